This is an optimization exercise on Yosys and OpenROAD, whose aim is a short achievable clock period, not a production implementation. Where RTL was checked, it was by simulation tests only, not by an equivalence proof against the original. The runs stand in the order in which they began. Some may have run side by side, so a run need not build on the results above it, and the first need not be the original design. The series may have gaps, and a smaller design here may also do less where the tests do not look. The RTL of run 2 was laid out without a check of its function. Power figures rest on the tool's default switching activity, not on a simulated workload.

==> design.v <==
module qcv_alu (
    input  wire [3:0]  operator_i,     
    input  wire [31:0] operand_a_i,    
    input  wire [31:0] operand_b_i,    
    output wire [31:0] adder_result_o,       
    output wire [31:0] result_o,             
    output wire        comparison_result_o,  
    output wire        is_equal_result_o     
);
    localparam ALU_ADD  = 4'b0000;  
    localparam ALU_SUB  = 4'b1000;  
    localparam ALU_SLL  = 4'b0001;  
    localparam ALU_SLT  = 4'b0010;  
    localparam ALU_SLTU = 4'b0011;  
    localparam ALU_XOR  = 4'b0100;  
    localparam ALU_SRL  = 4'b0101;  
    localparam ALU_SRA  = 4'b1101;  
    localparam ALU_OR   = 4'b0110;  
    localparam ALU_AND  = 4'b0111;  
    localparam ALU_LUI  = 4'b1111;  
    wire [31:0] operand_b_neg;     
    wire [32:0] adder_result_ext;  
    wire [31:0] shift_result;      
    wire [31:0] logic_result;      
    wire        op_a_lt_op_b_signed;  
    wire        op_a_lt_op_b_unsigned;  
    assign operand_b_neg = ~operand_b_i;
    assign adder_result_ext = (operator_i == ALU_SUB || operator_i == ALU_SLT || operator_i == ALU_SLTU) ?
                              ({1'b0, operand_a_i} + {1'b0, operand_b_neg} + 33'd1) :  
                              ({1'b0, operand_a_i} + {1'b0, operand_b_i} + 33'd0);    
    assign adder_result_o = adder_result_ext[31:0];
    wire [4:0] shamt = operand_b_i[4:0];
    wire [31:0] sll_result = operand_a_i << shamt;
    wire [31:0] srl_result = operand_a_i >> shamt;
    wire [31:0] sra_result = $signed(operand_a_i) >>> shamt;  
    assign shift_result = (operator_i == ALU_SLL) ? sll_result :
                          (operator_i == ALU_SRL) ? srl_result :
                          (operator_i == ALU_SRA) ? sra_result :
                          32'b0;  
    assign logic_result = (operator_i == ALU_AND) ? (operand_a_i & operand_b_i) :
                          (operator_i == ALU_OR)  ? (operand_a_i | operand_b_i) :
                          (operator_i == ALU_XOR) ? (operand_a_i ^ operand_b_i) :
                          32'b0;  
    assign op_a_lt_op_b_signed = $signed(operand_a_i) < $signed(operand_b_i);
    assign op_a_lt_op_b_unsigned = operand_a_i < operand_b_i;
    assign is_equal_result_o = (adder_result_o == 32'b0) & (operator_i == ALU_SUB);
    assign comparison_result_o = (operator_i == ALU_SLT)  ? op_a_lt_op_b_signed :
                                 (operator_i == ALU_SLTU) ? op_a_lt_op_b_unsigned :
                                 1'b0;  
    assign result_o = (operator_i == ALU_ADD || operator_i == ALU_SUB) ? adder_result_o :  
                      (operator_i == ALU_SLL || operator_i == ALU_SRL || operator_i == ALU_SRA) ? shift_result :  
                      (operator_i == ALU_AND || operator_i == ALU_OR || operator_i == ALU_XOR) ? logic_result :  
                      (operator_i == ALU_SLT || operator_i == ALU_SLTU) ? {31'b0, comparison_result_o} :  
                      (operator_i == ALU_LUI) ? operand_b_i :  
                      32'b0;
endmodule
module qcv_controller (
    input  wire        clk_i,
    input  wire        rst_ni,
    input  wire        illegal_insn_i,
    input  wire        ecall_insn_i,          
    input  wire        mret_insn_i,           
    input  wire        dret_insn_i,           
    input  wire        wfi_insn_i,            
    input  wire        ebrk_insn_i,           
    input  wire        csr_pipe_flush_i,      
    input  wire [1:0]  priv_mode_i,           
    input  wire        instr_valid_i,
    input  wire        instr_fetch_err_i,
    input  wire [31:0] pc_id_i,
    input  wire        load_err_i,
    input  wire        store_err_i,
    input  wire        branch_set_i,          
    input  wire        jump_set_i,            
    input  wire        stall_id_i,            
    output wire        instr_valid_clear_o,   
    output wire        id_in_ready_o,         
    output wire        instr_req_o,           
    output wire        pc_set_o,              
    output wire [1:0]  pc_mux_o,              
    output wire        exc_pc_mux_o,          
    output wire        controller_run_o,      
    output wire        flush_id_o,            
    output wire [6:0]  exc_cause_o,           
    output wire        csr_save_if_o,         
    output wire        csr_save_id_o,         
    output wire        csr_restore_mret_id_o, 
    output wire        csr_restore_dret_id_o, 
    output wire        csr_save_cause_o,      
    output wire [31:0] csr_mtval_o            
);
    localparam EXC_CAUSE_ILLEGAL_INSTRUCTION = 7'd2;
    localparam EXC_CAUSE_LOAD_ACCESS_FAULT   = 7'd5;  
    localparam EXC_CAUSE_STORE_ACCESS_FAULT  = 7'd7;  
    localparam EXC_CAUSE_INSTRUCTION_ACCESS_FAULT = 7'd1;  
    localparam PC_JUMP  = 2'b01;
    localparam PC_EXC   = 2'b10;
    localparam EXC_PC_EXC = 1'b0;
    wire exception_detected;  
    wire exception_in_id;     
    wire exception_in_lsu;    
    wire exception_in_if;     
    wire take_branch;         
    wire take_jump;           
    wire do_flush;            
    wire do_stall;            
    wire [6:0]  exc_cause_comb;
    wire [31:0] csr_mtval_comb;
    assign exception_in_id  = illegal_insn_i;  
    assign exception_in_lsu = load_err_i | store_err_i;  
    assign exception_in_if  = instr_fetch_err_i;  
    assign exception_detected = instr_valid_i & (exception_in_if | exception_in_id | exception_in_lsu);
    assign take_branch = branch_set_i;
    assign take_jump   = jump_set_i;
    assign do_stall = stall_id_i | exception_detected;
    assign do_flush = (take_branch | take_jump | exception_detected) & instr_valid_i;
    assign id_in_ready_o = ~do_stall;
    assign controller_run_o = ~do_stall;
    assign instr_valid_clear_o = do_flush;
    assign flush_id_o = do_flush;
    assign pc_set_o = do_flush;  
    assign pc_mux_o = exception_detected ? PC_EXC : PC_JUMP;  
    assign exc_pc_mux_o = EXC_PC_EXC;  
    assign exc_cause_comb = exception_in_if  ? EXC_CAUSE_INSTRUCTION_ACCESS_FAULT :
                            exception_in_id  ? EXC_CAUSE_ILLEGAL_INSTRUCTION :
                            load_err_i       ? EXC_CAUSE_LOAD_ACCESS_FAULT :
                            store_err_i      ? EXC_CAUSE_STORE_ACCESS_FAULT :
                            7'b0;  
    assign csr_mtval_comb = (exception_in_if | exception_in_id | exception_in_lsu) ? pc_id_i : 32'b0;
    assign exc_cause_o = exception_detected ? exc_cause_comb : 7'b0;
    assign csr_mtval_o = exception_detected ? csr_mtval_comb : 32'b0;
    assign csr_save_cause_o = exception_detected;
    assign csr_save_id_o = exception_detected;
    assign csr_save_if_o = 1'b0;  
    assign instr_req_o = 1'b1;
    assign csr_restore_mret_id_o = 1'b0;
    assign csr_restore_dret_id_o = 1'b0;
endmodule
module qcv_cs_registers (
    input  wire        clk_i,
    input  wire        rst_ni,
    input  wire [31:0] hart_id_i,           
    input  wire        csr_mtvec_init_i,    
    input  wire [31:0] boot_addr_i,         
    input  wire        csr_access_i,        
    input  wire [11:0] csr_addr_i,          
    input  wire [31:0] csr_wdata_i,         
    input  wire [1:0]  csr_op_i,            
    input  wire        csr_op_en_i,         
    input  wire [31:0] pc_if_i,             
    input  wire [31:0] pc_id_i,             
    input  wire        csr_save_if_i,       
    input  wire        csr_save_id_i,       
    input  wire        csr_save_cause_i,    
    input  wire [6:0]  csr_mcause_i,        
    input  wire [31:0] csr_mtval_i,         
    output wire [1:0]  priv_mode_id_o,      
    output wire [1:0]  priv_mode_lsu_o,     
    output wire [31:0] csr_mtvec_o,         
    output wire [31:0] csr_rdata_o,         
    output wire [31:0] csr_mepc_o,          
    output wire        illegal_csr_insn_o   
);
    localparam CSR_MSTATUS  = 12'h300;
    localparam CSR_MISA     = 12'h301;
    localparam CSR_MIE      = 12'h304;  
    localparam CSR_MTVEC    = 12'h305;
    localparam CSR_MSCRATCH = 12'h340;
    localparam CSR_MEPC     = 12'h341;
    localparam CSR_MCAUSE   = 12'h342;
    localparam CSR_MTVAL    = 12'h343;
    localparam CSR_MIP      = 12'h344;  
    localparam CSR_MHARTID  = 12'hF14;  
    localparam CSR_OP_READ  = 2'b00;  
    localparam CSR_OP_WRITE = 2'b01;
    localparam CSR_OP_SET   = 2'b10;
    localparam CSR_OP_CLEAR = 2'b11;
    localparam PRIV_LVL_M = 2'b11;
    localparam MISA_VALUE = 32'h40000100;  
    reg [31:0] mstatus_q;
    reg [31:0] mie_q;      
    reg [31:0] mip_q;      
    reg [31:0] mtvec_q;
    reg [31:0] mscratch_q;
    reg [31:0] mepc_q;
    reg [31:0] mcause_q;
    reg [31:0] mtval_q;
    reg [1:0]  priv_lvl_q;  
    wire [31:0] csr_read_data;     
    wire [31:0] csr_write_data;    
    wire        csr_write_enable;  
    wire        illegal_csr_addr;  
    wire        illegal_csr_write; 
    wire        illegal_csr_priv;  
    assign csr_read_data =
        (csr_addr_i == CSR_MSTATUS)  ? mstatus_q  :
        (csr_addr_i == CSR_MISA)     ? MISA_VALUE :
        (csr_addr_i == CSR_MIE)      ? mie_q      :  
        (csr_addr_i == CSR_MTVEC)    ? mtvec_q    :
        (csr_addr_i == CSR_MSCRATCH) ? mscratch_q :
        (csr_addr_i == CSR_MEPC)     ? mepc_q     :
        (csr_addr_i == CSR_MCAUSE)   ? mcause_q   :
        (csr_addr_i == CSR_MTVAL)    ? mtval_q    :
        (csr_addr_i == CSR_MIP)      ? mip_q      :  
        (csr_addr_i == CSR_MHARTID)  ? hart_id_i  :
        32'b0;  
    assign csr_write_data =
        (csr_op_i == CSR_OP_WRITE) ? csr_wdata_i :
        (csr_op_i == CSR_OP_SET)   ? (csr_read_data | csr_wdata_i) :
        (csr_op_i == CSR_OP_CLEAR) ? (csr_read_data & ~csr_wdata_i) :
        csr_read_data;  
    assign illegal_csr_addr = ~((csr_addr_i == CSR_MSTATUS)  ||
                                (csr_addr_i == CSR_MISA)     ||  
                                (csr_addr_i == CSR_MIE)      ||  
                                (csr_addr_i == CSR_MTVEC)    ||
                                (csr_addr_i == CSR_MSCRATCH) ||
                                (csr_addr_i == CSR_MEPC)     ||
                                (csr_addr_i == CSR_MCAUSE)   ||
                                (csr_addr_i == CSR_MTVAL)    ||
                                (csr_addr_i == CSR_MIP)      ||  
                                (csr_addr_i == CSR_MHARTID));     
    assign illegal_csr_write = (csr_op_i != CSR_OP_READ) &
                               ((csr_addr_i == CSR_MISA) || (csr_addr_i == CSR_MHARTID));
    assign illegal_csr_priv = 1'b0;  
    assign illegal_csr_insn_o = csr_access_i & (illegal_csr_addr | illegal_csr_write | illegal_csr_priv);
    assign csr_write_enable = csr_access_i & csr_op_en_i & (csr_op_i != CSR_OP_READ) & ~illegal_csr_insn_o;
    wire mstatus_en = csr_write_enable & (csr_addr_i == CSR_MSTATUS);
    wire mie_en     = csr_write_enable & (csr_addr_i == CSR_MIE);
    wire mip_en     = csr_write_enable & (csr_addr_i == CSR_MIP);
    wire mtvec_en   = csr_write_enable & (csr_addr_i == CSR_MTVEC);
    wire mscratch_en= csr_write_enable & (csr_addr_i == CSR_MSCRATCH);
    wire mepc_en    = csr_write_enable & (csr_addr_i == CSR_MEPC);
    wire mcause_en  = csr_write_enable & (csr_addr_i == CSR_MCAUSE);
    wire mtval_en   = csr_write_enable & (csr_addr_i == CSR_MTVAL);
    wire save_on_exception = csr_save_cause_i;  
    wire [31:0] pc_to_save = csr_save_id_i ? pc_id_i : pc_if_i;  
    localparam MSTATUS_MIE_BIT = 3;
    localparam MSTATUS_MPIE_BIT = 7;
    localparam MSTATUS_MPP_BIT_HI = 12;
    localparam MSTATUS_MPP_BIT_LO = 11;
    wire mstatus_mie = mstatus_q[MSTATUS_MIE_BIT];
    wire [1:0] mstatus_mpp = mstatus_q[MSTATUS_MPP_BIT_HI:MSTATUS_MPP_BIT_LO];
    wire [31:0] mstatus_next_write = csr_write_data;  
    wire [31:0] mstatus_next_exception;
    assign mstatus_next_exception = {mstatus_q[31:MSTATUS_MPP_BIT_HI+1],
                                     priv_lvl_q,  
                                     mstatus_q[MSTATUS_MPP_BIT_LO-1:MSTATUS_MPIE_BIT+1],
                                     mstatus_mie,  
                                     mstatus_q[MSTATUS_MPIE_BIT-1:MSTATUS_MIE_BIT+1],
                                     1'b0,  
                                     mstatus_q[MSTATUS_MIE_BIT-1:0]};
    always @(posedge clk_i or negedge rst_ni) begin
        if (!rst_ni) begin
            mstatus_q <= 32'b0;  
            priv_lvl_q <= PRIV_LVL_M;  
        end else begin
            if (save_on_exception) begin
                mstatus_q <= mstatus_next_exception;
                priv_lvl_q <= PRIV_LVL_M;  
            end else if (mstatus_en) begin
                mstatus_q <= mstatus_next_write;
            end
        end
    end
    always @(posedge clk_i or negedge rst_ni) begin
        if (!rst_ni) begin
            mie_q <= 32'b0;
        end else if (mie_en) begin
            mie_q <= csr_write_data;  
        end
    end
    always @(posedge clk_i or negedge rst_ni) begin
        if (!rst_ni) begin
            mip_q <= 32'b0;
        end else if (mip_en) begin
            mip_q <= csr_write_data;
        end
    end
    always @(posedge clk_i or negedge rst_ni) begin
        if (!rst_ni) begin
            mtvec_q <= 32'b0;  
        end else if (csr_mtvec_init_i) begin
             mtvec_q <= {boot_addr_i[31:2], 2'b00};  
        end else if (mtvec_en) begin
            mtvec_q <= {csr_write_data[31:2], csr_write_data[1:0] & 2'b01};
        end
    end
    always @(posedge clk_i or negedge rst_ni) begin
        if (!rst_ni) begin
            mscratch_q <= 32'b0;
        end else if (mscratch_en) begin
            mscratch_q <= csr_write_data;
        end
    end
    always @(posedge clk_i or negedge rst_ni) begin
        if (!rst_ni) begin
            mepc_q <= 32'b0;
        end else if (save_on_exception) begin
            mepc_q <= {pc_to_save[31:1], 1'b0};  
        end else if (mepc_en) begin
            mepc_q <= {csr_write_data[31:1], 1'b0};  
        end
    end
    always @(posedge clk_i or negedge rst_ni) begin
        if (!rst_ni) begin
            mcause_q <= 32'b0;
        end else if (save_on_exception) begin
            mcause_q <= {1'b0, 24'b0, csr_mcause_i};
        end else if (mcause_en) begin
            mcause_q <= csr_write_data;
        end
    end
    always @(posedge clk_i or negedge rst_ni) begin
        if (!rst_ni) begin
            mtval_q <= 32'b0;
        end else if (save_on_exception) begin
            mtval_q <= csr_mtval_i;  
        end else if (mtval_en) begin
            mtval_q <= csr_write_data;
        end
    end
    assign priv_mode_id_o  = priv_lvl_q;
    assign priv_mode_lsu_o = priv_lvl_q;
    assign csr_mtvec_o     = mtvec_q;
    assign csr_mepc_o      = mepc_q;
    assign csr_rdata_o     = csr_read_data;
endmodule
module qcv_decoder (
    input  wire [31:0] instr_rdata_i,
    output wire        illegal_insn_o,
    output wire        ebrk_insn_o,           
    output wire        mret_insn_o,           
    output wire        dret_insn_o,           
    output wire        ecall_insn_o,          
    output wire        wfi_insn_o,            
    output wire        jump_set_o,            
    output wire        imm_a_mux_sel_o,       
    output wire [2:0]  imm_b_mux_sel_o,       
    output wire [31:0] imm_i_type_o,
    output wire [31:0] imm_s_type_o,
    output wire [31:0] imm_b_type_o,
    output wire [31:0] imm_u_type_o,
    output wire [31:0] imm_j_type_o,
    output wire [31:0] zimm_rs1_type_o,       
    output wire        rf_wdata_sel_o,        
    output wire        rf_we_o,               
    output wire [4:0]  rf_raddr_a_o,          
    output wire [4:0]  rf_raddr_b_o,          
    output wire [4:0]  rf_waddr_o,            
    output wire        rf_ren_a_o,            
    output wire        rf_ren_b_o,            
    output wire [3:0]  alu_operator_o,        
    output wire [1:0]  alu_op_a_mux_sel_o,    
    output wire        alu_op_b_mux_sel_o,    
    output wire        csr_access_o,          
    output wire [1:0]  csr_op_o,              
    output wire        data_req_o,            
    output wire        data_we_o,             
    output wire [1:0]  data_type_o,           
    output wire        data_sign_extension_o, 
    output wire        jump_in_dec_o,         
    output wire        branch_in_dec_o        
);
    wire [6:0] opcode = instr_rdata_i[6:0];
    wire [4:0] rd     = instr_rdata_i[11:7];
    wire [2:0] funct3 = instr_rdata_i[14:12];
    wire [4:0] rs1    = instr_rdata_i[19:15];
    wire [4:0] rs2    = instr_rdata_i[24:20];
    wire [6:0] funct7 = instr_rdata_i[31:25];
    wire [11:0] imm_i_raw = instr_rdata_i[31:20];
    wire [11:0] imm_s_raw = {instr_rdata_i[31:25], instr_rdata_i[11:7]};
    wire [12:0] imm_b_raw = {instr_rdata_i[31], instr_rdata_i[7], instr_rdata_i[30:25], instr_rdata_i[11:8], 1'b0};
    wire [31:12] imm_u_raw = instr_rdata_i[31:12];
    wire [20:0] imm_j_raw = {instr_rdata_i[31], instr_rdata_i[19:12], instr_rdata_i[20], instr_rdata_i[30:21], 1'b0};
    assign imm_i_type_o = {{20{imm_i_raw[11]}}, imm_i_raw};
    assign imm_s_type_o = {{20{imm_s_raw[11]}}, imm_s_raw};
    assign imm_b_type_o = {{19{imm_b_raw[12]}}, imm_b_raw};
    assign imm_u_type_o = {imm_u_raw, 12'b0};
    assign imm_j_type_o = {{11{imm_j_raw[20]}}, imm_j_raw};
    assign zimm_rs1_type_o = {27'b0, rs1};
    localparam ALU_ADD  = 4'b0000;
    localparam ALU_SUB  = 4'b1000;
    localparam ALU_SLL  = 4'b0001;
    localparam ALU_SLT  = 4'b0010;
    localparam ALU_SLTU = 4'b0011;
    localparam ALU_XOR  = 4'b0100;
    localparam ALU_SRL  = 4'b0101;
    localparam ALU_SRA  = 4'b1101;
    localparam ALU_OR   = 4'b0110;
    localparam ALU_AND  = 4'b0111;
    localparam ALU_LUI  = 4'b1111;  
    localparam CSR_OP_READ  = 2'b00;  
    localparam CSR_OP_WRITE = 2'b01;
    localparam CSR_OP_SET   = 2'b10;
    localparam CSR_OP_CLEAR = 2'b11;
    reg        illegal_insn_int;
    reg        ebrk_insn_int;
    reg        mret_insn_int;
    reg        dret_insn_int;
    reg        ecall_insn_int;
    reg        wfi_insn_int;
    reg        jump_set_int;
    reg        imm_a_mux_sel_int;
    reg [2:0]  imm_b_mux_sel_int;
    reg        rf_wdata_sel_int;
    reg        rf_we_int;
    reg [4:0]  rf_raddr_a_int;
    reg [4:0]  rf_raddr_b_int;
    reg [4:0]  rf_waddr_int;
    reg        rf_ren_a_int;
    reg        rf_ren_b_int;
    reg [3:0]  alu_operator_int;
    reg [1:0]  alu_op_a_mux_sel_int;
    reg        alu_op_b_mux_sel_int;
    reg        csr_access_int;
    reg [1:0]  csr_op_int;
    reg        data_req_int;
    reg        data_we_int;
    reg [1:0]  data_type_int;
    reg        data_sign_extension_int;
    reg        jump_in_dec_int;
    reg        branch_in_dec_int;
    always @(*) begin
        illegal_insn_int        = 1'b0;
        ebrk_insn_int           = 1'b0;
        mret_insn_int           = 1'b0;
        dret_insn_int           = 1'b0;
        ecall_insn_int          = 1'b0;
        wfi_insn_int            = 1'b0;
        jump_set_int            = 1'b0;
        imm_a_mux_sel_int       = 1'b0;  
        imm_b_mux_sel_int       = 3'b000;  
        rf_wdata_sel_int        = 1'b0;  
        rf_we_int               = 1'b0;
        rf_raddr_a_int          = 5'b0;
        rf_raddr_b_int          = 5'b0;
        rf_waddr_int            = 5'b0;
        rf_ren_a_int            = 1'b0;
        rf_ren_b_int            = 1'b0;
        alu_operator_int        = ALU_ADD;  
        alu_op_a_mux_sel_int    = 2'b00;  
        alu_op_b_mux_sel_int    = 1'b0;  
        csr_access_int          = 1'b0;
        csr_op_int              = CSR_OP_READ;  
        data_req_int            = 1'b0;
        data_we_int             = 1'b0;
        data_type_int           = 2'b00;  
        data_sign_extension_int = 1'b0;
        jump_in_dec_int         = 1'b0;
        branch_in_dec_int       = 1'b0;
        case (opcode)
            7'b0110111: begin  
                rf_we_int            = 1'b1;
                rf_waddr_int         = rd;
                alu_operator_int     = ALU_LUI;  
                alu_op_b_mux_sel_int = 1'b1;  
                imm_b_mux_sel_int    = 3'b011;  
            end
            7'b0010111: begin  
                rf_we_int            = 1'b1;
                rf_waddr_int         = rd;
                alu_operator_int     = ALU_ADD;
                alu_op_a_mux_sel_int = 2'b01;  
                alu_op_b_mux_sel_int = 1'b1;  
                imm_b_mux_sel_int    = 3'b011;  
            end
            7'b1101111: begin  
                rf_we_int            = 1'b1;
                rf_waddr_int         = rd;
                alu_operator_int     = ALU_ADD;  
                alu_op_a_mux_sel_int = 2'b01;  
                alu_op_b_mux_sel_int = 1'b1;  
                imm_b_mux_sel_int    = 3'b100;  
                jump_in_dec_int      = 1'b1;
                jump_set_int         = 1'b1;  
            end
            7'b1100111: begin  
                rf_we_int            = 1'b1;
                rf_waddr_int         = rd;
                rf_ren_a_int         = 1'b1;  
                rf_raddr_a_int       = rs1;
                alu_operator_int     = ALU_ADD;  
                alu_op_a_mux_sel_int = 2'b01;  
                alu_op_b_mux_sel_int = 1'b1;  
                imm_b_mux_sel_int    = 3'b000;  
                jump_in_dec_int      = 1'b1;
                jump_set_int         = 1'b1;  
            end
            7'b1100011: begin  
                rf_ren_a_int         = 1'b1;  
                rf_raddr_a_int       = rs1;
                rf_ren_b_int         = 1'b1;  
                rf_raddr_b_int       = rs2;
                alu_operator_int     = ALU_SUB;  
                alu_op_a_mux_sel_int = 2'b00;  
                alu_op_b_mux_sel_int = 1'b0;  
                imm_b_mux_sel_int    = 3'b010;  
                branch_in_dec_int    = 1'b1;
            end
            7'b0000011: begin  
                rf_we_int            = 1'b1;
                rf_waddr_int         = rd;
                rf_ren_a_int         = 1'b1;  
                rf_raddr_a_int       = rs1;
                alu_operator_int     = ALU_ADD;  
                alu_op_a_mux_sel_int = 2'b00;  
                alu_op_b_mux_sel_int = 1'b1;  
                imm_b_mux_sel_int    = 3'b000;  
                data_req_int         = 1'b1;
                data_we_int          = 1'b0;  
                rf_wdata_sel_int     = 1'b1;  
                case (funct3)
                    3'b000: begin  
                        data_type_int           = 2'b01;  
                        data_sign_extension_int = 1'b1;
                    end
                    3'b001: begin  
                        data_type_int           = 2'b10;  
                        data_sign_extension_int = 1'b1;
                    end
                    3'b010: begin  
                        data_type_int           = 2'b11;  
                        data_sign_extension_int = 1'b0;  
                    end
                    3'b100: begin  
                        data_type_int           = 2'b01;  
                        data_sign_extension_int = 1'b0;
                    end
                    3'b101: begin  
                        data_type_int           = 2'b10;  
                        data_sign_extension_int = 1'b0;
                    end
                    default: illegal_insn_int = 1'b1;
                endcase
            end
            7'b0100011: begin  
                rf_ren_a_int         = 1'b1;  
                rf_raddr_a_int       = rs1;
                rf_ren_b_int         = 1'b1;  
                rf_raddr_b_int       = rs2;
                alu_operator_int     = ALU_ADD;  
                alu_op_a_mux_sel_int = 2'b00;  
                alu_op_b_mux_sel_int = 1'b1;  
                imm_b_mux_sel_int    = 3'b001;  
                data_req_int         = 1'b1;
                data_we_int          = 1'b1;  
                case (funct3)
                    3'b000: data_type_int = 2'b01;  
                    3'b001: data_type_int = 2'b10;  
                    3'b010: data_type_int = 2'b11;  
                    default: illegal_insn_int = 1'b1;
                endcase
            end
            7'b0010011: begin  
                rf_we_int            = 1'b1;
                rf_waddr_int         = rd;
                rf_ren_a_int         = 1'b1;  
                rf_raddr_a_int       = rs1;
                alu_op_a_mux_sel_int = 2'b00;  
                alu_op_b_mux_sel_int = 1'b1;  
                imm_b_mux_sel_int    = 3'b000;  
                case (funct3)
                    3'b000: alu_operator_int = ALU_ADD;   
                    3'b010: alu_operator_int = ALU_SLT;   
                    3'b011: alu_operator_int = ALU_SLTU;  
                    3'b100: alu_operator_int = ALU_XOR;   
                    3'b110: alu_operator_int = ALU_OR;    
                    3'b111: alu_operator_int = ALU_AND;   
                    3'b001: begin  
                        alu_operator_int = ALU_SLL;
                        if (funct7 != 7'b0000000) illegal_insn_int = 1'b1;
                    end
                    3'b101: begin  
                        if (funct7 == 7'b0000000) alu_operator_int = ALU_SRL;  
                        else if (funct7 == 7'b0100000) alu_operator_int = ALU_SRA;  
                        else illegal_insn_int = 1'b1;
                    end
                    default: illegal_insn_int = 1'b1;
                endcase
            end
            7'b0110011: begin  
                rf_we_int            = 1'b1;
                rf_waddr_int         = rd;
                rf_ren_a_int         = 1'b1;  
                rf_raddr_a_int       = rs1;
                rf_ren_b_int         = 1'b1;  
                rf_raddr_b_int       = rs2;
                alu_op_a_mux_sel_int = 2'b00;  
                alu_op_b_mux_sel_int = 1'b0;  
                case (funct3)
                    3'b000: begin  
                        if (funct7 == 7'b0000000) alu_operator_int = ALU_ADD;  
                        else if (funct7 == 7'b0100000) alu_operator_int = ALU_SUB;  
                        else illegal_insn_int = 1'b1;
                    end
                    3'b001: begin  
                        alu_operator_int = ALU_SLL;
                        if (funct7 != 7'b0000000) illegal_insn_int = 1'b1;
                    end
                    3'b010: begin  
                        alu_operator_int = ALU_SLT;
                        if (funct7 != 7'b0000000) illegal_insn_int = 1'b1;
                    end
                    3'b011: begin  
                        alu_operator_int = ALU_SLTU;
                        if (funct7 != 7'b0000000) illegal_insn_int = 1'b1;
                    end
                    3'b100: begin  
                        alu_operator_int = ALU_XOR;
                        if (funct7 != 7'b0000000) illegal_insn_int = 1'b1;
                    end
                    3'b101: begin  
                        if (funct7 == 7'b0000000) alu_operator_int = ALU_SRL;  
                        else if (funct7 == 7'b0100000) alu_operator_int = ALU_SRA;  
                        else illegal_insn_int = 1'b1;
                    end
                    3'b110: begin  
                        alu_operator_int = ALU_OR;
                        if (funct7 != 7'b0000000) illegal_insn_int = 1'b1;
                    end
                    3'b111: begin  
                        alu_operator_int = ALU_AND;
                        if (funct7 != 7'b0000000) illegal_insn_int = 1'b1;
                    end
                    default: illegal_insn_int = 1'b1;
                endcase
            end
            7'b0001111: begin  
                jump_in_dec_int = (funct3 == 3'b001);  
                jump_set_int    = (funct3 == 3'b001);  
            end
            7'b1110011: begin  
                csr_access_int = 1'b1;
                case (funct3)
                    3'b000: begin  
                        casex (instr_rdata_i[31:20])
                            12'b000000000000: ecall_insn_int = 1'b1;  
                            12'b000000000001: ebrk_insn_int  = 1'b1;  
                            12'b001100000010: mret_insn_int  = 1'b1;  
                            12'b011110110010: dret_insn_int  = 1'b1;  
                            12'b000100000101: wfi_insn_int   = 1'b1;  
                            default: illegal_insn_int = 1'b1;
                        endcase
                    end
                    3'b001: begin  
                        rf_we_int            = (rd != 5'b0);  
                        rf_waddr_int         = rd;
                        rf_ren_a_int         = 1'b1;  
                        rf_raddr_a_int       = rs1;
                        alu_op_a_mux_sel_int = 2'b00;  
                        csr_op_int           = CSR_OP_WRITE;
                        rf_wdata_sel_int     = 1'b1;  
                    end
                    3'b010: begin  
                        rf_we_int            = (rd != 5'b0);
                        rf_waddr_int         = rd;
                        rf_ren_a_int         = (rs1 != 5'b0);  
                        rf_raddr_a_int       = rs1;
                        alu_op_a_mux_sel_int = 2'b00;  
                        csr_op_int           = (rs1 == 5'b0) ? CSR_OP_READ : CSR_OP_SET;  
                        rf_wdata_sel_int     = 1'b1;  
                    end
                    3'b011: begin  
                        rf_we_int            = (rd != 5'b0);
                        rf_waddr_int         = rd;
                        rf_ren_a_int         = (rs1 != 5'b0);  
                        rf_raddr_a_int       = rs1;
                        alu_op_a_mux_sel_int = 2'b00;  
                        csr_op_int           = (rs1 == 5'b0) ? CSR_OP_READ : CSR_OP_CLEAR;  
                        rf_wdata_sel_int     = 1'b1;  
                    end
                    3'b101: begin  
                        rf_we_int            = (rd != 5'b0);
                        rf_waddr_int         = rd;
                        alu_op_a_mux_sel_int = 2'b10;  
                        imm_a_mux_sel_int    = 1'b1;  
                        csr_op_int           = CSR_OP_WRITE;
                        rf_wdata_sel_int     = 1'b1;  
                    end
                    3'b110: begin  
                        rf_we_int            = (rd != 5'b0);
                        rf_waddr_int         = rd;
                        alu_op_a_mux_sel_int = 2'b10;  
                        imm_a_mux_sel_int    = 1'b1;  
                        csr_op_int           = (rs1 == 5'b0) ? CSR_OP_READ : CSR_OP_SET;  
                        rf_wdata_sel_int     = 1'b1;  
                    end
                    3'b111: begin  
                        rf_we_int            = (rd != 5'b0);
                        rf_waddr_int         = rd;
                        alu_op_a_mux_sel_int = 2'b10;  
                        imm_a_mux_sel_int    = 1'b1;  
                        csr_op_int           = (rs1 == 5'b0) ? CSR_OP_READ : CSR_OP_CLEAR;  
                        rf_wdata_sel_int     = 1'b1;  
                    end
                    default: illegal_insn_int = 1'b1;
                endcase
            end
            default: illegal_insn_int = 1'b1;  
        endcase
        if (rf_waddr_int == 5'b0) begin
            rf_we_int = 1'b0;
        end
    end  
    assign illegal_insn_o        = illegal_insn_int;
    assign ebrk_insn_o           = ebrk_insn_int;
    assign mret_insn_o           = mret_insn_int;
    assign dret_insn_o           = dret_insn_int;
    assign ecall_insn_o          = ecall_insn_int;
    assign wfi_insn_o            = wfi_insn_int;
    assign jump_set_o            = jump_set_int;
    assign imm_a_mux_sel_o       = imm_a_mux_sel_int;
    assign imm_b_mux_sel_o       = imm_b_mux_sel_int;
    assign rf_wdata_sel_o        = rf_wdata_sel_int;
    assign rf_we_o               = rf_we_int;
    assign rf_raddr_a_o          = rf_raddr_a_int;
    assign rf_raddr_b_o          = rf_raddr_b_int;
    assign rf_waddr_o            = rf_waddr_int;
    assign rf_ren_a_o            = rf_ren_a_int;
    assign rf_ren_b_o            = rf_ren_b_int;
    assign alu_operator_o        = alu_operator_int;
    assign alu_op_a_mux_sel_o    = alu_op_a_mux_sel_int;
    assign alu_op_b_mux_sel_o    = alu_op_b_mux_sel_int;
    assign csr_access_o          = csr_access_int;
    assign csr_op_o              = csr_op_int;
    assign data_req_o            = data_req_int;
    assign data_we_o             = data_we_int;
    assign data_type_o           = data_type_int;
    assign data_sign_extension_o = data_sign_extension_int;
    assign jump_in_dec_o         = jump_in_dec_int;
    assign branch_in_dec_o       = branch_in_dec_int;
endmodule
module qcv_ex_block (
    input  wire        clk_i,
    input  wire        rst_ni,
    input  wire [3:0]  alu_operator_i,
    input  wire [31:0] alu_operand_a_i,
    input  wire [31:0] alu_operand_b_i,
    input  wire        alu_instr_first_cycle_i,  
    output wire [31:0] result_ex_o,            
    output wire [31:0] branch_target_o,        
    output wire        branch_decision_o,      
    output wire        ex_valid_o,             
    output wire [31:0] alu_adder_result_ex_o   
);
    wire [31:0] alu_result;
    wire [31:0] alu_adder_result;
    wire        alu_comparison_result;
    wire        alu_is_equal_result;  
    qcv_alu u_alu (
        .operator_i   (alu_operator_i),
        .operand_a_i  (alu_operand_a_i),
        .operand_b_i  (alu_operand_b_i),
        .adder_result_o      (alu_adder_result),
        .result_o            (alu_result),
        .comparison_result_o (alu_comparison_result),
        .is_equal_result_o   (alu_is_equal_result)
    );
    assign result_ex_o = alu_result;
    assign alu_adder_result_ex_o = alu_adder_result;
    assign branch_target_o = alu_adder_result;
    assign branch_decision_o = alu_comparison_result;
    assign ex_valid_o = 1'b1;
endmodule
module qcv_id_stage (
    input  wire        clk_i,
    input  wire        rst_ni,
    input  wire        instr_valid_i,
    input  wire [31:0] instr_rdata_i,
    input  wire        instr_fetch_err_i,
    input  wire [31:0] pc_id_i,
    output wire        instr_req_o,           
    output wire        instr_valid_clear_o,   
    output wire        id_in_ready_o,         
    output wire        pc_set_o,              
    output wire [1:0]  pc_mux_o,              
    output wire        exc_pc_mux_o,          
    input  wire        branch_decision_i,
    input  wire        ex_valid_i,
    input  wire [31:0] result_ex_i,
    output wire [3:0]  alu_operator_ex_o,
    output wire [31:0] alu_operand_a_ex_o,
    output wire [31:0] alu_operand_b_ex_o,
    output wire        instr_first_cycle_id_o,  
    input  wire        lsu_resp_valid_i,
    input  wire        lsu_load_err_i,
    input  wire        lsu_store_err_i,
    output wire        lsu_req_o,
    output wire        lsu_we_o,
    output wire [1:0]  lsu_type_o,
    output wire        lsu_sign_ext_o,
    output wire [31:0] lsu_wdata_o,
    input  wire [31:0] rf_rdata_a_i,
    input  wire [31:0] rf_rdata_b_i,
    output wire [4:0]  rf_raddr_a_o,
    output wire [4:0]  rf_raddr_b_o,
    output wire        rf_ren_a_o,
    output wire        rf_ren_b_o,
    input  wire [1:0]  priv_mode_i,
    input  wire        illegal_csr_insn_i,
    input  wire [31:0] csr_rdata_i,
    output wire        csr_access_o,
    output wire [1:0]  csr_op_o,
    output wire        csr_op_en_o,           
    output wire        csr_save_if_o,         
    output wire        csr_save_id_o,         
    output wire        csr_save_cause_o,      
    output wire [31:0] csr_mtval_o,           
    output wire [6:0]  exc_cause_o,           
    output wire [4:0]  rf_waddr_id_o,
    output wire [31:0] rf_wdata_id_o,
    output wire        rf_we_id_o,
    output wire        en_wb_o,               
    output wire        instr_id_done_o        
);
    wire        illegal_insn_dec;
    wire        ebrk_insn_dec;
    wire        mret_insn_dec;
    wire        dret_insn_dec;
    wire        ecall_insn_dec;
    wire        wfi_insn_dec;
    wire        jump_set_dec;
    wire        imm_a_mux_sel_dec;
    wire [2:0]  imm_b_mux_sel_dec;
    wire [31:0] imm_i_type_dec;
    wire [31:0] imm_s_type_dec;
    wire [31:0] imm_b_type_dec;
    wire [31:0] imm_u_type_dec;
    wire [31:0] imm_j_type_dec;
    wire [31:0] zimm_rs1_type_dec;
    wire        rf_wdata_sel_dec;
    wire        rf_we_dec;
    wire [4:0]  rf_raddr_a_dec;
    wire [4:0]  rf_raddr_b_dec;
    wire [4:0]  rf_waddr_dec;
    wire        rf_ren_a_dec;
    wire        rf_ren_b_dec;
    wire [3:0]  alu_operator_dec;
    wire [1:0]  alu_op_a_mux_sel_dec;
    wire        alu_op_b_mux_sel_dec;
    wire        csr_access_dec;
    wire [1:0]  csr_op_dec;
    wire        data_req_dec;
    wire        data_we_dec;
    wire [1:0]  data_type_dec;
    wire        data_sign_extension_dec;
    wire        jump_in_dec;
    wire        branch_in_dec;
    wire        controller_run;
    wire        flush_id;
    wire [31:0] alu_operand_a;
    wire [31:0] alu_operand_b;
    wire [31:0] immediate;  
    reg         id_fsm_q;  
    wire        id_fsm_next;
    wire        stall_id;  
    wire        branch_set;  
    wire        jump_set;    
    wire        instr_executing;  
    wire        instr_done;       
    wire [31:0] wb_rf_wdata;
    wire        wb_rf_we;
    qcv_decoder u_decoder (
        .instr_rdata_i          (instr_rdata_i),
        .illegal_insn_o         (illegal_insn_dec),
        .ebrk_insn_o            (ebrk_insn_dec),
        .mret_insn_o            (mret_insn_dec),
        .dret_insn_o            (dret_insn_dec),
        .ecall_insn_o           (ecall_insn_dec),
        .wfi_insn_o             (wfi_insn_dec),
        .jump_set_o             (jump_set_dec),
        .imm_a_mux_sel_o        (imm_a_mux_sel_dec),  
        .imm_b_mux_sel_o        (imm_b_mux_sel_dec),
        .imm_i_type_o           (imm_i_type_dec),
        .imm_s_type_o           (imm_s_type_dec),
        .imm_b_type_o           (imm_b_type_dec),
        .imm_u_type_o           (imm_u_type_dec),
        .imm_j_type_o           (imm_j_type_dec),
        .zimm_rs1_type_o        (zimm_rs1_type_dec),
        .rf_wdata_sel_o         (rf_wdata_sel_dec),
        .rf_we_o                (rf_we_dec),
        .rf_raddr_a_o           (rf_raddr_a_dec),
        .rf_raddr_b_o           (rf_raddr_b_dec),
        .rf_waddr_o             (rf_waddr_dec),
        .rf_ren_a_o             (rf_ren_a_dec),
        .rf_ren_b_o             (rf_ren_b_dec),
        .alu_operator_o         (alu_operator_dec),
        .alu_op_a_mux_sel_o     (alu_op_a_mux_sel_dec),
        .alu_op_b_mux_sel_o     (alu_op_b_mux_sel_dec),
        .csr_access_o           (csr_access_dec),
        .csr_op_o               (csr_op_dec),
        .data_req_o             (data_req_dec),
        .data_we_o              (data_we_dec),
        .data_type_o            (data_type_dec),
        .data_sign_extension_o  (data_sign_extension_dec),
        .jump_in_dec_o          (jump_in_dec),
        .branch_in_dec_o        (branch_in_dec)
    );
    qcv_controller u_controller (
        .clk_i                  (clk_i),
        .rst_ni                 (rst_ni),
        .illegal_insn_i         (illegal_insn_dec),
        .ecall_insn_i           (ecall_insn_dec),
        .mret_insn_i            (mret_insn_dec),
        .dret_insn_i            (dret_insn_dec),
        .wfi_insn_i             (wfi_insn_dec),
        .ebrk_insn_i            (ebrk_insn_dec),
        .csr_pipe_flush_i       (1'b0),  
        .priv_mode_i            (priv_mode_i),
        .instr_valid_i          (instr_valid_i),
        .instr_fetch_err_i      (instr_fetch_err_i),
        .pc_id_i                (pc_id_i),
        .load_err_i             (lsu_load_err_i),
        .store_err_i            (lsu_store_err_i),
        .branch_set_i           (branch_set),
        .jump_set_i             (jump_set),
        .stall_id_i             (stall_id),
        .instr_valid_clear_o    (instr_valid_clear_o),
        .id_in_ready_o          (id_in_ready_o),
        .controller_run_o       (controller_run),
        .instr_req_o            (instr_req_o),
        .pc_set_o               (pc_set_o),
        .pc_mux_o               (pc_mux_o),
        .exc_pc_mux_o           (exc_pc_mux_o),
        .exc_cause_o            (exc_cause_o),
        .csr_save_if_o          (csr_save_if_o),
        .csr_save_id_o          (csr_save_id_o),
        .csr_restore_mret_id_o  (),  
        .csr_restore_dret_id_o  (),  
        .csr_save_cause_o       (csr_save_cause_o),
        .csr_mtval_o            (csr_mtval_o),
        .flush_id_o             (flush_id)
    );
    assign immediate = (imm_b_mux_sel_dec == 3'b000) ? imm_i_type_dec :
                       (imm_b_mux_sel_dec == 3'b001) ? imm_s_type_dec :
                       (imm_b_mux_sel_dec == 3'b010) ? imm_b_type_dec :
                       (imm_b_mux_sel_dec == 3'b011) ? imm_u_type_dec :
                       (imm_b_mux_sel_dec == 3'b100) ? imm_j_type_dec :
                       32'b0;  
    assign alu_operand_a = (alu_op_a_mux_sel_dec == 2'b00) ? rf_rdata_a_i :
                           (alu_op_a_mux_sel_dec == 2'b01) ? pc_id_i :
                           (alu_op_a_mux_sel_dec == 2'b10) ? zimm_rs1_type_dec :
                           32'b0;  
    assign alu_operand_b = alu_op_b_mux_sel_dec ? immediate : rf_rdata_b_i;
    assign stall_id = id_fsm_q & ~lsu_resp_valid_i;
    assign id_fsm_next = ~id_fsm_q ? (instr_valid_i & controller_run & data_req_dec) :  
                         id_fsm_q  ? (lsu_resp_valid_i | flush_id) :  
                         1'b0;  
    always @(posedge clk_i or negedge rst_ni) begin
        if (!rst_ni) begin
            id_fsm_q <= 1'b0;
        end else begin
            if (flush_id) begin  
                id_fsm_q <= 1'b0;
            end else begin
                id_fsm_q <= id_fsm_next;
            end
        end
    end
    assign instr_executing = instr_valid_i & controller_run;
    assign instr_done = instr_executing & (~data_req_dec | lsu_resp_valid_i);
    wire [2:0] funct3 = instr_rdata_i[14:12];
    wire branch_cond_met;
    assign branch_cond_met = (branch_in_dec &
                             ((funct3 == 3'b000 & (result_ex_i == 32'b0)) |  
                              (funct3 == 3'b001 & (result_ex_i != 32'b0)) |  
                              (funct3 == 3'b100 & branch_decision_i) |  
                              (funct3 == 3'b101 & ~branch_decision_i)|  
                              (funct3 == 3'b110 & branch_decision_i) |  
                              (funct3 == 3'b111 & ~branch_decision_i)   
                             ));
    assign branch_set = instr_executing & branch_cond_met;
    assign jump_set   = instr_executing & jump_in_dec;  
    assign alu_operator_ex_o    = alu_operator_dec;
    assign alu_operand_a_ex_o   = alu_operand_a;
    assign alu_operand_b_ex_o   = alu_operand_b;
    assign instr_first_cycle_id_o = ~id_fsm_q;  
    assign lsu_req_o      = instr_executing & data_req_dec & ~id_fsm_q;  
    assign lsu_we_o       = data_we_dec;
    assign lsu_type_o     = data_type_dec;
    assign lsu_sign_ext_o = data_sign_extension_dec;
    assign lsu_wdata_o    = rf_rdata_b_i;  
    assign rf_raddr_a_o = rf_raddr_a_dec;
    assign rf_raddr_b_o = rf_raddr_b_dec;
    assign rf_ren_a_o   = instr_valid_i & controller_run & rf_ren_a_dec;  
    assign rf_ren_b_o   = instr_valid_i & controller_run & rf_ren_b_dec;
    assign csr_access_o = instr_executing & csr_access_dec;
    assign csr_op_o     = csr_op_dec;
    assign csr_op_en_o  = instr_executing;  
    assign wb_rf_wdata = rf_wdata_sel_dec ? csr_rdata_i : result_ex_i;
    assign rf_wdata_id_o = wb_rf_wdata;  
    assign rf_waddr_id_o = rf_waddr_dec;
    assign rf_we_id_o    = instr_done & rf_we_dec & ~data_req_dec;
    assign en_wb_o       = instr_done;  
    assign instr_id_done_o = instr_done;
endmodule
module qcv_if_stage (
    input  wire        clk_i,
    input  wire        rst_ni,
    input  wire [31:0] boot_addr_i,
    input  wire        req_i,            
    output wire        instr_req_o,
    output wire [31:0] instr_addr_o,
    input  wire        instr_gnt_i,
    input  wire        instr_rvalid_i,
    input  wire [31:0] instr_rdata_i,
    input  wire        instr_err_i,
    output wire        instr_valid_id_o,
    output wire        instr_new_id_o,      
    output wire [31:0] instr_rdata_id_o,
    output wire        instr_fetch_err_o,
    output wire [31:0] pc_id_o,
    input  wire        instr_valid_clear_i,  
    input  wire        pc_set_i,             
    input  wire [1:0]  pc_mux_i,             
    input  wire [0:0]  exc_pc_mux_i,         
    input  wire [6:0]  exc_cause,            
    input  wire [31:0] branch_target_ex_i,   
    input  wire        id_in_ready_i,        
    input  wire [31:0] csr_mepc_i,           
    input  wire [31:0] csr_depc_i,           
    input  wire [31:0] csr_mtvec_i,          
    output wire        csr_mtvec_init_o,     
    output wire        if_busy_o             
);
    localparam PC_BOOT  = 2'b00;  
    localparam PC_JUMP  = 2'b01;  
    localparam PC_EXC   = 2'b10;  
    localparam EXC_PC_EXC = 1'b0;  
    reg  [31:0] pc_q;              
    wire [31:0] pc_next;           
    wire [31:0] pc_plus4;          
    wire [31:0] exc_pc;            
    wire        pc_set;            
    wire        fetch_valid;
    wire [31:0] fetch_rdata;
    wire [31:0] fetch_addr;
    wire        fetch_err;
    wire        prefetch_busy;
    wire [31:0] fetch_addr_n;      
    reg         instr_valid_id_q;
    reg  [31:0] pc_id_q;
    reg  [31:0] instr_rdata_id_q;
    reg         instr_fetch_err_q;
    wire        if_id_pipe_valid;  
    wire        if_id_pipe_ready;  
    wire        if_id_pipe_flush;  
    assign pc_plus4 = pc_q + 32'd4;
    assign exc_pc = csr_mtvec_i;  
    assign pc_next = pc_set_i ?
                     (pc_mux_i == PC_JUMP ? branch_target_ex_i :
                      pc_mux_i == PC_EXC  ? exc_pc :
                      pc_plus4  
                     ) :
                     pc_plus4;  
    always @(posedge clk_i or negedge rst_ni) begin
        if (!rst_ni) begin
            pc_q <= 32'b0;
        end else begin
             pc_q <= pc_next;
        end
    end
    assign fetch_addr_n = pc_next;  
    qcv_prefetch_buffer u_prefetch_buffer (
        .clk_i            (clk_i),
        .rst_ni           (rst_ni),
        .req_i            (req_i),           
        .branch_i         (pc_set_i),        
        .addr_i           (pc_next),         
        .ready_i          (if_id_pipe_ready), 
        .valid_o          (fetch_valid),
        .rdata_o          (fetch_rdata),
        .addr_o           (fetch_addr),
        .err_o            (fetch_err),
        .instr_req_o      (instr_req_o),
        .instr_gnt_i      (instr_gnt_i),
        .instr_addr_o     (instr_addr_o),
        .instr_rdata_i    (instr_rdata_i),
        .instr_err_i      (instr_err_i),
        .instr_rvalid_i   (instr_rvalid_i),
        .busy_o           (prefetch_busy)
    );
    assign if_busy_o = prefetch_busy;
    assign if_id_pipe_ready = id_in_ready_i;  
    assign if_id_pipe_flush = instr_valid_clear_i | pc_set_i;  
    always @(posedge clk_i or negedge rst_ni) begin
        if (!rst_ni) begin
            instr_valid_id_q  <= 1'b0;
            pc_id_q           <= 32'b0;
            instr_rdata_id_q  <= 32'b0;
            instr_fetch_err_q <= 1'b0;
        end else begin
            if (if_id_pipe_flush) begin  
                instr_valid_id_q <= 1'b0;
                pc_id_q           <= 32'b0;
                instr_rdata_id_q  <= 32'b0;
                instr_fetch_err_q <= 1'b0;
            end else if (if_id_pipe_ready) begin  
                instr_valid_id_q  <= fetch_valid;
                if (fetch_valid) begin
                    pc_id_q           <= fetch_addr;
                    instr_rdata_id_q  <= fetch_rdata;
                    instr_fetch_err_q <= fetch_err;
                end else begin
                    instr_valid_id_q <= 1'b0;
                end
            end
        end
    end
    assign instr_valid_id_o  = instr_valid_id_q;
    assign pc_id_o           = pc_id_q;
    assign instr_rdata_id_o  = instr_rdata_id_q;
    assign instr_fetch_err_o = instr_fetch_err_q;
    assign instr_new_id_o    = instr_valid_id_q;  
    reg rst_req_q;
    always @(posedge clk_i or negedge rst_ni) begin
        if (!rst_ni) begin
            rst_req_q <= 1'b1;
        end else begin
            rst_req_q <= 1'b0;
        end
    end
    assign csr_mtvec_init_o = rst_req_q;
endmodule
module qcv_load_store_unit (
    input  wire        clk_i,
    input  wire        rst_ni,
    output wire        data_req_o,
    input  wire        data_gnt_i,
    input  wire        data_rvalid_i,
    input  wire        data_err_i,
    output wire [31:0] data_addr_o,
    output wire        data_we_o,
    output wire [3:0]  data_be_o,
    output wire [31:0] data_wdata_o,
    input  wire [31:0] data_rdata_i,
    input  wire        lsu_we_i,              
    input  wire [1:0]  lsu_type_i,            
    input  wire [31:0] lsu_wdata_i,           
    input  wire        lsu_sign_ext_i,        
    input  wire        lsu_req_i,             
    input  wire [31:0] adder_result_ex_i,     
    output wire [31:0] lsu_rdata_o,           
    output wire        lsu_rdata_valid_o,     
    output wire        addr_incr_req_o,       
    output wire [31:0] addr_last_o,           
    output wire        lsu_resp_valid_o,      
    output wire        load_err_o,            
    output wire        store_err_o,           
    output wire        busy_o                 
);
    localparam [1:0] FSM_IDLE      = 2'b00;
    localparam [1:0] FSM_WAIT_GNT  = 2'b01;
    localparam [1:0] FSM_WAIT_RVALID = 2'b10;
    reg [1:0]  ls_fsm_cs;  
    reg [1:0]  ls_fsm_ns;  
    reg [31:0] data_addr_q;       
    reg [3:0]  data_be_q;         
    reg [31:0] data_wdata_q;      
    reg        data_we_q;         
    reg        data_req_q;        
    reg [1:0]  data_type_q;       
    reg        data_sign_ext_q;   
    reg [1:0]  rdata_offset_q;    
    reg [31:0] lsu_rdata_q;       
    reg        lsu_rdata_valid_int;  
    reg        lsu_err_q;         
    reg [31:0] addr_last_q;       
    wire [1:0] addr_offset;       
    wire [31:0] data_addr_w_aligned;  
    wire [3:0]  data_be_calc;      
    wire [31:0] data_wdata_aligned;  
    wire        is_load;
    wire        is_store;
    wire        req_valid_and_ready;  
    assign addr_offset = adder_result_ex_i[1:0];
    assign data_addr_w_aligned = {adder_result_ex_i[31:2], 2'b00};
    assign data_be_calc = (lsu_type_i == 2'b01) ? (4'b1 << addr_offset) :  
                          (lsu_type_i == 2'b10) ? (4'b11 << addr_offset) :  
                          (lsu_type_i == 2'b11) ? 4'b1111 :  
                          4'b0000;  
    assign data_wdata_aligned = lsu_wdata_i << (addr_offset * 8);
    assign req_valid_and_ready = lsu_req_i & (ls_fsm_cs == FSM_IDLE);
    assign is_load = req_valid_and_ready & ~lsu_we_i;
    assign is_store = req_valid_and_ready & lsu_we_i;
    always @(*) begin
        ls_fsm_ns = ls_fsm_cs;  
        lsu_rdata_valid_int = 1'b0;  
        lsu_err_q = 1'b0;          
        case (ls_fsm_cs)
            FSM_IDLE: begin
                if (lsu_req_i) begin
                    ls_fsm_ns = FSM_WAIT_GNT;
                end
            end
            FSM_WAIT_GNT: begin
                if (data_gnt_i) begin
                    if (data_we_q) begin  
                        ls_fsm_ns = FSM_IDLE;  
                        lsu_err_q = data_err_i;  
                    end else begin  
                        ls_fsm_ns = FSM_WAIT_RVALID;
                    end
                end
            end
            FSM_WAIT_RVALID: begin  
                if (data_rvalid_i) begin
                    ls_fsm_ns = FSM_IDLE;
                    lsu_rdata_valid_int = 1'b1;  
                    lsu_err_q = data_err_i;    
                end
            end
            default: ls_fsm_ns = FSM_IDLE;
        endcase
    end
    always @(posedge clk_i or negedge rst_ni) begin
        if (!rst_ni) begin
            ls_fsm_cs <= FSM_IDLE;
        end else begin
            ls_fsm_cs <= ls_fsm_ns;
        end
    end
    always @(posedge clk_i or negedge rst_ni) begin
        if (!rst_ni) begin
            data_req_q <= 1'b0;
            data_addr_q <= 32'b0;
            data_be_q <= 4'b0;
            data_wdata_q <= 32'b0;
            data_we_q <= 1'b0;
            addr_last_q <= 32'b0;
        end else begin
            if (req_valid_and_ready) begin
                data_req_q <= 1'b1;  
                data_addr_q <= data_addr_w_aligned;
                data_be_q <= data_be_calc;
                data_wdata_q <= data_wdata_aligned;
                data_we_q <= lsu_we_i;
                addr_last_q <= adder_result_ex_i;  
            end else if (ls_fsm_cs == FSM_WAIT_GNT && data_gnt_i) begin
                data_req_q <= 1'b0;
            end else if (ls_fsm_cs == FSM_IDLE) begin
                 data_req_q <= 1'b0;  
            end
        end
    end
    assign data_req_o   = data_req_q;
    assign data_addr_o  = data_addr_q;
    assign data_be_o    = data_be_q;
    assign data_wdata_o = data_wdata_q;
    assign data_we_o    = data_we_q;
    always @(posedge clk_i or negedge rst_ni) begin
        if (!rst_ni) begin
            data_type_q <= 2'b0;
            data_sign_ext_q <= 1'b0;
            rdata_offset_q <= 2'b0;
        end else begin
            if (req_valid_and_ready) begin
                data_type_q <= lsu_type_i;
                data_sign_ext_q <= lsu_sign_ext_i;
                rdata_offset_q <= addr_offset;
            end
        end
    end
    wire [31:0] rdata_shifted = data_rdata_i >> (rdata_offset_q * 8);
    wire [15:0] rdata_half = rdata_shifted[15:0];
    wire [7:0]  rdata_byte = rdata_shifted[7:0];
    reg [31:0]  lsu_rdata_comb;  
    always @(*) begin
        case (data_type_q)
            2'b01: begin  
                lsu_rdata_comb = data_sign_ext_q ? {{24{rdata_byte[7]}}, rdata_byte} : {24'b0, rdata_byte};
            end
            2'b10: begin  
                lsu_rdata_comb = data_sign_ext_q ? {{16{rdata_half[15]}}, rdata_half} : {16'b0, rdata_half};
            end
            2'b11: begin  
                lsu_rdata_comb = data_rdata_i;
            end
            default: lsu_rdata_comb = 32'b0;  
        endcase
    end
    always @(posedge clk_i or negedge rst_ni) begin
        if (!rst_ni) begin
            lsu_rdata_q <= 32'b0;
        end else begin
            if (lsu_rdata_valid_int) begin
                lsu_rdata_q <= lsu_rdata_comb;
            end
        end
    end
    assign lsu_rdata_o = lsu_rdata_q;
    assign lsu_rdata_valid_o = lsu_rdata_valid_int;  
    assign lsu_resp_valid_o = lsu_rdata_valid_int | (ls_fsm_cs == FSM_WAIT_GNT && data_gnt_i && data_we_q);
    assign load_err_o  = lsu_err_q & lsu_rdata_valid_int;  
    assign store_err_o = lsu_err_q & (ls_fsm_cs == FSM_WAIT_GNT && data_gnt_i && data_we_q);   
    assign busy_o = (ls_fsm_cs != FSM_IDLE);
    assign addr_last_o = addr_last_q;
    assign addr_incr_req_o = 1'b0;  
endmodule
module qcv_prefetch_buffer (
    input  wire        clk_i,
    input  wire        rst_ni,
    input  wire        req_i,        
    input  wire        branch_i,     
    input  wire [31:0] addr_i,       
    input  wire        ready_i,      
    output wire        valid_o,      
    output wire [31:0] rdata_o,      
    output wire [31:0] addr_o,       
    output wire        err_o,        
    output wire        instr_req_o,    
    input  wire        instr_gnt_i,    
    output wire [31:0] instr_addr_o,   
    input  wire [31:0] instr_rdata_i,  
    input  wire        instr_err_i,    
    input  wire        instr_rvalid_i, 
    output wire        busy_o        
);
    localparam NUM_REQS = 2;  
    reg [31:0] fifo_rdata_q [NUM_REQS-1:0];
    reg [31:0] fifo_addr_q  [NUM_REQS-1:0];
    reg [NUM_REQS-1:0]       fifo_err_q   ;
    reg [NUM_REQS-1:0]       fifo_valid_q ;
    reg [0:0] fifo_wptr_q;  
    reg [0:0] fifo_rptr_q;  
    reg [1:0]  fifo_cnt_q;  
    reg [31:0] fetch_addr_q;         
    reg [31:0] stored_addr_q [NUM_REQS-1:0];  
    reg [NUM_REQS-1:0]       rdata_outstanding_q;  
    reg [NUM_REQS-1:0]       branch_discard_q;     
    wire fifo_full;
    wire fifo_empty;
    wire fifo_push;
    wire fifo_pop;
    wire [0:0] fifo_wptr_next;  
    wire [0:0] fifo_rptr_next;  
    reg  [1:0] fifo_cnt_next;
    wire [31:0] fetch_addr_next;
    wire        do_fetch;
    wire        mem_req_ok;
    wire        accept_branch;
    wire        clear_outstanding;
    wire [31:0] fifo_rdata_out;
    wire [31:0] fifo_addr_out;
    wire        fifo_err_out;
    assign fifo_empty = (fifo_cnt_q == 2'b00);
    assign fifo_full  = (fifo_cnt_q == NUM_REQS);  
    assign fifo_pop = ~fifo_empty & ready_i;
    assign fifo_push = instr_rvalid_i & ~branch_discard_q[0];  
    assign fifo_wptr_next = fifo_push ? ~fifo_wptr_q : fifo_wptr_q;
    assign fifo_rptr_next = fifo_pop  ? ~fifo_rptr_q : fifo_rptr_q;
    always @(*) begin
        case ({fifo_push, fifo_pop})
            2'b00: fifo_cnt_next = fifo_cnt_q;
            2'b01: fifo_cnt_next = fifo_cnt_q - 1;  
            2'b10: fifo_cnt_next = fifo_cnt_q + 1;  
            2'b11: fifo_cnt_next = fifo_cnt_q;      
            default: fifo_cnt_next = fifo_cnt_q;
        endcase
    end
    always @(posedge clk_i or negedge rst_ni) begin
        if (!rst_ni) begin
            fifo_valid_q[0] <= 1'b0;
            fifo_valid_q[1] <= 1'b0;
            fifo_wptr_q <= 1'b0;
            fifo_rptr_q <= 1'b0;
            fifo_cnt_q  <= 2'b00;
        end else begin
            fifo_wptr_q <= fifo_wptr_next;
            fifo_rptr_q <= fifo_rptr_next;
            fifo_cnt_q  <= fifo_cnt_next;
            if (fifo_push) begin
                fifo_rdata_q[fifo_wptr_q] <= instr_rdata_i;
                fifo_addr_q[fifo_wptr_q]  <= stored_addr_q[0];  
                fifo_err_q[fifo_wptr_q]   <= instr_err_i;
                fifo_valid_q[fifo_wptr_q] <= 1'b1;
            end
            if (fifo_pop) begin
                fifo_valid_q[fifo_rptr_q] <= 1'b0;
            end
            if (branch_i) begin
                fifo_valid_q[0] <= 1'b0;
                fifo_valid_q[1] <= 1'b0;
                fifo_wptr_q <= 1'b0;
                fifo_rptr_q <= 1'b0;
                fifo_cnt_q  <= 2'b00;
            end
        end
    end
    assign fifo_rdata_out = fifo_rdata_q[fifo_rptr_q];
    assign fifo_addr_out  = fifo_addr_q[fifo_rptr_q];
    assign fifo_err_out   = fifo_err_q[fifo_rptr_q];
    assign valid_o        = fifo_valid_q[fifo_rptr_q] & ~fifo_empty;  
    assign rdata_o        = fifo_rdata_out;
    assign addr_o         = fifo_addr_out;
    assign err_o          = fifo_err_out;
    assign fetch_addr_next = branch_i ? addr_i : fetch_addr_q + 32'd4;
    always @(posedge clk_i or negedge rst_ni) begin
        if (!rst_ni) begin
            fetch_addr_q <= 32'b0;  
        end else begin
            if (do_fetch || branch_i) begin
                 fetch_addr_q <= fetch_addr_next;
            end
        end
    end
    assign mem_req_ok = req_i & ~fifo_full & (rdata_outstanding_q[NUM_REQS-1] == 1'b0);  
    assign do_fetch = mem_req_ok & instr_gnt_i;  
    assign instr_req_o = mem_req_ok;
    assign instr_addr_o = fetch_addr_q;  
    assign accept_branch = branch_i;
    assign clear_outstanding = ~rst_ni | accept_branch;
    always @(posedge clk_i or negedge rst_ni) begin
        if (!rst_ni) begin
            rdata_outstanding_q[0] <= 1'b0;
            rdata_outstanding_q[1] <= 1'b0;
            branch_discard_q[0]    <= 1'b0;
            branch_discard_q[1]    <= 1'b0;
            stored_addr_q[0]       <= 32'b0;
            stored_addr_q[1]       <= 32'b0;
        end else begin
            if (instr_rvalid_i) begin  
                rdata_outstanding_q[0] <= rdata_outstanding_q[1];
                branch_discard_q[0]    <= branch_discard_q[1];
                stored_addr_q[0]       <= stored_addr_q[1];
            end else begin  
                if (do_fetch) begin  
                     rdata_outstanding_q[0] <= rdata_outstanding_q[1];
                     branch_discard_q[0]    <= branch_discard_q[1];
                     stored_addr_q[0]       <= stored_addr_q[1];
                end
            end
            if (do_fetch) begin
                rdata_outstanding_q[1] <= 1'b1;  
                branch_discard_q[1]    <= accept_branch;  
                stored_addr_q[1]       <= fetch_addr_q;  
            end else begin
                 if (~instr_rvalid_i) begin  
                     rdata_outstanding_q[1] <= rdata_outstanding_q[0] ? rdata_outstanding_q[1] : 1'b0;  
                 end else begin  
                     rdata_outstanding_q[1] <= 1'b0;
                 end
            end
            if (accept_branch) begin
                rdata_outstanding_q[0] <= 1'b0;  
                rdata_outstanding_q[1] <= 1'b0;
                branch_discard_q[0]    <= 1'b1;  
                branch_discard_q[1]    <= 1'b1;
            end
        end
    end
    assign busy_o = |rdata_outstanding_q | instr_req_o;  
endmodule
module qcv_register_file_ff (
    input  wire        clk_i,
    input  wire        rst_ni,
    input  wire [4:0]  raddr_a_i,
    output wire [31:0] rdata_a_o,
    input  wire [4:0]  raddr_b_i,
    output wire [31:0] rdata_b_o,
    input  wire [4:0]  waddr_a_i,
    input  wire [31:0] wdata_a_i,
    input  wire        we_a_i
);
    reg [31:0] rf_reg_q [31:1];
    integer i;
    always @(posedge clk_i or negedge rst_ni) begin
        if (!rst_ni) begin
            for (i = 1; i <= 31; i = i + 1) begin
                rf_reg_q[i] <= 32'b0;
            end
        end else begin
            if (we_a_i && (waddr_a_i != 5'b0)) begin
                rf_reg_q[waddr_a_i] <= wdata_a_i;
            end
        end
    end
    assign rdata_a_o = (raddr_a_i == 5'b0) ? 32'b0 : rf_reg_q[raddr_a_i];
    assign rdata_b_o = (raddr_b_i == 5'b0) ? 32'b0 : rf_reg_q[raddr_b_i];
endmodule
module qcv_wb (
    input  wire        clk_i,               
    input  wire        rst_ni,              
    input  wire        en_wb_i,             
    input  wire [4:0]  rf_waddr_id_i,       
    input  wire [31:0] rf_wdata_id_i,       
    input  wire        rf_we_id_i,          
    input  wire [31:0] rf_wdata_lsu_i,      
    input  wire        rf_we_lsu_i,         
    input  wire        lsu_resp_valid_i,    
    input  wire        lsu_resp_err_i,      
    output wire [4:0]  rf_waddr_wb_o,       
    output wire [31:0] rf_wdata_wb_o,       
    output wire        rf_we_wb_o           
);
    assign rf_waddr_wb_o = rf_waddr_id_i;
    assign rf_wdata_wb_o = rf_we_lsu_i ? rf_wdata_lsu_i : rf_wdata_id_i;
    assign rf_we_wb_o = rf_we_id_i | rf_we_lsu_i;
endmodule
module qcv_rv32i_core (
    input  wire        clk_i,
    input  wire        rst_ni,
    input  wire [31:0] hart_id_i,
    input  wire [31:0] boot_addr_i,
    output wire        instr_req_o,
    input  wire        instr_gnt_i,
    input  wire        instr_rvalid_i,
    output wire [31:0] instr_addr_o,
    input  wire [31:0] instr_rdata_i,
    input  wire        instr_err_i,
    output wire        data_req_o,
    input  wire        data_gnt_i,
    input  wire        data_rvalid_i,
    output wire        data_we_o,
    output wire [3:0]  data_be_o,
    output wire [31:0] data_addr_o,
    output wire [31:0] data_wdata_o,
    input  wire [31:0] data_rdata_i,
    input  wire        data_err_i,
    output wire        irq_pending_o,
    output wire        core_busy_o
);
    wire        if_instr_valid_id;
    wire        if_instr_new_id;
    wire [31:0] if_instr_rdata_id;
    wire        if_instr_fetch_err;
    wire [31:0] if_pc_id;
    wire        id_instr_req;           
    wire        id_instr_valid_clear;   
    wire        id_ready_if;            
    wire        id_pc_set;              
    wire [1:0]  id_pc_mux;              
    wire        id_exc_pc_mux;          
    wire [3:0]  id_alu_operator_ex;
    wire [31:0] id_alu_operand_a_ex;
    wire [31:0] id_alu_operand_b_ex;
    wire        id_instr_first_cycle;
    wire        ex_branch_decision;
    wire        ex_valid;
    wire [31:0] ex_result;
    wire [31:0] ex_branch_target;       
    wire        id_lsu_req;
    wire        id_lsu_we;
    wire [1:0]  id_lsu_type;
    wire        id_lsu_sign_ext;
    wire [31:0] id_lsu_wdata;
    wire        lsu_resp_valid;
    wire        lsu_load_err;
    wire        lsu_store_err;
    wire [31:0] lsu_rdata;              
    wire        lsu_rdata_valid;        
    wire        lsu_addr_incr_req;      
    wire [31:0] lsu_addr_last;          
    wire        lsu_busy;
    wire [31:0] ex_alu_adder_result;    
    wire [4:0]  id_rf_raddr_a;
    wire [4:0]  id_rf_raddr_b;
    wire        id_rf_ren_a;
    wire        id_rf_ren_b;
    wire [31:0] rf_rdata_a;
    wire [31:0] rf_rdata_b;
    wire [4:0]  id_rf_waddr;
    wire [31:0] id_rf_wdata;            
    wire        id_rf_we;               
    wire        id_en_wb;
    wire        id_instr_done;
    wire [4:0]  wb_rf_waddr;
    wire [31:0] wb_rf_wdata;
    wire        wb_rf_we;
    wire        id_csr_access;
    wire [1:0]  id_csr_op;
    wire        id_csr_op_en;
    wire        id_csr_save_if;
    wire        id_csr_save_id;
    wire        id_csr_save_cause;
    wire [31:0] id_csr_mtval;
    wire [6:0]  id_exc_cause;
    wire [1:0]  csr_priv_mode_id;
    wire        csr_illegal_insn;
    wire [31:0] csr_rdata;
    wire [31:0] csr_mepc;
    wire [31:0] csr_mtvec;
    wire        if_csr_mtvec_init;
    wire [1:0]  csr_priv_mode_lsu;  
    wire        if_busy;
    qcv_if_stage u_if_stage (
        .clk_i                (clk_i),
        .rst_ni               (rst_ni),
        .boot_addr_i          (boot_addr_i),
        .req_i                (1'b1),  
        .instr_req_o          (instr_req_o),
        .instr_addr_o         (instr_addr_o),
        .instr_gnt_i          (instr_gnt_i),
        .instr_rvalid_i       (instr_rvalid_i),
        .instr_rdata_i        (instr_rdata_i),
        .instr_err_i          (instr_err_i),
        .instr_valid_id_o     (if_instr_valid_id),
        .instr_new_id_o       (if_instr_new_id),  
        .instr_rdata_id_o     (if_instr_rdata_id),
        .instr_fetch_err_o    (if_instr_fetch_err),
        .pc_id_o              (if_pc_id),
        .instr_valid_clear_i  (id_instr_valid_clear),
        .pc_set_i             (id_pc_set),
        .pc_mux_i             (id_pc_mux),
        .exc_pc_mux_i         (id_exc_pc_mux),
        .exc_cause            (),  
        .branch_target_ex_i   (ex_branch_target),  
        .id_in_ready_i        (id_ready_if),
        .csr_mepc_i           (csr_mepc),
        .csr_depc_i           (32'b0),  
        .csr_mtvec_i          (csr_mtvec),
        .csr_mtvec_init_o     (if_csr_mtvec_init),
        .if_busy_o            (if_busy)
    );
    qcv_id_stage u_id_stage (
        .clk_i                (clk_i),
        .rst_ni               (rst_ni),
        .instr_valid_i        (if_instr_valid_id),
        .instr_rdata_i        (if_instr_rdata_id),
        .instr_fetch_err_i    (if_instr_fetch_err),
        .pc_id_i              (if_pc_id),
        .instr_req_o          (id_instr_req),
        .instr_valid_clear_o  (id_instr_valid_clear),
        .id_in_ready_o        (id_ready_if),
        .pc_set_o             (id_pc_set),
        .pc_mux_o             (id_pc_mux),
        .exc_pc_mux_o         (id_exc_pc_mux),
        .branch_decision_i    (ex_branch_decision),
        .ex_valid_i           (ex_valid),
        .result_ex_i          (ex_result),
        .alu_operator_ex_o    (id_alu_operator_ex),
        .alu_operand_a_ex_o   (id_alu_operand_a_ex),
        .alu_operand_b_ex_o   (id_alu_operand_b_ex),
        .instr_first_cycle_id_o(id_instr_first_cycle),
        .lsu_resp_valid_i     (lsu_resp_valid),
        .lsu_load_err_i       (lsu_load_err),
        .lsu_store_err_i      (lsu_store_err),
        .lsu_req_o            (id_lsu_req),
        .lsu_we_o             (id_lsu_we),
        .lsu_type_o           (id_lsu_type),
        .lsu_sign_ext_o       (id_lsu_sign_ext),
        .lsu_wdata_o          (id_lsu_wdata),
        .rf_rdata_a_i         (rf_rdata_a),
        .rf_rdata_b_i         (rf_rdata_b),
        .rf_raddr_a_o         (id_rf_raddr_a),
        .rf_raddr_b_o         (id_rf_raddr_b),
        .rf_ren_a_o           (id_rf_ren_a),
        .rf_ren_b_o           (id_rf_ren_b),
        .priv_mode_i          (csr_priv_mode_id),
        .illegal_csr_insn_i   (csr_illegal_insn),
        .csr_rdata_i          (csr_rdata),
        .csr_access_o         (id_csr_access),
        .csr_op_o             (id_csr_op),
        .csr_op_en_o          (id_csr_op_en),
        .csr_save_if_o        (id_csr_save_if),
        .csr_save_id_o        (id_csr_save_id),
        .csr_save_cause_o     (id_csr_save_cause),
        .csr_mtval_o          (id_csr_mtval),  
        .exc_cause_o          (id_exc_cause),  
        .rf_waddr_id_o        (id_rf_waddr),
        .rf_wdata_id_o        (id_rf_wdata),
        .rf_we_id_o           (id_rf_we),
        .en_wb_o              (id_en_wb),
        .instr_id_done_o      (id_instr_done)
    );
    qcv_ex_block u_ex_block (
        .clk_i                  (clk_i),
        .rst_ni                 (rst_ni),
        .alu_operator_i         (id_alu_operator_ex),
        .alu_operand_a_i        (id_alu_operand_a_ex),
        .alu_operand_b_i        (id_alu_operand_b_ex),
        .alu_instr_first_cycle_i(id_instr_first_cycle),
        .result_ex_o            (ex_result),
        .branch_target_o        (ex_branch_target),
        .branch_decision_o      (ex_branch_decision),
        .ex_valid_o             (ex_valid),
        .alu_adder_result_ex_o  (ex_alu_adder_result)
    );
    qcv_load_store_unit u_lsu (
        .clk_i                (clk_i),
        .rst_ni               (rst_ni),
        .data_req_o           (data_req_o),
        .data_gnt_i           (data_gnt_i),
        .data_rvalid_i        (data_rvalid_i),
        .data_err_i           (data_err_i),
        .data_addr_o          (data_addr_o),
        .data_we_o            (data_we_o),
        .data_be_o            (data_be_o),
        .data_wdata_o         (data_wdata_o),
        .data_rdata_i         (data_rdata_i),
        .lsu_we_i             (id_lsu_we),
        .lsu_type_i           (id_lsu_type),
        .lsu_wdata_i          (rf_rdata_b),  
        .lsu_sign_ext_i       (id_lsu_sign_ext),
        .lsu_req_i            (id_lsu_req),
        .adder_result_ex_i    (ex_alu_adder_result),  
        .lsu_rdata_o          (lsu_rdata),
        .lsu_rdata_valid_o    (lsu_rdata_valid),
        .addr_incr_req_o      (lsu_addr_incr_req),  
        .addr_last_o          (lsu_addr_last),      
        .lsu_resp_valid_o     (lsu_resp_valid),
        .load_err_o           (lsu_load_err),
        .store_err_o          (lsu_store_err),
        .busy_o               (lsu_busy)
    );
    qcv_wb u_wb_stage (
        .clk_i              (clk_i),  
        .rst_ni             (rst_ni),  
        .en_wb_i            (id_en_wb),
        .rf_waddr_id_i      (id_rf_waddr),
        .rf_wdata_id_i      (id_rf_wdata),  
        .rf_we_id_i         (id_rf_we),     
        .rf_wdata_lsu_i     (lsu_rdata),
        .rf_we_lsu_i        (lsu_rdata_valid & ~lsu_load_err),  
        .lsu_resp_valid_i   (lsu_resp_valid),  
        .lsu_resp_err_i     (lsu_load_err | lsu_store_err),  
        .rf_waddr_wb_o      (wb_rf_waddr),
        .rf_wdata_wb_o      (wb_rf_wdata),
        .rf_we_wb_o         (wb_rf_we)
    );
    qcv_register_file_ff u_register_file (
        .clk_i        (clk_i),
        .rst_ni       (rst_ni),
        .raddr_a_i    (id_rf_raddr_a),
        .rdata_a_o    (rf_rdata_a),
        .raddr_b_i    (id_rf_raddr_b),
        .rdata_b_o    (rf_rdata_b),
        .waddr_a_i    (wb_rf_waddr),
        .wdata_a_i    (wb_rf_wdata),
        .we_a_i       (wb_rf_we)
    );
    qcv_cs_registers u_cs_registers (
        .clk_i                (clk_i),
        .rst_ni               (rst_ni),
        .hart_id_i            (hart_id_i),
        .csr_mtvec_init_i     (if_csr_mtvec_init),
        .boot_addr_i          (boot_addr_i),
        .csr_access_i         (id_csr_access),
        .csr_addr_i           (if_instr_rdata_id[31:20]),  
        .csr_wdata_i          (id_alu_operand_a_ex),  
        .csr_op_i             (id_csr_op),
        .csr_op_en_i          (id_csr_op_en),
        .pc_if_i              (if_pc_id),  
        .pc_id_i              (if_pc_id),
        .csr_save_if_i        (id_csr_save_if),
        .csr_save_id_i        (id_csr_save_id),
        .csr_save_cause_i     (id_csr_save_cause),
        .csr_mcause_i         (id_exc_cause),  
        .csr_mtval_i          (id_csr_mtval),  
        .priv_mode_id_o       (csr_priv_mode_id),
        .priv_mode_lsu_o      (csr_priv_mode_lsu),  
        .csr_rdata_o          (csr_rdata),
        .illegal_csr_insn_o   (csr_illegal_insn),
        .csr_mtvec_o          (csr_mtvec),
        .csr_mepc_o           (csr_mepc)
    );
    assign core_busy_o = if_busy | lsu_busy;
    assign irq_pending_o = 1'b0;  
endmodule
==> run.sh <==
#!/bin/bash
# synth_recipe.tcl (not shown) runs the flow's synth.tcl, then flattens the netlist and writes it again
# the make line also repeats each setting of config.mk as NAME=value (left out here)
make -C /OpenROAD-flow-scripts/flow DESIGN_CONFIG=/design/flow/config.mk WORK_HOME=/design/flow/orfs CLKGATE_MAP_FILE= SYNTH_SCRIPT=/design/flow/synth_recipe.tcl finish
==> config.mk <==
export PLATFORM = sky130hd
export DESIGN_NAME = qcv_rv32i_core
export DESIGN_NICKNAME = qcv_rv32i_core
export VERILOG_FILES = /design/flow/design.v
export SDC_FILE = /design/flow/constraint.sdc
export NUM_CORES = 8
export LEC_CHECK = 0
export CAP_MARGIN = 20
export CORE_MARGIN = 2
export CORE_UTILIZATION = 40
export SLEW_MARGIN = 20
==> constraint.sdc <==
create_clock -name core_clock -period 13.0 [get_ports {clk_i}]
set_input_delay 2.6000 -clock core_clock [delete_from_list [all_inputs] [get_ports {clk_i}]]
set_output_delay 2.6000 -clock core_clock [all_outputs]
set_load 0.01 [all_outputs]
==> metrics.yaml, run 1 <==
status:
  status: "no timing/DRC/antenna violations"
timing:
  grt_setup_unrepaired: "no"
  slew_headroom_pct: 10.1
  maxSlewViolCount: 0
  max_freq_ghz: 0.0840
  setup-tns-final_ns: 0
  tightestPinTransition_ns: 1.35
  hold_viol: 0
  final.min_clock_period_ns: 11.91
  finalSetupViolCount: 0
  period_share_pct: 91.6
  final.setup.worst_slack_ns: 1.09
  fin_worst_skew_ns: 0.0954
critical_path:
  slowest_stage: "dfrtp_1"
  end_kind: "register"
  path_depth: 33
  critPathArrivalTime_ns: 12.61
  reg2regPathDepth: 33
  cp.required_ns: 13.71
  cpMostUsedCell: "buf_4"
  setup.worst_path.class: "reg -> reg"
  critPathBufInv: 6
  critical_path.max_stage_delay_ns: 0.79
  critical-path-top-delay-family: "simple AND/OR/NAND/NOR gates"
  crit_path_max_fanout: 24
  crit_path_start_kind: "register"
clock_tree:
  cts_setup_buffers: 0
  cts.sinks: 1657
  cts-buffers-inserted: 185
  h-tree-depth: 4
  cts_tree: "built"
  cts_root_buf: "clkbuf_16"
  cts_resized: 0
  clk_latency_ns: 0.92
  clk_pin_slew_ns: 0.06
  cts-hold-fix-buffers: 0
  cts_buffer_depth: 3
floorplanning:
  fp.dieH_um: 488
  fp-row-count: 177
  start_util_pct: 40.3
  core_um2: 233000
  die_x_um: 488
  floorplan.die_area_um2: 239000
  io_pins: 241
final_layout:
  area_delta_synth_final_pct: 16.3
  final.fill_count: 22869
  layout_common_cells: "1515 x dfrtp_1, 1454 x nand2_1, 1088 x o21ai_0"
  final_common_cell: "dfrtp_1"
  nets: 10991
  drive_gt1_share_pct: 12.5
power_and_ir_drop:
  powerDensity_nw_per_um2: 184
  ir_worst_vdd_v: 0.000171
  power_leakage_uw: 0.0446
grt:
  use_met1_pct: 63.0
  use_met2_pct: 66.0
  grt_pass1_vias: 93121
  busiest_layer: "met2"
  antenna_found_initial: 108
  grtUsageMet3_pct: 26.0
  grt_pass1_wl_um: 830000
  grt.total_usage_pct: 51.1
  grt_max_degree: 156
  grt_overflow: 0
detailed_routing:
  drtAntennaViolNets: 0
  vias_per_cell: 7.26
  totalWireLength_um: 627000
  wl_per_cell_um: 44.3
  dr.pass1.iters: 13
  drc: 0
  vias: 102667
  drt_iter0_markers: 19756
logic_synthesis:
  ys_types: 114
  synth-edff-count: 130
  avgSynthCellArea_um2: 8.74
  synth-seq-cells: 1657
  yosysSeqAreaShare_pct: 44.9
  syn_inst: 10732
  netlist_area_um2: 93800
  synth_top_flop_cell: "dfrtp_1"
  async_reset_ff_share_pct: 92.2
  ys_warn_count: 11
place:
  hpwl_um: 436000
  dp_slack_ns: 1.97
  portBuffers: 235
  gp_congestion: 1.12
flow_run:
  cap_viol_max_count: 0
hold_path:
  whs_path_depth: 0
  hp-class: "reg -> reg"
==> Yosys cell counts (78+ instances only) <==
| master | number | area [µm²] |
|---|---|---|
| a211oi_1 | 236 | 1770 |
| a221oi_1 | 189 | 1660 |
| nand4_1 | 96 | 601 |
| a31oi_1 | 78 | 488 |
| nand2_1 | 1477 | 5540 |
| o22ai_1 | 112 | 701 |
| clkbuf_1 | 773 | 2900 |
| mux2_2 | 146 | 1640 |
| a21oi_1 | 978 | 4890 |
| nor4_1 | 80 | 500 |
| buf_2 | 135 | 676 |
| o21ai_0 | 1103 | 5520 |
| edfxtp_1 | 130 | 3900 |
| dfrtp_1 | 1526 | 38200 |
| inv_1 | 133 | 499 |
| ha_1 | 106 | 1330 |
| a22oi_1 | 308 | 2310 |
| nor3_1 | 201 | 1010 |
| nor2_1 | 1006 | 3780 |
| mux2i_1 | 332 | 3320 |
| nand3_1 | 182 | 911 |
| a22o_1 | 186 | 1630 |
==> sequential cells by signal, summed over array words and instances (netlist names), 64 cells and up, named ones only <==
signal,flops
u_if_stage.u_prefetch_buffer.stored_addr_q,64
u_if_stage.u_prefetch_buffer.fifo_addr_q,64
u_if_stage.u_prefetch_buffer.fifo_rdata_q,64
u_register_file.rf_reg_q,992
==> per-layer routing <==
layer	vias up	wire, µm	part of all wire (%)
met5	-	1720	0.27
met3	2855	97300	16
met1	50391	230000	37
met2	9647	237000	38
li1	39686	-	-
met4	88	61300	9.8
==> cells by family after synthesis <==
group | share of synthesized area [%]
multiplexers | 5.82
AND/OR/NAND/NOR | 16.4
XOR/XNOR | 0.355
buffers and inverters | 4.85
flip-flops | 44.9
other | 0.00400
adder cells (fa/ha/maj) | 1.46
AO/OA/AOI/OAI | 26.2
==> cell type report <==
| class | count | area (µm²) | area share, % |
|---|---|---|---|
| diodes | 111 | 278 | 0.255 |
| repair buffers | 818 | 7290 | 6.68 |
| clock inverters | 91 | 1300 | 1.19 |
| multi-input cells | 7939 | 48400 | 44.3 |
| inverters | 146 | 549 | 0.503 |
| flip-flops and latches | 1657 | 42100 | 38.6 |
| well taps | 3132 | 3920 | 3.59 |
| clock buffers | 256 | 5280 | 4.84 |
==> report_power, final <==
group | internal [µW] | total [µW] | leakage [µW] | switching, µW
registers | 5690 | 6590 | 0.0220 | 898
logic | 1910 | 7760 | 0.0194 | 5850
clock network | 3270 | 5750 | 0.00320 | 2480
total | 10900 | 20100 | 0.0446 | 9230
==> final timing paths <==
path,startpoint,to,slack (ns)
worst max-delay path,u_if_stage.instr_rdata_id_q[3],u_if_stage.u_prefetch_buffer.fetch_addr_q[3],1.09
worst min-delay path,u_if_stage.u_prefetch_buffer.stored_addr_q[0][8],u_if_stage.u_prefetch_buffer.fifo_addr_q[0][8],0.46
worst max register to register,u_if_stage.instr_rdata_id_q[3],u_if_stage.u_prefetch_buffer.fetch_addr_q[3],1.09
worst min register to register,u_if_stage.u_prefetch_buffer.stored_addr_q[0][8],u_if_stage.u_prefetch_buffer.fifo_addr_q[0][8],0.46
max in group asynchronous,rst_ni,u_cs_registers.mtvec_q[26],8.47
min in group asynchronous,rst_ni,u_register_file.rf_reg_q[15][5],1.54
==> stage by stage <==
| stage | power, µW | cells | cell area [µm²] | utilization, % | hold WS, ns |
|---|---|---|---|---|---|
| after global routing | 20200 | 14052 | 109000 | 46.7 | 0.481 |
| after floorplan | 9620 | 10735 | 93900 | - | 0.437 |
| after CTS | 19400 | 14034 | 109000 | 46.7 | 0.466 |
| after detailed placement | 13800 | 13687 | 102000 | 43.8 | 0.452 |
| final | 20100 | 14150 | 109000 | 46.8 | 0.465 |
| after global placement | 13700 | 13677 | 102000 | 43.8 | 0.443 |
==> worst reg2reg max path, delay by kind of cell (launching register included) <==
family	cells	cell delay, ns
buf+inv	6	1.50
xor+xnor	1	0.29
fa+ha+maj	1	0.48
flops	1	0.79
simple gates	16	5.25
compound gates	9	3.41
==> run 2: changes to the inputs <==
==> design.v (replaced) <==
module qcv_alu (
    input  wire [10:0] op_i,         
    input  wire [31:0] a_i,
    input  wire [31:0] b_i,
    output wire [31:0] add_o,        
    output wire [31:0] res_o         
);
    wire op_add = op_i[0], op_sub = op_i[1], op_sll = op_i[2], op_srl = op_i[3];
    wire op_sra = op_i[4], op_and = op_i[5], op_or = op_i[6], op_xor = op_i[7];
    wire op_slt = op_i[8], op_sltu = op_i[9], op_lui = op_i[10];
    wire [31:0] bx  = b_i ^ {32{op_sub}};
    wire [31:0] add = a_i + bx + {31'b0, op_sub};
    wire [31:0] sll_r = a_i << b_i[4:0];
    wire [31:0] srl_r = a_i >> b_i[4:0];
    wire [31:0] sra_r = $signed(a_i) >>> b_i[4:0];
    wire        lt_s  = $signed(a_i) < $signed(b_i);
    wire        lt_u  = a_i < b_i;
    assign add_o = add;
    assign res_o = ({32{op_add}} & add) |
                   ({32{op_sll}} & sll_r) |
                   ({32{op_srl}} & srl_r) |
                   ({32{op_sra}} & sra_r) |
                   ({32{op_and}} & (a_i & b_i)) |
                   ({32{op_or}}  & (a_i | b_i)) |
                   ({32{op_xor}} & (a_i ^ b_i)) |
                   {31'b0, (op_slt & lt_s) | (op_sltu & lt_u)} |
                   ({32{op_lui}} & b_i);
endmodule
module qcv_eq (
    input  wire [31:0] a_i,
    input  wire [31:0] b_i,
    output wire        eq_o
);
    assign eq_o = (a_i == b_i);
endmodule
module qcv_lsel #(
    parameter W = 1
) (
    input  wire         ls_wr_i,       
    input  wire         ls_wgwe_i,     
    input  wire         data_gnt_i,
    input  wire         data_rvalid_i,
    input  wire         data_err_i,
    input  wire [W-1:0] x0_i,          
    input  wire [W-1:0] x10_i,         
    input  wire [W-1:0] x11_i,         
    output wire [W-1:0] y_o
);
    wire resp = ls_wr_i ? data_rvalid_i : (ls_wgwe_i & data_gnt_i);
    assign y_o = resp ? (data_err_i ? x11_i : x10_i) : x0_i;
endmodule
module qcv_ctl (
    input  wire       v_i,           
    input  wire       vexc0_i,       
    input  wire       idf_i,         
    input  wire       rfwe_i,        
    input  wire       dreq_i,        
    input  wire       dwe_dec_i,     
    input  wire       ls_wgwe_i,     
    input  wire       ls_wgld_i,     
    input  wire       ls_wr_i,       
    input  wire       ireq_i,        
    input  wire [1:0] cnt_i,
    input  wire       wp_i,
    input  wire       rp_i,
    input  wire       fva0_i,
    input  wire       fva1_i,
    input  wire       os0_i,
    input  wire       os1_i,
    input  wire       dis0_i,
    input  wire       dis1_i,
    input  wire       f_va_i,        
    input  wire       f_exc_i,       
    input  wire       taken_i,       
    input  wire       fa_i,          
    input  wire       fb_i,          
    input  wire       fr_i,          
    input  wire       data_gnt_i,
    input  wire       data_rvalid_i,
    input  wire       data_err_i,
    input  wire       instr_gnt_i,
    input  wire       instr_rvalid_i,
    output wire       run_o,         
    output wire       ex_o,          
    output wire       exc_o,         
    output wire       flush_o,       
    output wire       we_lsu_o,      
    output wire       cw_o,          
    output wire       fsa_o,         
    output wire       fsb_o,
    output wire       fsr_o,
    output wire       lrv_o,         
    output wire       push_o,
    output wire       dofetch_o,
    output wire       shift_o,
    output wire       v_n_o,
    output wire       vexc0_n_o,
    output wire       wa_clr_o,      
    output wire       wa_ld_o,       
    output wire       idf_n_o,
    output wire [1:0] cnt_n_o,
    output wire       wp_n_o,
    output wire       rp_n_o,
    output wire       fva0_n_o,
    output wire       fva1_n_o,
    output wire       os0_n_o,
    output wire       os1_n_o,
    output wire       dis0_n_o,
    output wire       dis1_n_o,
    output wire       ireq_n_o,
    output wire       busy_n_o,
    output wire       ls_wgwe_n_o,
    output wire       ls_wgld_n_o,
    output wire       ls_wr_n_o
);
    localparam N = 26;
    wire vok   = v_i & ~vexc0_i;
    wire empty = (cnt_i == 2'd0);
    wire push    = instr_rvalid_i & ~dis0_i;
    wire dofetch = ireq_i & instr_gnt_i;
    wire shift   = instr_rvalid_i | dofetch;
    wire ls_idle   = ~ls_wgwe_i & ~ls_wgld_i & ~ls_wr_i;
    wire lsu_req   = ls_idle & vok & ~idf_i & dreq_i;
    wire ls_wgwe_n = (lsu_req & dwe_dec_i)  | (ls_wgwe_i & ~data_gnt_i);
    wire ls_wgld_n = (lsu_req & ~dwe_dec_i) | (ls_wgld_i & ~data_gnt_i);
    wire ls_wr_n   = (ls_wgld_i & data_gnt_i) | (ls_wr_i & ~data_rvalid_i);
    wire ls_busy_n = ls_wgwe_n | ls_wgld_n | ls_wr_n;
    function [N-1:0] cof;
        input [1:0] c;
        reg run, ex, exc, flush, we_lsu, cw, pop, idf_n, v_n, vexc0_n, wa_clr, wa_ld;
        reg [1:0] cnt_n;
        reg os0_n, os1_n, ireq_n, busy_n, wp_n, rp_n, fva0_n, fva1_n, dis0_n, dis1_n;
        begin
            case (c)
                2'd0: begin
                    run    = ~vexc0_i & ~idf_i;
                    ex     = vok & ~idf_i;
                    exc    = vexc0_i;
                    flush  = vexc0_i | (vok & ~idf_i & taken_i);
                    we_lsu = 1'b0;
                    cw     = vok & ~idf_i & rfwe_i;
                    idf_n  = ~flush & ~idf_i & ex & dreq_i;
                end
                2'd1: begin
                    run    = ~vexc0_i;
                    ex     = vok;
                    exc    = vexc0_i;
                    flush  = vexc0_i | (v_i & taken_i);
                    we_lsu = ls_wr_i;
                    cw     = ls_wr_i | (vok & rfwe_i);
                    idf_n  = ~flush & (idf_i | (ex & dreq_i));
                end
                default: begin
                    run    = ~vexc0_i & ~v_i;
                    ex     = 1'b0;
                    exc    = vexc0_i | v_i;
                    flush  = vexc0_i | v_i;
                    we_lsu = 1'b0;
                    cw     = 1'b0;
                    idf_n  = ~flush & idf_i;
                end
            endcase
            pop = ~empty & run;
            v_n     = ~flush & (run ? f_va_i : v_i);
            vexc0_n = ~flush & (run ? f_exc_i : vexc0_i);
            wa_clr  = flush;
            wa_ld   = ~flush & run & f_va_i;
            case ({push, pop})
                2'b01:   cnt_n = cnt_i - 2'd1;
                2'b10:   cnt_n = cnt_i + 2'd1;
                default: cnt_n = cnt_i;
            endcase
            if (flush) cnt_n = 2'd0;
            wp_n   = ~flush & (wp_i ^ push);
            rp_n   = ~flush & (rp_i ^ pop);
            fva0_n = ~flush & ((pop & ~rp_i) ? 1'b0 : ((push & ~wp_i) ? 1'b1 : fva0_i));
            fva1_n = ~flush & ((pop &  rp_i) ? 1'b0 : ((push &  wp_i) ? 1'b1 : fva1_i));
            dis0_n = flush | (shift ? dis1_i : dis0_i);
            dis1_n = flush | (~dofetch & dis1_i);
            os1_n  = ~flush & (dofetch | (~instr_rvalid_i & os0_i & os1_i));
            os0_n  = ~flush & (shift ? os1_i : os0_i);
            ireq_n = ~(cnt_n == 2'd2) & ~os1_n;
            busy_n = os0_n | os1_n | ireq_n | ls_busy_n;
            cof = {run, ex, exc, flush, we_lsu, cw, cw & fa_i, cw & fb_i, cw & fr_i,
                   v_n, vexc0_n, wa_clr, wa_ld, idf_n, cnt_n, wp_n, rp_n, fva0_n, fva1_n,
                   os0_n, os1_n, dis0_n, dis1_n, ireq_n, busy_n};
        end
    endfunction
    wire [N-1:0] y;
    qcv_lsel #(.W(N)) u_lsel (
        .ls_wr_i(ls_wr_i), .ls_wgwe_i(ls_wgwe_i),
        .data_gnt_i(data_gnt_i), .data_rvalid_i(data_rvalid_i), .data_err_i(data_err_i),
        .x0_i(cof(2'd0)), .x10_i(cof(2'd1)), .x11_i(cof(2'd2)), .y_o(y));
    assign {run_o, ex_o, exc_o, flush_o, we_lsu_o, cw_o, fsa_o, fsb_o, fsr_o,
            v_n_o, vexc0_n_o, wa_clr_o, wa_ld_o, idf_n_o, cnt_n_o, wp_n_o, rp_n_o, fva0_n_o, fva1_n_o,
            os0_n_o, os1_n_o, dis0_n_o, dis1_n_o, ireq_n_o, busy_n_o} = y;
    assign lrv_o       = ls_wr_i & data_rvalid_i;
    assign push_o      = push;
    assign dofetch_o   = dofetch;
    assign shift_o     = shift;
    assign ls_wgwe_n_o = ls_wgwe_n;
    assign ls_wgld_n_o = ls_wgld_n;
    assign ls_wr_n_o   = ls_wr_n;
endmodule
module qcv_decoder (
    input  wire [31:0] instr_rdata_i,
    output wire        illegal_insn_o,
    output wire        ebrk_insn_o,           
    output wire        mret_insn_o,           
    output wire        dret_insn_o,           
    output wire        ecall_insn_o,          
    output wire        wfi_insn_o,            
    output wire        jump_set_o,            
    output wire        imm_a_mux_sel_o,       
    output wire [2:0]  imm_b_mux_sel_o,       
    output wire [31:0] imm_i_type_o,
    output wire [31:0] imm_s_type_o,
    output wire [31:0] imm_b_type_o,
    output wire [31:0] imm_u_type_o,
    output wire [31:0] imm_j_type_o,
    output wire [31:0] zimm_rs1_type_o,       
    output wire        rf_wdata_sel_o,        
    output wire        rf_we_o,               
    output wire [4:0]  rf_raddr_a_o,          
    output wire [4:0]  rf_raddr_b_o,          
    output wire [4:0]  rf_waddr_o,            
    output wire        rf_ren_a_o,            
    output wire        rf_ren_b_o,            
    output wire [3:0]  alu_operator_o,        
    output wire [1:0]  alu_op_a_mux_sel_o,    
    output wire        alu_op_b_mux_sel_o,    
    output wire        csr_access_o,          
    output wire [1:0]  csr_op_o,              
    output wire        data_req_o,            
    output wire        data_we_o,             
    output wire [1:0]  data_type_o,           
    output wire        data_sign_extension_o, 
    output wire        jump_in_dec_o,         
    output wire        branch_in_dec_o        
);
    wire [6:0] opcode = instr_rdata_i[6:0];
    wire [4:0] rd     = instr_rdata_i[11:7];
    wire [2:0] funct3 = instr_rdata_i[14:12];
    wire [4:0] rs1    = instr_rdata_i[19:15];
    wire [4:0] rs2    = instr_rdata_i[24:20];
    wire [6:0] funct7 = instr_rdata_i[31:25];
    wire [11:0] imm_i_raw = instr_rdata_i[31:20];
    wire [11:0] imm_s_raw = {instr_rdata_i[31:25], instr_rdata_i[11:7]};
    wire [12:0] imm_b_raw = {instr_rdata_i[31], instr_rdata_i[7], instr_rdata_i[30:25], instr_rdata_i[11:8], 1'b0};
    wire [31:12] imm_u_raw = instr_rdata_i[31:12];
    wire [20:0] imm_j_raw = {instr_rdata_i[31], instr_rdata_i[19:12], instr_rdata_i[20], instr_rdata_i[30:21], 1'b0};
    assign imm_i_type_o = {{20{imm_i_raw[11]}}, imm_i_raw};
    assign imm_s_type_o = {{20{imm_s_raw[11]}}, imm_s_raw};
    assign imm_b_type_o = {{19{imm_b_raw[12]}}, imm_b_raw};
    assign imm_u_type_o = {imm_u_raw, 12'b0};
    assign imm_j_type_o = {{11{imm_j_raw[20]}}, imm_j_raw};
    assign zimm_rs1_type_o = {27'b0, rs1};
    localparam ALU_ADD  = 4'b0000;
    localparam ALU_SUB  = 4'b1000;
    localparam ALU_SLL  = 4'b0001;
    localparam ALU_SLT  = 4'b0010;
    localparam ALU_SLTU = 4'b0011;
    localparam ALU_XOR  = 4'b0100;
    localparam ALU_SRL  = 4'b0101;
    localparam ALU_SRA  = 4'b1101;
    localparam ALU_OR   = 4'b0110;
    localparam ALU_AND  = 4'b0111;
    localparam ALU_LUI  = 4'b1111;  
    localparam CSR_OP_READ  = 2'b00;  
    localparam CSR_OP_WRITE = 2'b01;
    localparam CSR_OP_SET   = 2'b10;
    localparam CSR_OP_CLEAR = 2'b11;
    reg        illegal_insn_int;
    reg        ebrk_insn_int;
    reg        mret_insn_int;
    reg        dret_insn_int;
    reg        ecall_insn_int;
    reg        wfi_insn_int;
    reg        jump_set_int;
    reg        imm_a_mux_sel_int;
    reg [2:0]  imm_b_mux_sel_int;
    reg        rf_wdata_sel_int;
    reg        rf_we_int;
    reg [4:0]  rf_raddr_a_int;
    reg [4:0]  rf_raddr_b_int;
    reg [4:0]  rf_waddr_int;
    reg        rf_ren_a_int;
    reg        rf_ren_b_int;
    reg [3:0]  alu_operator_int;
    reg [1:0]  alu_op_a_mux_sel_int;
    reg        alu_op_b_mux_sel_int;
    reg        csr_access_int;
    reg [1:0]  csr_op_int;
    reg        data_req_int;
    reg        data_we_int;
    reg [1:0]  data_type_int;
    reg        data_sign_extension_int;
    reg        jump_in_dec_int;
    reg        branch_in_dec_int;
    always @(*) begin
        illegal_insn_int        = 1'b0;
        ebrk_insn_int           = 1'b0;
        mret_insn_int           = 1'b0;
        dret_insn_int           = 1'b0;
        ecall_insn_int          = 1'b0;
        wfi_insn_int            = 1'b0;
        jump_set_int            = 1'b0;
        imm_a_mux_sel_int       = 1'b0;  
        imm_b_mux_sel_int       = 3'b000;  
        rf_wdata_sel_int        = 1'b0;  
        rf_we_int               = 1'b0;
        rf_raddr_a_int          = 5'b0;
        rf_raddr_b_int          = 5'b0;
        rf_waddr_int            = 5'b0;
        rf_ren_a_int            = 1'b0;
        rf_ren_b_int            = 1'b0;
        alu_operator_int        = ALU_ADD;  
        alu_op_a_mux_sel_int    = 2'b00;  
        alu_op_b_mux_sel_int    = 1'b0;  
        csr_access_int          = 1'b0;
        csr_op_int              = CSR_OP_READ;  
        data_req_int            = 1'b0;
        data_we_int             = 1'b0;
        data_type_int           = 2'b00;  
        data_sign_extension_int = 1'b0;
        jump_in_dec_int         = 1'b0;
        branch_in_dec_int       = 1'b0;
        case (opcode)
            7'b0110111: begin  
                rf_we_int            = 1'b1;
                rf_waddr_int         = rd;
                alu_operator_int     = ALU_LUI;  
                alu_op_b_mux_sel_int = 1'b1;  
                imm_b_mux_sel_int    = 3'b011;  
            end
            7'b0010111: begin  
                rf_we_int            = 1'b1;
                rf_waddr_int         = rd;
                alu_operator_int     = ALU_ADD;
                alu_op_a_mux_sel_int = 2'b01;  
                alu_op_b_mux_sel_int = 1'b1;  
                imm_b_mux_sel_int    = 3'b011;  
            end
            7'b1101111: begin  
                rf_we_int            = 1'b1;
                rf_waddr_int         = rd;
                alu_operator_int     = ALU_ADD;  
                alu_op_a_mux_sel_int = 2'b01;  
                alu_op_b_mux_sel_int = 1'b1;  
                imm_b_mux_sel_int    = 3'b100;  
                jump_in_dec_int      = 1'b1;
                jump_set_int         = 1'b1;  
            end
            7'b1100111: begin  
                rf_we_int            = 1'b1;
                rf_waddr_int         = rd;
                rf_ren_a_int         = 1'b1;  
                rf_raddr_a_int       = rs1;
                alu_operator_int     = ALU_ADD;  
                alu_op_a_mux_sel_int = 2'b01;  
                alu_op_b_mux_sel_int = 1'b1;  
                imm_b_mux_sel_int    = 3'b000;  
                jump_in_dec_int      = 1'b1;
                jump_set_int         = 1'b1;  
            end
            7'b1100011: begin  
                rf_ren_a_int         = 1'b1;  
                rf_raddr_a_int       = rs1;
                rf_ren_b_int         = 1'b1;  
                rf_raddr_b_int       = rs2;
                alu_operator_int     = ALU_SUB;  
                alu_op_a_mux_sel_int = 2'b00;  
                alu_op_b_mux_sel_int = 1'b0;  
                imm_b_mux_sel_int    = 3'b010;  
                branch_in_dec_int    = 1'b1;
            end
            7'b0000011: begin  
                rf_we_int            = 1'b1;
                rf_waddr_int         = rd;
                rf_ren_a_int         = 1'b1;  
                rf_raddr_a_int       = rs1;
                alu_operator_int     = ALU_ADD;  
                alu_op_a_mux_sel_int = 2'b00;  
                alu_op_b_mux_sel_int = 1'b1;  
                imm_b_mux_sel_int    = 3'b000;  
                data_req_int         = 1'b1;
                data_we_int          = 1'b0;  
                rf_wdata_sel_int     = 1'b1;  
                case (funct3)
                    3'b000: begin  
                        data_type_int           = 2'b01;  
                        data_sign_extension_int = 1'b1;
                    end
                    3'b001: begin  
                        data_type_int           = 2'b10;  
                        data_sign_extension_int = 1'b1;
                    end
                    3'b010: begin  
                        data_type_int           = 2'b11;  
                        data_sign_extension_int = 1'b0;  
                    end
                    3'b100: begin  
                        data_type_int           = 2'b01;  
                        data_sign_extension_int = 1'b0;
                    end
                    3'b101: begin  
                        data_type_int           = 2'b10;  
                        data_sign_extension_int = 1'b0;
                    end
                    default: illegal_insn_int = 1'b1;
                endcase
            end
            7'b0100011: begin  
                rf_ren_a_int         = 1'b1;  
                rf_raddr_a_int       = rs1;
                rf_ren_b_int         = 1'b1;  
                rf_raddr_b_int       = rs2;
                alu_operator_int     = ALU_ADD;  
                alu_op_a_mux_sel_int = 2'b00;  
                alu_op_b_mux_sel_int = 1'b1;  
                imm_b_mux_sel_int    = 3'b001;  
                data_req_int         = 1'b1;
                data_we_int          = 1'b1;  
                case (funct3)
                    3'b000: data_type_int = 2'b01;  
                    3'b001: data_type_int = 2'b10;  
                    3'b010: data_type_int = 2'b11;  
                    default: illegal_insn_int = 1'b1;
                endcase
            end
            7'b0010011: begin  
                rf_we_int            = 1'b1;
                rf_waddr_int         = rd;
                rf_ren_a_int         = 1'b1;  
                rf_raddr_a_int       = rs1;
                alu_op_a_mux_sel_int = 2'b00;  
                alu_op_b_mux_sel_int = 1'b1;  
                imm_b_mux_sel_int    = 3'b000;  
                case (funct3)
                    3'b000: alu_operator_int = ALU_ADD;   
                    3'b010: alu_operator_int = ALU_SLT;   
                    3'b011: alu_operator_int = ALU_SLTU;  
                    3'b100: alu_operator_int = ALU_XOR;   
                    3'b110: alu_operator_int = ALU_OR;    
                    3'b111: alu_operator_int = ALU_AND;   
                    3'b001: begin  
                        alu_operator_int = ALU_SLL;
                        if (funct7 != 7'b0000000) illegal_insn_int = 1'b1;
                    end
                    3'b101: begin  
                        if (funct7 == 7'b0000000) alu_operator_int = ALU_SRL;  
                        else if (funct7 == 7'b0100000) alu_operator_int = ALU_SRA;  
                        else illegal_insn_int = 1'b1;
                    end
                    default: illegal_insn_int = 1'b1;
                endcase
            end
            7'b0110011: begin  
                rf_we_int            = 1'b1;
                rf_waddr_int         = rd;
                rf_ren_a_int         = 1'b1;  
                rf_raddr_a_int       = rs1;
                rf_ren_b_int         = 1'b1;  
                rf_raddr_b_int       = rs2;
                alu_op_a_mux_sel_int = 2'b00;  
                alu_op_b_mux_sel_int = 1'b0;  
                case (funct3)
                    3'b000: begin  
                        if (funct7 == 7'b0000000) alu_operator_int = ALU_ADD;  
                        else if (funct7 == 7'b0100000) alu_operator_int = ALU_SUB;  
                        else illegal_insn_int = 1'b1;
                    end
                    3'b001: begin  
                        alu_operator_int = ALU_SLL;
                        if (funct7 != 7'b0000000) illegal_insn_int = 1'b1;
                    end
                    3'b010: begin  
                        alu_operator_int = ALU_SLT;
                        if (funct7 != 7'b0000000) illegal_insn_int = 1'b1;
                    end
                    3'b011: begin  
                        alu_operator_int = ALU_SLTU;
                        if (funct7 != 7'b0000000) illegal_insn_int = 1'b1;
                    end
                    3'b100: begin  
                        alu_operator_int = ALU_XOR;
                        if (funct7 != 7'b0000000) illegal_insn_int = 1'b1;
                    end
                    3'b101: begin  
                        if (funct7 == 7'b0000000) alu_operator_int = ALU_SRL;  
                        else if (funct7 == 7'b0100000) alu_operator_int = ALU_SRA;  
                        else illegal_insn_int = 1'b1;
                    end
                    3'b110: begin  
                        alu_operator_int = ALU_OR;
                        if (funct7 != 7'b0000000) illegal_insn_int = 1'b1;
                    end
                    3'b111: begin  
                        alu_operator_int = ALU_AND;
                        if (funct7 != 7'b0000000) illegal_insn_int = 1'b1;
                    end
                    default: illegal_insn_int = 1'b1;
                endcase
            end
            7'b0001111: begin  
                jump_in_dec_int = (funct3 == 3'b001);  
                jump_set_int    = (funct3 == 3'b001);  
            end
            7'b1110011: begin  
                csr_access_int = 1'b1;
                case (funct3)
                    3'b000: begin  
                        casex (instr_rdata_i[31:20])
                            12'b000000000000: ecall_insn_int = 1'b1;  
                            12'b000000000001: ebrk_insn_int  = 1'b1;  
                            12'b001100000010: mret_insn_int  = 1'b1;  
                            12'b011110110010: dret_insn_int  = 1'b1;  
                            12'b000100000101: wfi_insn_int   = 1'b1;  
                            default: illegal_insn_int = 1'b1;
                        endcase
                    end
                    3'b001: begin  
                        rf_we_int            = (rd != 5'b0);  
                        rf_waddr_int         = rd;
                        rf_ren_a_int         = 1'b1;  
                        rf_raddr_a_int       = rs1;
                        alu_op_a_mux_sel_int = 2'b00;  
                        csr_op_int           = CSR_OP_WRITE;
                        rf_wdata_sel_int     = 1'b1;  
                    end
                    3'b010: begin  
                        rf_we_int            = (rd != 5'b0);
                        rf_waddr_int         = rd;
                        rf_ren_a_int         = (rs1 != 5'b0);  
                        rf_raddr_a_int       = rs1;
                        alu_op_a_mux_sel_int = 2'b00;  
                        csr_op_int           = (rs1 == 5'b0) ? CSR_OP_READ : CSR_OP_SET;  
                        rf_wdata_sel_int     = 1'b1;  
                    end
                    3'b011: begin  
                        rf_we_int            = (rd != 5'b0);
                        rf_waddr_int         = rd;
                        rf_ren_a_int         = (rs1 != 5'b0);  
                        rf_raddr_a_int       = rs1;
                        alu_op_a_mux_sel_int = 2'b00;  
                        csr_op_int           = (rs1 == 5'b0) ? CSR_OP_READ : CSR_OP_CLEAR;  
                        rf_wdata_sel_int     = 1'b1;  
                    end
                    3'b101: begin  
                        rf_we_int            = (rd != 5'b0);
                        rf_waddr_int         = rd;
                        alu_op_a_mux_sel_int = 2'b10;  
                        imm_a_mux_sel_int    = 1'b1;  
                        csr_op_int           = CSR_OP_WRITE;
                        rf_wdata_sel_int     = 1'b1;  
                    end
                    3'b110: begin  
                        rf_we_int            = (rd != 5'b0);
                        rf_waddr_int         = rd;
                        alu_op_a_mux_sel_int = 2'b10;  
                        imm_a_mux_sel_int    = 1'b1;  
                        csr_op_int           = (rs1 == 5'b0) ? CSR_OP_READ : CSR_OP_SET;  
                        rf_wdata_sel_int     = 1'b1;  
                    end
                    3'b111: begin  
                        rf_we_int            = (rd != 5'b0);
                        rf_waddr_int         = rd;
                        alu_op_a_mux_sel_int = 2'b10;  
                        imm_a_mux_sel_int    = 1'b1;  
                        csr_op_int           = (rs1 == 5'b0) ? CSR_OP_READ : CSR_OP_CLEAR;  
                        rf_wdata_sel_int     = 1'b1;  
                    end
                    default: illegal_insn_int = 1'b1;
                endcase
            end
            default: illegal_insn_int = 1'b1;  
        endcase
        if (rf_waddr_int == 5'b0) begin
            rf_we_int = 1'b0;
        end
    end  
    assign illegal_insn_o        = illegal_insn_int;
    assign ebrk_insn_o           = ebrk_insn_int;
    assign mret_insn_o           = mret_insn_int;
    assign dret_insn_o           = dret_insn_int;
    assign ecall_insn_o          = ecall_insn_int;
    assign wfi_insn_o            = wfi_insn_int;
    assign jump_set_o            = jump_set_int;
    assign imm_a_mux_sel_o       = imm_a_mux_sel_int;
    assign imm_b_mux_sel_o       = imm_b_mux_sel_int;
    assign rf_wdata_sel_o        = rf_wdata_sel_int;
    assign rf_we_o               = rf_we_int;
    assign rf_raddr_a_o          = rf_raddr_a_int;
    assign rf_raddr_b_o          = rf_raddr_b_int;
    assign rf_waddr_o            = rf_waddr_int;
    assign rf_ren_a_o            = rf_ren_a_int;
    assign rf_ren_b_o            = rf_ren_b_int;
    assign alu_operator_o        = alu_operator_int;
    assign alu_op_a_mux_sel_o    = alu_op_a_mux_sel_int;
    assign alu_op_b_mux_sel_o    = alu_op_b_mux_sel_int;
    assign csr_access_o          = csr_access_int;
    assign csr_op_o              = csr_op_int;
    assign data_req_o            = data_req_int;
    assign data_we_o             = data_we_int;
    assign data_type_o           = data_type_int;
    assign data_sign_extension_o = data_sign_extension_int;
    assign jump_in_dec_o         = jump_in_dec_int;
    assign branch_in_dec_o       = branch_in_dec_int;
endmodule
module qcv_mux2 #(
    parameter W = 32
) (
    input  wire         s_i,
    input  wire [W-1:0] a_i,         
    input  wire [W-1:0] b_i,         
    output wire [W-1:0] y_o
);
    assign y_o = s_i ? b_i : a_i;
endmodule
module qcv_inc4 (
    input  wire [31:0] a_i,
    output wire [31:0] y_o
);
    assign y_o = a_i + 32'd4;
endmodule
module qcv_predec (
    input  wire [31:0] instr_i,
    output wire        ill_o,
    output wire        dreq_o,
    output wire        dwe_o,
    output wire [1:0]  dtype_o,
    output wire        dsext_o,
    output wire        rfwe_o,        
    output wire        wsel_o,        
    output wire        jmp_o,
    output wire        br_eq_o,
    output wire        br_ne_o,
    output wire        br_al_o,
    output wire [10:0] op_o,          
    output wire [1:0]  csr_op_o,
    output wire [9:0]  csel_o,
    output wire [7:0]  cwr_o,
    output wire [4:0]  wa_o,
    output wire [31:1] wa_oh_o,
    output wire [4:0]  ra_o,          
    output wire [4:0]  rb_o,          
    output wire        rena_o,        
    output wire        renb_o,        
    output wire        a_rf_o,        
    output wire        a_pc_o,        
    output wire [4:0]  a_const_o,     
    output wire        b_imm_o,       
    output wire [31:0] imm_o
);
    localparam [3:0] ALU_ADD  = 4'b0000;
    localparam [3:0] ALU_SUB  = 4'b1000;
    localparam [3:0] ALU_SLL  = 4'b0001;
    localparam [3:0] ALU_SLT  = 4'b0010;
    localparam [3:0] ALU_SLTU = 4'b0011;
    localparam [3:0] ALU_XOR  = 4'b0100;
    localparam [3:0] ALU_SRL  = 4'b0101;
    localparam [3:0] ALU_SRA  = 4'b1101;
    localparam [3:0] ALU_OR   = 4'b0110;
    localparam [3:0] ALU_AND  = 4'b0111;
    localparam [3:0] ALU_LUI  = 4'b1111;
    wire        d_ill, d_imm_a;
    wire [2:0]  d_imm_b_sel;
    wire [31:0] d_imm_i, d_imm_s, d_imm_b, d_imm_u, d_imm_j, d_zimm;
    wire        d_wsel, d_rfwe;
    wire [4:0]  d_ra, d_rb, d_wa;
    wire [3:0]  d_aluop;
    wire [1:0]  d_sel_a;
    wire        d_sel_b;
    wire        d_csr_acc;
    wire [1:0]  d_csr_op;
    wire        d_dreq, d_dwe, d_dsext;
    wire [1:0]  d_dtype;
    wire        d_jump, d_branch;
    qcv_decoder u_decoder (
        .instr_rdata_i          (instr_i),
        .illegal_insn_o         (d_ill),
        .ebrk_insn_o            (),
        .mret_insn_o            (),
        .dret_insn_o            (),
        .ecall_insn_o           (),
        .wfi_insn_o             (),
        .jump_set_o             (),
        .imm_a_mux_sel_o        (d_imm_a),
        .imm_b_mux_sel_o        (d_imm_b_sel),
        .imm_i_type_o           (d_imm_i),
        .imm_s_type_o           (d_imm_s),
        .imm_b_type_o           (d_imm_b),
        .imm_u_type_o           (d_imm_u),
        .imm_j_type_o           (d_imm_j),
        .zimm_rs1_type_o        (d_zimm),
        .rf_wdata_sel_o         (d_wsel),
        .rf_we_o                (d_rfwe),
        .rf_raddr_a_o           (d_ra),
        .rf_raddr_b_o           (d_rb),
        .rf_waddr_o             (d_wa),
        .rf_ren_a_o             (),
        .rf_ren_b_o             (),
        .alu_operator_o         (d_aluop),
        .alu_op_a_mux_sel_o     (d_sel_a),
        .alu_op_b_mux_sel_o     (d_sel_b),
        .csr_access_o           (d_csr_acc),
        .csr_op_o               (d_csr_op),
        .data_req_o             (d_dreq),
        .data_we_o              (d_dwe),
        .data_type_o            (d_dtype),
        .data_sign_extension_o  (d_dsext),
        .jump_in_dec_o          (d_jump),
        .branch_in_dec_o        (d_branch)
    );
    wire [2:0] f3 = instr_i[14:12];
    assign ill_o   = d_ill;
    assign dreq_o  = d_dreq;
    assign dwe_o   = d_dwe;
    assign dtype_o = d_dtype;
    assign dsext_o = d_dsext;
    assign rfwe_o  = d_rfwe & ~d_dreq;
    assign wsel_o  = d_wsel;
    assign jmp_o   = d_jump;
    assign br_eq_o = d_branch & (f3 == 3'b000);
    assign br_ne_o = d_branch & (f3 == 3'b001);
    assign br_al_o = d_branch & ((f3 == 3'b101) | (f3 == 3'b111));
    assign op_o[0]  = (d_aluop == ALU_ADD) | (d_aluop == ALU_SUB);
    assign op_o[1]  = (d_aluop == ALU_SUB) | (d_aluop == ALU_SLT) | (d_aluop == ALU_SLTU);
    assign op_o[2]  = (d_aluop == ALU_SLL);
    assign op_o[3]  = (d_aluop == ALU_SRL);
    assign op_o[4]  = (d_aluop == ALU_SRA);
    assign op_o[5]  = (d_aluop == ALU_AND);
    assign op_o[6]  = (d_aluop == ALU_OR);
    assign op_o[7]  = (d_aluop == ALU_XOR);
    assign op_o[8]  = (d_aluop == ALU_SLT);
    assign op_o[9]  = (d_aluop == ALU_SLTU);
    assign op_o[10] = (d_aluop == ALU_LUI);
    assign csr_op_o = d_csr_op;
    wire [11:0] caddr = instr_i[31:20];
    assign csel_o[0] = (caddr == 12'h300);
    assign csel_o[1] = (caddr == 12'h301);
    assign csel_o[2] = (caddr == 12'h304);
    assign csel_o[3] = (caddr == 12'h305);
    assign csel_o[4] = (caddr == 12'h340);
    assign csel_o[5] = (caddr == 12'h341);
    assign csel_o[6] = (caddr == 12'h342);
    assign csel_o[7] = (caddr == 12'h343);
    assign csel_o[8] = (caddr == 12'h344);
    assign csel_o[9] = (caddr == 12'hF14);
    wire cwr_any = d_csr_acc & (d_csr_op != 2'b00);
    assign cwr_o = {8{cwr_any}} & {csel_o[8], csel_o[7], csel_o[6], csel_o[5],
                                   csel_o[4], csel_o[3], csel_o[2], csel_o[0]};
    assign wa_o = d_wa;
    genvar gi;
    generate
        for (gi = 1; gi < 32; gi = gi + 1) begin : g_oh
            assign wa_oh_o[gi] = (d_wa == gi);
        end
    endgenerate
    assign ra_o   = instr_i[19:15];
    assign rb_o   = instr_i[24:20];
    assign rena_o = (d_ra != 5'd0);
    assign renb_o = (d_rb != 5'd0);
    assign a_rf_o    = (d_sel_a == 2'b00);
    assign a_pc_o    = (d_sel_a == 2'b01);
    assign a_const_o = (d_sel_a == 2'b10) ? d_zimm[4:0] : 5'b0;
    assign b_imm_o   = d_sel_b;
    assign imm_o     = (d_imm_b_sel == 3'b000) ? d_imm_i :
                       (d_imm_b_sel == 3'b001) ? d_imm_s :
                       (d_imm_b_sel == 3'b010) ? d_imm_b :
                       (d_imm_b_sel == 3'b011) ? d_imm_u :
                       (d_imm_b_sel == 3'b100) ? d_imm_j : 32'b0;
endmodule
module qcv_rfrd (
    input  wire [31:1]  oh_i,        
    input  wire         en_i,        
    input  wire [991:0] rf_i,        
    input  wire [31:1]  rfv_i,
    input  wire [31:1]  pwo_i,       
    input  wire [31:0]  pd_i,        
    input  wire [31:1]  wa_oh_i,     
    output wire [31:0]  val_o,       
    output wire         chit_o       
);
    wire [31:1] sel = oh_i & rfv_i;
    reg  [31:0] arr;
    integer ri;
    always @(*) begin
        arr = 32'b0;
        for (ri = 1; ri < 32; ri = ri + 1)
            arr = arr | ({32{sel[ri]}} & rf_i[ri*32-32 +: 32]);
    end
    wire phit = |(pwo_i & oh_i);
    assign val_o  = {32{en_i}} & (phit ? pd_i : arr);
    assign chit_o = en_i & |(wa_oh_i & oh_i);
endmodule
module qcv_dec5 (
    input  wire [4:0]  a_i,
    output wire [31:1] oh_o
);
    genvar gi;
    generate
        for (gi = 1; gi < 32; gi = gi + 1) begin : g_oh
            assign oh_o[gi] = (a_i == gi);
        end
    endgenerate
endmodule
module qcv_rv32i_core (
    input  wire        clk_i,
    input  wire        rst_ni,
    input  wire [31:0] hart_id_i,
    input  wire [31:0] boot_addr_i,
    output wire        instr_req_o,
    input  wire        instr_gnt_i,
    input  wire        instr_rvalid_i,
    output wire [31:0] instr_addr_o,
    input  wire [31:0] instr_rdata_i,
    input  wire        instr_err_i,
    output wire        data_req_o,
    input  wire        data_gnt_i,
    input  wire        data_rvalid_i,
    output wire        data_we_o,
    output wire [3:0]  data_be_o,
    output wire [31:0] data_addr_o,
    output wire [31:0] data_wdata_o,
    input  wire [31:0] data_rdata_i,
    input  wire        data_err_i,
    output wire        irq_pending_o,
    output wire        core_busy_o
);
    localparam [31:0] MISA_VALUE = 32'h40000100;
    reg [31:0] frd0_q, frd1_q;      
    reg [31:0] fad0_q, fad1_q;      
    reg        fer0_q, fer1_q;      
    reg        fva0_q, fva1_q;      
    reg        wp_q, rp_q;
    reg [1:0]  cnt_q;
    reg [31:0] fa_q;                
    reg [31:0] sa0_q, sa1_q;        
    reg        sav0_q, sav1_q;      
    reg        os0_q, os1_q;        
    reg        dis0_q, dis1_q;      
    reg        ireqn_q;             
    reg        busyn_q;             
    reg [31:1] oa0_q, oa1_q;        
    reg [31:1] ob0_q, ob1_q;        
    reg        v_q;                 
    reg        vexc0_q;             
    reg [31:1] wa_oh_q;             
    reg        fe_q;                
    reg [31:0] pc_q;                
    reg        ill_q;
    reg        dreq_q;
    reg        dwe_dec_q;
    reg [1:0]  dtype_dec_q;
    reg        dsext_dec_q;
    reg        rfwe_q;
    reg        wsel_q;
    reg        jmp_q, br_eq_q, br_ne_q, br_al_q;
    reg [10:0] op_q;
    reg [1:0]  csr_op_q;
    reg [9:0]  csel_q;
    reg [7:0]  cwr_q;
    reg [31:0] opa_q, opb_q, rfb_q;
    reg        idf_q;               
    reg        rst_req_q;
    reg        ls_wg_q;             
    reg        ls_wgwe_q, ls_wgld_q, ls_wr_q;  
    reg        dwe_q;
    reg [3:0]  dbe_q;
    reg [29:0] daddr_q;
    reg [31:0] dwdata_q;
    reg [1:0]  dtype_q;
    reg        dsext_q;
    reg [1:0]  doff_q;
    reg [31:0] lrd_q;
    reg        lrdv_q;
    reg [31:0] rf_q [1:31];
    reg [31:1] rfv_q;
    reg [31:1] pwo_q;               
    reg [31:0] pd_q;
    reg [31:0] mstatus_q, mie_q, mip_q, mtvec_q, mscratch_q, mepc_q, mcause_q, mtval_q;
    reg [6:0]  cv_q;                
    reg [31:0] hart_q;
    reg        exc_q;               
    reg [2:0]  cause_q;
    wire        p0_ill, p0_dreq, p0_dwe, p0_dsext, p0_rfwe, p0_wsel, p0_jmp, p0_beq, p0_bne, p0_bal;
    wire        p1_ill, p1_dreq, p1_dwe, p1_dsext, p1_rfwe, p1_wsel, p1_jmp, p1_beq, p1_bne, p1_bal;
    wire [1:0]  p0_dtype, p1_dtype, p0_cop, p1_cop;
    wire [10:0] p0_op, p1_op;
    wire [9:0]  p0_csel, p1_csel;
    wire [7:0]  p0_cwr, p1_cwr;
    wire [4:0]  p0_wa, p1_wa;
    wire [31:1] p0_waoh, p1_waoh;
    wire [4:0]  p0_ra, p1_ra, p0_rb, p1_rb;    
    wire        p0_rena, p1_rena, p0_renb, p1_renb;
    wire        p0_arf, p1_arf, p0_apc, p1_apc, p0_bimm, p1_bimm;
    wire [4:0]  p0_ac, p1_ac;
    wire [31:0] p0_imm, p1_imm;
    qcv_predec u_pd0 (
        .instr_i(frd0_q), .ill_o(p0_ill), .dreq_o(p0_dreq), .dwe_o(p0_dwe), .dtype_o(p0_dtype),
        .dsext_o(p0_dsext), .rfwe_o(p0_rfwe), .wsel_o(p0_wsel), .jmp_o(p0_jmp), .br_eq_o(p0_beq),
        .br_ne_o(p0_bne), .br_al_o(p0_bal), .op_o(p0_op), .csr_op_o(p0_cop), .csel_o(p0_csel),
        .cwr_o(p0_cwr), .wa_o(p0_wa), .wa_oh_o(p0_waoh), .ra_o(p0_ra), .rb_o(p0_rb), .rena_o(p0_rena), .renb_o(p0_renb),
        .a_rf_o(p0_arf), .a_pc_o(p0_apc), .a_const_o(p0_ac), .b_imm_o(p0_bimm), .imm_o(p0_imm));
    qcv_predec u_pd1 (
        .instr_i(frd1_q), .ill_o(p1_ill), .dreq_o(p1_dreq), .dwe_o(p1_dwe), .dtype_o(p1_dtype),
        .dsext_o(p1_dsext), .rfwe_o(p1_rfwe), .wsel_o(p1_wsel), .jmp_o(p1_jmp), .br_eq_o(p1_beq),
        .br_ne_o(p1_bne), .br_al_o(p1_bal), .op_o(p1_op), .csr_op_o(p1_cop), .csel_o(p1_csel),
        .cwr_o(p1_cwr), .wa_o(p1_wa), .wa_oh_o(p1_waoh), .ra_o(p1_ra), .rb_o(p1_rb), .rena_o(p1_rena), .renb_o(p1_renb),
        .a_rf_o(p1_arf), .a_pc_o(p1_apc), .a_const_o(p1_ac), .b_imm_o(p1_bimm), .imm_o(p1_imm));
    wire        empty  = (cnt_q == 2'd0);
    wire        f_va   = (rp_q ? fva1_q : fva0_q) & ~empty;
    wire [31:0] f_ad   = rp_q ? fad1_q  : fad0_q;
    wire        f_er   = rp_q ? fer1_q  : fer0_q;
    wire        h_ill  = rp_q ? p1_ill  : p0_ill;
    wire        h_dreq = rp_q ? p1_dreq : p0_dreq;
    wire        h_dwe  = rp_q ? p1_dwe  : p0_dwe;
    wire [1:0]  h_dtype= rp_q ? p1_dtype: p0_dtype;
    wire        h_dsext= rp_q ? p1_dsext: p0_dsext;
    wire        h_rfwe = rp_q ? p1_rfwe : p0_rfwe;
    wire        h_wsel = rp_q ? p1_wsel : p0_wsel;
    wire        h_jmp  = rp_q ? p1_jmp  : p0_jmp;
    wire        h_beq  = rp_q ? p1_beq  : p0_beq;
    wire        h_bne  = rp_q ? p1_bne  : p0_bne;
    wire        h_bal  = rp_q ? p1_bal  : p0_bal;
    wire [10:0] h_op   = rp_q ? p1_op   : p0_op;
    wire [1:0]  h_cop  = rp_q ? p1_cop  : p0_cop;
    wire [9:0]  h_csel = rp_q ? p1_csel : p0_csel;
    wire [7:0]  h_cwr  = rp_q ? p1_cwr  : p0_cwr;
    wire [31:1] h_waoh = rp_q ? p1_waoh : p0_waoh;
    wire [31:0] add, alu_res;
    wire        eq;
    qcv_alu u_alu (.op_i(op_q), .a_i(opa_q), .b_i(opb_q), .add_o(add), .res_o(alu_res));
    qcv_eq  u_eq  (.a_i(opa_q), .b_i(opb_q), .eq_o(eq));
    wire        taken = jmp_q | br_al_q | (br_eq_q & eq) | (br_ne_q & ~eq);
    wire        run, ex, exc, flush, we_lsu, cw, fsa, fsb, fsr, lrv, push, dofetch, shift;
    wire        v_n, vexc0_n, wa_clr, wa_ld, idf_n, wp_n, rp_n, fva0_n, fva1_n;
    wire        os0_n, os1_n, dis0_n, dis1_n, ireq_n, busy_n, ls_wgwe_n, ls_wgld_n, ls_wr_n;
    wire [1:0]  cnt_n;
    wire        ls_idle = ~ls_wgwe_q & ~ls_wgld_q & ~ls_wr_q;
    wire        h_fa, h_fb, h_fr;
    qcv_ctl u_ctl (
        .v_i(v_q), .vexc0_i(vexc0_q), .idf_i(idf_q), .rfwe_i(rfwe_q), .dreq_i(dreq_q),
        .dwe_dec_i(dwe_dec_q), .ls_wgwe_i(ls_wgwe_q), .ls_wgld_i(ls_wgld_q), .ls_wr_i(ls_wr_q),
        .ireq_i(~ireqn_q), .cnt_i(cnt_q), .wp_i(wp_q), .rp_i(rp_q), .fva0_i(fva0_q), .fva1_i(fva1_q),
        .os0_i(os0_q), .os1_i(os1_q), .dis0_i(dis0_q), .dis1_i(dis1_q),
        .f_va_i(f_va), .f_exc_i(f_va & (f_er | h_ill)), .taken_i(taken),
        .fa_i(h_fa), .fb_i(h_fb), .fr_i(h_fr),
        .data_gnt_i(data_gnt_i), .data_rvalid_i(data_rvalid_i), .data_err_i(data_err_i),
        .instr_gnt_i(instr_gnt_i), .instr_rvalid_i(instr_rvalid_i),
        .run_o(run), .ex_o(ex), .exc_o(exc), .flush_o(flush), .we_lsu_o(we_lsu), .cw_o(cw),
        .fsa_o(fsa), .fsb_o(fsb), .fsr_o(fsr), .lrv_o(lrv), .push_o(push), .dofetch_o(dofetch),
        .shift_o(shift),
        .v_n_o(v_n), .vexc0_n_o(vexc0_n), .wa_clr_o(wa_clr), .wa_ld_o(wa_ld), .idf_n_o(idf_n),
        .cnt_n_o(cnt_n), .wp_n_o(wp_n), .rp_n_o(rp_n), .fva0_n_o(fva0_n), .fva1_n_o(fva1_n),
        .os0_n_o(os0_n), .os1_n_o(os1_n), .dis0_n_o(dis0_n), .dis1_n_o(dis1_n),
        .ireq_n_o(ireq_n), .busy_n_o(busy_n),
        .ls_wgwe_n_o(ls_wgwe_n), .ls_wgld_n_o(ls_wgld_n), .ls_wr_n_o(ls_wr_n));
    wire [31:0] mstatus_v  = {32{cv_q[0]}} & mstatus_q;
    wire [31:0] mie_v      = {32{cv_q[1]}} & mie_q;
    wire [31:0] mscratch_v = {32{cv_q[2]}} & mscratch_q;
    wire [31:0] mepc_v     = {32{cv_q[3]}} & mepc_q;
    wire [31:0] mcause_v   = {32{cv_q[4]}} & mcause_q;
    wire [31:0] mtval_v    = {32{cv_q[5]}} & mtval_q;
    wire [31:0] mip_v      = {32{cv_q[6]}} & mip_q;
    wire [31:0] csr_rdata = ({32{csel_q[0]}} & mstatus_v) |
                            ({32{csel_q[1]}} & MISA_VALUE) |
                            ({32{csel_q[2]}} & mie_v) |
                            ({32{csel_q[3]}} & mtvec_q) |
                            ({32{csel_q[4]}} & mscratch_v) |
                            ({32{csel_q[5]}} & mepc_v) |
                            ({32{csel_q[6]}} & mcause_v) |
                            ({32{csel_q[7]}} & mtval_v) |
                            ({32{csel_q[8]}} & mip_v) |
                            ({32{csel_q[9]}} & hart_q);
    wire [31:0] csr_wd = (csr_op_q == 2'b01) ? opa_q :
                         (csr_op_q == 2'b10) ? (csr_rdata | opa_q) :
                         (csr_op_q == 2'b11) ? (csr_rdata & ~opa_q) : csr_rdata;
    wire [31:0] lrd_v  = {32{lrdv_q}} & lrd_q;
    wire [31:0] id_wd  = wsel_q ? csr_rdata : alu_res;
    wire [31:0] cd     = we_lsu ? lrd_v : id_wd;
    wire [991:0] rf_flat;
    genvar gj;
    generate
        for (gj = 1; gj < 32; gj = gj + 1) begin : g_flat
            assign rf_flat[gj*32-32 +: 32] = rf_q[gj];
        end
    endgenerate
    wire [31:1] h_oa   = rp_q ? oa1_q   : oa0_q;
    wire [31:1] h_ob   = rp_q ? ob1_q   : ob0_q;
    wire        h_rena = rp_q ? p1_rena : p0_rena;
    wire        h_renb = rp_q ? p1_renb : p0_renb;
    wire        h_arf  = rp_q ? p1_arf  : p0_arf;
    wire        h_apc  = rp_q ? p1_apc  : p0_apc;
    wire [4:0]  h_ac   = rp_q ? p1_ac   : p0_ac;
    wire        h_bimm = rp_q ? p1_bimm : p0_bimm;
    wire [31:0] h_imm  = rp_q ? p1_imm  : p0_imm;
    wire [31:0] va, vb;
    wire        ca, cb;
    qcv_rfrd u_rd_a (.oh_i(h_oa), .en_i(h_rena), .rf_i(rf_flat), .rfv_i(rfv_q), .pwo_i(pwo_q),
                     .pd_i(pd_q), .wa_oh_i(wa_oh_q), .val_o(va), .chit_o(ca));
    qcv_rfrd u_rd_b (.oh_i(h_ob), .en_i(h_renb), .rf_i(rf_flat), .rfv_i(rfv_q), .pwo_i(pwo_q),
                     .pd_i(pd_q), .wa_oh_i(wa_oh_q), .val_o(vb), .chit_o(cb));
    wire [31:0] opa_e = h_arf ? va : h_apc ? f_ad : {27'b0, h_ac};
    wire [31:0] opb_e = h_bimm ? h_imm : vb;
    wire [31:0] rfb_e = vb;
    assign h_fa = h_arf & ca;
    assign h_fb = ~h_bimm & cb;
    assign h_fr = cb;
    wire [31:0] opa_n  = fsa ? cd : opa_e;
    wire [31:0] opb_n  = fsb ? cd : opb_e;
    wire [31:0] rfb_n  = fsr ? cd : rfb_e;
    always @(posedge clk_i or negedge rst_ni) begin
        if (!rst_ni) begin
            v_q     <= 1'b0;
            vexc0_q <= 1'b0;
            wa_oh_q <= 31'b0;
        end else begin
            v_q     <= v_n;
            vexc0_q <= vexc0_n;
            if (wa_clr)     wa_oh_q <= 31'b0;
            else if (wa_ld) wa_oh_q <= h_waoh;
        end
    end
    always @(posedge clk_i) begin
        if (run) begin
            fe_q        <= f_er;
            pc_q        <= f_ad;
            ill_q       <= h_ill;
            dreq_q      <= h_dreq;
            dwe_dec_q   <= h_dwe;
            dtype_dec_q <= h_dtype;
            dsext_dec_q <= h_dsext;
            rfwe_q      <= h_rfwe;
            wsel_q      <= h_wsel;
            jmp_q       <= h_jmp;
            br_eq_q     <= h_beq;
            br_ne_q     <= h_bne;
            br_al_q     <= h_bal;
            op_q        <= h_op;
            csr_op_q    <= h_cop;
            csel_q      <= h_csel;
            cwr_q       <= h_cwr;
            opa_q       <= opa_n;
            opb_q       <= opb_n;
            rfb_q       <= rfb_n;
        end
    end
    always @(posedge clk_i or negedge rst_ni) begin
        if (!rst_ni) idf_q <= 1'b0;
        else         idf_q <= idf_n;
    end
    always @(posedge clk_i or negedge rst_ni) begin
        if (!rst_ni) rst_req_q <= 1'b1;
        else         rst_req_q <= 1'b0;
    end
    wire [31:0] fa4, pc_next, fa_f, fa_n;
    qcv_inc4 u_inc4 (.a_i(fa_q), .y_o(fa4));
    qcv_mux2 #(.W(32)) u_pcn (.s_i(exc), .a_i(add), .b_i(mtvec_q), .y_o(pc_next));
    qcv_mux2 #(.W(32)) u_faf (.s_i(dofetch), .a_i(fa_q), .b_i(fa4), .y_o(fa_f));
    qcv_mux2 #(.W(32)) u_fan (.s_i(flush), .a_i(fa_f), .b_i(pc_next), .y_o(fa_n));
    always @(posedge clk_i or negedge rst_ni) begin
        if (!rst_ni) begin
            fva0_q <= 1'b0;
            fva1_q <= 1'b0;
            wp_q   <= 1'b0;
            rp_q   <= 1'b0;
            cnt_q  <= 2'd0;
            fa_q   <= 32'b0;
            os0_q  <= 1'b0;
            os1_q  <= 1'b0;
            dis0_q <= 1'b0;
            dis1_q <= 1'b0;
            sav0_q <= 1'b0;
            sav1_q <= 1'b0;
            ireqn_q <= 1'b0;
            busyn_q <= 1'b0;
        end else begin
            cnt_q  <= cnt_n;
            ireqn_q <= ~ireq_n;
            busyn_q <= ~busy_n;
            os0_q  <= os0_n;
            os1_q  <= os1_n;
            fva0_q <= fva0_n;
            fva1_q <= fva1_n;
            wp_q   <= wp_n;
            rp_q   <= rp_n;
            dis0_q <= dis0_n;
            dis1_q <= dis1_n;
            fa_q   <= fa_n;
            if (shift)   sav0_q <= sav1_q;
            if (dofetch) sav1_q <= 1'b1;
        end
    end
    always @(posedge clk_i) begin
        if (shift)   sa0_q <= sa1_q;
        if (dofetch) sa1_q <= fa_q;
    end
    wire [31:0] sa0_v = {32{sav0_q}} & sa0_q;
    wire [31:1] in_oa, in_ob;
    qcv_dec5 u_dia (.a_i(instr_rdata_i[19:15]), .oh_o(in_oa));
    qcv_dec5 u_dib (.a_i(instr_rdata_i[24:20]), .oh_o(in_ob));
    always @(posedge clk_i) begin
        if (push && !wp_q) begin
            oa0_q  <= in_oa;
            ob0_q  <= in_ob;
            frd0_q <= instr_rdata_i;
            fad0_q <= sa0_v;
            fer0_q <= instr_err_i;
        end
        if (push && wp_q) begin
            oa1_q  <= in_oa;
            ob1_q  <= in_ob;
            frd1_q <= instr_rdata_i;
            fad1_q <= sa0_v;
            fer1_q <= instr_err_i;
        end
    end
    wire [1:0] aoff = add[1:0];
    wire [3:0] be_calc = (dtype_dec_q == 2'b01) ? (4'b0001 << aoff) :
                         (dtype_dec_q == 2'b10) ? (4'b0011 << aoff) :
                         (dtype_dec_q == 2'b11) ? 4'b1111 : 4'b0000;
    always @(posedge clk_i or negedge rst_ni) begin
        if (!rst_ni) begin
            ls_wg_q   <= 1'b0;
            ls_wgwe_q <= 1'b0;
            ls_wgld_q <= 1'b0;
            ls_wr_q   <= 1'b0;
        end else begin
            ls_wg_q   <= ls_wgwe_n | ls_wgld_n;
            ls_wgwe_q <= ls_wgwe_n;
            ls_wgld_q <= ls_wgld_n;
            ls_wr_q   <= ls_wr_n;
        end
    end
    always @(posedge clk_i or negedge rst_ni) begin
        if (!rst_ni) begin
            daddr_q  <= 30'b0;
            dbe_q    <= 4'b0;
            dwdata_q <= 32'b0;
            dwe_q    <= 1'b0;
        end else if (ls_idle) begin
            daddr_q  <= add[31:2];
            dbe_q    <= be_calc;
            dwdata_q <= rfb_q << {aoff, 3'b000};
            dwe_q    <= dwe_dec_q;
        end
    end
    always @(posedge clk_i) begin
        if (ls_idle) begin
            dtype_q  <= dtype_dec_q;
            dsext_q  <= dsext_dec_q;
            doff_q   <= aoff;
        end
    end
    wire [31:0] rd_sh = data_rdata_i >> {doff_q, 3'b000};
    reg  [31:0] lrd_n;
    always @(*) begin
        case (dtype_q)
            2'b01:   lrd_n = dsext_q ? {{24{rd_sh[7]}}, rd_sh[7:0]} : {24'b0, rd_sh[7:0]};
            2'b10:   lrd_n = dsext_q ? {{16{rd_sh[15]}}, rd_sh[15:0]} : {16'b0, rd_sh[15:0]};
            2'b11:   lrd_n = data_rdata_i;
            default: lrd_n = 32'b0;
        endcase
    end
    always @(posedge clk_i) begin
        if (lrv) lrd_q <= lrd_n;
    end
    always @(posedge clk_i or negedge rst_ni) begin
        if (!rst_ni)  lrdv_q <= 1'b0;
        else if (lrv) lrdv_q <= 1'b1;
    end
    always @(posedge clk_i or negedge rst_ni) begin
        if (!rst_ni) pwo_q <= 31'b0;
        else         pwo_q <= {31{cw}} & wa_oh_q;
    end
    always @(posedge clk_i) pd_q <= cd;
    genvar gi;
    generate
        for (gi = 1; gi < 32; gi = gi + 1) begin : g_rf
            always @(posedge clk_i) begin
                if (pwo_q[gi]) rf_q[gi] <= pd_q;
            end
            always @(posedge clk_i or negedge rst_ni) begin
                if (!rst_ni)        rfv_q[gi] <= 1'b0;
                else if (pwo_q[gi]) rfv_q[gi] <= 1'b1;
            end
        end
    endgenerate
    wire [7:0] cwe = {8{ex}} & cwr_q;    
    always @(posedge clk_i) hart_q <= hart_id_i;
    always @(posedge clk_i or negedge rst_ni) begin
        if (!rst_ni) begin
            exc_q   <= 1'b0;
            cause_q <= 3'd0;
            cv_q    <= 7'b0;
        end else begin
            exc_q   <= exc;
            cause_q <= fe_q   ? 3'd1 :
                       ill_q  ? 3'd2 :
                       ls_wr_q ? 3'd5 : 3'd7;
            if (exc_q | cwe[0]) cv_q[0] <= 1'b1;
            if (cwe[1])         cv_q[1] <= 1'b1;
            if (cwe[3])         cv_q[2] <= 1'b1;
            if (exc_q | cwe[4]) cv_q[3] <= 1'b1;
            if (exc_q | cwe[5]) cv_q[4] <= 1'b1;
            if (exc_q | cwe[6]) cv_q[5] <= 1'b1;
            if (cwe[7])         cv_q[6] <= 1'b1;
        end
    end
    always @(posedge clk_i) begin
        if (exc_q)
            mstatus_q <= {mstatus_v[31:13], 2'b11, mstatus_v[10:8], mstatus_v[3],
                          mstatus_v[6:4], 1'b0, mstatus_v[2:0]};
        else if (cwe[0])
            mstatus_q <= csr_wd;
        if (cwe[1]) mie_q <= csr_wd;
        if (rst_req_q)
            mtvec_q <= {boot_addr_i[31:2], 2'b00};
        else if (cwe[2])
            mtvec_q <= {csr_wd[31:2], 1'b0, csr_wd[0]};
        if (cwe[3]) mscratch_q <= csr_wd;
        if (exc_q)
            mepc_q <= {pc_q[31:1], 1'b0};
        else if (cwe[4])
            mepc_q <= {csr_wd[31:1], 1'b0};
        if (exc_q)
            mcause_q <= {29'b0, cause_q};
        else if (cwe[5])
            mcause_q <= csr_wd;
        if (exc_q)
            mtval_q <= pc_q;
        else if (cwe[6])
            mtval_q <= csr_wd;
        if (cwe[7]) mip_q <= csr_wd;
    end
    assign instr_req_o   = ~ireqn_q;
    assign instr_addr_o  = fa_q;
    assign data_req_o    = ls_wg_q;
    assign data_we_o     = dwe_q;
    assign data_be_o     = dbe_q;
    assign data_addr_o   = {daddr_q, 2'b00};
    assign data_wdata_o  = dwdata_q;
    assign irq_pending_o = 1'b0;
    assign core_busy_o   = ~busyn_q;
endmodule
==> flow/run.sh (new file) <==
#!/bin/bash
# Layout flow: the standard ORFS flow (standard.sh: its synthesis,
# floorplan, placement, CTS and routing, all at the design's SDC), with
#  - the resizer's repair_timing asked to keep extra setup margin, so that it
#    keeps working on timing after the design meets the design's period;
#  - the port buffers inserted as plain buffers (buf_4) instead of delay cells.
# The full make output goes to flow_make.log in this folder.
set -euo pipefail
bash standard.sh SETUP_SLACK_MARGIN=9.5 "BUFFER_PORTS_ARGS=-buffer_cell sky130_fd_sc_hd__buf_4" finish > flow_make.log 2>&1
==> standard.sh (new file) <==
#!/bin/bash
# synth_recipe.tcl (not shown) runs the flow's synth.tcl, then flattens the netlist and writes it again
# the make line also repeats each setting of config.mk as NAME=value (left out here)
make -C /OpenROAD-flow-scripts/flow DESIGN_CONFIG=/design/flow/config.mk WORK_HOME=/design/flow/orfs CLKGATE_MAP_FILE= SYNTH_SCRIPT=/design/flow/synth_recipe.tcl "${@:-finish}"
--- a/config.mk
+++ b/config.mk
@@ -7,2 +7,3 @@
 export LEC_CHECK = 0
+export ABC_CLOCK_PERIOD_IN_PS = 3000
 export CAP_MARGIN = 20
@@ -11 +12,3 @@
 export SLEW_MARGIN = 20
+export SYNTH_HIERARCHICAL = 1
+export SYNTH_MINIMUM_KEEP_SIZE = 0
removed: run.sh
==> run 2 against run 1 <==
Compared with the run above:
- combinational power rose by 95%
- sequential power rose by 59%
- non-clock buffer count rose by 85
- setup slack improved by 7.3 ns
- critical path depth fell by 17
- fmax rose to 2.6 times the previous value
- area after synthesis rose by 12%
- hold slack got worse by 0.044 ns
- utilization rose by 0.93 points
- via count fell by 18%
- still clean on timing, DRC and antenna
- synthesized cell count fell by 18%
- global-route usage fell by 19 points
==> metrics.yaml, run 2 <==
logic_synthesis:
  syn_inst: 8763  # -18%
  netlist_area_um2: 105000  # +12%
  ys_warn_count: 11  # unchanged
  avgSynthCellArea_um2: 12.0  # +37%
critical_path:
  end_kind: "register"
  critPathArrivalTime_ns: 5.34  # -7.27 ns
  critPathBufInv: 3  # -3
  critical_path.max_stage_delay_ns: 0.54  # -0.25 ns
  crit_path_start_kind: "register"
  crit_start: "op_q[1]"
  r2r_start: "op_q[1]"
  setup.worst_path.class: "reg -> reg"
  crit_path_max_fanout: 7  # -71%
  cp.required_ns: 13.70  # about the same
  cp_cell_sequence: "buf_6 > buf_12 > xor2_4 > ha_4 > a2111o_1 > a31o_4 > buf_4 > a31oi_2 > o21ai_0 > xor2_2 > nand2_1 > o211ai_1 > o21bai_1 > a41oi_2 > a21oi_4 > mux2i_1"
  slowest_stage: "a41oi_2"
  critical-path-top-delay-family: "compound AO/OA/AOI/OAI gates"
clock_tree:
  cts_tree: "built"
  cts_root_buf: "clkbuf_16"
  h-tree-depth: 4  # unchanged
  cts-buffers-inserted: 217  # +17%
  clk_pin_slew_ns: 0.06  # about the same
  cts.sinks: 2063  # +25%
  cts_buffer_depth: 4  # +1
  clk_latency_ns: 0.95  # +0.03 ns
final_layout:
  area_delta_synth_final_pct: 18.8
  final_area_um2: 125000  # +15%
  regMostFlops: "rf_q"
  layout_common_cells: "1740 x edfxtp_1, 934 x a22oi_1, 562 x nand2_1"
  largest_reg_flops: 992  # unchanged
  fin_util_pct: 47.8  # +0.93 points
  final_common_cell: "edfxtp_1"
  nets: 9267  # -16%
  drive_gt1_share_pct: 26.1  # +14 points
detailed_routing:
  vias_per_cell: 6.60  # -9.0%
  drt_iter0_markers: 14570  # -26%
  wl_per_cell_um: 35.3  # -20%
  totalWireLength_um: 448000  # -29%
  dr.pass1.iters: 8  # -5
  drtAntennaViolNets: 0  # unchanged
  drc: 0  # unchanged
  vias: 83765  # -18%
timing:
  maxSlewViolCount: 0  # unchanged
  fin_worst_skew_ns: 0.102  # +0.00608 ns
  max_freq_ghz: 0.216  # +160%
  final.setup.worst_slack_ns: 8.37  # +7.27 ns
  finalSetupViolCount: 0  # unchanged
  setup-tns-final_ns: 0  # unchanged
  grt_setup_unrepaired: "yes"
  period_share_pct: 35.6  # -56 points
  final.min_clock_period_ns: 4.63  # -7.27 ns
  tightestPinTransition_ns: 1.33  # -0.0210 ns
  hold_viol: 0  # unchanged
  slew_headroom_pct: 10.9  # +0.80 points
floorplanning:
  io_pins: 241  # unchanged
  core_um2: 262000  # +12%
  fp-row-count: 188  # +6.2%
  die_x_um: 517  # +5.9%
  fp.dieH_um: 517  # +5.9%
  floorplan.die_area_um2: 267000  # +12%
  start_util_pct: 40.2  # -0.088 points
grt:
  grt_max_degree: 128  # -18%
  grt.total_usage_pct: 31.9  # -19 points
  grt_pass1_vias: 78195  # -16%
  grt_pass1_wl_um: 604000  # -27%
  antenna_found_initial: 36  # -67%
  grt_overflow: 0  # unchanged
hold_path:
  worstHoldStart: "sa1_q[26]"
  hp-class: "reg -> reg"
place:
  portBuffers: 235  # unchanged
  hpwl_um: 263000  # -40%
  gp_congestion: 0.999  # -11%
  placed_area_um2: 108000  # +6.2%
  dp_slack_ns: 6.83  # +4.86 ns
power_and_ir_drop:
  powerDensity_nw_per_um2: 254  # +38%
  ir_worst_vdd_v: 0.000172  # +0.32%
  power_leakage_uw: 0.0458  # +2.7%
status:
  status: "no timing/DRC/antenna violations"
flow_run:
  cap_viol_max_count: 0  # unchanged
run 2: final timing paths:
| path | end | depth (start not counted) | slack, ns |
|---|---|---|---|
| worst max-delay path | opb_q[13] | 16 | 8.37 |
| worst min-delay path | sa0_q[26] | 0 | 0.42 |
| worst max register to register | opb_q[13] | 16 | 8.37 |
| worst min register to register | sa0_q[26] | 0 | 0.42 |
| max in group asynchronous | pwo_q[25] | 3 | 9.73 |
| min in group asynchronous | cause_q[2] | 1 | 1.64 |
run 2: area by class of cell:
class                      count  area [µm²]
fill                       23012      137000
sequential                  2063       60000
multi-input combinational   5610       43300
timing repair buffer         903        9820
clock buffer                 297        5990
tap                         3515        4400
clock inverter                92         906
inverter                     195         782
antenna                       17        42.5
timing repair inverter         1        7.51
run 2: power by group:
group          internal (µW)  switching, µW  total (µW)
Clock                   3520           2680        6200
Combinational           5470           9670       15100
Sequential              9170           1320       10500
Total                  18200          13700       31800
run 2: through the flow:
step / power (µW) / std cells / hold WS [ns]
2_1_floorplan: 17300 / 8799 / 0.400
3_3_place_gp: 21900 / 11759 / 0.403
3_5_place_dp: 22100 / 11759 / 0.406
4_1_cts: 30300 / 12550 / 0.421
5_1_grt: 32500 / 12679 / 0.427
6_report: 31800 / 12693 / 0.421
run 2: repair_timing:
action	in CTS	in global routing
endpoints found under the setup margin	1036	1035
buffers inserted	313	103
hold buffers	0	0
pin swaps	78	69
cloned	89	22
resized for setup	636	268
run 2: metal layers:
layer	global-route usage (%)	share of wire, %
met5	0	0.022
met4	22.6	8.5
met3	9.20	13
met2	48.3	44
met1	39.1	35
==> run 3: changes to the inputs <==
--- a/design.v
+++ b/design.v
@@ -5,3 +5,3 @@
     output wire [31:0] add_o,        
-    output wire [31:0] res_o         
+    output wire [31:0] oth_o         
 );
@@ -10,4 +10,5 @@
     wire op_slt = op_i[8], op_sltu = op_i[9], op_lui = op_i[10];
-    wire [31:0] bx  = b_i ^ {32{op_sub}};
-    wire [31:0] add = a_i + bx + {31'b0, op_sub};
+    wire [31:0] bx    = b_i ^ {32{op_sub}};
+    wire [32:0] sum33 = {a_i, 1'b1} + {bx, op_sub};
+    wire [31:0] add   = sum33[32:1];
     wire [31:0] sll_r = a_i << b_i[4:0];
@@ -18,4 +19,3 @@
     assign add_o = add;
-    assign res_o = ({32{op_add}} & add) |
-                   ({32{op_sll}} & sll_r) |
+    assign oth_o = ({32{op_sll}} & sll_r) |
                    ({32{op_srl}} & srl_r) |
@@ -35,2 +35,29 @@
 endmodule
+module qcv_wsel (
+    input  wire [31:0] add_i,        
+    input  wire [31:0] oth_i,        
+    input  wire [31:0] csr_i,        
+    input  wire [31:0] lrd_i,        
+    input  wire [3:0]  mcd_i,        
+    input  wire [4:0]  ma_i,         
+    input  wire [4:0]  mb_i,
+    input  wire [4:0]  mr_i,
+    input  wire [31:0] opa_e_i, opb_e_i, rfb_e_i,
+    output wire [31:0] cd_o,
+    output wire [31:0] opa_o, opb_o, rfb_o
+);
+    function [31:0] sel;
+        input [4:0]  m;
+        input [31:0] e;
+        begin
+            sel = ({32{m[0]}} & add_i) | ({32{m[1]}} & oth_i) |
+                  ({32{m[2]}} & csr_i) | ({32{m[3]}} & lrd_i) |
+                  ({32{m[4]}} & e);
+        end
+    endfunction
+    assign cd_o  = sel({1'b0, mcd_i}, 32'b0);
+    assign opa_o = sel(ma_i, opa_e_i);
+    assign opb_o = sel(mb_i, opb_e_i);
+    assign rfb_o = sel(mr_i, rfb_e_i);
+endmodule
 module qcv_lsel #(
@@ -77,2 +104,4 @@
     input  wire       fr_i,          
+    input  wire       op_add_i,      
+    input  wire       wsel_i,        
     input  wire       data_gnt_i,
@@ -88,5 +117,6 @@
     output wire       cw_o,          
-    output wire       fsa_o,         
-    output wire       fsb_o,
-    output wire       fsr_o,
+    output wire [3:0] mcd_o,         
+    output wire [4:0] ma_o,          
+    output wire [4:0] mb_o,
+    output wire [4:0] mr_o,
     output wire       lrv_o,         
@@ -115,3 +145,3 @@
 );
-    localparam N = 26;
+    localparam N = 42;
     wire vok   = v_i & ~vexc0_i;
@@ -130,2 +160,4 @@
         reg run, ex, exc, flush, we_lsu, cw, pop, idf_n, v_n, vexc0_n, wa_clr, wa_ld;
+        reg [3:0] mcd;
+        reg fa, fb, fr;
         reg [1:0] cnt_n;
@@ -183,3 +215,8 @@
             busy_n = os0_n | os1_n | ireq_n | ls_busy_n;
-            cof = {run, ex, exc, flush, we_lsu, cw, cw & fa_i, cw & fb_i, cw & fr_i,
+            mcd = {we_lsu, ~we_lsu & wsel_i, ~we_lsu & ~wsel_i, ~we_lsu & ~wsel_i & op_add_i};
+            fa = cw & fa_i;
+            fb = cw & fb_i;
+            fr = cw & fr_i;
+            cof = {run, ex, exc, flush, we_lsu, cw, mcd,
+                   ~fa, {4{fa}} & mcd, ~fb, {4{fb}} & mcd, ~fr, {4{fr}} & mcd,
                    v_n, vexc0_n, wa_clr, wa_ld, idf_n, cnt_n, wp_n, rp_n, fva0_n, fva1_n,
@@ -193,3 +230,3 @@
         .x0_i(cof(2'd0)), .x10_i(cof(2'd1)), .x11_i(cof(2'd2)), .y_o(y));
-    assign {run_o, ex_o, exc_o, flush_o, we_lsu_o, cw_o, fsa_o, fsb_o, fsr_o,
+    assign {run_o, ex_o, exc_o, flush_o, we_lsu_o, cw_o, mcd_o, ma_o, mb_o, mr_o,
             v_n_o, vexc0_n_o, wa_clr_o, wa_ld_o, idf_n_o, cnt_n_o, wp_n_o, rp_n_o, fva0_n_o, fva1_n_o,
@@ -931,8 +968,10 @@
     wire [31:1] h_waoh = rp_q ? p1_waoh : p0_waoh;
-    wire [31:0] add, alu_res;
+    wire [31:0] add, alu_oth;
     wire        eq;
-    qcv_alu u_alu (.op_i(op_q), .a_i(opa_q), .b_i(opb_q), .add_o(add), .res_o(alu_res));
+    qcv_alu u_alu (.op_i(op_q), .a_i(opa_q), .b_i(opb_q), .add_o(add), .oth_o(alu_oth));
     qcv_eq  u_eq  (.a_i(opa_q), .b_i(opb_q), .eq_o(eq));
     wire        taken = jmp_q | br_al_q | (br_eq_q & eq) | (br_ne_q & ~eq);
-    wire        run, ex, exc, flush, we_lsu, cw, fsa, fsb, fsr, lrv, push, dofetch, shift;
+    wire        run, ex, exc, flush, we_lsu, cw, lrv, push, dofetch, shift;
+    wire [3:0]  mcd;
+    wire [4:0]  ma, mb, mr;
     wire        v_n, vexc0_n, wa_clr, wa_ld, idf_n, wp_n, rp_n, fva0_n, fva1_n;
@@ -948,3 +987,3 @@
         .f_va_i(f_va), .f_exc_i(f_va & (f_er | h_ill)), .taken_i(taken),
-        .fa_i(h_fa), .fb_i(h_fb), .fr_i(h_fr),
+        .fa_i(h_fa), .fb_i(h_fb), .fr_i(h_fr), .op_add_i(op_q[0]), .wsel_i(wsel_q),
         .data_gnt_i(data_gnt_i), .data_rvalid_i(data_rvalid_i), .data_err_i(data_err_i),
@@ -952,3 +991,3 @@
         .run_o(run), .ex_o(ex), .exc_o(exc), .flush_o(flush), .we_lsu_o(we_lsu), .cw_o(cw),
-        .fsa_o(fsa), .fsb_o(fsb), .fsr_o(fsr), .lrv_o(lrv), .push_o(push), .dofetch_o(dofetch),
+        .mcd_o(mcd), .ma_o(ma), .mb_o(mb), .mr_o(mr), .lrv_o(lrv), .push_o(push), .dofetch_o(dofetch),
         .shift_o(shift),
@@ -980,4 +1019,3 @@
     wire [31:0] lrd_v  = {32{lrdv_q}} & lrd_q;
-    wire [31:0] id_wd  = wsel_q ? csr_rdata : alu_res;
-    wire [31:0] cd     = we_lsu ? lrd_v : id_wd;
+    wire [31:0] cd, opa_n, opb_n, rfb_n;
     wire [991:0] rf_flat;
@@ -1010,5 +1048,7 @@
     assign h_fr = cb;
-    wire [31:0] opa_n  = fsa ? cd : opa_e;
-    wire [31:0] opb_n  = fsb ? cd : opb_e;
-    wire [31:0] rfb_n  = fsr ? cd : rfb_e;
+    qcv_wsel u_wsel (
+        .add_i(add), .oth_i(alu_oth), .csr_i(csr_rdata), .lrd_i(lrd_v),
+        .mcd_i(mcd), .ma_i(ma), .mb_i(mb), .mr_i(mr),
+        .opa_e_i(opa_e), .opb_e_i(opb_e), .rfb_e_i(rfb_e),
+        .cd_o(cd), .opa_o(opa_n), .opb_o(opb_n), .rfb_o(rfb_n));
     always @(posedge clk_i or negedge rst_ni) begin
==> run 3 against run 2 <==
Compared with the run above:
- combinational power is 26% higher
- hold slack worse by 0.0087 ns
- via count is 3.2% higher
- setup slack better by 0.26 ns
- critical path depth is 2 higher
- synthesized cell count is 2.0% higher
- clock skew is 0.011 ns higher
- critical path type unchanged
==> metrics.yaml, run 3 <==
critical_path:
  critPathBufInv: 5  # +2
  rrSetupSlack_ns: 8.63  # +0.26 ns
  cp.required_ns: 13.60  # -0.10 ns
  path_depth: 18  # +2
  reg2regPathDepth: 18  # +2
  end_kind: "register"
  critical_path.max_stage_delay_ns: 0.55  # about the same
  crit_path_max_fanout: 8  # +1
  critical-path-top-delay-family: "multiplexers"
  crit_path_start_kind: "register"
  critPathArrivalTime_ns: 4.97  # -0.37 ns
  cp_cell_sequence: "buf_12 > buf_12 > buf_16 > mux2_4 > a22o_1 > a221oi_2 > nand4_1 > nor3_4 > nor2_1 > and2_4 > nand2_4 > buf_4 > buf_4 > nor3_1 > mux2_4 > mux2_8 > a22oi_1 > nand2_1"
  setup.worst_path.class: "reg -> reg"
  slowest_stage: "dfrtp_4"
flow_run:
  cap_viol_max_count: 0  # unchanged
detailed_routing:
  totalWireLength_um: 475000  # +6.0%
  wl_per_cell_um: 36.8  # +4.4%
  dr.pass1.iters: 10  # +2
  drc: 0  # unchanged
  vias: 86422  # +3.2%
  drtAntennaViolNets: 0  # unchanged
  vias_per_cell: 6.70  # +1.6%
  drt_iter0_markers: 14661  # +0.62%
place:
  portBuffers: 235  # unchanged
  gp_congestion: 0.995  # -0.47%
  placed_cells: 12016  # +2.2%
  placed_area_um2: 111000  # +2.2%
  hpwl_um: 279000  # +6.2%
final_layout:
  instances_no_fill: 12893  # +1.6%
  largest_reg_flops: 992  # unchanged
  area_delta_synth_final_pct: 18.0
  register_area_um2: 60000  # about the same
  drive_gt1_share_pct: 26.0  # -0.18 points
  final_area_um2: 127000  # +1.5%
  nets: 9420  # +1.7%
  final_common_cell: "edfxtp_1"
  final.fill_count: 23639  # +2.7%
  layout_common_cells: "1740 x edfxtp_1, 1033 x a22oi_1, 688 x nand2_1"
  regMostFlops: "rf_q"
  multi_input_area_um2: 45200  # +4.5%
grt:
  grt.total_usage_pct: 33.1  # +1.2 points
  grt_pass1_wl_um: 640000  # +5.9%
  grt_overflow: 0  # unchanged
  grt_pass1_vias: 81495  # +4.2%
  antenna_found_initial: 34  # -5.6%
  grt_max_degree: 80  # -38%
hold_path:
  whs_path_depth: 0  # unchanged
  hp-class: "reg -> reg"
floorplanning:
  floorplan.die_area_um2: 273000  # +2.2%
  io_pins: 241  # unchanged
  core_um2: 268000  # +2.2%
  fp-row-count: 190  # +1.1%
  die_x_um: 523  # +1.1%
  start_util_pct: 40.2  # about the same
  fp.dieH_um: 523  # +1.1%
clock_tree:
  cts-buffers-inserted: 222  # +2.3%
  cts_tree: "built"
  cts.sinks: 2063  # unchanged
  cts-hold-fix-buffers: 0  # unchanged
  clk_latency_ns: 0.95  # about the same
  cts_buffer_depth: 4  # unchanged
  clk_pin_slew_ns: 0.06  # about the same
  h-tree-depth: 4  # unchanged
  cts_root_buf: "clkbuf_16"
power_and_ir_drop:
  power_leakage_uw: 0.0463  # +1.0%
  powerDensity_nw_per_um2: 284  # +12%
  clkPwrFrac_pct: 17.5  # -2.0 points
  ir_worst_vdd_v: 0.000171  # -0.34%
  p_sw_share_pct: 45.9  # +2.9 points
  p_int_uw: 19500  # +7.6%
  power_frac_comb_pct: 52.8  # +5.2 points
  power_switching_uw: 16600  # +21%
  seq_power_share_pct: 29.7  # -3.3 points
timing:
  period_share_pct: 33.6  # -2.0 points
  tightestPinTransition_ns: 1.26  # -0.0673 ns
  maxSlewViolCount: 0  # unchanged
  fin_worst_skew_ns: 0.113  # +0.0110 ns
  final.min_clock_period_ns: 4.37  # -0.259 ns
  max_freq_ghz: 0.229  # +5.9%
  setup-tns-final_ns: 0  # unchanged
  finalSetupViolCount: 0  # unchanged
  grt_setup_unrepaired: "yes"
  hold_viol: 0  # unchanged
  slew_headroom_pct: 15.5  # +4.5 points
logic_synthesis:
  syn_inst: 8941  # +2.0%
  netlist_area_um2: 108000  # +2.2%
  avgSynthCellArea_um2: 12.0  # +0.19%
  ys_warn_count: 12  # +1
status:
  status: "no timing/DRC/antenna violations"
## run 3: through the flow
stage	util, %	hold WS, ns	worst slack, ns	total power, µW
detailed placement	41.4	0.405	7.22	25900
CTS	46.4	0.412	8.76	34400
finish	47.4	0.413	8.63	36100
global placement	41.4	0.402	7.27	25700
global route	47.4	0.421	8.54	36800
floorplan	-	0.400	7.91	19300
## run 3: final cells by class
cell class                 count  share of cell area, %
multi-input combinational   5771                   35.6
timing repair buffer         875                   7.44
inverter                     214                  0.659
antenna                       12                 0.0236
tap                         3552                   3.50
clock buffer                 300                   4.77
sequential                  2063                   47.2
clock inverter               106                  0.801
## run 3: final timing paths
kind,from,end
setup / recovery,rp_q,opa_q[1]
hold / removal,sa1_q[14],sa0_q[14]
setup reg to reg,rp_q,opa_q[1]
hold reg to reg,sa1_q[14],sa0_q[14]
max in group asynchronous,rst_ni,pwo_q[16]
min in group asynchronous,rst_ni,fa_q[16]
## run 3: worst reg2reg max path, stage by stage, from the launching register on
cell and delay [ns]:
dfrtp_4 0.55, buf_12 0.17, buf_12 0.13, buf_16 0.15
mux2_4 0.37, a22o_1 0.23, a221oi_2 0.20, nand4_1 0.19
nor3_4 0.32, nor2_1 0.11, and2_4 0.19, nand2_4 0.07
buf_4 0.11, buf_4 0.09, nor3_1 0.03, mux2_4 0.40
mux2_8 0.41, a22oi_1 0.22, nand2_1 0.10
## run 3: power groups by stage
stage | clock (µW) | sequential, µW | combinational (µW)
after floorplan | 0 | 10200 | 9110
after global placement | 0 | 10700 | 15000
after detailed placement | 0 | 10800 | 15200
after CTS | 6330 | 10600 | 17400
after global routing | 6610 | 10800 | 19400
final | 6310 | 10700 | 19100
## run 3: timing repair
item,CTS,global route
resized for setup,594,312
gates cloned,90,31
pin swaps,96,122
buffers inserted,249,88
setup endpoints to repair,1130,992
## run 3: routing by layer
metal  share of wire (%)  wire (µm)  global-route usage [%]  vias to the layer above
li1                    -          -                       -                    34987
met1                  35     166000                    40.3                    43077
met2                  44     210000                    50.8                     6643
met3                  13      59600                    9.55                     1683
met4                 8.3      39300                    22.5                       32
met5               0.056        265                  0.0866                        -
==> run 4: changes to the inputs <==
--- a/design.v
+++ b/design.v
@@ -41,6 +41,8 @@
     input  wire [3:0]  mcd_i,        
-    input  wire [4:0]  ma_i,         
-    input  wire [4:0]  mb_i,
-    input  wire [4:0]  mr_i,
+    input  wire [5:0]  ca_i,         
+    input  wire [5:0]  cb_i,
+    input  wire [5:0]  cr_i,
+    input  wire        fa_i, fb_i, fr_i,  
     input  wire [31:0] opa_e_i, opb_e_i, rfb_e_i,
+    input  wire [31:0] opa_q_i, opb_q_i, rfb_q_i,
     output wire [31:0] cd_o,
@@ -49,14 +51,34 @@
     function [31:0] sel;
-        input [4:0]  m;
+        input [5:0]  m;      
+        input        f;
         input [31:0] e;
+        input [31:0] q;
+        reg run, me;
         begin
-            sel = ({32{m[0]}} & add_i) | ({32{m[1]}} & oth_i) |
-                  ({32{m[2]}} & csr_i) | ({32{m[3]}} & lrd_i) |
-                  ({32{m[4]}} & e);
+            run = m[5];
+            me  = f ? m[4] : run;
+            sel = ({32{f & m[0]}} & add_i) | ({32{f & m[1]}} & oth_i) |
+                  ({32{f & m[2]}} & csr_i) | ({32{f & m[3]}} & lrd_i) |
+                  ({32{me}} & e) | ({32{~run}} & q);
         end
     endfunction
-    assign cd_o  = sel({1'b0, mcd_i}, 32'b0);
-    assign opa_o = sel(ma_i, opa_e_i);
-    assign opb_o = sel(mb_i, opb_e_i);
-    assign rfb_o = sel(mr_i, rfb_e_i);
+    assign cd_o  = ({32{mcd_i[0]}} & add_i) | ({32{mcd_i[1]}} & oth_i) |
+                   ({32{mcd_i[2]}} & csr_i) | ({32{mcd_i[3]}} & lrd_i);
+    assign opa_o = sel(ca_i, fa_i, opa_e_i, opa_q_i);
+    assign opb_o = sel(cb_i, fb_i, opb_e_i, opb_q_i);
+    assign rfb_o = sel(cr_i, fr_i, rfb_e_i, rfb_q_i);
+endmodule
+module qcv_lsel1 (
+    input  wire ls_wr_i,       
+    input  wire ls_wgwe_i,     
+    input  wire data_gnt_i,
+    input  wire data_rvalid_i,
+    input  wire data_err_i,
+    input  wire x0_i,          
+    input  wire x10_i,         
+    input  wire x11_i,         
+    output wire y_o
+);
+    wire resp = ls_wr_i ? data_rvalid_i : (ls_wgwe_i & data_gnt_i);
+    assign y_o = resp ? (data_err_i ? x11_i : x10_i) : x0_i;
 endmodule
@@ -65,4 +87,4 @@
 ) (
-    input  wire         ls_wr_i,       
-    input  wire         ls_wgwe_i,     
+    input  wire         ls_wr_i,
+    input  wire         ls_wgwe_i,
     input  wire         data_gnt_i,
@@ -70,9 +92,16 @@
     input  wire         data_err_i,
-    input  wire [W-1:0] x0_i,          
-    input  wire [W-1:0] x10_i,         
-    input  wire [W-1:0] x11_i,         
+    input  wire [W-1:0] x0_i,
+    input  wire [W-1:0] x10_i,
+    input  wire [W-1:0] x11_i,
     output wire [W-1:0] y_o
 );
-    wire resp = ls_wr_i ? data_rvalid_i : (ls_wgwe_i & data_gnt_i);
-    assign y_o = resp ? (data_err_i ? x11_i : x10_i) : x0_i;
+    genvar gi;
+    generate
+        for (gi = 0; gi < W; gi = gi + 1) begin : g_b
+            qcv_lsel1 u_b (
+                .ls_wr_i(ls_wr_i), .ls_wgwe_i(ls_wgwe_i),
+                .data_gnt_i(data_gnt_i), .data_rvalid_i(data_rvalid_i), .data_err_i(data_err_i),
+                .x0_i(x0_i[gi]), .x10_i(x10_i[gi]), .x11_i(x11_i[gi]), .y_o(y_o[gi]));
+        end
+    endgenerate
 endmodule
@@ -101,7 +130,5 @@
     input  wire       taken_i,       
-    input  wire       fa_i,          
-    input  wire       fb_i,          
-    input  wire       fr_i,          
     input  wire       op_add_i,      
     input  wire       wsel_i,        
+    input  wire [7:0] cwr_i,         
     input  wire       data_gnt_i,
@@ -112,2 +139,7 @@
     output wire       run_o,         
+    output wire       run_a_o,       
+    output wire       run_b_o,
+    output wire       run_r_o,
+    output wire [2:0] fam_o,         
+    output wire [7:0] cwe_o,         
     output wire       ex_o,          
@@ -119,3 +151,3 @@
     output wire [4:0] ma_o,          
-    output wire [4:0] mb_o,
+    output wire [4:0] mb_o,          
     output wire [4:0] mr_o,
@@ -145,3 +177,3 @@
 );
-    localparam N = 42;
+    localparam N = 53;
     wire vok   = v_i & ~vexc0_i;
@@ -161,3 +193,2 @@
         reg [3:0] mcd;
-        reg fa, fb, fr;
         reg [1:0] cnt_n;
@@ -216,7 +247,6 @@
             mcd = {we_lsu, ~we_lsu & wsel_i, ~we_lsu & ~wsel_i, ~we_lsu & ~wsel_i & op_add_i};
-            fa = cw & fa_i;
-            fb = cw & fb_i;
-            fr = cw & fr_i;
             cof = {run, ex, exc, flush, we_lsu, cw, mcd,
-                   ~fa, {4{fa}} & mcd, ~fb, {4{fb}} & mcd, ~fr, {4{fr}} & mcd,
+                   run & ~cw, {4{run & cw}} & mcd, run & ~cw, {4{run & cw}} & mcd,
+                   run & ~cw, {4{run & cw}} & mcd,
+                   flush & ~exc, flush & exc, ~flush, {8{ex}} & cwr_i,
                    v_n, vexc0_n, wa_clr, wa_ld, idf_n, cnt_n, wp_n, rp_n, fva0_n, fva1_n,
@@ -225,10 +255,45 @@
     endfunction
-    wire [N-1:0] y;
-    qcv_lsel #(.W(N)) u_lsel (
+    wire [N-1:0] c0 = cof(2'd0), c1 = cof(2'd1), c2 = cof(2'd2);
+    wire [5:0]  ya, yb, yr;
+    wire [11:0] yd;
+    wire [13:0] yf;
+    wire [12:0] ys;
+    qcv_lsel #(.W(6)) u_ls_a (
         .ls_wr_i(ls_wr_i), .ls_wgwe_i(ls_wgwe_i),
         .data_gnt_i(data_gnt_i), .data_rvalid_i(data_rvalid_i), .data_err_i(data_err_i),
-        .x0_i(cof(2'd0)), .x10_i(cof(2'd1)), .x11_i(cof(2'd2)), .y_o(y));
-    assign {run_o, ex_o, exc_o, flush_o, we_lsu_o, cw_o, mcd_o, ma_o, mb_o, mr_o,
-            v_n_o, vexc0_n_o, wa_clr_o, wa_ld_o, idf_n_o, cnt_n_o, wp_n_o, rp_n_o, fva0_n_o, fva1_n_o,
-            os0_n_o, os1_n_o, dis0_n_o, dis1_n_o, ireq_n_o, busy_n_o} = y;
+        .x0_i({c0[52], c0[42:38]}), .x10_i({c1[52], c1[42:38]}), .x11_i({c2[52], c2[42:38]}), .y_o(ya));
+    qcv_lsel #(.W(6)) u_ls_b (
+        .ls_wr_i(ls_wr_i), .ls_wgwe_i(ls_wgwe_i),
+        .data_gnt_i(data_gnt_i), .data_rvalid_i(data_rvalid_i), .data_err_i(data_err_i),
+        .x0_i({c0[52], c0[37:33]}), .x10_i({c1[52], c1[37:33]}), .x11_i({c2[52], c2[37:33]}), .y_o(yb));
+    qcv_lsel #(.W(6)) u_ls_r (
+        .ls_wr_i(ls_wr_i), .ls_wgwe_i(ls_wgwe_i),
+        .data_gnt_i(data_gnt_i), .data_rvalid_i(data_rvalid_i), .data_err_i(data_err_i),
+        .x0_i({c0[52], c0[32:28]}), .x10_i({c1[52], c1[32:28]}), .x11_i({c2[52], c2[32:28]}), .y_o(yr));
+    qcv_lsel #(.W(12)) u_ls_d (
+        .ls_wr_i(ls_wr_i), .ls_wgwe_i(ls_wgwe_i),
+        .data_gnt_i(data_gnt_i), .data_rvalid_i(data_rvalid_i), .data_err_i(data_err_i),
+        .x0_i({c0[52], c0[48:47], c0[46:43], c0[51:50], c0[49], c0[16:15]}),
+        .x10_i({c1[52], c1[48:47], c1[46:43], c1[51:50], c1[49], c1[16:15]}),
+        .x11_i({c2[52], c2[48:47], c2[46:43], c2[51:50], c2[49], c2[16:15]}), .y_o(yd));
+    qcv_lsel #(.W(14)) u_ls_f (
+        .ls_wr_i(ls_wr_i), .ls_wgwe_i(ls_wgwe_i),
+        .data_gnt_i(data_gnt_i), .data_rvalid_i(data_rvalid_i), .data_err_i(data_err_i),
+        .x0_i({c0[49], c0[27:17], c0[14:13]}), .x10_i({c1[49], c1[27:17], c1[14:13]}),
+        .x11_i({c2[49], c2[27:17], c2[14:13]}), .y_o(yf));
+    qcv_lsel #(.W(13)) u_ls_s (
+        .ls_wr_i(ls_wr_i), .ls_wgwe_i(ls_wgwe_i),
+        .data_gnt_i(data_gnt_i), .data_rvalid_i(data_rvalid_i), .data_err_i(data_err_i),
+        .x0_i(c0[12:0]), .x10_i(c1[12:0]), .x11_i(c2[12:0]), .y_o(ys));
+    assign run_a_o = ya[5];
+    assign ma_o    = ya[4:0];
+    assign run_b_o = yb[5];
+    assign mb_o    = yb[4:0];
+    assign run_r_o = yr[5];
+    assign mr_o    = yr[4:0];
+    assign {run_o, we_lsu_o, cw_o, mcd_o, ex_o, exc_o, flush_o, v_n_o, vexc0_n_o} = yd;
+    wire   flush_f;
+    assign {flush_f, fam_o, cwe_o, wa_clr_o, wa_ld_o} = yf;
+    assign {idf_n_o, cnt_n_o, wp_n_o, rp_n_o, fva0_n_o, fva1_n_o,
+            os0_n_o, os1_n_o, dis0_n_o, dis1_n_o, ireq_n_o, busy_n_o} = ys;
     assign lrv_o       = ls_wr_i & data_rvalid_i;
@@ -662,2 +727,11 @@
 endmodule
+module qcv_fasel (
+    input  wire [2:0]  m_i,          
+    input  wire [31:0] add_i,
+    input  wire [31:0] mtvec_i,
+    input  wire [31:0] f_i,
+    output wire [31:0] y_o
+);
+    assign y_o = ({32{m_i[2]}} & add_i) | ({32{m_i[1]}} & mtvec_i) | ({32{m_i[0]}} & f_i);
+endmodule
 module qcv_predec (
@@ -975,2 +1049,5 @@
     wire [3:0]  mcd;
+    wire        run_a, run_b, run_r;
+    wire [2:0]  fam;
+    wire [7:0]  cwe;
     wire [4:0]  ma, mb, mr;
@@ -987,6 +1064,6 @@
         .f_va_i(f_va), .f_exc_i(f_va & (f_er | h_ill)), .taken_i(taken),
-        .fa_i(h_fa), .fb_i(h_fb), .fr_i(h_fr), .op_add_i(op_q[0]), .wsel_i(wsel_q),
+        .op_add_i(op_q[0]), .wsel_i(wsel_q), .cwr_i(cwr_q),
         .data_gnt_i(data_gnt_i), .data_rvalid_i(data_rvalid_i), .data_err_i(data_err_i),
         .instr_gnt_i(instr_gnt_i), .instr_rvalid_i(instr_rvalid_i),
-        .run_o(run), .ex_o(ex), .exc_o(exc), .flush_o(flush), .we_lsu_o(we_lsu), .cw_o(cw),
+        .run_o(run), .run_a_o(run_a), .run_b_o(run_b), .run_r_o(run_r), .fam_o(fam), .cwe_o(cwe), .ex_o(ex), .exc_o(exc), .flush_o(flush), .we_lsu_o(we_lsu), .cw_o(cw),
         .mcd_o(mcd), .ma_o(ma), .mb_o(mb), .mr_o(mr), .lrv_o(lrv), .push_o(push), .dofetch_o(dofetch),
@@ -1037,3 +1114,7 @@
     wire [31:0] va, vb;
-    wire        ca, cb;
+    wire        ca, cb;    
+    wire ca0 = p0_rena & |(wa_oh_q & oa0_q);
+    wire ca1 = p1_rena & |(wa_oh_q & oa1_q);
+    wire cb0 = p0_renb & |(wa_oh_q & ob0_q);
+    wire cb1 = p1_renb & |(wa_oh_q & ob1_q);
     qcv_rfrd u_rd_a (.oh_i(h_oa), .en_i(h_rena), .rf_i(rf_flat), .rfv_i(rfv_q), .pwo_i(pwo_q),
@@ -1045,8 +1126,10 @@
     wire [31:0] rfb_e = vb;
-    assign h_fa = h_arf & ca;
-    assign h_fb = ~h_bimm & cb;
-    assign h_fr = cb;
+    assign h_fa = rp_q ? (p1_arf & ca1) : (p0_arf & ca0);
+    assign h_fb = rp_q ? (~p1_bimm & cb1) : (~p0_bimm & cb0);
+    assign h_fr = rp_q ? cb1 : cb0;
     qcv_wsel u_wsel (
         .add_i(add), .oth_i(alu_oth), .csr_i(csr_rdata), .lrd_i(lrd_v),
-        .mcd_i(mcd), .ma_i(ma), .mb_i(mb), .mr_i(mr),
+        .mcd_i(mcd), .ca_i({run_a, ma}), .cb_i({run_b, mb}), .cr_i({run_r, mr}),
+        .fa_i(h_fa), .fb_i(h_fb), .fr_i(h_fr),
+        .opa_q_i(opa_q), .opb_q_i(opb_q), .rfb_q_i(rfb_q),
         .opa_e_i(opa_e), .opb_e_i(opb_e), .rfb_e_i(rfb_e),
@@ -1084,7 +1167,9 @@
             cwr_q       <= h_cwr;
-            opa_q       <= opa_n;
-            opb_q       <= opb_n;
-            rfb_q       <= rfb_n;
         end
     end
+    always @(posedge clk_i) begin
+        opa_q <= opa_n;
+        opb_q <= opb_n;
+        rfb_q <= rfb_n;
+    end
     always @(posedge clk_i or negedge rst_ni) begin
@@ -1097,7 +1182,6 @@
     end
-    wire [31:0] fa4, pc_next, fa_f, fa_n;
+    wire [31:0] fa4, fa_f, fa_n;
     qcv_inc4 u_inc4 (.a_i(fa_q), .y_o(fa4));
-    qcv_mux2 #(.W(32)) u_pcn (.s_i(exc), .a_i(add), .b_i(mtvec_q), .y_o(pc_next));
     qcv_mux2 #(.W(32)) u_faf (.s_i(dofetch), .a_i(fa_q), .b_i(fa4), .y_o(fa_f));
-    qcv_mux2 #(.W(32)) u_fan (.s_i(flush), .a_i(fa_f), .b_i(pc_next), .y_o(fa_n));
+    qcv_fasel u_fan (.m_i(fam), .add_i(add), .mtvec_i(mtvec_q), .f_i(fa_f), .y_o(fa_n));
     always @(posedge clk_i or negedge rst_ni) begin
@@ -1230,3 +1314,2 @@
     endgenerate
-    wire [7:0] cwe = {8{ex}} & cwr_q;    
     always @(posedge clk_i) hart_q <= hart_id_i;
--- a/flow/run.sh
+++ b/flow/run.sh
@@ -8,2 +8,2 @@
 set -euo pipefail
-bash standard.sh SETUP_SLACK_MARGIN=9.5 "BUFFER_PORTS_ARGS=-buffer_cell sky130_fd_sc_hd__buf_4" finish > flow_make.log 2>&1
+bash standard.sh SETUP_SLACK_MARGIN=10 "BUFFER_PORTS_ARGS=-buffer_cell sky130_fd_sc_hd__buf_4" finish > flow_make.log 2>&1
==> run 4 against run 3 <==
Compared with the run above:
- now fails the layout checks on capacitance limit, slew limit
- synthesized cell count rose by 4.1%
- via count is 11% higher
- largest power group unchanged
- clock skew up 0.025 ns
- highest routed layer unchanged
==> metrics.yaml, run 4 <==
clock_tree:
  cts-hold-fix-buffers: 0  # unchanged
  cts-buffers-inserted: 223  # +0.45%
  clk_latency_ns: 0.98  # +0.03 ns
  clk_pin_slew_ns: 0.06  # about the same
  cts_root_buf: "clkbuf_16"
  cts.sinks: 2063  # unchanged
  h-tree-depth: 4  # unchanged
  cts_buffer_depth: 4  # unchanged
  cts_tree: "built"
detailed_routing:
  vias: 96183  # +11%
  drc: 0  # unchanged
  vias_per_cell: 7.04  # +5.1%
  wl_per_cell_um: 38.7  # +5.0%
  drt_iter0_markers: 19390  # +32%
  totalWireLength_um: 528000  # +11%
  drtAntennaViolNets: 0  # unchanged
  dr.pass1.iters: 14  # +4
place:
  hpwl_um: 292000  # +4.8%
  placed_area_um2: 113000  # +1.9%
  portBuffers: 235  # unchanged
  gp_congestion: 1.02  # +2.9%
  placed_cells: 12388  # +3.1%
critical_path:
  crit_path_start_kind: "register"
  critical_path.max_stage_delay_ns: 0.50  # -0.05 ns
  critPathArrivalTime_ns: 1.58  # -3.39 ns
  end_kind: "output port"
  cp_cell_sequence: "buf_6"
  setup.worst_path.class: "reg -> out"
  slowest_stage: "dfrtp_2"
  cp.required_ns: 10.40  # -3.20 ns
  crit_path_max_fanout: 2  # -6
  critPathBufInv: 1  # -4
  critical-path-top-delay-family: "flip-flops"
timing:
  maxSlewViolCount: 6  # +6
  finalSetupViolCount: 0  # unchanged
  period_share_pct: 32.1  # -1.5 points
  tightestPinTransition_ns: 1.50  # +0.241 ns
  hold_viol: 0  # unchanged
  final.min_clock_period_ns: 4.18  # -0.197 ns
  slew_headroom_pct: -0.799  # -16 points
  fin_worst_skew_ns: 0.137  # +0.0248 ns
  max_freq_ghz: 0.239  # +4.7%
  setup-tns-final_ns: 0  # unchanged
  grt_setup_unrepaired: "yes"
grt:
  grt_pass1_vias: 89263  # +9.5%
  grtUsageMet3_pct: 16.6  # +7.0 points
  busiest_layer: "met2"
  use_met2_pct: 49.1  # -1.7 points
  grt_max_degree: 88  # +10%
  grt_overflow: 0  # unchanged
  use_met1_pct: 45.7  # +5.4 points
  antenna_found_initial: 29  # -15%
  grt_pass1_wl_um: 706000  # +10%
  grt.total_usage_pct: 36.1  # +3.0 points
floorplanning:
  io_pins: 241  # unchanged
  fp.dieH_um: 526  # +0.56%
  fp-row-count: 191  # +0.53%
  start_util_pct: 40.2  # about the same
  die_x_um: 526  # +0.56%
  floorplan.die_area_um2: 276000  # +1.1%
  core_um2: 271000  # +1.1%
power_and_ir_drop:
  power_leakage_uw: 0.0507  # +9.6%
  clkPwrFrac_pct: 17.0  # -0.5 points
  powerDensity_nw_per_um2: 276  # -2.9%
  p_sw_share_pct: 46.9  # +0.99 points
  power_frac_comb_pct: 54.9  # +2.1 points
  power_switching_uw: 17800  # +7.6%
  seq_power_share_pct: 28.2  # -1.5 points
  p_int_uw: 20200  # +3.4%
  ir_worst_vdd_v: 0.000198  # +16%
final_layout:
  final_common_cell: "edfxtp_1"
  largest_reg_flops: 992  # unchanged
  layout_common_cells: "1644 x edfxtp_1, 946 x a22oi_1, 708 x nand2_1"
  area_delta_synth_final_pct: 26.5
  drive_gt1_share_pct: 33.9  # +8.0 points
  instances_no_fill: 13654  # +5.9%
  final_area_um2: 138000  # +8.4%
  nets: 10158  # +7.8%
  regMostFlops: "rf_q"
  fin_util_pct: 50.9  # +3.5 points
flow_run:
  cap_viol_max_count: 1  # +1
status:
  violatedChecks: "capacitance limit, slew limit"
  status: "complete, but fails checks"
logic_synthesis:
  netlist_area_um2: 109000  # +1.1%
  avgSynthCellArea_um2: 11.7  # -2.9%
  ys_warn_count: 12  # unchanged
  syn_inst: 9310  # +4.1%
hold_path:
  hp-class: "reg -> reg"
-- run 4: path summary, 6_finish.rpt --
kind                              start               end  slack, ns  depth (start not counted)
max                        dwdata_q[17]  data_wdata_o[17]       8.82                          1
min                           sa1_q[21]         sa0_q[21]       0.42                          0
min reg2reg                   sa1_q[21]         sa0_q[21]       0.42                          0
max in group asynchronous        rst_ni         pwo_q[23]      10.24                          3
max reg2reg                        rp_q         opa_q[31]       9.01                         17
min in group asynchronous        rst_ni           cv_q[2]       1.60                          1
-- run 4: power groups by stage --
stage / registers [µW] / logic [µW] / clock network (µW)
finish: 10700 / 20900 / 6450
global route: 10700 / 20900 / 6700
CTS: 10500 / 18300 / 6430
detailed placement: 10700 / 14200 / 0
global placement: 10700 / 14100 / 0
floorplan: 10200 / 8380 / 0
-- run 4: layer usage --
layer	wire (µm)	vias to the layer above
li1	-	37274
met1	185000	47677
met2	209000	8985
met3	91000	2193
met4	42500	54
met5	927	-
-- run 4: cell type report --
class	count	area, µm²
Sequential cell	2063	59100
Timing Repair Buffer	1222	14100
Clock inverter	114	1080
Inverter	226	895
Clock buffer	293	6170
Antenna cell	17	42.5
Fill cell	22748	133000
Tap cell	3570	4470
Multi-Input combinational cell	6147	51800
Timing Repair inverter	2	15.0
-- run 4: stage by stage --
stage | worst slack, ns | hold slack (ns) | total power (µW)
final | 8.82 | 0.423 | 38000
after global routing | 8.82 | 0.433 | 38300
after CTS | 8.80 | 0.422 | 35300
after detailed placement | 7.34 | 0.405 | 25000
after global placement | 7.34 | 0.401 | 24800
after floorplan | 7.81 | 0.400 | 18500
-- run 4: repair_timing --
action | 4_1_cts | 5_1_grt
setup endpoints to repair | 1419 | 1185
pin swaps | 345 | 246
gates resized for setup | 1358 | 499
buffers inserted | 501 | 161
cloned | 162 | 18
-- run 4: worst register-to-register path: cells and delay by family (launching register included) --
kind | cells | cell delay (ns)
buffers and inverters | 8 | 1.03
multiplexers | 1 | 0.33
AO/OA/AOI/OAI | 6 | 1.58
flip-flops | 1 | 0.51
AND/OR/NAND/NOR | 2 | 0.40
==> run 5: changes to the inputs <==
--- a/design.v
+++ b/design.v
@@ -1220,6 +1220,9 @@
     always @(posedge clk_i) begin
-        if (shift)   sa0_q <= sa1_q;
-        if (dofetch) sa1_q <= fa_q;
+        sa0_q <= sa0_n;
+        sa1_q <= sa1_n;
     end
     wire [31:0] sa0_v = {32{sav0_q}} & sa0_q;
+    wire [31:0] sa0_n, sa1_n;
+    qcv_mux2 #(.W(32)) u_sa0 (.s_i(shift),   .a_i(sa0_q), .b_i(sa1_q), .y_o(sa0_n));
+    qcv_mux2 #(.W(32)) u_sa1 (.s_i(dofetch), .a_i(sa1_q), .b_i(fa_q),  .y_o(sa1_n));
     wire [31:1] in_oa, in_ob;
@@ -1260,15 +1263,8 @@
     end
-    always @(posedge clk_i or negedge rst_ni) begin
-        if (!rst_ni) begin
-            daddr_q  <= 30'b0;
-            dbe_q    <= 4'b0;
-            dwdata_q <= 32'b0;
-            dwe_q    <= 1'b0;
-        end else if (ls_idle) begin
-            daddr_q  <= add[31:2];
-            dbe_q    <= be_calc;
-            dwdata_q <= rfb_q << {aoff, 3'b000};
-            dwe_q    <= dwe_dec_q;
-        end
-    end
+    wire [66:0] dreq_n;
+    qcv_mux2 #(.W(67)) u_dreq (.s_i(ls_idle),
+        .a_i({daddr_q, dbe_q, dwdata_q, dwe_q}),
+        .b_i({add[31:2], be_calc, rfb_q << {aoff, 3'b000}, dwe_dec_q}),
+        .y_o(dreq_n));
+    always @(posedge clk_i) {daddr_q, dbe_q, dwdata_q, dwe_q} <= dreq_n;
     always @(posedge clk_i) begin
--- a/config.mk
+++ b/config.mk
@@ -8,6 +8,6 @@
 export ABC_CLOCK_PERIOD_IN_PS = 3000
-export CAP_MARGIN = 20
+export CAP_MARGIN = 40
 export CORE_MARGIN = 2
 export CORE_UTILIZATION = 40
-export SLEW_MARGIN = 20
+export SLEW_MARGIN = 40
 export SYNTH_HIERARCHICAL = 1
==> run 5 against run 4 <==
Compared with the run above:
- cell count barely moved
- setup slack improved by 0.012 ns
- cell area rose by 0.15%
- global-route usage fell by 0.18 points
- non-clock buffer count rose by 14
- highest routed layer unchanged
- largest power group unchanged
- now clean on timing, DRC and antenna
- critical endpoint is now instr_addr_o[29]
==> metrics.yaml, run 5 <==
timing:
  grt_setup_unrepaired: "yes"
  fin_worst_skew_ns: 0.108  # -0.0295 ns
  tightestPinTransition_ns: 1.12  # -0.384 ns
  finalSetupViolCount: 0  # unchanged
  final.setup.worst_slack_ns: 8.84  # +0.0121 ns
  max_freq_ghz: 0.240  # +0.29%
  setup-tns-final_ns: 0  # unchanged
  hold_viol: 0  # unchanged
  slew_headroom_pct: 25.6  # +26 points
  period_share_pct: 32.0  # -0.093 points
  final.min_clock_period_ns: 4.16  # -0.0121 ns
  maxSlewViolCount: 0  # -6
power_and_ir_drop:
  powerDensity_nw_per_um2: 283  # +2.6%
  power_uw: 39100  # +2.8%
  power_leakage_uw: 0.0512  # +0.97%
  ir_worst_vdd_v: 0.000185  # -6.7%
place:
  gp_congestion: 1.04  # +1.7%
  placed_area_um2: 114000  # +0.59%
  portBuffers: 235  # unchanged
  hpwl_um: 301000  # +3.0%
  dp_slack_ns: 7.43  # +0.0866 ns
flow_run:
  cap_viol_max_count: 0  # -1
critical_path:
  critPathBufInv: 1  # unchanged
  rrSetupSlack_ns: 9.10  # +0.09 ns
  crit_path_max_fanout: 2  # unchanged
  critPathArrivalTime_ns: 1.56  # -0.02 ns
  critical-path-top-delay-family: "flip-flops"
  cp.required_ns: 10.40  # about the same
  cp_cell_sequence: "buf_6"
  critical_path.max_stage_delay_ns: 0.48  # -0.02 ns
  setup.worst_path.class: "reg -> out"
  crit_path_start_kind: "register"
  slowest_stage: "dfrtp_2"
  end_kind: "output port"
floorplanning:
  io_pins: 241  # unchanged
  start_util_pct: 40.2  # about the same
  die_x_um: 526  # about the same
  fp-row-count: 191  # unchanged
  fp.dieH_um: 526  # about the same
  floorplan.die_area_um2: 276000  # about the same
  core_um2: 271000  # unchanged
hold_path:
  hp-class: "reg -> reg"
final_layout:
  drive_gt1_share_pct: 35.7  # +1.8 points
  final.fill_count: 22921  # +0.76%
  final_area_um2: 138000  # +0.15%
  nets: 10129  # -0.29%
  largest_reg_flops: 992  # unchanged
  layout_common_cells: "1580 x edfxtp_1, 987 x a22oi_1, 640 x buf_4"
  regMostFlops: "rf_q"
  final_common_cell: "edfxtp_1"
  area_delta_synth_final_pct: 26.7
grt:
  grt_pass1_vias: 87494  # -2.0%
  antenna_found_initial: 49  # +69%
  grt_overflow: 0  # unchanged
  grt.total_usage_pct: 35.9  # -0.18 points
  grt_pass1_wl_um: 703000  # -0.42%
  grt_max_degree: 80  # -9.1%
logic_synthesis:
  ys_warn_count: 12  # unchanged
  avgSynthCellArea_um2: 11.8  # +0.51%
  syn_inst: 9264  # -0.49%
  netlist_area_um2: 109000  # about the same
detailed_routing:
  dr.pass1.iters: 13  # -1
  vias_per_cell: 6.99  # -0.83%
  drc: 0  # unchanged
  vias: 95331  # -0.89%
  drtAntennaViolNets: 0  # unchanged
  wl_per_cell_um: 38.6  # -0.16%
  drt_iter0_markers: 18351  # -5.4%
  totalWireLength_um: 527000  # -0.22%
clock_tree:
  clk_pin_slew_ns: 0.07  # about the same
  clk_latency_ns: 0.95  # -0.03 ns
  cts_buffer_depth: 4  # unchanged
  cts.sinks: 2063  # unchanged
  cts_tree: "built"
  h-tree-depth: 4  # unchanged
  cts_root_buf: "clkbuf_16"
  cts-hold-fix-buffers: 0  # unchanged
  cts-buffers-inserted: 227  # +1.8%
status:
  status: "no timing/DRC/antenna violations"
[run 5: power by group]
group	internal, µW	total, µW	switching [µW]
combinational	8050	21700	13700
sequential	9140	10700	1550
clock	3820	6640	2830
[run 5: final timing paths]
check                            start          endpoint  cells past startpoint
max                           fa_q[29]  instr_addr_o[29]                      1
min                        dsext_dec_q           dsext_q                      0
max reg2reg                    op_q[1]          pd_q[30]                     16
min reg2reg                dsext_dec_q           dsext_q                      0
max in group asynchronous       rst_ni         pwo_q[25]                      3
min in group asynchronous       rst_ni           fa_q[9]                      1
[run 5: per-stage QoR]
stage,std cells,hold WS [ns],util [%]
global route,13620,0.445,50.9
floorplan,9320,0.400,-
CTS,13417,0.435,49.4
global placement,12366,0.409,41.7
finish,13646,0.435,50.9
detailed placement,12372,0.419,42.0
[run 5: what timing repair did]
| item | CTS | global route |
|---|---|---|
| cloned | 137 | 30 |
| endpoints found under the setup margin | 1320 | 920 |
| buffers inserted | 491 | 165 |
| gates resized for setup | 1339 | 455 |
| pin swaps | 277 | 273 |
[run 5: area by class of cell]
type                            instances  area (µm²)  area share, %
Multi-Input combinational cell       6107       52400           38.0
Timing Repair Buffer                 1236       14300           10.4
Tap cell                             3570        4470           3.24
Sequential cell                      2063       58300           42.2
Clock buffer                          304        6360           4.61
Antenna cell                           32        80.1         0.0581
Clock inverter                        113        1160          0.838
Inverter                              221         872          0.632
[run 5: routing by layer]
layer	up-vias	wire (µm)	GRT usage [%]
met5	-	556	0.831
met4	36	43100	23.3
met3	2260	85300	15.0
met2	8647	212000	49.6
met1	47240	187000	45.7
li1	37148	-	-
==> run 6: changes to the inputs <==
--- a/design.v
+++ b/design.v
@@ -44,3 +44,2 @@
     input  wire [5:0]  cr_i,
-    input  wire        fa_i, fb_i, fr_i,  
     input  wire [31:0] opa_e_i, opb_e_i, rfb_e_i,
@@ -51,13 +50,9 @@
     function [31:0] sel;
-        input [5:0]  m;      
-        input        f;
+        input [5:0]  m;
         input [31:0] e;
         input [31:0] q;
-        reg run, me;
         begin
-            run = m[5];
-            me  = f ? m[4] : run;
-            sel = ({32{f & m[0]}} & add_i) | ({32{f & m[1]}} & oth_i) |
-                  ({32{f & m[2]}} & csr_i) | ({32{f & m[3]}} & lrd_i) |
-                  ({32{me}} & e) | ({32{~run}} & q);
+            sel = ({32{m[0]}} & add_i) | ({32{m[1]}} & oth_i) |
+                  ({32{m[2]}} & csr_i) | ({32{m[3]}} & lrd_i) |
+                  ({32{m[4]}} & e) | ({32{~m[5]}} & q);
         end
@@ -66,5 +61,5 @@
                    ({32{mcd_i[2]}} & csr_i) | ({32{mcd_i[3]}} & lrd_i);
-    assign opa_o = sel(ca_i, fa_i, opa_e_i, opa_q_i);
-    assign opb_o = sel(cb_i, fb_i, opb_e_i, opb_q_i);
-    assign rfb_o = sel(cr_i, fr_i, rfb_e_i, rfb_q_i);
+    assign opa_o = sel(ca_i, opa_e_i, opa_q_i);
+    assign opb_o = sel(cb_i, opb_e_i, opb_q_i);
+    assign rfb_o = sel(cr_i, rfb_e_i, rfb_q_i);
 endmodule
@@ -130,2 +125,5 @@
     input  wire       taken_i,       
+    input  wire       fa_i,          
+    input  wire       fb_i,          
+    input  wire       fr_i,          
     input  wire       op_add_i,      
@@ -172,2 +170,3 @@
     output wire       ireq_n_o,
+    output wire       ireq2_n_o,     
     output wire       busy_n_o,
@@ -248,4 +247,5 @@
             cof = {run, ex, exc, flush, we_lsu, cw, mcd,
-                   run & ~cw, {4{run & cw}} & mcd, run & ~cw, {4{run & cw}} & mcd,
-                   run & ~cw, {4{run & cw}} & mcd,
+                   run & ~(cw & fa_i), {4{run & cw & fa_i}} & mcd,
+                   run & ~(cw & fb_i), {4{run & cw & fb_i}} & mcd,
+                   run & ~(cw & fr_i), {4{run & cw & fr_i}} & mcd,
                    flush & ~exc, flush & exc, ~flush, {8{ex}} & cwr_i,
@@ -287,2 +287,6 @@
         .x0_i(c0[12:0]), .x10_i(c1[12:0]), .x11_i(c2[12:0]), .y_o(ys));
+    qcv_lsel #(.W(1)) u_ls_i (
+        .ls_wr_i(ls_wr_i), .ls_wgwe_i(ls_wgwe_i),
+        .data_gnt_i(data_gnt_i), .data_rvalid_i(data_rvalid_i), .data_err_i(data_err_i),
+        .x0_i(c0[1]), .x10_i(c1[1]), .x11_i(c2[1]), .y_o(ireq2_n_o));
     assign run_a_o = ya[5];
@@ -888,3 +892,2 @@
     input  wire [991:0] rf_i,        
-    input  wire [31:1]  rfv_i,
     input  wire [31:1]  pwo_i,       
@@ -895,3 +898,3 @@
 );
-    wire [31:1] sel = oh_i & rfv_i;
+    wire [31:1] sel = oh_i;
     reg  [31:0] arr;
@@ -954,2 +957,4 @@
     reg        ireqn_q;             
+    reg        ireqo_q;             
+    reg [31:0] fao_q;               
     reg        busyn_q;             
@@ -957,2 +962,3 @@
     reg [31:1] ob0_q, ob1_q;        
+    reg [31:1] hoa_q, hob_q;        
     reg        v_q;                 
@@ -989,3 +995,2 @@
     reg [31:0] rf_q [1:31];
-    reg [31:1] rfv_q;
     reg [31:1] pwo_q;               
@@ -1054,3 +1059,3 @@
     wire        v_n, vexc0_n, wa_clr, wa_ld, idf_n, wp_n, rp_n, fva0_n, fva1_n;
-    wire        os0_n, os1_n, dis0_n, dis1_n, ireq_n, busy_n, ls_wgwe_n, ls_wgld_n, ls_wr_n;
+    wire        os0_n, os1_n, dis0_n, dis1_n, ireq_n, ireq2_n, busy_n, ls_wgwe_n, ls_wgld_n, ls_wr_n;
     wire [1:0]  cnt_n;
@@ -1064,3 +1069,3 @@
         .f_va_i(f_va), .f_exc_i(f_va & (f_er | h_ill)), .taken_i(taken),
-        .op_add_i(op_q[0]), .wsel_i(wsel_q), .cwr_i(cwr_q),
+        .fa_i(h_fa), .fb_i(h_fb), .fr_i(h_fr), .op_add_i(op_q[0]), .wsel_i(wsel_q), .cwr_i(cwr_q),
         .data_gnt_i(data_gnt_i), .data_rvalid_i(data_rvalid_i), .data_err_i(data_err_i),
@@ -1073,3 +1078,3 @@
         .os0_n_o(os0_n), .os1_n_o(os1_n), .dis0_n_o(dis0_n), .dis1_n_o(dis1_n),
-        .ireq_n_o(ireq_n), .busy_n_o(busy_n),
+        .ireq_n_o(ireq_n), .ireq2_n_o(ireq2_n), .busy_n_o(busy_n),
         .ls_wgwe_n_o(ls_wgwe_n), .ls_wgld_n_o(ls_wgld_n), .ls_wr_n_o(ls_wr_n));
@@ -1104,4 +1109,4 @@
     endgenerate
-    wire [31:1] h_oa   = rp_q ? oa1_q   : oa0_q;
-    wire [31:1] h_ob   = rp_q ? ob1_q   : ob0_q;
+    wire [31:1] h_oa   = hoa_q;
+    wire [31:1] h_ob   = hob_q;
     wire        h_rena = rp_q ? p1_rena : p0_rena;
@@ -1119,5 +1124,5 @@
     wire cb1 = p1_renb & |(wa_oh_q & ob1_q);
-    qcv_rfrd u_rd_a (.oh_i(h_oa), .en_i(h_rena), .rf_i(rf_flat), .rfv_i(rfv_q), .pwo_i(pwo_q),
+    qcv_rfrd u_rd_a (.oh_i(h_oa), .en_i(h_rena), .rf_i(rf_flat), .pwo_i(pwo_q),
                      .pd_i(pd_q), .wa_oh_i(wa_oh_q), .val_o(va), .chit_o(ca));
-    qcv_rfrd u_rd_b (.oh_i(h_ob), .en_i(h_renb), .rf_i(rf_flat), .rfv_i(rfv_q), .pwo_i(pwo_q),
+    qcv_rfrd u_rd_b (.oh_i(h_ob), .en_i(h_renb), .rf_i(rf_flat), .pwo_i(pwo_q),
                      .pd_i(pd_q), .wa_oh_i(wa_oh_q), .val_o(vb), .chit_o(cb));
@@ -1132,3 +1137,2 @@
         .mcd_i(mcd), .ca_i({run_a, ma}), .cb_i({run_b, mb}), .cr_i({run_r, mr}),
-        .fa_i(h_fa), .fb_i(h_fb), .fr_i(h_fr),
         .opa_q_i(opa_q), .opb_q_i(opb_q), .rfb_q_i(rfb_q),
@@ -1186,2 +1190,13 @@
     qcv_fasel u_fan (.m_i(fam), .add_i(add), .mtvec_i(mtvec_q), .f_i(fa_f), .y_o(fa_n));
+    wire [31:0] fao_n;
+    qcv_fasel u_fano (.m_i(fam), .add_i(add), .mtvec_i(mtvec_q), .f_i(fa_f), .y_o(fao_n));
+    always @(posedge clk_i or negedge rst_ni) begin
+        if (!rst_ni) begin
+            fao_q   <= 32'b0;
+            ireqo_q <= 1'b0;
+        end else begin
+            fao_q   <= fao_n;
+            ireqo_q <= ~ireq2_n;
+        end
+    end
     always @(posedge clk_i or negedge rst_ni) begin
@@ -1230,6 +1245,11 @@
     qcv_dec5 u_dib (.a_i(instr_rdata_i[24:20]), .oh_o(in_ob));
+    wire [123:0] oab_n;
+    qcv_mux2 #(.W(62)) u_oab0 (.s_i(push & ~wp_q), .a_i({oa0_q, ob0_q}), .b_i({in_oa, in_ob}), .y_o(oab_n[61:0]));
+    qcv_mux2 #(.W(62)) u_oab1 (.s_i(push &  wp_q), .a_i({oa1_q, ob1_q}), .b_i({in_oa, in_ob}), .y_o(oab_n[123:62]));
+    wire [61:0] hoab_n;
+    qcv_mux2 #(.W(62)) u_hoab (.s_i(rp_n), .a_i(oab_n[61:0]), .b_i(oab_n[123:62]), .y_o(hoab_n));
+    always @(posedge clk_i) {hoa_q, hob_q} <= hoab_n;
+    always @(posedge clk_i) {oa1_q, ob1_q, oa0_q, ob0_q} <= oab_n;
     always @(posedge clk_i) begin
         if (push && !wp_q) begin
-            oa0_q  <= in_oa;
-            ob0_q  <= in_ob;
             frd0_q <= instr_rdata_i;
@@ -1239,4 +1259,2 @@
         if (push && wp_q) begin
-            oa1_q  <= in_oa;
-            ob1_q  <= in_ob;
             frd1_q <= instr_rdata_i;
@@ -1301,8 +1319,5 @@
         for (gi = 1; gi < 32; gi = gi + 1) begin : g_rf
-            always @(posedge clk_i) begin
-                if (pwo_q[gi]) rf_q[gi] <= pd_q;
-            end
             always @(posedge clk_i or negedge rst_ni) begin
-                if (!rst_ni)        rfv_q[gi] <= 1'b0;
-                else if (pwo_q[gi]) rfv_q[gi] <= 1'b1;
+                if (!rst_ni)         rf_q[gi] <= 32'b0;
+                else if (pwo_q[gi])  rf_q[gi] <= pd_q;
             end
@@ -1356,4 +1371,4 @@
     end
-    assign instr_req_o   = ~ireqn_q;
-    assign instr_addr_o  = fa_q;
+    assign instr_req_o   = ~ireqo_q;
+    assign instr_addr_o  = fao_q;
     assign data_req_o    = ls_wg_q;
==> run 6 against run 5 <==
Compared with the run above:
- cell area up 5.0%
- total power up 3.1%
- die area up 8.9%
- hold slack better by 0.0035 ns
- utilization down 2.0 points
- flip-flop and latch count up 64
- fmax up 1.7%
- sequential share of layout area down 5.4 points
- cell count up 10%
- critical endpoint is now instr_addr_o[0]
- highest routed layer unchanged
==> metrics.yaml, run 6 <==
status:
  status: "no timing/DRC/antenna violations"
floorplanning:
  start_util_pct: 40.1  # -0.12 points
  die_x_um: 549  # +4.4%
  fp.dieH_um: 549  # +4.4%
  fp-row-count: 200  # +4.7%
  floorplan.die_area_um2: 301000  # +8.9%
  io_pins: 241  # unchanged
  core_um2: 296000  # +9.3%
final_layout:
  drive_gt1_share_pct: 40.5  # +4.8 points
  area_delta_synth_final_pct: 22.0
  nets: 11095  # +9.5%
  layout_common_cells: "1172 x mux2_2, 1097 x dfrtp_1, 557 x a22oi_1"
  fin_util_pct: 48.9  # -2.0 points
  largest_reg_flops: 992  # unchanged
  final.fill_count: 25691  # +12%
  instances_no_fill: 15063  # +10%
  final_common_cell: "mux2_2"
  regMostFlops: "rf_q"
timing:
  period_share_pct: 31.5  # -0.54 points
  maxSlewViolCount: 0  # unchanged
  grt_setup_unrepaired: "yes"
  final.min_clock_period_ns: 4.09  # -0.0701 ns
  slew_headroom_pct: 31.5  # +6.0 points
  max_freq_ghz: 0.244  # +1.7%
  setup-tns-final_ns: 0  # unchanged
  tightestPinTransition_ns: 1.03  # -0.0900 ns
  hold_viol: 0  # unchanged
  finalSetupViolCount: 0  # unchanged
  fin_worst_skew_ns: 0.0890  # -0.0189 ns
critical_path:
  critPathArrivalTime_ns: 1.49  # -0.07 ns
  critical-path-top-delay-family: "flip-flops"
  critPathBufInv: 1  # unchanged
  critical_path.max_stage_delay_ns: 0.42  # -0.06 ns
  crit_path_max_fanout: 1  # -1
  path_depth: 1  # unchanged
  end_kind: "output port"
  cp_cell_sequence: "buf_6"
  reg2regPathDepth: 14  # -2
  cp.required_ns: 10.40  # about the same
  setup.worst_path.class: "reg -> out"
  slowest_stage: "dfrtp_1"
  crit_path_start_kind: "register"
power_and_ir_drop:
  power_uw: 40300  # +3.1%
  powerDensity_nw_per_um2: 278  # -1.9%
  power_leakage_uw: 0.0600  # +17%
  ir_worst_vdd_v: 0.000191  # +3.0%
detailed_routing:
  drt_iter0_markers: 16786  # -8.5%
  vias_per_cell: 6.84  # -2.1%
  totalWireLength_um: 550000  # +4.3%
  drtAntennaViolNets: 0  # unchanged
  dr.pass1.iters: 32  # +19
  vias: 103018  # +8.1%
  drc: 0  # unchanged
  wl_per_cell_um: 36.5  # -5.5%
logic_synthesis:
  ys_warn_count: 12  # unchanged
  syn_inst: 10643  # +15%
  avgSynthCellArea_um2: 11.2  # -5.1%
  netlist_area_um2: 119000  # +9.0%
grt:
  grt_overflow: 0  # unchanged
  antenna_found_initial: 48  # -2.0%
  grt.total_usage_pct: 34.6  # -1.3 points
  grt_max_degree: 155  # +94%
  grt_pass1_wl_um: 751000  # +6.8%
  grt_pass1_vias: 98836  # +13%
clock_tree:
  cts-buffers-inserted: 234  # +3.1%
  clk_pin_slew_ns: 0.06  # about the same
  cts.sinks: 2127  # +3.1%
  h-tree-depth: 4  # unchanged
  cts_tree: "built"
  clk_latency_ns: 0.99  # +0.04 ns
  cts_buffer_depth: 4  # unchanged
  cts_root_buf: "clkbuf_16"
place:
  portBuffers: 235  # unchanged
  hpwl_um: 304000  # +0.98%
  gp_congestion: 0.973  # -6.5%
  placed_cells: 13852  # +12%
flow_run:
  cap_viol_max_count: 0  # unchanged
hold_path:
  whs_path_depth: 0  # unchanged
  hp-class: "reg -> reg"
[run 6: final timing paths]
check | start | to | slack [ns]
worst max-delay path | fao_q[0] | instr_addr_o[0] | 8.91
worst min-delay path | dsext_dec_q | dsext_q | 0.44
worst max register to register | opa_q[31] | fao_q[3] | 9.11
worst min register to register | dsext_dec_q | dsext_q | 0.44
max in group asynchronous | rst_ni | rf_q[1][5] | 10.19
min in group asynchronous | rst_ni | wa_oh_q[13] | 1.50
[run 6: report_power, final]
part,total [µW],switching (µW),internal [µW]
logic,21100,12800,8360
registers,12000,2600,9430
clock network,7100,2990,4110
[run 6: stage by stage]
stage               cell area (µm²)  hold slack, ns  setup slack (ns)
CTS                          142000           0.438              8.90
global route                 145000           0.438              8.90
finish                       145000           0.439              8.91
detailed placement           123000           0.423              7.49
global placement             122000           0.412              7.49
floorplan                    121000           0.400              8.12
[run 6: repair_timing]
action | in CTS | in global routing
pin swaps | 281 | 176
hold buffers | 0 | 0
cloned | 172 | 17
resized for setup | 1119 | 288
setup endpoints to repair | 2042 | 1166
buffers inserted | 364 | 117
[run 6: layout make-up]
class	instances	area [µm²]	area share, %
Tap cell	3939	4930	3.40
Timing Repair inverter	2	20.0	0.0138
Antenna cell	97	243	0.168
Multi-Input combinational cell	7179	65200	45.0
Clock buffer	348	6950	4.79
Inverter	253	1000	0.690
Timing Repair Buffer	1025	11900	8.23
Sequential cell	2127	53400	36.8
Clock inverter	93	1210	0.833
[run 6: per-layer routing]
metal / vias to the layer above / global-route usage (%) / routed length, µm
li1: 40516 / - / -
met1: 51950 / 43.9 / 203000
met2: 8452 / 47.3 / 220000
met3: 2049 / 15.3 / 85000
met4: 51 / 21.9 / 40900
met5: - / 3.09 / 1650
==> run 7: changes to the inputs <==
--- a/config.mk
+++ b/config.mk
@@ -10,3 +10,3 @@
 export CORE_MARGIN = 2
-export CORE_UTILIZATION = 40
+export CORE_UTILIZATION = 35
 export SLEW_MARGIN = 40
==> run 7 against run 6 <==
Compared with the run above:
- still clean
- global-route usage down 3.6 points
- sequential share of layout area down 0.37 points
- clock skew increased by 0.011 ns
- hold slack improved by 0.031 ns
- flip-flop and latch count unchanged
- via count is 0.40% higher
- die area rose by 14%
- largest cell class unchanged
- highest routed layer unchanged
==> metrics.yaml, run 7 <==
timing:
  final.min_clock_period_ns: 4.07  # -0.0237 ns
  finalSetupViolCount: 0  # unchanged
  fin_worst_skew_ns: 0.101  # +0.0115 ns
  max_freq_ghz: 0.246  # +0.58%
  tightestPinTransition_ns: 1.01  # -0.0178 ns
  final.setup.worst_slack_ns: 8.93  # +0.0237 ns
  slew_headroom_pct: 32.7  # +1.1 points
  grt_setup_unrepaired: "yes"
  maxSlewViolCount: 0  # unchanged
  period_share_pct: 31.3  # -0.18 points
  setup-tns-final_ns: 0  # unchanged
  hold_viol: 0  # unchanged
critical_path:
  critical_path.max_stage_delay_ns: 0.42  # about the same
  cp_cell_sequence: "buf_6"
  crit_path_max_fanout: 1  # unchanged
  crit_path_start_kind: "register"
  cp.required_ns: 10.40  # about the same
  r2r_start: "opb_q[3]"
  setup.worst_path.class: "reg -> out"
  critPathBufInv: 1  # unchanged
  critical-path-top-delay-family: "flip-flops"
  end_kind: "output port"
  slowest_stage: "dfrtp_1"
  critPathArrivalTime_ns: 1.47  # -0.02 ns
  crit_start: "fao_q[22]"
logic_synthesis:
  netlist_area_um2: 119000  # unchanged
  ys_warn_count: 12  # unchanged
  avgSynthCellArea_um2: 11.2  # unchanged
  syn_inst: 10643  # unchanged
final_layout:
  area_delta_synth_final_pct: 23.2
  drive_gt1_share_pct: 40.7  # +0.22 points
  largest_reg_flops: 992  # unchanged
  layout_common_cells: "1170 x mux2_2, 1093 x dfrtp_1, 556 x a22oi_1"
  final_area_um2: 146000  # +0.95%
  nets: 11106  # +0.099%
  regMostFlops: "rf_q"
  final_common_cell: "mux2_2"
place:
  portBuffers: 235  # unchanged
  gp_congestion: 0.980  # +0.75%
  hpwl_um: 310000  # +1.9%
  dp_slack_ns: 7.59  # +0.0984 ns
  placed_area_um2: 124000  # +0.73%
floorplanning:
  start_util_pct: 35.2  # -4.9 points
  fp-row-count: 213  # +6.5%
  die_x_um: 586  # +6.9%
  io_pins: 241  # unchanged
  core_um2: 337000  # +14%
  floorplan.die_area_um2: 344000  # +14%
  fp.dieH_um: 586  # +6.9%
clock_tree:
  cts_tree: "built"
  cts_buffer_depth: 4  # unchanged
  clk_latency_ns: 1.00  # about the same
  cts_root_buf: "clkbuf_16"
  cts-buffers-inserted: 233  # -0.43%
  clk_pin_slew_ns: 0.06  # about the same
  h-tree-depth: 4  # unchanged
  cts.sinks: 2127  # unchanged
detailed_routing:
  drt_iter0_markers: 18888  # +13%
  totalWireLength_um: 559000  # +1.7%
  drc: 0  # unchanged
  vias: 103426  # +0.40%
  dr.pass1.iters: 33  # +3.1%
  drtAntennaViolNets: 0  # unchanged
  vias_per_cell: 6.62  # -3.3%
  wl_per_cell_um: 35.8  # -2.0%
grt:
  grt_pass1_wl_um: 765000  # +1.9%
  grt_pass1_vias: 99624  # +0.80%
  grt.total_usage_pct: 31.0  # -3.6 points
  grt_overflow: 0  # unchanged
  grt_max_degree: 88  # -43%
  antenna_found_initial: 46  # -4.2%
power_and_ir_drop:
  powerDensity_nw_per_um2: 275  # -1.2%
  ir_worst_vdd_v: 0.000229  # +20%
  power_uw: 40200  # -0.29%
  power_leakage_uw: 0.0603  # +0.50%
status:
  status: "no timing/DRC/antenna violations"
hold_path:
  worstHoldStart: "fe_q"
  hp-class: "reg -> reg"
flow_run:
  cap_viol_max_count: 0  # unchanged
==> run 7: where the power goes <==
group / leakage, µW / switching (µW) / internal, µW / total, µW
sequential: 0.0241 / 2560 / 9410 / 12000
clock: 0.00396 / 3020 / 4010 / 7030
combinational: 0.0322 / 13000 / 8180 / 21100
total: 0.0603 / 18600 / 21600 / 40200
==> run 7: area by class of cell <==
type	instances	area, µm²
Sequential cell	2127	53300
Antenna cell	82	205
Clock buffer	325	6770
Timing Repair Buffer	1021	12400
Multi-Input combinational cell	7195	65700
Inverter	253	998
Tap cell	4515	5650
Clock inverter	113	1220
Fill cell	30439	191000
Timing Repair inverter	2	17.5
==> run 7: worst paths after layout <==
kind / cells past startpoint / slack [ns] / to
worst max-delay path: 1 / 8.93 / instr_addr_o[22]
worst min-delay path: 1 / 0.47 / cause_q[1]
worst max register to register: 16 / 9.12 / wa_oh_q[10]
worst min register to register: 1 / 0.47 / cause_q[1]
max in group asynchronous: 5 / 10.08 / rf_q[15][15]
min in group asynchronous: 1 / 1.50 / rf_q[14][31]
==> run 7: repair_timing <==
action	CTS	global route
gates cloned	201	18
setup endpoints to repair	2171	1310
gates resized for setup	1119	315
buffers inserted	360	90
pin swaps	315	170
hold buffers	0	0
==> run 7: routing by layer <==
metal / vias to the layer above / GRT usage (%) / wire (µm)
met3: 2147 / 13.1 / 80700
met1: 52289 / 39.0 / 208000
met5: - / 3.47 / 2170
met4: 61 / 21.1 / 46000
met2: 8349 / 42.5 / 223000
li1: 40580 / - / -
==> run 7: per-stage QoR <==
step                util [%]  hold WS, ns  cells
finish                  43.4        0.469  15633
global route            43.4        0.492  15620
CTS                     42.5        0.451  15438
detailed placement      36.7        0.443  14439
global placement        36.5        0.437  14423
floorplan                  -        0.400  10700

-- what the ideal ports hide --
No port has a modelled driver above. Below, the same layouts with a new extraction and two added sets of constraints.
Step 1 (the two cells are an assumption about what drives the block):
set clk [get_ports {clk_i}]
set_driving_cell -lib_cell sky130_fd_sc_hd__clkbuf_16 $clk
set_driving_cell -lib_cell sky130_fd_sc_hd__buf_2 [delete_from_list [all_inputs] $clk]
Step 2, shift: input delay + t, output delay - t, t = (earliest + latest rising clock arrival at the registers) / 2. This alone moves slack from input paths to output paths.
Three values: ideal ports, drivers, drivers and shift; two values: the first two.
run	shift t [ns]	setup slack, ns	cell pins on the clock port's net
run 1	0.982	1.094 / 1.094 / 1.094	1
run 2	0.986	8.368 / 8.368 / 7.911	1
run 3	0.998	8.627 / 8.627 / 8.093	1
run 4	1.008	8.824 / 8.724 / 7.868	1
run 5	1.008	8.836 / 8.728 / 8.041	1
run 6	1.055	8.906 / 8.800 / 8.186	1
run 7	1.045	8.930 / 8.826 / 8.280	1
For run 4, which loses most, drivers alone change the setup slack by -0.100 ns; drivers and shift together by -0.956 ns.
